Background: an optimization exercise with open tools, aiming at small area and a short achievable clock period. Do not read the settings as production practice.
RTL that was checked went through simulation tests only; none was proved equivalent to the original.
Runs are listed by start time; runs that overlapped did not see each other's results, and the first one shown may already differ from the original design.
Some runs may be left out. An edit can pass the tests and still lose a function that they never use.
No functional check of the RTL was part of runs 2 and 3.

File: flow/design.v
module dff (din, clk, q, se, si, so);
parameter SIZE = 1;
input	[SIZE-1:0]	din ;	 
input			clk ;	 
output	[SIZE-1:0]	q ;	 
input			se ;	 
input	[SIZE-1:0]	si ;	 
output	[SIZE-1:0]	so ;	 
reg 	[SIZE-1:0]	q ;
always @ (posedge clk)
  q[SIZE-1:0]  <= din[SIZE-1:0] ;
endmodule  
module dffre (din, rst, en, clk, q, se, si, so);
parameter SIZE = 1;
input	[SIZE-1:0]	din ;	 
input			en ;	 
input			rst ;	 
input			clk ;	 
output	[SIZE-1:0]	q ;	 
input			se ;	 
input	[SIZE-1:0]	si ;	 
output	[SIZE-1:0]	so ;	 
reg 	[SIZE-1:0]	q ;
always @ (posedge clk)
	q[SIZE-1:0]  <= (rst ? {SIZE{1'b0}} : ((en) ? din[SIZE-1:0] : q[SIZE-1:0])) ;
endmodule  
module mul64(rs1_l, rs2, valid, areg, accreg, x2, out, rclk, si, so, se, 
	mul_rst_l, mul_step);
	input	[63:0]		rs1_l;
	input	[63:0]		rs2;
	input			valid;
	input	[96:0]		areg;
	input	[135:129]	accreg;
	input			x2;
	input			rclk;
	input			si;
	input			se;
	input			mul_rst_l;
	input			mul_step;
	output			so;
	output	[135:0]		out;
reg [135:0] myout, myout_a1, myout_a2, myout_a3;
reg [63:0] rs1_ff;
reg [64:0] rs2_ff;
reg [63:0] par1, par2;
reg [64:0] par3, par4;
reg [5:0] state;
always @(posedge rclk)
  state <= {valid,state[5:1]};
always @(posedge rclk) begin
  if(mul_step) begin
    if(valid) begin
      rs1_ff <= ~rs1_l;
      rs2_ff <= x2 ? {rs2,1'b0} : {1'b0,rs2};
    end else begin
      rs1_ff <= {32'b0, rs1_ff[63:32]};
    end
    par1 <= (rs1_ff[31:0] * rs2_ff[31:0]);
    par3 <= rs1_ff[31:0] * rs2_ff[64:32];
    myout_a1 <= ({32'b0, myout_a1[135:32]} & {136{state[3]}}) + par1 + {par3, 32'b0} + areg;
    myout <= {(myout_a1[103:97]+accreg),myout_a1[96:0],myout[63:32]};
  end 
end
assign out = myout;
assign so = 1'b0;
endmodule
module sparc_mul_cntl(
  ecl_mul_req_vld,
  spu_mul_req_vld,
  spu_mul_acc,
  spu_mul_areg_shf,
  spu_mul_areg_rst,
  spu_mul_mulres_lshft,
  c0_act,
  spick,
  byp_sel,
  byp_imm,
  acc_imm,
  acc_actc2,
  acc_actc3,
  acc_actc5,
  acc_reg_enb,
  acc_reg_rst,
  acc_reg_shf,
  x2,
  mul_ecl_ack,
  mul_spu_ack,
  mul_spu_shf_ack,
  rst_l,
  rclk
  );
input		rclk;
input		rst_l;			 
input		ecl_mul_req_vld; 	 
input		spu_mul_req_vld;	 
input		spu_mul_acc;		 
input 		spu_mul_areg_shf;	 
input 		spu_mul_areg_rst;	 
input		spu_mul_mulres_lshft;	 
output		c0_act;			 
output		spick;
output		byp_sel;		 
output		byp_imm;
output		acc_imm;
output		acc_actc2, acc_actc3;	 
output		acc_actc5;		 
output		acc_reg_enb;		 
output		acc_reg_rst;		 
output		acc_reg_shf;		 
output		x2;
output		mul_ecl_ack;		 
output		mul_spu_ack;		 
output		mul_spu_shf_ack;	 
reg 		mul_ecl_ack_d;
reg		mul_spu_ack_d;
reg		c1_act;			 
reg		c2_act;			 
reg		c3_act;			 
reg		favor_e;		 
reg 		acc_actc1, acc_actc2, acc_actc3, acc_actc4, acc_actc5;
reg		acc_reg_shf, acc_reg_rst; 
wire		exu_req_vld, spu_req_vld;
wire		epick;			 
wire		nobyps;			 
wire		noshft;			 
wire		acc_reg_shf_in;
wire 		spu_mul_byp = ~spu_mul_acc ; 
wire		clk;
assign clk = rclk ;
assign	c0_act = epick | spick ;				 
assign  nobyps = c1_act | acc_actc2 | acc_actc3 | acc_actc4 ; 	 
assign  x2 = spick & spu_mul_mulres_lshft;
assign	exu_req_vld = ecl_mul_req_vld & ~c1_act ;
assign	spu_req_vld = spu_mul_req_vld & ~c1_act & ~(nobyps & spu_mul_byp); 
assign	epick = exu_req_vld & ( favor_e | ~spu_req_vld) ; 
assign  spick = spu_req_vld & (~favor_e | ~exu_req_vld) ;
assign    mul_spu_ack = rst_l & spick ;
assign    mul_ecl_ack = rst_l & epick ;
always @(posedge clk)
  begin
	mul_ecl_ack_d <= rst_l & epick ;
	mul_spu_ack_d <= rst_l & spick ;
	c1_act <= rst_l & c0_act ;
	c2_act <= rst_l & c1_act ; 
	c3_act <= rst_l & c2_act ; 
	favor_e <= rst_l & (mul_spu_ack_d & ~mul_ecl_ack_d);		
  end
assign 	byp_sel = spick & spu_mul_byp ;	 
assign  noshft = acc_actc1 | acc_actc2 | c3_act | acc_actc4 ;
assign  acc_reg_shf_in =   spu_mul_areg_shf &	 
			  ~noshft	    &	 
			  ~acc_reg_shf ;	 
always @(posedge clk)
  begin
	acc_reg_shf <= rst_l & acc_reg_shf_in ;		 
	acc_reg_rst <=  spu_mul_areg_rst ;		 
        acc_actc1 <= rst_l & (spick & spu_mul_acc) ;	 
        acc_actc2 <= rst_l & acc_actc1 ;			 
        acc_actc3 <= rst_l & acc_actc2 ;			 
        acc_actc4 <= rst_l & acc_actc3 ;			 
        acc_actc5 <= rst_l & acc_actc4 ;			 
  end
assign  mul_spu_shf_ack = acc_reg_shf;
assign 	byp_imm = acc_actc5 ;
assign 	acc_imm = (acc_actc2 & acc_actc4) | ((acc_actc2 | acc_actc3) & acc_actc5)  ; 
assign 	acc_reg_enb = acc_actc5 | acc_reg_shf;		 
endmodule  
module sparc_mul_dp(
  ecl_mul_rs1_data,
  ecl_mul_rs2_data,
  spu_mul_op1_data,
  spu_mul_op2_data,
  valid,
  spick,
  byp_sel,
  byp_imm,
  acc_imm,
  acc_actc2,
  acc_actc3,
  acc_actc5,
  acc_reg_enb,
  acc_reg_rst,
  acc_reg_shf,
  x2,
  mul_data_out,
  rst_l,
  si,
  so,
  se,
  rclk
  );
input [63:0]	ecl_mul_rs1_data;	 
input [63:0]	ecl_mul_rs2_data;	 
input [63:0]	spu_mul_op1_data;	 
input [63:0]	spu_mul_op2_data;	 
input		valid;			 
input 		spick;			 
input		byp_sel;		 
input		byp_imm;		 
input		acc_imm;		 
input		acc_actc2, acc_actc3;	 
input		acc_actc5;		 
input		acc_reg_enb;		 
input		acc_reg_rst;		 
input 		acc_reg_shf;		 
input		x2;			 
input		rst_l;			 
input		si;			 
input		se;			 
input		rclk;
output		so;			 
output [63:0]	mul_data_out;		 
wire  [63:0]	mul_op1_d, mul_op2_d, bypreg;
wire  [63:32]	mux1_reg, mux1_mou;
wire  [96:0]    mux2_reg, areg;
wire  [135:0]	mout, acc_reg_in, acc_reg;
wire 		op2_s0, op2_s1, op2_s2;
wire 		acc_reg_shf2, clk_enb1;
wire 		clk;
assign clk = rclk ;
  assign mul_op1_d = ({64{spick}}  & spu_mul_op1_data) |
                     ({64{~spick}} & ecl_mul_rs1_data );
  assign op2_s0 = ~spick;
  assign op2_s1 = spick & byp_sel ; 
  assign op2_s2 = spick & ~byp_sel ; 
  assign mul_op2_d = (op2_s0 & op2_s1)|(op2_s0 & op2_s2)|(op2_s1 & op2_s2) ? 64'hxx :
                     (op2_s0 ? ecl_mul_rs2_data : 
		     (op2_s1 ? bypreg : 
		     (op2_s2 ? spu_mul_op2_data : 64'hxx)
		      ));
  assign mux1_reg[63:32] = acc_actc2 ? acc_reg[31:0] 
				     : acc_reg[63:32] ;
  assign mux1_mou[63:32] = (acc_actc2 & acc_actc5) ? mout[31:0]
				     		   : mout[63:32] ;
  assign mux2_reg[96:0]  = acc_imm   ? {mout[128:64],mux1_mou[63:32]}
                                     : {acc_reg[128:64],mux1_reg[63:32]};
  assign areg[96:32] = mux2_reg[96:32] & {65{acc_actc3}} ;
  assign areg[31:0] =  mux2_reg[31:0]  & {32{(acc_actc3 | acc_actc2)}};
  mul64		mulcore(.rs1_l	(~mul_op1_d),
			.rs2	(mul_op2_d),
			.valid	(valid),
			.areg	(areg),
			.accreg	(acc_reg[135:129]),
			.x2	(x2),
			.out	(mout),
			.rclk	(clk),
			.si	(),
			.so	(),
			.se	(se),
			.mul_rst_l (rst_l),
			.mul_step  (1'b1)
			);
  dff        	dffshf (.din    (acc_reg_shf),
                        .clk    (clk),
                        .q      (acc_reg_shf2),
                        .se     (se),
                        .si     (),
                        .so     ()
                        );
  assign acc_reg_in  =	acc_reg_shf  ?	{64'b0,acc_reg[135:64]}
				     :	mout ;
  assign mul_data_out =	acc_reg_shf2 ?	acc_reg[63:0]
				     :	mout[63:0]	;
  dffre  #(136)  accum  (.din    (acc_reg_in),
                        .rst    (acc_reg_rst),
                        .en (acc_reg_enb | acc_reg_rst), .clk(clk),  
                        .q      (acc_reg),
                        .se     (se),
                        .si     (),
                        .so     ()
                        );
  assign bypreg =  byp_imm ? mout[63:0]
			   : acc_reg[63:0] ;
endmodule 
module sparc_mul_top( 
   mul_exu_ack, mul_spu_ack, mul_spu_shf_ack, mul_data_out,
   rclk, grst_l, exu_mul_input_vld, exu_mul_rs1_data, exu_mul_rs2_data, 
   spu_mul_req_vld, spu_mul_acc, spu_mul_areg_shf, spu_mul_areg_rst, 
   spu_mul_op1_data, spu_mul_op2_data, spu_mul_mulres_lshft
   );
input		rclk;
input		grst_l;			 
input		exu_mul_input_vld;	 
input [63:0]	exu_mul_rs1_data;	 
input [63:0]	exu_mul_rs2_data;	 
input		spu_mul_req_vld;	 
input		spu_mul_acc;		 
input		spu_mul_areg_shf;	 
input		spu_mul_areg_rst;	 
input [63:0]	spu_mul_op1_data;	 
input [63:0]	spu_mul_op2_data;	 
input spu_mul_mulres_lshft;
output		mul_exu_ack;		 
output		mul_spu_ack;		 
output		mul_spu_shf_ack;	 
output [63:0]	mul_data_out;		 
wire 		acc_imm, acc_actc2, acc_actc3, acc_actc5, acc_reg_enb;
wire 		acc_reg_rst, acc_reg_shf;
wire		byp_sel, byp_imm, spick, x2;
wire		c0_act;
wire 		rst_l;
wire		clk;
wire		se = 1'b0;		 
assign clk = rclk ;
dff		rstff	(
			.din	(grst_l),
			.clk	(clk),
			.q	(rst_l),
			.se	(se),
			.si	(),
			.so	()); 
sparc_mul_cntl	control	(
			.ecl_mul_req_vld  	(exu_mul_input_vld),
			.spu_mul_req_vld  	(spu_mul_req_vld),
			.spu_mul_acc	  	(spu_mul_acc),
			.spu_mul_areg_shf 	(spu_mul_areg_shf),
			.spu_mul_areg_rst 	(spu_mul_areg_rst),
			.spu_mul_mulres_lshft 	(spu_mul_mulres_lshft),
			.c0_act	  	  	(c0_act),
			.spick	  	  	(spick),
			.byp_sel	  	(byp_sel),
			.byp_imm	  	(byp_imm),
			.acc_imm 	  	(acc_imm),
			.acc_actc2 	  	(acc_actc2),
			.acc_actc3	  	(acc_actc3),
			.acc_actc5	  	(acc_actc5),
			.acc_reg_enb	  	(acc_reg_enb),
			.acc_reg_rst	  	(acc_reg_rst),
			.acc_reg_shf	  	(acc_reg_shf),
			.x2		  	(x2),
			.mul_ecl_ack	  	(mul_exu_ack),
			.mul_spu_ack	  	(mul_spu_ack),
			.mul_spu_shf_ack  	(mul_spu_shf_ack),
			.rst_l		  	(rst_l),
			.rclk 		  	(clk));
sparc_mul_dp	dpath 	(
			.ecl_mul_rs1_data 	(exu_mul_rs1_data),
			.ecl_mul_rs2_data 	(exu_mul_rs2_data),
			.spu_mul_op1_data 	(spu_mul_op1_data),
			.spu_mul_op2_data 	(spu_mul_op2_data),
			.valid		  	(c0_act),
			.spick		  	(spick),
			.byp_sel	  	(byp_sel),
			.byp_imm	  	(byp_imm),
			.acc_imm          	(acc_imm),
			.acc_actc2        	(acc_actc2),
                        .acc_actc3        	(acc_actc3),  
                        .acc_actc5        	(acc_actc5),  
                        .acc_reg_enb      	(acc_reg_enb),
                        .acc_reg_rst      	(acc_reg_rst),
                        .acc_reg_shf      	(acc_reg_shf),
			.x2		  	(x2),
			.mul_data_out	  	(mul_data_out),
			.rst_l		  	(rst_l),
			.si		  	(),
			.so		  	(),
			.se		  	(se),
			.rclk		  	(clk));
endmodule  
File: flow/run.sh
#!/bin/bash
# synth_recipe.tcl (not shown) runs the flow's synth.tcl, then flattens the netlist and writes it again
# the make line also repeats each setting of config.mk as NAME=value (left out here)
make -C /OpenROAD-flow-scripts/flow DESIGN_CONFIG=/design/flow/config.mk WORK_HOME=/design/flow/orfs CLKGATE_MAP_FILE= SYNTH_SCRIPT=/design/flow/synth_recipe.tcl finish
File: flow/config.mk
export PLATFORM = sky130hd
export DESIGN_NAME = sparc_mul_top
export DESIGN_NICKNAME = sparc_mul_top
export VERILOG_FILES = /design/flow/design.v
export SDC_FILE = /design/flow/constraint.sdc
export NUM_CORES = 4
export LEC_CHECK = 0
export CAP_MARGIN = 20
export CORE_MARGIN = 2
export CORE_UTILIZATION = 40
export SLEW_MARGIN = 20
File: flow/constraint.sdc
create_clock -name core_clock -period 10.0 [get_ports {rclk}]
set_input_delay 2.0000 -clock core_clock [delete_from_list [all_inputs] [get_ports {rclk}]]
set_output_delay 2.0000 -clock core_clock [all_outputs]
set_load 0.01 [all_outputs]
==> metrics.yaml, run 1 <==
route.detailed.drc: 0
htree_levels: 3
crit_slowest_cell: "edfxtp_1"
synthCells: 11010
cts_resized: 0
first_pass_iters: 5
clock_latency_ns: 0.75
reg2reg_slack_ns: 1.07
worstPathRequired_ns: 10.53
numClockSinks: 647
path_clk_slew_ns: 0.06
grt_overflow: 0
final_common_cell: "fa_1"
max_stage_delay_ns: 0.92
crit_path_start: "dpath.mulcore.rs2_ff[10]"
rr_startpoint: "dpath.mulcore.rs2_ff[10]"
gp_congestion: 0.9988
fin_crit_sh: 0.8933
final_cell_mix: "fa_1, inv_1, nand2_1"
die_area_mm2: 0.2526
nFillCells: 24110
cp_cell_sequence: "buf_4, nand2_1, fa_1, fa_1, fa_1, fa_1, inv_1, fa_1, fa_1, fa_1, fa_1, ha_1, nand2_1, or3_1, nor2_1, nand3_1, o21ai_0, buf_4, a31oi_1, o31ai_1, a31oi_1, xnor2_1"
avgSynthCellArea_um2: 9.030
final.setup.tns_ns: 0
post_cts_buffers: 0
finClkSkew_ns: 0.1047
synth.top_cell.area_share: 0.3874
synth-async-reset-ratio: 0
cts_hold_buffers: 0
worstMarginPinSlew_ns: 1.212
grt_max_degree: 111
critPathMaxFanout: 18
postLayoutSetupSlackWorst_ns: 1.067
synth_seq_cells: 647
rr_endpoint: "dpath.mulcore.par1[60]"
cpMostUsedCell: "fa_1"
dr_wl_met3_um: 26630
rows: 183
crit_end: "dpath.mulcore.par1[60]"
synth-edff-count: 65
r2r_cells: 22
cts_tree: "done"
slew_violations: 0
min_path_type: "flop to flop"
grt_pass1_vias: 82060
synth_area_leaders: "fa_1, dfxtp_1, ha_1"
highest_layer: "met5"
rsz0062_at_grt: "false"
finish.utilization: 0.4404
fmax_mhz: 112.0
synth_nets: 13920
status: "no timing/DRC/antenna violations"
syn_area_mm2: 0.09943
drive_above_1_share: 0.05348
core_area_mm2: 0.2480
cp.arrival_ns: 9.46
die_w_um: 502.6
start_util: 0.4010
wl_met2_um: 160600
setup_viol: 0
period_minus_slack_ns: 8.933
vias: 76630
cts_made_buffers: 79
synth_warnings: 4
relSlewSlack: 0.1918
nets: 13890
cp-start-kind: "flop"
grt_usage: 0.2768
wl_per_cell_um: 24.12
cts_root_buf: "clkbuf_16"
hold_viol: 0
clk_path_buf_depth: 3
ys_seq_area_frac: 0.1368
drtAntennaViolNets: 0
hpwl_um: 289500
m1WireLength_um: 142600
synth_cell_type_count: 90
routed_wl_um: 347000
grt_pass1_wl_um: 521000
ioPinCount: 331
worstSetupPathType: "flop to flop"
drt-initial-drc-count: 5864
drv_cap: 0
die_y_um: 502.6
yosys.area.top_type: "fa_1"
ys.flop_type: "dfxtp_1"
viasPerCell: 5.326
cp-end-kind: "flop"
pre_cts_ws_ns: 1.113
antenna_found_initial: 27
portBuffers: 330
syn_to_final_growth_pct: 9.837
through the flow:
| stage | cells | area [um2] | hold slack [ns] |
|---|---|---|---|
| 2_1_floorplan | 11010 | 99430 | 0.3096 |
| 6_report | 14390 | 109200 | 0.3210 |
| 3_5_place_dp | 14230 | 106300 | 0.3121 |
| 5_1_grt | 14380 | 109200 | 0.3256 |
| 4_1_cts | 14380 | 109100 | 0.3204 |
| 3_3_place_gp | 14230 | 106300 | 0.3105 |
synthesized netlist by cell type, types with 21 or more instances:
cell type	instances
edfxtp_1	65
nor2_1	507
inv_1	1853
nand2_1	1683
a31oi_1	55
nor2b_1	78
a21boi_0	76
a21oi_1	329
o21a_1	21
nor3_1	105
nand3_1	44
o21ai_0	220
xor2_1	76
mux2i_1	143
clkbuf_1	607
nand4_1	66
mux2_2	128
buf_1	52
dfxtp_1	582
o21bai_1	52
xnor2_1	140
a221oi_1	43
fa_1	1924
a21o_1	140
a211oi_1	27
o31ai_1	21
and2_1	1047
ha_1	719
area by class of cell:
type | count | area (um2) | share of cell area
Sequential cell | 647 | 13660 | 0.1251
Antenna cell | 8 | 20.02 | 0.0001833
Multi-Input combinational cell | 7833 | 76300 | 0.6987
Tap cell | 3330 | 4167 | 0.03815
Timing Repair Buffer | 569 | 5299 | 0.04852
Inverter | 1854 | 6962 | 0.06375
Clock buffer | 95 | 2108 | 0.01931
Clock inverter | 52 | 694.4 | 0.006359
metal layers:
metal | vias up | track usage
met1 | 39590 | 0.3631
met4 | 8 | 0.1169
li1 | 33490 | -
met3 | 619 | 0.05119
met2 | 2932 | 0.4482
met5 | - | 0
logic make-up (layout without fill, tap and decap cells):
group                      Yosys count  after routing  share of synthesized area
AOI/OAI and AO/OA                 1093           1093                    0.07021
xor gates and xnor gates           216            216                    0.01903
adders and majority gates         2643           2643                     0.4779
buffers and inverters             2531           2570                    0.09633
DFF                                647            647                     0.1368
muxes                              271            271                    0.02889
other                                0              8                          0
and+or+nand+nor                   3610           3610                     0.1709
how the worst min path moves through the flow:
stage                          startpoint                      end  slack (ns)  cells after the start
2_1_floorplan   dpath.mulcore.myout_a1[0]  dpath.mulcore.myout[32]        0.31                      0
3_5_place_dp   dpath.mulcore.myout_a1[11]  dpath.mulcore.myout[43]        0.31                      0
6_report       dpath.mulcore.myout_a1[30]  dpath.mulcore.myout[62]        0.32                      0
3_3_place_gp    dpath.mulcore.myout_a1[3]  dpath.mulcore.myout[35]        0.31                      0
4_1_cts         dpath.mulcore.myout_a1[5]  dpath.mulcore.myout[37]        0.32                      0
5_1_grt         dpath.mulcore.myout_a1[4]  dpath.mulcore.myout[36]        0.33                      0
worst max-delay path, delay by kind of cell, from the launching register on:
kind,cells,cell delay [ns]
adder cells (fa/ha/maj),9,4.60
buffers and inverters,3,0.64
flip-flops,1,0.92
XOR/XNOR,1,0.17
AO/OA/AOI/OAI,4,1.37
AND/OR/NAND/NOR,5,0.99
Power of run 1 is left out: the tool's default activity adds up to more than one toggle a clock period on the data nets, which glitch-free logic cannot reach.
--- run 2: outline of the changes from run 1 ---
flow/design.v: 359 -> 7733 lines; modules unchanged: 2
  mul64: edited, 40 -> 7457 lines, shown in part
  sparc_mul_cntl: edited, 101 -> 90 lines
  sparc_mul_dp: edited, 107 -> 93 lines
  sparc_mul_top: edited, 85 -> 67 lines
==> module mul64, changes in run 2, first 87 of 7497 lines <==
@@ -1,40 +1,7457 @@
-module mul64(rs1_l, rs2, valid, areg, accreg, x2, out, rclk, si, so, se, 
-	mul_rst_l, mul_step);
-	input	[63:0]		rs1_l;
-	input	[63:0]		rs2;
-	input			valid;
-	input	[96:0]		areg;
-	input	[135:129]	accreg;
-	input			x2;
-	input			rclk;
-	input			si;
-	input			se;
-	input			mul_rst_l;
-	input			mul_step;
-	output			so;
-	output	[135:0]		out;
-reg [135:0] myout, myout_a1, myout_a2, myout_a3;
-reg [63:0] rs1_ff;
-reg [64:0] rs2_ff;
-reg [63:0] par1, par2;
-reg [64:0] par3, par4;
-reg [5:0] state;
-always @(posedge rclk)
-  state <= {valid,state[5:1]};
-always @(posedge rclk) begin
-  if(mul_step) begin
-    if(valid) begin
-      rs1_ff <= ~rs1_l;
-      rs2_ff <= x2 ? {rs2,1'b0} : {1'b0,rs2};
-    end else begin
-      rs1_ff <= {32'b0, rs1_ff[63:32]};
-    end
-    par1 <= (rs1_ff[31:0] * rs2_ff[31:0]);
-    par3 <= rs1_ff[31:0] * rs2_ff[64:32];
-    myout_a1 <= ({32'b0, myout_a1[135:32]} & {136{state[3]}}) + par1 + {par3, 32'b0} + areg;
-    myout <= {(myout_a1[103:97]+accreg),myout_a1[96:0],myout[63:32]};
-  end 
-end
-assign out = myout;
-assign so = 1'b0;
+module mul64(ch, b, p2, si, ci, so, co);
+input [31:0] ch;
+input [64:0] b;
+input p2;
+input [98:0] si, ci;
+output [98:0] so, co;
+wire one0;
+wire two0;
+wire neg0;
+wire pp0_0;
+wire pp0_1;
+wire pp0_2;
+wire pp0_3;
+wire pp0_4;
+wire pp0_5;
+wire pp0_6;
+wire pp0_7;
+wire pp0_8;
+wire pp0_9;
+wire pp0_10;
+wire pp0_11;
+wire pp0_12;
+wire pp0_13;
+wire pp0_14;
+wire pp0_15;
+wire pp0_16;
+wire pp0_17;
+wire pp0_18;
+wire pp0_19;
+wire pp0_20;
+wire pp0_21;
+wire pp0_22;
+wire pp0_23;
+wire pp0_24;
+wire pp0_25;
+wire pp0_26;
+wire pp0_27;
+wire pp0_28;
+wire pp0_29;
+wire pp0_30;
+wire pp0_31;
+wire pp0_32;
+wire pp0_33;
+wire pp0_34;
+wire pp0_35;
+wire pp0_36;
+wire pp0_37;
==> module sparc_mul_cntl as of run 2 <==
module sparc_mul_cntl(
  ecl_mul_req_vld,
  spu_mul_req_vld,
  spu_mul_acc,
  spu_mul_areg_shf,
  spu_mul_areg_rst,
  spu_mul_mulres_lshft,
  sel_spu,
  x2,
  c1_act,
  c2_act,
  c3_act,
  acc_actc2,
  acc_actc3,
  acc_clr,
  acc_reg_rst,
  acc_reg_shf,
  acc_reg_shf2,
  mul_ecl_ack,
  mul_spu_ack,
  mul_spu_shf_ack,
  grst_l,
  rclk
  );
input		rclk;
input		grst_l;
input		ecl_mul_req_vld;
input		spu_mul_req_vld;
input		spu_mul_acc;
input 		spu_mul_areg_shf;
input 		spu_mul_areg_rst;
input		spu_mul_mulres_lshft;
output		sel_spu;		 
output		x2;
output		c1_act, c2_act, c3_act;	 
output		acc_actc2, acc_actc3;	 
output		acc_clr;		 
output		acc_reg_rst;
output		acc_reg_shf;
output		acc_reg_shf2;
output		mul_ecl_ack;
output		mul_spu_ack;
output		mul_spu_shf_ack;
reg		rst_l;
reg		c1_act, c2_act, c3_act;
reg		spu_ack_d, favor_e;
reg		acc_actc1, acc_actc2, acc_actc3, acc_actc4;
reg		acc_reg_shf, acc_reg_rst, acc_reg_shf2;
reg		ok;		 
reg		ok_f;		 
reg		ok_nb;		 
reg		nf;		 
reg		nf_nb;		 
wire		nb3 = acc_actc2 | acc_actc3 | acc_actc4;
assign mul_ecl_ack = ecl_mul_req_vld &
		     (ok_f | (ok & ~spu_mul_req_vld) | (ok_nb & ~spu_mul_acc));
assign mul_spu_ack = spu_mul_req_vld & ok & (spu_mul_acc | ~ok_nb) &
		     (~favor_e | ~ecl_mul_req_vld);
assign sel_spu = ~ecl_mul_req_vld | (spu_mul_req_vld & nf & (spu_mul_acc | nf_nb));
assign x2 = sel_spu & spu_mul_mulres_lshft;
wire c0_act = mul_ecl_ack | mul_spu_ack;
wire noshft = acc_actc1 | acc_actc2 | c3_act | acc_actc4;
wire acc_reg_shf_in = spu_mul_areg_shf & ~noshft & ~acc_reg_shf;
wire ok_n  = grst_l & ~c0_act;
wire fe_n  = rst_l & spu_ack_d;
wire nb3_n = rst_l & (acc_actc1 | acc_actc2 | acc_actc3);
always @(posedge rclk)
  begin
	rst_l <= grst_l;
	c1_act <= c0_act;
	c2_act <= rst_l & c1_act;
	c3_act <= rst_l & c2_act;
	spu_ack_d <= mul_spu_ack;
	favor_e <= fe_n;
	acc_actc1 <= mul_spu_ack & spu_mul_acc;
	acc_actc2 <= rst_l & acc_actc1;
	acc_actc3 <= rst_l & acc_actc2;
	acc_actc4 <= rst_l & acc_actc3;
	acc_reg_shf <= rst_l & acc_reg_shf_in;
	acc_reg_rst <= spu_mul_areg_rst;
	acc_reg_shf2 <= acc_reg_shf;
	ok <= ok_n;
	ok_f <= ok_n & fe_n;
	ok_nb <= ok_n & nb3_n;
	nf <= ~fe_n;
	nf_nb <= ~fe_n & ~nb3_n;
  end
assign mul_spu_shf_ack = acc_reg_shf;
assign acc_clr = acc_reg_rst & ~(acc_actc3 | acc_actc4);
endmodule
==> module sparc_mul_dp as of run 2 <==
module sparc_mul_dp(
  ecl_mul_rs1_data,
  ecl_mul_rs2_data,
  spu_mul_op1_data,
  spu_mul_op2_data,
  spu_mul_acc,
  sel_spu,
  x2,
  c1_act,
  c2_act,
  c3_act,
  acc_actc2,
  acc_actc3,
  acc_clr,
  acc_reg_rst,
  acc_reg_shf,
  acc_reg_shf2,
  mul_data_out,
  rclk
  );
input [63:0]	ecl_mul_rs1_data;
input [63:0]	ecl_mul_rs2_data;
input [63:0]	spu_mul_op1_data;
input [63:0]	spu_mul_op2_data;
input		spu_mul_acc;
input		sel_spu;
input		x2;
input		c1_act, c2_act, c3_act;
input		acc_actc2, acc_actc3;
input		acc_clr;
input		acc_reg_rst;
input		acc_reg_shf;
input		acc_reg_shf2;
input		rclk;
output [63:0]	mul_data_out;
reg  [63:0]	rs1_ff;
reg  [64:0]	rs2_ff;
reg  [98:0]	rs, rc;
reg  [31:0]	lw;
reg		lc1, lc2;
reg  [63:0]	myout;
reg  [135:0]	acc_reg;
wire [63:0] op1 = sel_spu ? spu_mul_op1_data : ecl_mul_rs1_data;
wire [63:0] op2 = sel_spu ? (spu_mul_acc ? spu_mul_op2_data : acc_reg[63:0])
			  : ecl_mul_rs2_data;
always @(posedge rclk) begin
  if (c1_act) begin
    rs1_ff <= {32'b0, rs1_ff[63:32]};
  end else begin
    rs1_ff <= op1;
    rs2_ff <= x2 ? {op2, 1'b0} : {1'b0, op2};
  end
end
wire [98:0] ts, tc;
mul64 mulcore (.ch(rs1_ff[31:0]), .b(rs2_ff), .p2(c2_act),
	       .si(rs), .ci(rc), .so(ts), .co(tc));
always @(posedge rclk) begin
  rs <= ts;
  rc <= tc;
end
wire [31:0] areg2 = acc_reg[31:0] & {32{acc_actc2}};
wire [31:0] l_s = rs[31:0] ^ rc[31:0] ^ areg2;
wire [31:0] l_c = (rs[31:0] & rc[31:0]) | (rs[31:0] & areg2) | (rc[31:0] & areg2);
wire [32:0] l_sum = {1'b0, l_s} + {1'b0, l_c[30:0], 1'b0};
always @(posedge rclk) begin
  lw  <= l_sum[31:0];
  lc1 <= l_c[31];
  lc2 <= l_sum[32];
end
wire        xd = rs[98] ^ rc[98];
wire [6:0]  top = acc_reg_rst ? 7'b0 : acc_reg[135:129];
wire [6:0]  topx = top - {5'b0, xd, 1'b0};
wire [103:0] h_a = {6'b0, rs[97:0]};
wire [103:0] h_b = {6'b0, rc[97:0]};
wire [103:0] h_c = {topx, acc_reg[128:32] & {97{acc_actc3}}};
wire [103:0] h_s = h_a ^ h_b ^ h_c;
wire [103:0] h_k = (h_a & h_b) | (h_a & h_c) | (h_b & h_c);
wire [103:0] hi = h_s + {h_k[102:0], lc1} + {103'b0, lc2};
wire [135:0] result = {hi, lw};
always @(posedge rclk) begin
  if (c3_act)
    myout <= result[63:0];
end
always @(posedge rclk) begin
  if (acc_clr)
    acc_reg <= 136'b0;
  else if (acc_actc3)
    acc_reg <= result;
  else if (acc_reg_shf)
    acc_reg <= {64'b0, acc_reg[135:64]};
end
assign mul_data_out = acc_reg_shf2 ? acc_reg[63:0] : myout;
endmodule
==> module sparc_mul_top as of run 2 <==
module sparc_mul_top(
   mul_exu_ack, mul_spu_ack, mul_spu_shf_ack, mul_data_out,
   rclk, grst_l, exu_mul_input_vld, exu_mul_rs1_data, exu_mul_rs2_data,
   spu_mul_req_vld, spu_mul_acc, spu_mul_areg_shf, spu_mul_areg_rst,
   spu_mul_op1_data, spu_mul_op2_data, spu_mul_mulres_lshft
   );
input		rclk;
input		grst_l;
input		exu_mul_input_vld;
input [63:0]	exu_mul_rs1_data;
input [63:0]	exu_mul_rs2_data;
input		spu_mul_req_vld;
input		spu_mul_acc;
input		spu_mul_areg_shf;
input		spu_mul_areg_rst;
input [63:0]	spu_mul_op1_data;
input [63:0]	spu_mul_op2_data;
input		spu_mul_mulres_lshft;
output		mul_exu_ack;
output		mul_spu_ack;
output		mul_spu_shf_ack;
output [63:0]	mul_data_out;
wire sel_spu, x2, c1_act, c2_act, c3_act, acc_actc2, acc_actc3, acc_clr;
wire acc_reg_rst, acc_reg_shf, acc_reg_shf2;
sparc_mul_cntl control (
	.ecl_mul_req_vld	(exu_mul_input_vld),
	.spu_mul_req_vld	(spu_mul_req_vld),
	.spu_mul_acc		(spu_mul_acc),
	.spu_mul_areg_shf	(spu_mul_areg_shf),
	.spu_mul_areg_rst	(spu_mul_areg_rst),
	.spu_mul_mulres_lshft	(spu_mul_mulres_lshft),
	.sel_spu		(sel_spu),
	.x2			(x2),
	.c1_act			(c1_act),
	.c2_act			(c2_act),
	.c3_act			(c3_act),
	.acc_actc2		(acc_actc2),
	.acc_actc3		(acc_actc3),
	.acc_clr		(acc_clr),
	.acc_reg_rst		(acc_reg_rst),
	.acc_reg_shf		(acc_reg_shf),
	.acc_reg_shf2		(acc_reg_shf2),
	.mul_ecl_ack		(mul_exu_ack),
	.mul_spu_ack		(mul_spu_ack),
	.mul_spu_shf_ack	(mul_spu_shf_ack),
	.grst_l			(grst_l),
	.rclk			(rclk));
sparc_mul_dp dpath (
	.ecl_mul_rs1_data	(exu_mul_rs1_data),
	.ecl_mul_rs2_data	(exu_mul_rs2_data),
	.spu_mul_op1_data	(spu_mul_op1_data),
	.spu_mul_op2_data	(spu_mul_op2_data),
	.spu_mul_acc		(spu_mul_acc),
	.sel_spu		(sel_spu),
	.x2			(x2),
	.c1_act			(c1_act),
	.c2_act			(c2_act),
	.c3_act			(c3_act),
	.acc_actc2		(acc_actc2),
	.acc_actc3		(acc_actc3),
	.acc_clr		(acc_clr),
	.acc_reg_rst		(acc_reg_rst),
	.acc_reg_shf		(acc_reg_shf),
	.acc_reg_shf2		(acc_reg_shf2),
	.mul_data_out		(mul_data_out),
	.rclk			(rclk));
endmodule
removed: flow/run.sh
==> flow/flow/run.sh (new file) <==
#!/bin/bash
# Standard layout, except that synthesis skips the quick ABC pass that Yosys's
# synth runs before ORFS's full-adder extraction: that pass rewrites the
# carry-save tree's gates with mixed polarities, and extract_fa then leaves an
# inverter on most full-adder connections. Registers and everything else are
# as the standard synthesis makes them.
set -euo pipefail
export SYNTH_ARGS="-noabc"
bash standard.sh finish > flow_make.log 2>&1
==> flow/standard.sh (new file) <==
#!/bin/bash
# synth_recipe.tcl (not shown) runs the flow's synth.tcl, then flattens the netlist and writes it again
# the make line also repeats each setting of config.mk as NAME=value (left out here)
make -C /OpenROAD-flow-scripts/flow DESIGN_CONFIG=/design/flow/config.mk WORK_HOME=/design/flow/orfs CLKGATE_MAP_FILE= SYNTH_SCRIPT=/design/flow/synth_recipe.tcl "${@:-finish}"
--- a/flow/config.mk
+++ b/flow/config.mk
@@ -8,4 +8,5 @@
 export CAP_MARGIN = 20
 export CORE_MARGIN = 2
 export CORE_UTILIZATION = 40
+export SETUP_SLACK_MARGIN = 5.0
 export SLEW_MARGIN = 20
==> run 2 against run 1 <==
Against the previous run: still clean on timing, DRC and antenna; maximum frequency rose by 79%; final area fell by 23%; non-clock buffer count fell by 47; critical path type unchanged.
==> metrics.yaml, run 2 <==
status: "no timing/DRC/antenna violations"  # unchanged
hold_path.startpoint: "dpath.rs1_ff[62]"  # was dpath.mulcore.myout_a1[30]
final_cell_mix: "fa_1, xnor2_1, a22oi_1"  # was fa_1, inv_1, nand2_1
synth_seq_cells: 576  # was 647
relSlewSlack: 0.2995  # was 0.1918
cp.arrival_ns: 5.58  # was 9.46 ns
first_pass_iters: 9  # was 5
setup_viol: 0  # unchanged
numClockSinks: 576  # was 647
ys_seq_area_frac: 0.1710  # was 0.1368
synthCells: 7367  # was 11,010
r2r_cells: 11  # was 22
grt_usage: 0.3518  # was 0.2768
grt_pass1_vias: 65240  # was 82,060
synth_fa_ha_area_frac: 0.3610  # was 0.4779
htree_levels: 3  # unchanged
yosys-top-cells-count: "fa_1, xnor2_1, a22oi_1, clkbuf_1, nand2_1"  # was fa_1, inv_1, nand2_1, and2_1, ha_1
cts_tree: "done"  # unchanged
finish.utilization: 0.4520  # was 0.4404
min_path_type: "flop to flop"  # unchanged
synth-edff-count: 129  # was 65
syn_area_mm2: 0.07499  # was 0.09943 mm2
cpMostUsedCell: "fa_1"  # unchanged
rows: 158  # was 183
path_clk_slew_ns: 0.06  # about the same
vias: 62890  # was 76,630
cts_made_buffers: 72  # was 79
die_y_um: 437.0  # was 502.6 um
start_util: 0.4035  # was 0.4010
drv_cap: 0  # unchanged
ys.flop_type: "dfxtp_1"  # unchanged
hold_depth: 2  # was 0
drt-initial-drc-count: 8741  # was 5,864
fin_crit_sh: 0.4990  # was 0.8933
syn_to_final_growth_pct: 12.00  # was 9.837%
routed_wl_um: 344300  # was 347,000 um
worstMarginPinSlew_ns: 1.051  # was 1.212 ns
synth_cell_type_count: 85  # was 90
cp_cell_sequence: "ha_4, nand2b_2, clkinv_8, buf_8, xnor2_2, fa_1, fa_1, fa_1, fa_1, fa_1, fa_1"  # was buf_4, nand2_1, fa_1, fa_1, fa_1, fa_1, inv_1, fa_1, fa_1, fa_1, fa_1, ha_1, nand2_1, or3_1, nor2_1, nand3_1, o21ai_0, buf_4, a31oi_1, o31ai_1, a31oi_1, xnor2_1
hold_path_end: "dpath.rs1_ff[30]"  # was dpath.mulcore.myout[62]
drtAntennaViolNets: 0  # unchanged
cts_root_buf: "clkbuf_16"  # unchanged
fmax_mhz: 200.4  # was 112.0 MHz
rr_endpoint: "dpath.rc[71]"  # was dpath.mulcore.par1[60]
synth.most_common_cell: "fa_1"  # unchanged
gp_congestion: 1.005  # was 0.9988
avgSynthCellArea_um2: 10.18  # was 9.030 um2
max_stage_delay_ns: 0.65  # was 0.92 ns
hold_viol: 0  # unchanged
reg2reg_slack_ns: 5.01  # was 1.07 ns
slew_violations: 0  # unchanged
route.detailed.drc: 0  # unchanged
clock_latency_ns: 0.73  # was 0.75 ns
grt_max_degree: 92  # was 111
grt_overflow: 0  # unchanged
rr_startpoint: "dpath.rs1_ff[9]"  # was dpath.mulcore.rs2_ff[10]
synth_compound_area_frac: 0.1611  # was 0.07021
wl_per_cell_um: 35.37  # was 24.12 um
synth_nets: 9058  # was 13,920
final.setup.tns_ns: 0  # unchanged
yosys.area.top_type: "fa_1"  # unchanged
synth_mux_area_frac: 0.04250  # was 0.02889
critPathMaxFanout: 26  # was 18
ioPinCount: 331  # unchanged
cp-end-kind: "flop"  # unchanged
viasPerCell: 6.460  # was 5.326
worstSetupPathType: "flop to flop"  # unchanged
synthSimpleGateAreaFrac: 0.07732  # was 0.1709
portBuffers: 330  # unchanged
period_minus_slack_ns: 4.990  # was 8.933 ns
synth_warnings: 2  # was 4
finClkSkew_ns: 0.04056  # was 0.1047 ns
die_area_mm2: 0.1909  # was 0.2526 mm2
synth.top_cell.area_share: 0.3278  # was 0.3874
core_area_mm2: 0.1858  # was 0.2480 mm2
cp-start-kind: "flop"  # unchanged
final_common_cell: "fa_1"  # unchanged
synth_top_family_by_area: "adder cells"  # unchanged
worstPathRequired_ns: 10.59  # was 10.53 ns
clk_path_buf_depth: 3  # unchanged
grt_pass1_wl_um: 482300  # was 521,000 um
nets: 8883  # was 13,890
crit_slowest_cell: "fa_1"  # was edfxtp_1
antenna_found_initial: 24  # was 27
synthXorXnorAreaFrac: 0.1381  # was 0.01903
hpwl_um: 236700  # was 289,500 um
synth_area_leaders: "fa_1, xnor2_1, dfxtp_1"  # was fa_1, dfxtp_1, ha_1
drive_above_1_share: 0.07752  # was 0.05348
die_w_um: 437.0  # was 502.6 um
rsz0062_at_grt: "true"  # was false
largest_reg_flops: 136
synth-async-reset-ratio: 0  # unchanged
[run 2: layer usage]
layer | vias to the layer above | GRT usage | part of all wire
met5 | - | 0.001260 | 0.00060
met4 | 26 | 0.2195 | 0.081
met3 | 1485 | 0.1284 | 0.14
met2 | 4959 | 0.5172 | 0.42
met1 | 31680 | 0.4370 | 0.36
li1 | 24740 | - | -
[run 2: critical path: cells and delay by family (launching register included)]
| kind | cells | cell delay (ns) |
|---|---|---|
| fa+ha+maj | 7 | 3.18 |
| simple gates | 1 | 0.28 |
| buf+inv | 2 | 0.56 |
| flops | 1 | 0.48 |
| xor+xnor | 1 | 0.27 |
[run 2: worst max-delay path by stage]
stage	start	end	slack, ns	depth (start not counted)
final	dpath.rs1_ff[9]	dpath.rc[71]	5.01	11
after global routing	dpath.rs1_ff[15]	dpath.rc[71]	4.94	10
after CTS	dpath.rs1_ff[3]	dpath.rc[71]	4.97	13
after detailed placement	spu_mul_acc	mul_spu_ack	3.93	4
after global placement	spu_mul_acc	mul_spu_ack	3.93	4
after floorplan	dpath.rs1_ff[1]	dpath.rc[32]	5.28	12
[run 2: timing repair]
action,CTS,global route
cloned,3,4
gates resized for setup,163,81
hold buffers,0,0
setup buffers,12,20
setup endpoints to repair,217,116
endpoints found under the hold margin,0,0
pin swaps,6,9
[run 2: logic make-up (layout without fill, tap and decap cells)]
group | count (synthesis) | count (layout)
other | 0 | 5
muxes | 240 | 240
adders and majority gates | 1427 | 1427
and+or+nand+nor | 1215 | 1215
AOI/OAI and AO/OA | 1768 | 1770
DFF | 576 | 576
xor gates and xnor gates | 1182 | 1182
buffers and inverters | 959 | 840
[run 2: layout make-up]
cell class                      count  area, um2
Clock buffer                       88       1923
Tap cell                         2480       3103
Timing Repair Buffer              522       5731
Sequential cell                   576      12870
Fill cell                       17380     101800
Inverter                          186      853.3
Clock inverter                     44      578.1
Antenna cell                        5      12.51
Multi-Input combinational cell   5834      58920
[run 2: metrics by stage]
stage / hold WS [ns] / setup slack, ns / std cells / cell area, um2
5_1_grt: 0.4411 / 4.940 / 9731 / 83980
2_1_floorplan: 0.3888 / 5.280 / 7367 / 74990
3_3_place_gp: 0.3983 / 3.928 / 9559 / 79860
3_5_place_dp: 0.4156 / 3.928 / 9559 / 79860
4_1_cts: 0.4116 / 4.973 / 9706 / 83280
6_report: 0.4069 / 5.010 / 9735 / 83990
Power of run 2 is left out for the same reason.
--- run 3: outline of the changes from run 2 ---
flow/design.v: 7733 -> 8060 lines; modules unchanged: 2
  mul64: edited, 7457 -> 7765 lines, shown in part
  sparc_mul_cntl: edited, 90 -> 91 lines
  sparc_mul_dp: edited, 93 -> 109 lines
  sparc_mul_top: edited, 67 -> 69 lines
==> module mul64, changes in run 3, first 122 of 7925 lines <==
@@ -1,12 +1,11 @@
-module mul64(ch, b, p2, si, ci, so, co);
-input [31:0] ch;
+module mul64(one, two, neg, ch31, b, ea, p2, si, ci, so, co);
+input [15:0] one, two, neg;
+input ch31;
 input [64:0] b;
+input [96:0] ea;
 input p2;
-input [98:0] si, ci;
-output [98:0] so, co;
-wire one0;
-wire two0;
-wire neg0;
+input [99:0] si, ci;
+output [99:0] so, co;
 wire pp0_0;
 wire pp0_1;
 wire pp0_2;
@@ -74,9 +73,6 @@
 wire pp0_64;
 wire pp0_65;
 wire nn0;
-wire one1;
-wire two1;
-wire neg1;
 wire pp1_0;
 wire pp1_1;
 wire pp1_2;
@@ -144,9 +140,6 @@
 wire pp1_64;
 wire pp1_65;
 wire nn1;
-wire one2;
-wire two2;
-wire neg2;
 wire pp2_0;
 wire pp2_1;
 wire pp2_2;
@@ -214,9 +207,6 @@
 wire pp2_64;
 wire pp2_65;
 wire nn2;
-wire one3;
-wire two3;
-wire neg3;
 wire pp3_0;
 wire pp3_1;
 wire pp3_2;
@@ -284,9 +274,6 @@
 wire pp3_64;
 wire pp3_65;
 wire nn3;
-wire one4;
-wire two4;
-wire neg4;
 wire pp4_0;
 wire pp4_1;
 wire pp4_2;
@@ -354,9 +341,6 @@
 wire pp4_64;
 wire pp4_65;
 wire nn4;
-wire one5;
-wire two5;
-wire neg5;
 wire pp5_0;
 wire pp5_1;
 wire pp5_2;
@@ -424,9 +408,6 @@
 wire pp5_64;
 wire pp5_65;
 wire nn5;
-wire one6;
-wire two6;
-wire neg6;
 wire pp6_0;
 wire pp6_1;
 wire pp6_2;
@@ -494,9 +475,6 @@
 wire pp6_64;
 wire pp6_65;
 wire nn6;
-wire one7;
-wire two7;
-wire neg7;
 wire pp7_0;
 wire pp7_1;
 wire pp7_2;
@@ -564,9 +542,6 @@
 wire pp7_64;
 wire pp7_65;
 wire nn7;
-wire one8;
-wire two8;
-wire neg8;
 wire pp8_0;
 wire pp8_1;
 wire pp8_2;
@@ -634,9 +609,6 @@
 wire pp8_64;
 wire pp8_65;
 wire nn8;
-wire one9;
-wire two9;
-wire neg9;
 wire pp9_0;
 wire pp9_1;
 wire pp9_2;
@@ -704,9 +676,6 @@
 wire pp9_64;
 wire pp9_65;
 wire nn9;
-wire one10;
-wire two10;
-wire neg10;
 wire pp10_0;
 wire pp10_1;
 wire pp10_2;
@@ -774,9 +743,6 @@
 wire pp10_64;
 wire pp10_65;
==> module sparc_mul_cntl, changes in run 3 <==
@@ -10,6 +10,7 @@
   c1_act,
   c2_act,
   c3_act,
+  acc_actc1,
   acc_actc2,
   acc_actc3,
   acc_clr,
@@ -33,7 +34,7 @@
 output		sel_spu;		 
 output		x2;
 output		c1_act, c2_act, c3_act;	 
-output		acc_actc2, acc_actc3;	 
+output		acc_actc1, acc_actc2, acc_actc3;	 
 output		acc_clr;		 
 output		acc_reg_rst;
 output		acc_reg_shf;
==> module sparc_mul_dp as of run 3 <==
module sparc_mul_dp(
  ecl_mul_rs1_data,
  ecl_mul_rs2_data,
  spu_mul_op1_data,
  spu_mul_op2_data,
  spu_mul_acc,
  sel_spu,
  x2,
  c1_act,
  c2_act,
  c3_act,
  acc_actc1,
  acc_actc2,
  acc_actc3,
  acc_clr,
  acc_reg_rst,
  acc_reg_shf,
  acc_reg_shf2,
  mul_data_out,
  rclk
  );
input [63:0]	ecl_mul_rs1_data;
input [63:0]	ecl_mul_rs2_data;
input [63:0]	spu_mul_op1_data;
input [63:0]	spu_mul_op2_data;
input		spu_mul_acc;
input		sel_spu;
input		x2;
input		c1_act, c2_act, c3_act;
input		acc_actc1, acc_actc2, acc_actc3;
input		acc_clr;
input		acc_reg_rst;
input		acc_reg_shf;
input		acc_reg_shf2;
input		rclk;
output [63:0]	mul_data_out;
reg  [63:32]	rs1_ff;		 
reg  [15:0]	b_one, b_two, b_neg;	 
reg		b_top;		 
reg  [64:0]	rs2_ff;
reg  [99:0]	rs, rc;
reg  [31:0]	lw;
reg		lc;
reg  [63:0]	myout;
reg  [135:0]	acc_reg;
wire [63:0] op1 = sel_spu ? spu_mul_op1_data : ecl_mul_rs1_data;
wire [63:0] op2 = sel_spu ? (spu_mul_acc ? spu_mul_op2_data : acc_reg[63:0])
			  : ecl_mul_rs2_data;
wire [31:0] chunk = c1_act ? rs1_ff[63:32] : op1[31:0];
wire [15:0] e_one, e_two, e_neg;
genvar gi;
generate for (gi = 0; gi < 16; gi = gi + 1) begin : benc
  wire b2 = chunk[2*gi+1];
  wire b1 = chunk[2*gi];
  wire b0;
  if (gi == 0) begin : z
    assign b0 = 1'b0;
  end else begin : nz
    assign b0 = chunk[2*gi-1];
  end
  assign e_one[gi] = b1 ^ b0;
  assign e_two[gi] = (b2 & ~b1 & ~b0) | (~b2 & b1 & b0);
  assign e_neg[gi] = b2 & ~(b1 & b0);
end endgenerate
always @(posedge rclk) begin
  b_one <= e_one;
  b_two <= e_two;
  b_neg <= e_neg;
  b_top <= chunk[31];
  if (~c1_act) begin
    rs1_ff <= op1[63:32];
    rs2_ff <= x2 ? {op2, 1'b0} : {1'b0, op2};
  end
end
wire [135:0] acc_d;
wire [96:0] ea = acc_actc1 ? {65'b0, acc_d[31:0]} :
		 (acc_actc2 & ~acc_clr) ? acc_reg[128:32] : 97'b0;
wire [99:0] ts, tc;
mul64 mulcore (.one(b_one), .two(b_two), .neg(b_neg), .ch31(b_top), .b(rs2_ff),
	       .ea(ea), .p2(c2_act), .si(rs), .ci(rc), .so(ts), .co(tc));
always @(posedge rclk) begin
  rs <= ts;
  rc <= tc;
end
wire [32:0] l_sum = {1'b0, rs[31:0]} + {1'b0, rc[31:0]};
always @(posedge rclk) begin
  lw  <= l_sum[31:0];
  lc  <= l_sum[32];
end
wire        xd = rs[99] ^ rc[99];
wire [6:0]  top = acc_reg_rst ? 7'b0 : acc_reg[135:129];
wire [6:0]  topx = top - {4'b0, xd, 2'b0};
wire [1:0]  f_s = rs[98:97] ^ rc[98:97] ^ topx[1:0];
wire [1:0]  f_k = (rs[98:97] & rc[98:97]) | (rs[98:97] & topx[1:0]) | (rc[98:97] & topx[1:0]);
wire [103:0] h_x = {topx[6:2], f_s, rs[96:0]};
wire [103:0] h_y = {4'b0, f_k, 1'b0, rc[96:0]};
wire [103:0] hi = h_x + h_y + {103'b0, lc};
wire [135:0] result = {hi, lw};
always @(posedge rclk) begin
  if (c3_act)
    myout <= result[63:0];
end
assign acc_d = acc_clr ? 136'b0 :
	       acc_actc3 ? result :
	       acc_reg_shf ? {64'b0, acc_reg[135:64]} : acc_reg;
always @(posedge rclk)
  acc_reg <= acc_d;
assign mul_data_out = acc_reg_shf2 ? acc_reg[63:0] : myout;
endmodule
==> module sparc_mul_top, changes in run 3 <==
@@ -20,7 +20,7 @@
 output		mul_spu_ack;
 output		mul_spu_shf_ack;
 output [63:0]	mul_data_out;
-wire sel_spu, x2, c1_act, c2_act, c3_act, acc_actc2, acc_actc3, acc_clr;
+wire sel_spu, x2, c1_act, c2_act, c3_act, acc_actc1, acc_actc2, acc_actc3, acc_clr;
 wire acc_reg_rst, acc_reg_shf, acc_reg_shf2;
 sparc_mul_cntl control (
 	.ecl_mul_req_vld	(exu_mul_input_vld),
@@ -34,6 +34,7 @@
 	.c1_act			(c1_act),
 	.c2_act			(c2_act),
 	.c3_act			(c3_act),
+	.acc_actc1		(acc_actc1),
 	.acc_actc2		(acc_actc2),
 	.acc_actc3		(acc_actc3),
 	.acc_clr		(acc_clr),
@@ -56,6 +57,7 @@
 	.c1_act			(c1_act),
 	.c2_act			(c2_act),
 	.c3_act			(c3_act),
+	.acc_actc1		(acc_actc1),
 	.acc_actc2		(acc_actc2),
 	.acc_actc3		(acc_actc3),
 	.acc_clr		(acc_clr),
==> flow/flow/run.sh (replaced) <==
#!/bin/bash
# Standard layout with two changes:
# - synthesis skips the quick ABC pass that Yosys's synth runs before ORFS's
#   full-adder extraction: that pass rewrites the carry-save tree's gates with
#   mixed polarities, and extract_fa then leaves an inverter on most
#   full-adder connections. Registers are as the standard synthesis makes them.
# - the delay cells are kept out of the cell choice, so that the port buffers
#   (buffer_ports takes the weakest buffer) are plain buffers.
set -euo pipefail
export SYNTH_ARGS="-noabc"
DLY=""
for c in clkdlybuf4s15_1 clkdlybuf4s15_2 clkdlybuf4s18_1 clkdlybuf4s18_2 \
         clkdlybuf4s25_1 clkdlybuf4s25_2 clkdlybuf4s50_1 clkdlybuf4s50_2 \
         dlygate4sd1_1 dlygate4sd2_1 dlygate4sd3_1 \
         dlymetal6s2s_1 dlymetal6s4s_1 dlymetal6s6s_1; do
  DLY="$DLY sky130_fd_sc_hd__$c"
done
export DONT_USE_CELLS="$DLY"
bash standard.sh finish > flow_make.log 2>&1
==> run 3 against run 2 <==
Against the previous run: still clean on timing, DRC and antenna; clock-buffer cell count is 9 higher; sequential share of layout area is 1.3 points higher; wire length is 0.44% higher; synthesized cell count is 5.3% lower; maximum frequency is 1.2% lower; area after synthesis is 1.3% lower; critical path depth is 3 lower; non-clock buffer count is 15 lower; register-to-register slack worse by 0.06 ns; clock skew is 0.015 ns higher; first-iteration DRC count is 3.3% higher; worst hold slack better by 0.029 ns; critical path type unchanged; critical endpoint is now dpath.rc[32].
==> metrics.yaml, run 3 <==
final_area_mm2: 0.08192  # was 0.08399 mm2
clk_path_buf_depth: 3  # unchanged
grt_max_degree: 69  # was 92
drtAntennaViolNets: 0  # unchanged
cts_made_buffers: 73  # was 72
routed_wl_um: 345800  # was 344,300 um
ys_seq_area_frac: 0.1825  # was 0.1710
grt_usage: 0.3609  # was 0.3518
cp-end-kind: "flop"  # unchanged
relSlewSlack: 0.3396  # was 0.2995
syn_area_mm2: 0.07398  # was 0.07499 mm2
yosys-top-cells-count: "fa_1, xnor2_1, a22oi_1, clkbuf_1, dfxtp_1"  # was fa_1, xnor2_1, a22oi_1, clkbuf_1, nand2_1
die_y_um: 434.0  # was 437.0 um
reg2reg_slack_ns: 4.95  # was 5.01 ns
start_util: 0.4032  # was 0.4035
viasPerCell: 6.648  # was 6.460
dpl-instance-area_mm2: 0.07856  # was 0.07986 mm2
setup_viol: 0  # unchanged
hold_viol: 0  # unchanged
worstMarginPinSlew_ns: 0.9906  # was 1.051 ns
portBuffers: 330  # unchanged
drv_cap: 0  # unchanged
antenna_found_initial: 35  # was 24
synth_area_leaders: "fa_1, xnor2_1, dfxtp_1"  # unchanged
synthCells: 6976  # was 7,367
grt_pass1_vias: 64180  # was 65,240
rr_startpoint: "dpath.b_neg[1]"  # was dpath.rs1_ff[9]
hold_depth: 1  # was 2
cp.arrival_ns: 5.64  # was 5.58 ns
synth-edff-count: 161  # was 129
wl_per_cell_um: 37.20  # was 35.37 um
nets: 8399  # was 8,883
htree_levels: 3  # unchanged
worstSetupPathType: "flop to flop"  # unchanged
die_area_mm2: 0.1884  # was 0.1909 mm2
synth_seq_cells: 594  # was 576
whs_ns: 0.4358  # was 0.4069 ns
final_common_cell: "fa_1"  # unchanged
cts_tree: "done"  # unchanged
synth-async-reset-ratio: 0  # unchanged
final_cell_mix: "fa_1, xnor2_1, a22oi_1"  # unchanged
clock_latency_ns: 0.73  # about the same
worstPathRequired_ns: 10.59  # about the same
synth_nets: 8612  # was 9,058
path_clk_slew_ns: 0.06  # about the same
cts_root_buf: "clkbuf_16"  # unchanged
drt-initial-drc-count: 9027  # was 8,741
ioPinCount: 331  # unchanged
route.detailed.drc: 0  # unchanged
syn_to_final_growth_pct: 10.74  # was 12.00%
grt_overflow: 0  # unchanged
synth_warnings: 2  # unchanged
drive_above_1_share: 0.09659  # was 0.07752
hpwl_um: 243900  # was 236,700 um
synth_cell_type_count: 87  # was 85
status: "no timing/DRC/antenna violations"  # unchanged
hold_path.startpoint: "control.spu_ack_d"  # was dpath.rs1_ff[62]
slew_violations: 0  # unchanged
period_minus_slack_ns: 5.050  # was 4.990 ns
first_pass_iters: 9  # unchanged
core_area_mm2: 0.1835  # was 0.1858 mm2
grt_pass1_wl_um: 483000  # was 482,300 um
cp-start-kind: "flop"  # unchanged
synth.top_cell.area_share: 0.3228  # was 0.3278
ys.flop_type: "dfxtp_1"  # unchanged
die_w_um: 434.0  # was 437.0 um
finClkSkew_ns: 0.05563  # was 0.04056 ns
largest_reg_flops: 136  # unchanged
yosys.area.top_type: "fa_1"  # unchanged
critPathMaxFanout: 41  # was 26
vias: 61790  # was 62,890
rows: 157  # was 158
min_path_type: "flop to flop"  # unchanged
rr_endpoint: "dpath.rc[32]"  # was dpath.rc[71]
hold_path_end: "control.nf"  # was dpath.rs1_ff[30]
synth.most_common_cell: "fa_1"  # unchanged
fmax_mhz: 198.0  # was 200.4 MHz
fin_crit_sh: 0.5050  # was 0.4990
rsz0062_at_grt: "true"  # unchanged
nFillCells: 17170  # was 17,380
avgSynthCellArea_um2: 10.60  # was 10.18 um2
gp_congestion: 1.054  # was 1.005
numClockSinks: 594  # was 576
r2r_cells: 8  # was 11
final.setup.tns_ns: 0  # unchanged
==> run 3: cell count changes after synthesis, moves of 59 or more <==
cell / previous run / this run
nand2_1: 506 / 294
a21oi_1: 321 / 214
and2_1: 317 / 213
mux2_2: 67 / 161
buf_1: 104 / 176
inv_1: 184 / 113
a22oi_1: 960 / 1029
clkbuf_1: 648 / 579
o21ai_0: 220 / 161
==> run 3: cell families after synthesis <==
family | Yosys count | share of synthesized area
buffers and inverters | 909 | 0.04770
AOI/OAI and AO/OA | 1682 | 0.1602
muxes | 331 | 0.05698
and+or+nand+nor | 907 | 0.05969
DFF | 594 | 0.1825
adders and majority gates | 1372 | 0.3531
xor gates and xnor gates | 1181 | 0.1398
==> run 3: how the worst max path moves through the flow <==
stage                         endpoint                 from  depth (start not counted)  slack [ns]
final                     dpath.rc[32]       dpath.b_neg[1]                          8        4.95
after global routing      dpath.rc[25]    control.acc_actc3                         13        4.95
after CTS                  mul_spu_ack          spu_mul_acc                          4        4.99
after detailed placement   mul_spu_ack          spu_mul_acc                          4        4.37
after global placement    dpath.rc[31]  control.acc_reg_shf                         13        4.43
after floorplan           dpath.rc[70]    control.acc_actc3                         15        5.01
==> run 3: repair_timing <==
item,in CTS,in global routing
gates cloned,3,5
gates resized for setup,48,77
hold buffers,0,0
pin swaps,3,24
setup buffers,13,3
endpoints found under the setup margin,160,95
==> run 3: worst max-delay path, cell delays in order (launching register included) <==
cell and delay (ns):
dfxtp_4 0.89, buf_8 0.59, xnor2_1 0.21, fa_1 0.54, fa_1 0.69, fa_1 0.50
fa_1 0.41, fa_1 0.53, fa_1 0.41
==> run 3: routing by layer <==
layer	part of all wire	up-vias	GRT usage
met5	0.00073	-	0
met2	0.42	5284	0.5279
met3	0.14	1250	0.1231
met4	0.074	36	0.2227
li1	-	23720	-
met1	0.36	31500	0.4576
==> run 3: metrics by stage <==
stage	util	setup slack [ns]	instances
finish	0.4465	4.950	9295
floorplan	-	5.010	6976
global route	0.4464	4.947	9288
global placement	0.4282	4.434	9128
CTS	0.4442	4.989	9279
detailed placement	0.4282	4.368	9128
==> run 3: cell type report <==
class	instances	area, um2	area share
inverters	114	431.7	0.005269
well taps	2464	3083	0.03763
multi-input cells	5473	57070	0.6966
diodes	8	20.02	0.0002444
clock inverters	38	412.9	0.005040
clock buffers	97	2095	0.02557
flip-flops and latches	594	13630	0.1664
repair buffers	507	5181	0.06325
Power of run 3 is left out for the same reason.
## Run 4: large edit since run 3, in outline
flow/design.v: 8060 -> 8725 lines; modules unchanged: 4
  mul64: edited, 7765 -> 7627 lines, shown in part
  cpa104: new, 675 lines, not shown
  cpa32: new, 125 lines
  sparc_mul_dp: edited, 109 -> 112 lines
==> module mul64 as of run 4, first 133 of 7627 lines <==
module mul64(one, two, neg, ch31, b, ea, p2, si, ci, so, co);
input [15:0] one, two, neg;
input ch31;
input [64:0] b;
input [31:0] ea;
input p2;
input [98:0] si, ci;
output [98:0] so, co;
wire pp0_0;
wire pp0_1;
wire pp0_2;
wire pp0_3;
wire pp0_4;
wire pp0_5;
wire pp0_6;
wire pp0_7;
wire pp0_8;
wire pp0_9;
wire pp0_10;
wire pp0_11;
wire pp0_12;
wire pp0_13;
wire pp0_14;
wire pp0_15;
wire pp0_16;
wire pp0_17;
wire pp0_18;
wire pp0_19;
wire pp0_20;
wire pp0_21;
wire pp0_22;
wire pp0_23;
wire pp0_24;
wire pp0_25;
wire pp0_26;
wire pp0_27;
wire pp0_28;
wire pp0_29;
wire pp0_30;
wire pp0_31;
wire pp0_32;
wire pp0_33;
wire pp0_34;
wire pp0_35;
wire pp0_36;
wire pp0_37;
wire pp0_38;
wire pp0_39;
wire pp0_40;
wire pp0_41;
wire pp0_42;
wire pp0_43;
wire pp0_44;
wire pp0_45;
wire pp0_46;
wire pp0_47;
wire pp0_48;
wire pp0_49;
wire pp0_50;
wire pp0_51;
wire pp0_52;
wire pp0_53;
wire pp0_54;
wire pp0_55;
wire pp0_56;
wire pp0_57;
wire pp0_58;
wire pp0_59;
wire pp0_60;
wire pp0_61;
wire pp0_62;
wire pp0_63;
wire pp0_64;
wire pp0_65;
wire nn0;
wire pp1_0;
wire pp1_1;
wire pp1_2;
wire pp1_3;
wire pp1_4;
wire pp1_5;
wire pp1_6;
wire pp1_7;
wire pp1_8;
wire pp1_9;
wire pp1_10;
wire pp1_11;
wire pp1_12;
wire pp1_13;
wire pp1_14;
wire pp1_15;
wire pp1_16;
wire pp1_17;
wire pp1_18;
wire pp1_19;
wire pp1_20;
wire pp1_21;
wire pp1_22;
wire pp1_23;
wire pp1_24;
wire pp1_25;
wire pp1_26;
wire pp1_27;
wire pp1_28;
wire pp1_29;
wire pp1_30;
wire pp1_31;
wire pp1_32;
wire pp1_33;
wire pp1_34;
wire pp1_35;
wire pp1_36;
wire pp1_37;
wire pp1_38;
wire pp1_39;
wire pp1_40;
wire pp1_41;
wire pp1_42;
wire pp1_43;
wire pp1_44;
wire pp1_45;
wire pp1_46;
wire pp1_47;
wire pp1_48;
wire pp1_49;
wire pp1_50;
wire pp1_51;
wire pp1_52;
wire pp1_53;
wire pp1_54;
wire pp1_55;
wire pp1_56;
wire pp1_57;
==> module cpa32 as of run 4 <==
module cpa32(a, b, ci, s, co);
input [31:0] a, b;
input ci;
output [31:0] s;
output co;
wire [31:0] p0 = a ^ b;
wire [31:0] g0 = a & b;
wire gc0 = g0[0] | (p0[0] & ci);
wire gg0 = g0[1] | (p0[1] & gc0);
wire gg1 = g0[3] | (p0[3] & g0[2]);
wire pp1 = p0[3] & p0[2];
wire gg2 = g0[5] | (p0[5] & g0[4]);
wire pp2 = p0[5] & p0[4];
wire gg3 = g0[7] | (p0[7] & g0[6]);
wire pp3 = p0[7] & p0[6];
wire gg4 = g0[9] | (p0[9] & g0[8]);
wire pp4 = p0[9] & p0[8];
wire gg5 = g0[11] | (p0[11] & g0[10]);
wire pp5 = p0[11] & p0[10];
wire gg6 = g0[13] | (p0[13] & g0[12]);
wire pp6 = p0[13] & p0[12];
wire gg7 = g0[15] | (p0[15] & g0[14]);
wire pp7 = p0[15] & p0[14];
wire gg8 = g0[17] | (p0[17] & g0[16]);
wire pp8 = p0[17] & p0[16];
wire gg9 = g0[19] | (p0[19] & g0[18]);
wire pp9 = p0[19] & p0[18];
wire gg10 = g0[21] | (p0[21] & g0[20]);
wire pp10 = p0[21] & p0[20];
wire gg11 = g0[23] | (p0[23] & g0[22]);
wire pp11 = p0[23] & p0[22];
wire gg12 = g0[25] | (p0[25] & g0[24]);
wire pp12 = p0[25] & p0[24];
wire gg13 = g0[27] | (p0[27] & g0[26]);
wire pp13 = p0[27] & p0[26];
wire gg14 = g0[29] | (p0[29] & g0[28]);
wire pp14 = p0[29] & p0[28];
wire gg15 = g0[31] | (p0[31] & g0[30]);
wire pp15 = p0[31] & p0[30];
wire gg16 = gg1 | (pp1 & gg0);
wire gg17 = gg3 | (pp3 & gg2);
wire pp17 = pp3 & pp2;
wire gg18 = gg5 | (pp5 & gg4);
wire pp18 = pp5 & pp4;
wire gg19 = gg7 | (pp7 & gg6);
wire pp19 = pp7 & pp6;
wire gg20 = gg9 | (pp9 & gg8);
wire pp20 = pp9 & pp8;
wire gg21 = gg11 | (pp11 & gg10);
wire pp21 = pp11 & pp10;
wire gg22 = gg13 | (pp13 & gg12);
wire pp22 = pp13 & pp12;
wire gg23 = gg15 | (pp15 & gg14);
wire pp23 = pp15 & pp14;
wire gg24 = gg17 | (pp17 & gg16);
wire gg25 = gg19 | (pp19 & gg18);
wire pp25 = pp19 & pp18;
wire gg26 = gg21 | (pp21 & gg20);
wire pp26 = pp21 & pp20;
wire gg27 = gg23 | (pp23 & gg22);
wire pp27 = pp23 & pp22;
wire gg28 = gg25 | (pp25 & gg24);
wire gg29 = gg27 | (pp27 & gg26);
wire pp29 = pp27 & pp26;
wire gg30 = gg29 | (pp29 & gg28);
wire gg31 = gg26 | (pp26 & gg28);
wire gg32 = gg18 | (pp18 & gg24);
wire gg33 = gg20 | (pp20 & gg28);
wire gg34 = gg22 | (pp22 & gg31);
wire gg35 = gg2 | (pp2 & gg16);
wire gg36 = gg4 | (pp4 & gg24);
wire gg37 = gg6 | (pp6 & gg32);
wire gg38 = gg8 | (pp8 & gg28);
wire gg39 = gg10 | (pp10 & gg33);
wire gg40 = gg12 | (pp12 & gg31);
wire gg41 = gg14 | (pp14 & gg34);
wire gg42 = g0[2] | (p0[2] & gg0);
wire gg43 = g0[4] | (p0[4] & gg16);
wire gg44 = g0[6] | (p0[6] & gg35);
wire gg45 = g0[8] | (p0[8] & gg24);
wire gg46 = g0[10] | (p0[10] & gg36);
wire gg47 = g0[12] | (p0[12] & gg32);
wire gg48 = g0[14] | (p0[14] & gg37);
wire gg49 = g0[16] | (p0[16] & gg28);
wire gg50 = g0[18] | (p0[18] & gg38);
wire gg51 = g0[20] | (p0[20] & gg33);
wire gg52 = g0[22] | (p0[22] & gg39);
wire gg53 = g0[24] | (p0[24] & gg31);
wire gg54 = g0[26] | (p0[26] & gg40);
wire gg55 = g0[28] | (p0[28] & gg34);
wire gg56 = g0[30] | (p0[30] & gg41);
assign s[0] = p0[0] ^ ci;
assign s[1] = p0[1] ^ gc0;
assign s[2] = p0[2] ^ gg0;
assign s[3] = p0[3] ^ gg42;
assign s[4] = p0[4] ^ gg16;
assign s[5] = p0[5] ^ gg43;
assign s[6] = p0[6] ^ gg35;
assign s[7] = p0[7] ^ gg44;
assign s[8] = p0[8] ^ gg24;
assign s[9] = p0[9] ^ gg45;
assign s[10] = p0[10] ^ gg36;
assign s[11] = p0[11] ^ gg46;
assign s[12] = p0[12] ^ gg32;
assign s[13] = p0[13] ^ gg47;
assign s[14] = p0[14] ^ gg37;
assign s[15] = p0[15] ^ gg48;
assign s[16] = p0[16] ^ gg28;
assign s[17] = p0[17] ^ gg49;
assign s[18] = p0[18] ^ gg38;
assign s[19] = p0[19] ^ gg50;
assign s[20] = p0[20] ^ gg33;
assign s[21] = p0[21] ^ gg51;
assign s[22] = p0[22] ^ gg39;
assign s[23] = p0[23] ^ gg52;
assign s[24] = p0[24] ^ gg31;
assign s[25] = p0[25] ^ gg53;
assign s[26] = p0[26] ^ gg40;
assign s[27] = p0[27] ^ gg54;
assign s[28] = p0[28] ^ gg34;
assign s[29] = p0[29] ^ gg55;
assign s[30] = p0[30] ^ gg41;
assign s[31] = p0[31] ^ gg56;
assign co = gg30;
endmodule
==> module sparc_mul_dp, changes in run 4 <==
@@ -38,7 +38,7 @@
 reg  [15:0]	b_one, b_two, b_neg;	 
 reg		b_top;		 
 reg  [64:0]	rs2_ff;
-reg  [99:0]	rs, rc;
+reg  [98:0]	rs, rc;
 reg  [31:0]	lw;
 reg		lc;
 reg  [63:0]	myout;
@@ -73,28 +73,31 @@
   end
 end
 wire [135:0] acc_d;
-wire [96:0] ea = acc_actc1 ? {65'b0, acc_d[31:0]} :
-		 (acc_actc2 & ~acc_clr) ? acc_reg[128:32] : 97'b0;
-wire [99:0] ts, tc;
+wire [31:0] ea = acc_d[31:0] & {32{acc_actc1}};
+wire [98:0] ts, tc;
 mul64 mulcore (.one(b_one), .two(b_two), .neg(b_neg), .ch31(b_top), .b(rs2_ff),
 	       .ea(ea), .p2(c2_act), .si(rs), .ci(rc), .so(ts), .co(tc));
 always @(posedge rclk) begin
   rs <= ts;
   rc <= tc;
 end
-wire [32:0] l_sum = {1'b0, rs[31:0]} + {1'b0, rc[31:0]};
+wire [32:0] l_sum;
+cpa32 lowadd (.a(rs[31:0]), .b(rc[31:0]), .ci(1'b0), .s(l_sum[31:0]), .co(l_sum[32]));
 always @(posedge rclk) begin
   lw  <= l_sum[31:0];
   lc  <= l_sum[32];
 end
-wire        xd = rs[99] ^ rc[99];
+wire        xd = rs[98] ^ rc[98];
 wire [6:0]  top = acc_reg_rst ? 7'b0 : acc_reg[135:129];
-wire [6:0]  topx = top - {4'b0, xd, 2'b0};
-wire [1:0]  f_s = rs[98:97] ^ rc[98:97] ^ topx[1:0];
-wire [1:0]  f_k = (rs[98:97] & rc[98:97]) | (rs[98:97] & topx[1:0]) | (rc[98:97] & topx[1:0]);
-wire [103:0] h_x = {topx[6:2], f_s, rs[96:0]};
-wire [103:0] h_y = {4'b0, f_k, 1'b0, rc[96:0]};
-wire [103:0] hi = h_x + h_y + {103'b0, lc};
+wire [6:0]  topx = top - {5'b0, xd, 1'b0};
+wire [103:0] h_a = {6'b0, rs[97:0]};
+wire [103:0] h_b = {6'b0, rc[97:0]};
+wire [103:0] h_c = {topx, acc_reg[128:32] & {97{acc_actc3}}};
+wire [103:0] h_s = h_a ^ h_b ^ h_c;
+wire [103:0] h_k = (h_a & h_b) | (h_a & h_c) | (h_b & h_c);
+wire [103:0] hi;
+wire        hi_co;
+cpa104 hiadd (.a(h_s), .b({h_k[102:0], 1'b0}), .ci(lc), .s(hi), .co(hi_co));
 wire [135:0] result = {hi, lw};
 always @(posedge rclk) begin
   if (c3_act)
--- a/flow/flow/run.sh
+++ b/flow/flow/run.sh
@@ -8,6 +8,8 @@
 #   (buffer_ports takes the weakest buffer) are plain buffers.
 set -euo pipefail
 export SYNTH_ARGS="-noabc"
+# repair timing towards a 4.7 ns period (the clock stays at 10 ns)
+export SETUP_SLACK_MARGIN=5.3
 DLY=""
 for c in clkdlybuf4s15_1 clkdlybuf4s15_2 clkdlybuf4s18_1 clkdlybuf4s18_2 \
          clkdlybuf4s25_1 clkdlybuf4s25_2 clkdlybuf4s50_1 clkdlybuf4s50_2 \
--- a/flow/config.mk
+++ b/flow/config.mk
@@ -8,5 +8,4 @@
 export CAP_MARGIN = 20
 export CORE_MARGIN = 2
 export CORE_UTILIZATION = 40
-export SETUP_SLACK_MARGIN = 5.0
 export SLEW_MARGIN = 20
==> run 4 against run 3 <==
Against the previous run: largest cell class unchanged; final cell count decreased by 4.8%; clock skew shrank 0.011 ns; core utilization rose by 0.54 points; final area is essentially flat; die area fell by 1.3%; register-to-register slack improved by 0.32 ns; worst setup slack improved by 0.32 ns; maximum frequency rose by 6.8%; worst hold slack gained 0.0027 ns.
==> metrics.yaml, run 4 <==
status: "no timing/DRC/antenna violations"  # unchanged
cpMostUsedCell: "fa_1"  # unchanged
clk_path_buf_depth: 3  # unchanged
htree_levels: 3  # unchanged
cts_root_buf: "clkbuf_16"  # unchanged
drtAntennaViolNets: 0  # unchanged
cp-start-kind: "flop"  # unchanged
route.detailed.drc: 0  # unchanged
portBuffers: 330  # unchanged
final_common_cell: "fa_1"  # unchanged
synth.most_common_cell: "fa_1"  # unchanged
numClockSinks: 592  # was 594
ys.flop_type: "dfxtp_1"  # unchanged
clock_latency_ns: 0.72  # was 0.73 ns
rows: 156  # was 157
drt-initial-drc-count: 7316  # was 9,027
cp.arrival_ns: 5.30  # was 5.64 ns
cts_tree: "done"  # unchanged
worstPathRequired_ns: 10.58  # was 10.59 ns
vias: 58160  # was 61,790
largest_reg_flops: 136  # unchanged
period_minus_slack_ns: 4.726  # was 5.050 ns
grt_usage: 0.3332  # was 0.3609
hold_viol: 0  # unchanged
grt_pass1_wl_um: 445500  # was 483,000 um
ys_seq_area_frac: 0.1844  # was 0.1825
viasPerCell: 6.576  # was 6.648
synth_cell_type_count: 66  # was 87
slew_violations: 0  # unchanged
synth_seq_cells: 592  # was 594
fin_crit_sh: 0.4726  # was 0.5050
cts_made_buffers: 72  # was 73
worstSetupPathType: "flop to flop"  # unchanged
syn_area_mm2: 0.07299  # was 0.07398 mm2
crit_slowest_cell: "fa_2"  # was dfxtp_4
antenna_found_initial: 20  # was 35
die_area_mm2: 0.1859  # was 0.1884 mm2
die_y_um: 431.2  # was 434.0 um
path_clk_slew_ns: 0.06  # about the same
final_cell_mix: "fa_1, xnor2_1, a22oi_1"  # unchanged
synth_nets: 8278  # was 8,612
nFillCells: 16730  # was 17,170
nets: 8155  # was 8,399
fmax_mhz: 211.6  # was 198.0 MHz
synth-edff-count: 161  # unchanged
synth_area_leaders: "fa_1, xnor2_1, dfxtp_1"  # unchanged
synthCells: 6533  # was 6,976
multiInputGateArea_mm2: 0.05649  # was 0.05707 mm2
ioPinCount: 331  # unchanged
min_path_type: "flop to flop"  # unchanged
yosys.area.top_type: "fa_1"  # unchanged
synth.top_cell.area_share: 0.3423  # was 0.3228
yosys-top-cells-count: "fa_1, xnor2_1, a22oi_1, clkbuf_1, dfxtp_1"  # unchanged
cp-end-kind: "flop"  # unchanged
gp_congestion: 0.9469  # was 1.054
avgSynthCellArea_um2: 11.17  # was 10.60 um2
start_util: 0.4030  # was 0.4032
finClkSkew_ns: 0.04506  # was 0.05563 ns
max_stage_delay_ns: 0.72  # was 0.89 ns
routed_wl_um: 315900  # was 345,800 um
grt_overflow: 0  # unchanged
synth_warnings: 2  # unchanged
worstMarginPinSlew_ns: 1.070  # was 0.9906 ns
hold_depth: 0  # was 1
grt_max_degree: 109  # was 69
die_w_um: 431.2  # was 434.0 um
final.setup.tns_ns: 0  # unchanged
hpwl_um: 211200  # was 243,900 um
drive_above_1_share: 0.09988  # was 0.09659
core_area_mm2: 0.1811  # was 0.1835 mm2
r2r_cells: 10  # was 8
critPathMaxFanout: 44  # was 41
cp_cell_sequence: "buf_8, buf_8, a22oi_1, xnor2_1, fa_1, fa_1, fa_1, fa_1, fa_2, fa_1"  # was buf_8, xnor2_1, fa_1, fa_1, fa_1, fa_1, fa_1, fa_1
syn_to_final_growth_pct: 12.13  # was 10.74%
wl_per_cell_um: 35.72  # was 37.20 um
drv_cap: 0  # unchanged
grt_pass1_vias: 61920  # was 64,180
seq_area_mm2: 0.01363  # about the same
synth-async-reset-ratio: 0  # unchanged
rsz0062_at_grt: "true"  # unchanged
setup_viol: 0  # unchanged
first_pass_iters: 9  # unchanged
relSlewSlack: 0.2869  # was 0.3396
cts_hold_buffers: 0  # unchanged
## run 4: cell types whose count changed in the layout (fill, tap and decap cells not counted), sizes merged, moves of 16 or more
cell,previous run,this run
nor2,216,56
a21oi,214,79
and2,214,304
nand2,296,222
fa,1193,1248
ha,179,233
o21ai,174,129
xnor2,1116,1071
a211oi,41,7
nand4,39,10
buf,172,193
nor3,35,17
xor2,65,81
## run 4: path summary, 6_finish.rpt
kind / slack [ns] / from / to
setup / recovery: 5.27 / dpath.b_one[10] / dpath.rc[36]
hold / removal: 0.44 / dpath.lw[17] / dpath.myout[17]
setup reg to reg: 5.27 / dpath.b_one[10] / dpath.rc[36]
hold reg to reg: 0.44 / dpath.lw[17] / dpath.myout[17]
## run 4: per-layer routing
metal  vias up  GRT usage  routed length (um)
met5         -  0.0002602                 132
met4        20     0.2062               25260
met3      1500     0.1106               41700
met2      4712     0.5028              136200
met1     29670     0.4119              112600
li1      22260          -                   -
## run 4: final cells by class
| type | instances | share of cell area |
|---|---|---|
| Timing Repair Buffer | 530 | 0.07147 |
| Clock inverter | 31 | 0.003547 |
| Sequential cell | 592 | 0.1665 |
| Antenna cell | 7 | 0.0002140 |
| Tap cell | 2370 | 0.03623 |
| Clock buffer | 101 | 0.02637 |
| Inverter | 117 | 0.005396 |
| Multi-Input combinational cell | 5097 | 0.6902 |
## run 4: cells by family after synthesis
kind of cell	count (synthesis)	synth area share
compound gates	1431	0.1425
flops	592	0.1844
mux	333	0.05835
buf+inv	845	0.04385
fa+ha+maj	1481	0.3822
xor+xnor	1152	0.1382
simple gates	699	0.05040
## run 4: metrics by stage
step	area [um2]	setup WS (ns)	cells	hold slack (ns)	util
floorplan	72990	5.332	6533	0.3899	-
global placement	77810	4.429	8660	0.4162	0.4296
detailed placement	77810	4.381	8660	0.4194	0.4296
CTS	81040	5.213	8810	0.4376	0.4474
global route	81830	5.209	8839	0.4505	0.4518
finish	81850	5.274	8845	0.4385	0.4519
## run 4: repair_timing
action	4_1_cts	5_1_grt
pin swaps	5	15
gates cloned	5	4
hold endpoints to repair	0	0
setup endpoints to repair	249	80
gates resized for setup	127	97
buffers inserted	13	24
## run 4: critical path, delay by kind of cell (launching register included)
family	cells	cell delay, ns
AO/OA/AOI/OAI	1	0.13
XOR/XNOR	1	0.26
adder cells (fa/ha/maj)	6	3.06
buffers and inverters	2	0.71
flip-flops	1	0.33
Power of run 4 is left out for the same reason.
==> run 5, diff against run 4 <==
--- a/flow/design.v
+++ b/flow/design.v
@@ -8611,10 +8611,9 @@
   b_two <= e_two;
   b_neg <= e_neg;
   b_top <= chunk[31];
-  if (~c1_act) begin
-    rs1_ff <= op1[63:32];
+  rs1_ff <= op1[63:32];
+  if (~c1_act)
     rs2_ff <= x2 ? {op2, 1'b0} : {1'b0, op2};
-  end
 end
 wire [135:0] acc_d;
 wire [31:0] ea = acc_d[31:0] & {32{acc_actc1}};
==> flow/flow/run.sh (replaced) <==
#!/bin/bash
# Standard layout (standard.sh's make call) with a config that adds to
# the standard flow's config.mk:
# - SYNTH_ARGS=-noabc: synthesis skips the quick ABC pass that Yosys's synth
#   runs before ORFS's full-adder extraction. That pass rewrites the
#   carry-save tree's gates with mixed polarities, and extract_fa then leaves
#   an inverter on most full-adder connections. The registers are the ones
#   the standard synthesis makes.
# - the delay cells join DONT_USE_CELLS, so that the port buffers
#   (buffer_ports takes the weakest buffer) are plain buffers.
# - timing repair aims at a 4.7 ns period (the clock stays at 10 ns).
set -euo pipefail
W=$PWD
DLY=""
for c in clkdlybuf4s15_1 clkdlybuf4s15_2 clkdlybuf4s18_1 clkdlybuf4s18_2 \
         clkdlybuf4s25_1 clkdlybuf4s25_2 clkdlybuf4s50_1 clkdlybuf4s50_2 \
         dlygate4sd1_1 dlygate4sd2_1 dlygate4sd3_1 \
         dlymetal6s2s_1 dlymetal6s4s_1 dlymetal6s6s_1; do
  DLY="$DLY sky130_fd_sc_hd__$c"
done
cat > $W/flow/own_config.mk <<EOC
include $W/config.mk
export SYNTH_ARGS = -noabc
export SETUP_SLACK_MARGIN = 5.3
export DONT_USE_CELLS = $DLY
EOC
sed "s#DESIGN_CONFIG=[^ ]*#DESIGN_CONFIG=$W/flow/own_config.mk#" standard.sh > $W/flow/own_standard.sh
bash $W/flow/own_standard.sh finish > flow_make.log 2>&1
==> flow/flow/own_config.mk (new file) <==
include /design/flow/config.mk
export SYNTH_ARGS = -noabc
export SETUP_SLACK_MARGIN = 5.3
export DONT_USE_CELLS =  sky130_fd_sc_hd__clkdlybuf4s15_1 sky130_fd_sc_hd__clkdlybuf4s15_2 sky130_fd_sc_hd__clkdlybuf4s18_1 sky130_fd_sc_hd__clkdlybuf4s18_2 sky130_fd_sc_hd__clkdlybuf4s25_1 sky130_fd_sc_hd__clkdlybuf4s25_2 sky130_fd_sc_hd__clkdlybuf4s50_1 sky130_fd_sc_hd__clkdlybuf4s50_2 sky130_fd_sc_hd__dlygate4sd1_1 sky130_fd_sc_hd__dlygate4sd2_1 sky130_fd_sc_hd__dlygate4sd3_1 sky130_fd_sc_hd__dlymetal6s2s_1 sky130_fd_sc_hd__dlymetal6s4s_1 sky130_fd_sc_hd__dlymetal6s6s_1
==> flow/flow/own_standard.sh (new file) <==
#!/bin/bash
# The standard flow's own layout of this design, on the ORFS make targets given (by default finish). After
# finish it leaves the final layout's DEF at /design/flow/out/final.def.
set -euo pipefail
make -C /OpenROAD-flow-scripts/flow DESIGN_CONFIG=/design/flow/flow/own_config.mk WORK_HOME=/design/flow/orfs CLKGATE_MAP_FILE= SYNTH_SCRIPT=/design/flow/synth_recipe.tcl CAP_MARGIN=20 CORE_MARGIN=2 CORE_UTILIZATION=40 CTS_BUF_LIST=sky130_fd_sc_hd__clkbuf_8 SLEW_MARGIN=20 "${@:-finish}"
if [[ -f /design/flow/orfs/results/sky130hd/sparc_mul_top/base/6_final.odb ]]; then
  : # left out here: write the final layout as DEF
fi
--- a/flow/config.mk
+++ b/flow/config.mk
@@ -8,4 +8,5 @@
 export CAP_MARGIN = 20
 export CORE_MARGIN = 2
 export CORE_UTILIZATION = 40
+export CTS_BUF_LIST = sky130_fd_sc_hd__clkbuf_8
 export SLEW_MARGIN = 20
==> run 5 against run 4 <==
Against the previous run: sequential share of layout area increased by 0.12 points; worst setup slack better by 0.0078 ns; maximum frequency grew 0.16%; clock-buffer cell count rose by 15; non-clock buffer count increased by 51; first-iteration DRC count grew 11%; largest cell class unchanged.
==> metrics.yaml, run 5 <==
syn_to_final_growth_pct: 8.787  # was 12.13%
cp_top_family: "adder cells"  # unchanged
pre_cts_ws_ns: 4.452  # was 4.381 ns
crit_slowest_cell: "edfxtp_1"  # was fa_2
syn_area_mm2: 0.07295  # was 0.07299 mm2
postLayoutSetupSlackWorst_ns: 5.281  # was 5.274 ns
drive_above_1_share: 0.1048  # was 0.09988
synth_nets: 8358  # was 8,278
synth.most_common_cell: "fa_1"  # unchanged
ys_seq_area_frac: 0.1802  # was 0.1844
critPathMaxFanout: 31  # was 44
grtUsageMet2: 0.5022  # was 0.5028
grt_max_degree: 71  # was 109
synth_warnings: 2  # unchanged
htree_levels: 3  # unchanged
synth_area_leaders: "fa_1, dfxtp_1, xnor2_1"  # was fa_1, xnor2_1, dfxtp_1
min_path_type: "flop to flop"  # unchanged
max_stage_delay_ns: 0.72  # about the same
synth-edff-count: 129  # was 161
worstPathRequired_ns: 10.75  # was 10.58 ns
fmax_mhz: 211.9  # was 211.6 MHz
clock_latency_ns: 0.88  # was 0.72 ns
numClockSinks: 592  # unchanged
worstMarginPinSlew_ns: 1.091  # was 1.070 ns
crit_buf_inv: 1  # was 2
synth_cell_type_count: 75  # was 66
vias: 58420  # was 58,160
rows: 156  # unchanged
antenna_found_initial: 18  # was 20
ys.flop_type: "dfxtp_1"  # unchanged
die_y_um: 431.0  # was 431.2 um
start_util: 0.4032  # was 0.4030
worstSetupPathType: "flop to flop"  # unchanged
clk_path_buf_depth: 3  # unchanged
nets: 8322  # was 8,155
yosys.area.top_type: "fa_1"  # unchanged
cp_cell_sequence: "buf_6, a22oi_1, xnor2_1, fa_1, fa_1, fa_1, fa_1, fa_1, fa_1"  # was buf_8, buf_8, a22oi_1, xnor2_1, fa_1, fa_1, fa_1, fa_1, fa_2, fa_1
hold_viol: 0  # unchanged
drtAntennaViolNets: 0  # unchanged
drt-initial-drc-count: 8142  # was 7,316
final.setup.tns_ns: 0  # unchanged
first_pass_iters: 8  # was 9
cp-end-kind: "flop"  # unchanged
die_w_um: 431.0  # was 431.2 um
status: "no timing/DRC/antenna violations"  # unchanged
gp_congestion: 0.9476  # was 0.9469
slew_violations: 0  # unchanged
cts_root_buf: "clkbuf_8"  # was clkbuf_16
fin_crit_sh: 0.4719  # was 0.4726
drv_cap: 0  # unchanged
grt_pass1_wl_um: 445300  # was 445,500 um
avgSynthCellArea_um2: 11.03  # was 11.17 um2
route.detailed.drc: 0  # unchanged
final_common_cell: "fa_1"  # unchanged
synth.top_cell.area_share: 0.3425  # was 0.3423
portBuffers: 330  # unchanged
wl_per_cell_um: 34.96  # was 35.72 um
hpwl_um: 216700  # was 211,200 um
cts_made_buffers: 107  # was 72
grt_usage: 0.3335  # was 0.3332
cpMostUsedCell: "fa_1"  # unchanged
final_cell_mix: "fa_1, xnor2_1, a22oi_1"  # unchanged
viasPerCell: 6.460  # was 6.576
yosys-top-cells-count: "fa_1, xnor2_1, a22oi_1, clkbuf_1, dfxtp_1"  # unchanged
synthCells: 6613  # was 6,533
cp-start-kind: "flop"  # unchanged
synth-async-reset-ratio: 0  # unchanged
setup_viol: 0  # unchanged
grt_pass1_vias: 60960  # was 61,920
core_area_mm2: 0.1809  # was 0.1811 mm2
synth_seq_cells: 592  # unchanged
relSlewSlack: 0.2729  # was 0.2869
largest_reg_flops: 136  # unchanged
grtUsageMet3: 0.1083  # was 0.1106
routed_wl_um: 316200  # was 315,900 um
grt.met1_usage: 0.4186  # was 0.4119
ioPinCount: 331  # unchanged
cp.arrival_ns: 5.47  # was 5.30 ns
path_clk_slew_ns: 0.07  # was 0.06 ns
busiest_layer: "met2"  # unchanged
die_area_mm2: 0.1858  # was 0.1859 mm2
period_minus_slack_ns: 4.719  # was 4.726 ns
rsz0062_at_grt: "true"  # unchanged
cts_tree: "done"  # unchanged
finClkSkew_ns: 0.06259  # was 0.04506 ns
grt_overflow: 0  # unchanged
## run 5: cell type report
cell class	instances	area, um2
antenna	11	27.53
clock buffer	116	1597
clock inverter	79	725.7
fill	16980	101600
inverter	122	462.9
multi-input combinational	5173	56730
sequential	592	13310
tap	2370	2965
timing repair buffer	581	3537
## run 5: timing repair
| action | 4_1_cts | 5_1_grt |
|---|---|---|
| buffers inserted | 58 | 42 |
| resized for setup | 128 | 104 |
| hold buffers | 0 | 0 |
| gates cloned | 4 | 2 |
| setup endpoints to repair | 276 | 144 |
| pin swaps | 2 | 7 |
## run 5: worst paths after layout
path / startpoint / endpoint / slack (ns) / cells after the start
min: dpath.lw[4] / dpath.myout[4] / 0.43 / 0
max reg2reg: dpath.rs2_ff[21] / dpath.rc[29] / 5.28 / 9
max: dpath.rs2_ff[21] / dpath.rc[29] / 5.28 / 9
min reg2reg: dpath.lw[4] / dpath.myout[4] / 0.43 / 0
## run 5: through the flow
step	utilization	cells	cell area (um2)	hold slack, ns
after floorplan	-	6613	72950	0.3902
after global placement	0.4170	8731	75450	0.4186
after global routing	0.4385	9036	79340	0.4449
after CTS	0.4350	8989	78710	0.4270
after detailed placement	0.4172	8732	75480	0.4170
final	0.4386	9044	79360	0.4315
## run 5: metal layers
metal  vias to the layer above  part of all wire
met5                         -           0.00073
met4                        14             0.076
met3                      1277              0.13
met2                      4517              0.43
met1                     29900              0.36
li1                      22710                 -
## run 5: logic make-up after synthesis
group,synth area share
fa+ha+maj,0.3825
compound gates,0.1446
xor+xnor,0.1360
buf+inv,0.04396
simple gates,0.05437
flops,0.1802
mux,0.05840
Power of run 5 is left out for the same reason.
==> run 6, diff against run 5 <==
removed: flow/flow/own_config.mk
removed: flow/flow/own_standard.sh
==> run 6 against run 5 <==
Against the previous run: still clean; worst hold slack unchanged; non-clock buffer count unchanged; area after synthesis unchanged; die area unchanged; flip-flop and latch count unchanged; worst setup slack unchanged; register-to-register slack about the same; clock-buffer cell count unchanged; sequential share of layout area unchanged; synthesized cell count unchanged; global-route usage unchanged; highest routed layer unchanged.
==> metrics.yaml, run 6 <==
cts_root_buf: "clkbuf_8"  # unchanged
ys_seq_area_frac: 0.1802  # unchanged
gp_congestion: 0.9476  # unchanged
cp.arrival_ns: 5.47  # about the same
die_area_mm2: 0.1858  # unchanged
drtAntennaViolNets: 0  # unchanged
m1WireLength_um: 115100  # unchanged
hold_path.startpoint: "dpath.lw[4]"  # unchanged
grt_usage: 0.3335  # unchanged
hold_viol: 0  # unchanged
clock_latency_ns: 0.88  # about the same
cp-end-kind: "flop"  # unchanged
routed_wl_um: 316200  # unchanged
vias: 58420  # unchanged
max_stage_delay_ns: 0.72  # about the same
cts_tree: "done"  # unchanged
critPathMaxFanout: 31  # unchanged
first_pass_iters: 8  # unchanged
fin_crit_sh: 0.4719  # unchanged
rr_startpoint: "dpath.rs2_ff[21]"  # unchanged
cts_hold_buffers: 0  # unchanged
grt_pass1_wl_um: 445300  # unchanged
cp_cell_sequence: "buf_6, a22oi_1, xnor2_1, fa_1, fa_1, fa_1, fa_1, fa_1, fa_1"  # unchanged
highest_layer: "met5"  # unchanged
dr_wl_met3_um: 40170  # unchanged
status: "no timing/DRC/antenna violations"  # unchanged
route.detailed.drc: 0  # unchanged
yosys-top-cells-count: "fa_1, xnor2_1, a22oi_1, clkbuf_1, dfxtp_1"  # unchanged
grt_overflow: 0  # unchanged
synth_nets: 8358  # unchanged
largest_reg_flops: 136  # unchanged
synth.most_common_cell: "fa_1"  # unchanged
nFillCells: 16980  # unchanged
synth_area_leaders: "fa_1, dfxtp_1, xnor2_1"  # unchanged
worstPathRequired_ns: 10.75  # about the same
syn_area_mm2: 0.07295  # unchanged
worstMarginPinSlew_ns: 1.091  # unchanged
synthCells: 6613  # unchanged
synth_cell_type_count: 75  # unchanged
whs_ns: 0.4315  # unchanged
numClockSinks: 592  # unchanged
dpl-instance-area_mm2: 0.07548  # unchanged
synth-edff-count: 129  # unchanged
setup_viol: 0  # unchanged
cp-start-kind: "flop"  # unchanged
antenna_found_initial: 18  # unchanged
drv_cap: 0  # unchanged
synth_warnings: 2  # unchanged
die_w_um: 431.0  # unchanged
ioPinCount: 331  # unchanged
cpMostUsedCell: "fa_1"  # unchanged
min_path_type: "flop to flop"  # unchanged
portBuffers: 330  # unchanged
final_cell_mix: "fa_1, xnor2_1, a22oi_1"  # unchanged
final_common_cell: "fa_1"  # unchanged
grt_max_degree: 71  # unchanged
clk_path_buf_depth: 3  # unchanged
synth-async-reset-ratio: 0  # unchanged
crit_path_start: "dpath.rs2_ff[21]"  # unchanged
finClkSkew_ns: 0.06259  # unchanged
wl_met2_um: 136600  # unchanged
die_y_um: 431.0  # unchanged
worstSetupPathType: "flop to flop"  # unchanged
viasPerCell: 6.460  # unchanged
wl_per_cell_um: 34.96  # unchanged
cts_made_buffers: 107  # unchanged
rows: 156  # unchanged
htree_levels: 3  # unchanged
start_util: 0.4032  # unchanged
slew_violations: 0  # unchanged
synth.top_cell.area_share: 0.3425  # unchanged
syn_to_final_growth_pct: 8.787  # unchanged
drt-initial-drc-count: 8142  # unchanged
relSlewSlack: 0.2729  # unchanged
path_clk_slew_ns: 0.07  # about the same
fmax_mhz: 211.9  # unchanged
synth_seq_cells: 592  # unchanged
period_minus_slack_ns: 4.719  # unchanged
avgSynthCellArea_um2: 11.03  # unchanged
drive_above_1_share: 0.1048  # unchanged
grt_pass1_vias: 60960  # unchanged
final_area_mm2: 0.07936  # unchanged
hpwl_um: 216700  # unchanged
ys.flop_type: "dfxtp_1"  # unchanged
seq_area_mm2: 0.01331  # unchanged
crit_slowest_cell: "edfxtp_1"  # unchanged
nets: 8322  # unchanged
rsz0062_at_grt: "true"  # unchanged
multiInputGateArea_mm2: 0.05673  # unchanged
core_area_mm2: 0.1809  # unchanged
final.setup.tns_ns: 0  # unchanged
yosys.area.top_type: "fa_1"  # unchanged
-- run 6: worst paths after layout --
path | endpoint | slack, ns | cells after the start
setup / recovery | dpath.rc[29] | 5.28 | 9
hold / removal | dpath.myout[4] | 0.43 | 0
setup reg to reg | dpath.rc[29] | 5.28 | 9
hold reg to reg | dpath.myout[4] | 0.43 | 0
-- run 6: metal layers --
metal / vias to the layer above / global-route usage
met5: - / 0.0007806
met4: 14 / 0.1958
met3: 1277 / 0.1083
met2: 4517 / 0.5022
met1: 29900 / 0.4186
li1: 22710 / -
-- run 6: worst max-delay path, delay by kind of cell (launching register included) --
family / cells / cell delay, ns
adders and majority gates: 6 / 2.92
DFF: 1 / 0.72
buffers and inverters: 1 / 0.46
xor gates and xnor gates: 1 / 0.30
AOI/OAI and AO/OA: 1 / 0.19
-- run 6: layout make-up --
class / instances / area share
Multi-Input combinational cell: 5173 / 0.7148
Antenna cell: 11 / 0.0003469
Inverter: 122 / 0.005834
Timing Repair Buffer: 581 / 0.04457
Tap cell: 2370 / 0.03737
Clock buffer: 116 / 0.02012
Sequential cell: 592 / 0.1678
Clock inverter: 79 / 0.009145
-- run 6: cell families after synthesis --
kind of cell,share of synthesized area
buffers and inverters,0.04396
multiplexers,0.05840
XOR/XNOR,0.1360
flip-flops,0.1802
AO/OA/AOI/OAI,0.1446
adder cells (fa/ha/maj),0.3825
AND/OR/NAND/NOR,0.05437
-- run 6: repair_timing --
item | 4_1_cts | 5_1_grt
endpoints found under the hold margin | 0 | 0
pin swaps | 2 | 7
endpoints found under the setup margin | 276 | 144
resized for setup | 128 | 104
setup buffers | 58 | 42
gates cloned | 4 | 2
-- run 6: through the flow --
step / utilization / cells / setup WS [ns]
2_1_floorplan: - / 6613 / 5.322
3_3_place_gp: 0.4170 / 8731 / 4.430
3_5_place_dp: 0.4172 / 8732 / 4.452
4_1_cts: 0.4350 / 8989 / 5.283
5_1_grt: 0.4385 / 9036 / 5.258
6_report: 0.4386 / 9044 / 5.281
Power of run 6 is left out for the same reason.
==> run 7: too many edits to list; what changed since run 6 <==
flow/design.v: 8724 -> 8460 lines; modules unchanged: 7
  mul64: edited, 7627 -> 7363 lines, shown in part
==> module mul64 as of run 7, first 133 of 7363 lines <==
module mul64(one, two, neg, ch31, b, ea, p2, si, ci, so, co);
input [15:0] one, two, neg;
input ch31;
input [64:0] b;
input [31:0] ea;
input p2;
input [98:0] si, ci;
output [98:0] so, co;
wire pp0_0;
wire pp0_1;
wire pp0_2;
wire pp0_3;
wire pp0_4;
wire pp0_5;
wire pp0_6;
wire pp0_7;
wire pp0_8;
wire pp0_9;
wire pp0_10;
wire pp0_11;
wire pp0_12;
wire pp0_13;
wire pp0_14;
wire pp0_15;
wire pp0_16;
wire pp0_17;
wire pp0_18;
wire pp0_19;
wire pp0_20;
wire pp0_21;
wire pp0_22;
wire pp0_23;
wire pp0_24;
wire pp0_25;
wire pp0_26;
wire pp0_27;
wire pp0_28;
wire pp0_29;
wire pp0_30;
wire pp0_31;
wire pp0_32;
wire pp0_33;
wire pp0_34;
wire pp0_35;
wire pp0_36;
wire pp0_37;
wire pp0_38;
wire pp0_39;
wire pp0_40;
wire pp0_41;
wire pp0_42;
wire pp0_43;
wire pp0_44;
wire pp0_45;
wire pp0_46;
wire pp0_47;
wire pp0_48;
wire pp0_49;
wire pp0_50;
wire pp0_51;
wire pp0_52;
wire pp0_53;
wire pp0_54;
wire pp0_55;
wire pp0_56;
wire pp0_57;
wire pp0_58;
wire pp0_59;
wire pp0_60;
wire pp0_61;
wire pp0_62;
wire pp0_63;
wire pp0_64;
wire pp0_65;
wire nn0;
wire pp1_0;
wire pp1_1;
wire pp1_2;
wire pp1_3;
wire pp1_4;
wire pp1_5;
wire pp1_6;
wire pp1_7;
wire pp1_8;
wire pp1_9;
wire pp1_10;
wire pp1_11;
wire pp1_12;
wire pp1_13;
wire pp1_14;
wire pp1_15;
wire pp1_16;
wire pp1_17;
wire pp1_18;
wire pp1_19;
wire pp1_20;
wire pp1_21;
wire pp1_22;
wire pp1_23;
wire pp1_24;
wire pp1_25;
wire pp1_26;
wire pp1_27;
wire pp1_28;
wire pp1_29;
wire pp1_30;
wire pp1_31;
wire pp1_32;
wire pp1_33;
wire pp1_34;
wire pp1_35;
wire pp1_36;
wire pp1_37;
wire pp1_38;
wire pp1_39;
wire pp1_40;
wire pp1_41;
wire pp1_42;
wire pp1_43;
wire pp1_44;
wire pp1_45;
wire pp1_46;
wire pp1_47;
wire pp1_48;
wire pp1_49;
wire pp1_50;
wire pp1_51;
wire pp1_52;
wire pp1_53;
wire pp1_54;
wire pp1_55;
wire pp1_56;
wire pp1_57;
==> flow/flow/own_config.mk (new file) <==
include /design/flow/config.mk
export SYNTH_ARGS = -noabc
export SETUP_SLACK_MARGIN = 5.3
export DONT_USE_CELLS =  sky130_fd_sc_hd__clkdlybuf4s15_1 sky130_fd_sc_hd__clkdlybuf4s15_2 sky130_fd_sc_hd__clkdlybuf4s18_1 sky130_fd_sc_hd__clkdlybuf4s18_2 sky130_fd_sc_hd__clkdlybuf4s25_1 sky130_fd_sc_hd__clkdlybuf4s25_2 sky130_fd_sc_hd__clkdlybuf4s50_1 sky130_fd_sc_hd__clkdlybuf4s50_2 sky130_fd_sc_hd__dlygate4sd1_1 sky130_fd_sc_hd__dlygate4sd2_1 sky130_fd_sc_hd__dlygate4sd3_1 sky130_fd_sc_hd__dlymetal6s2s_1 sky130_fd_sc_hd__dlymetal6s4s_1 sky130_fd_sc_hd__dlymetal6s6s_1
==> flow/flow/own_standard.sh (new file) <==
#!/bin/bash
# The standard flow's own layout of this design, on the ORFS make targets given (by default finish). After
# finish it leaves the final layout's DEF at /design/flow/out/final.def.
set -euo pipefail
make -C /OpenROAD-flow-scripts/flow DESIGN_CONFIG=/design/flow/flow/own_config.mk WORK_HOME=/design/flow/orfs CLKGATE_MAP_FILE= SYNTH_SCRIPT=/design/flow/synth_recipe.tcl CAP_MARGIN=20 CORE_MARGIN=2 CORE_UTILIZATION=40 CTS_BUF_LIST=sky130_fd_sc_hd__clkbuf_8 SLEW_MARGIN=20 "${@:-finish}"
if [[ -f /design/flow/orfs/results/sky130hd/sparc_mul_top/base/6_final.odb ]]; then
  : # left out here: write the final layout as DEF
fi
==> run 7 against run 6 <==
Against the previous run: sequential share of layout area is 0.26 points higher; worst setup slack better by 0.027 ns; critical endpoint is now dpath.rc[64]; synthesized cell count grew 1.3%; maximum frequency up 0.58%; wire length up 1.2%; core utilization about the same; final cell count grew 0.97%; area after synthesis decreased by 1.7%; clock-buffer cell count rose by 11; worst hold slack worse by 0.00088 ns; final area down 1.5%; flip-flop and latch count stayed put.
==> metrics.yaml, run 7 <==
cts_hold_buffers: 0  # unchanged
routed_wl_um: 320100  # was 316,200 um
final_cell_mix: "fa_1, xnor2_1, a22oi_1"  # unchanged
cp-start-kind: "flop"  # unchanged
core_area_mm2: 0.1782  # was 0.1809 mm2
cp.arrival_ns: 5.39  # was 5.47 ns
slew_violations: 0  # unchanged
reg2reg_slack_ns: 5.31  # was 5.28 ns
die_w_um: 427.4  # was 431.0 um
gp_congestion: 1.000  # was 0.9476
worstPathRequired_ns: 10.70  # was 10.75 ns
synth.most_common_cell: "fa_1"  # unchanged
start_util: 0.4024  # was 0.4032
nets: 8357  # was 8,322
synth_warnings: 2  # unchanged
fmax_mhz: 213.2  # was 211.9 MHz
cts_made_buffers: 107  # unchanged
hold_path_end: "dpath.myout[28]"  # was dpath.myout[4]
drt-initial-drc-count: 8038  # was 8,142
cp_cell_sequence: "buf_6, buf_1, a22oi_1, xnor2_1, fa_1, fa_1, fa_1, fa_1, fa_1, fa_1"  # was buf_6, a22oi_1, xnor2_1, fa_1, fa_1, fa_1, fa_1, fa_1, fa_1
synth-edff-count: 129  # unchanged
yosys-top-cells-count: "fa_1, xnor2_1, a22oi_1, clkbuf_1, nand2_1"  # was fa_1, xnor2_1, a22oi_1, clkbuf_1, dfxtp_1
r2r_cells: 10  # was 9
syn_area_mm2: 0.07171  # was 0.07295 mm2
crit_path_start: "dpath.rs2_ff[43]"  # was dpath.rs2_ff[21]
cp-end-kind: "flop"  # unchanged
grt_pass1_wl_um: 449100  # was 445,300 um
fin_crit_sh: 0.4691  # was 0.4719
max_stage_delay_ns: 0.64  # was 0.72 ns
final_common_cell: "fa_1"  # unchanged
cts_tree: "done"  # unchanged
hold_depth: 0  # unchanged
synth.top_cell.area_share: 0.3395  # was 0.3425
rr_endpoint: "dpath.rc[64]"  # was dpath.rc[29]
hold_viol: 0  # unchanged
worstMarginPinSlew_ns: 1.153  # was 1.091 ns
rows: 155  # was 156
cts_root_buf: "clkbuf_8"  # unchanged
ys.flop_type: "dfxtp_1"  # unchanged
path_clk_slew_ns: 0.06  # was 0.07 ns
largest_reg_flops: 136  # unchanged
wl_per_cell_um: 35.06  # was 34.96 um
route.detailed.drc: 0  # unchanged
avgSynthCellArea_um2: 10.70  # was 11.03 um2
grt_max_degree: 80  # was 71
relSlewSlack: 0.2314  # was 0.2729
syn_to_final_growth_pct: 9.000  # was 8.787%
status: "no timing/DRC/antenna violations"  # unchanged
period_minus_slack_ns: 4.691  # was 4.719 ns
synth-async-reset-ratio: 0  # unchanged
min_path_type: "flop to flop"  # unchanged
rr_startpoint: "dpath.rs2_ff[43]"  # was dpath.rs2_ff[21]
drv_cap: 0  # unchanged
rsz0062_at_grt: "true"  # unchanged
antenna_found_initial: 24  # was 18
drtAntennaViolNets: 0  # unchanged
ioPinCount: 331  # unchanged
grt_pass1_vias: 62260  # was 60,960
synth_seq_cells: 592  # unchanged
hpwl_um: 217500  # was 216,700 um
synth_nets: 8379  # was 8,358
vias: 59330  # was 58,420
synth_cell_type_count: 74  # was 75
setup_viol: 0  # unchanged
grt_usage: 0.3441  # was 0.3335
nFillCells: 16840  # was 16,980
clk_path_buf_depth: 3  # unchanged
yosys.area.top_type: "fa_1"  # unchanged
synthCells: 6700  # was 6,613
grt_overflow: 0  # unchanged
clock_latency_ns: 0.90  # was 0.88 ns
synth_area_leaders: "fa_1, xnor2_1, dfxtp_1"  # was fa_1, dfxtp_1, xnor2_1
crit_slowest_cell: "buf_1"  # was edfxtp_1
numClockSinks: 592  # unchanged
worstSetupPathType: "flop to flop"  # unchanged
viasPerCell: 6.497  # was 6.460
ys_seq_area_frac: 0.1833  # was 0.1802
drive_above_1_share: 0.09502  # was 0.1048
cpMostUsedCell: "fa_1"  # unchanged
final.setup.tns_ns: 0  # unchanged
die_area_mm2: 0.1827  # was 0.1858 mm2
portBuffers: 330  # unchanged
first_pass_iters: 9  # was 8
critPathMaxFanout: 12  # was 31
finClkSkew_ns: 0.06013  # was 0.06259 ns
htree_levels: 3  # unchanged
die_y_um: 427.4  # was 431.0 um
hold_path.startpoint: "dpath.lw[28]"  # was dpath.lw[4]
-- run 7: logic make-up (layout without fill, tap and decap cells) --
logic type,Yosys count,in the layout,share of synthesized area
AO/OA/AOI/OAI,1478,1479,0.1501
adder cells (fa/ha/maj),1415,1415,0.3742
XOR/XNOR,1133,1133,0.1384
AND/OR/NAND/NOR,979,979,0.06428
buffers and inverters,861,927,0.04522
flip-flops,592,592,0.1833
multiplexers,242,242,0.04456
other,0,10,0
-- run 7: timing repair --
action / in CTS / in global routing
setup buffers: 63 / 63
pin swaps: 3 / 5
cloned: 2 / 2
setup endpoints to repair: 263 / 152
gates resized for setup: 143 / 86
-- run 7: cell type report --
type	instances	area (um2)	share of cell area
Sequential cell	592	13320	0.1703
Clock buffer	127	1748	0.02236
Inverter	120	459.2	0.005875
Timing Repair Buffer	609	3647	0.04666
Clock inverter	71	538.0	0.006883
Tap cell	2355	2947	0.03770
Antenna cell	10	25.02	0.0003201
Multi-Input combinational cell	5248	55490	0.7099
-- run 7: worst max-delay path by stage --
stage,endpoint
2_1_floorplan,mul_spu_ack
3_3_place_gp,dpath.rc[33]
3_5_place_dp,mul_spu_ack
4_1_cts,dpath.rc[64]
5_1_grt,dpath.acc_reg[124]
6_report,dpath.rc[64]
-- run 7: per-layer routing --
| metal | track usage | up-vias | share of wire |
|---|---|---|---|
| met1 | 0.4198 | 30140 | 0.35 |
| met3 | 0.1254 | 1423 | 0.14 |
| met2 | 0.5101 | 4876 | 0.43 |
| met4 | 0.2263 | 20 | 0.083 |
| met5 | 0 | - | 0.00051 |
| li1 | - | 22870 | - |
-- run 7: critical path, delay by kind of cell, from the launching register on --
| kind | cells | cell delay [ns] |
|---|---|---|
| compound gates | 1 | 0.26 |
| fa+ha+maj | 6 | 2.92 |
| xor+xnor | 1 | 0.21 |
| buf+inv | 2 | 0.78 |
| flops | 1 | 0.35 |
-- run 7: metrics by stage --
stage / hold WS, ns / std cells / instance area (um2) / utilization / worst slack (ns)
finish: 0.4307 / 9132 / 78170 / 0.4386 / 5.309
global route: 0.4525 / 9128 / 78160 / 0.4385 / 5.240
CTS: 0.4364 / 9057 / 77410 / 0.4343 / 5.198
detailed placement: 0.4220 / 8794 / 74150 / 0.4161 / 4.529
global placement: 0.4209 / 8793 / 74130 / 0.4159 / 4.614
floorplan: 0.3987 / 6700 / 71710 / - / 5.308
Power of run 7 is left out for the same reason.
==> run 8, diff against run 7 <==
==> flow/flow/own_standard.sh (replaced) <==
#!/bin/bash
# The standard flow's own layout of this design, on the ORFS make targets given (by default finish). After
# finish it leaves the final layout's DEF at /design/flow/out/final.def.
set -euo pipefail
make -C /OpenROAD-flow-scripts/flow DESIGN_CONFIG=/design/flow/flow/own_config.mk WORK_HOME=/design/flow/orfs CLKGATE_MAP_FILE= SYNTH_SCRIPT=/design/flow/synth_recipe.tcl CAP_MARGIN=20 CORE_MARGIN=2 CORE_UTILIZATION=55 CTS_BUF_LIST=sky130_fd_sc_hd__clkbuf_8 SLEW_MARGIN=20 "${@:-finish}"
if [[ -f /design/flow/orfs/results/sky130hd/sparc_mul_top/base/6_final.odb ]]; then
  : # left out here: write the final layout as DEF
fi
--- a/flow/config.mk
+++ b/flow/config.mk
@@ -7,6 +7,6 @@
 export LEC_CHECK = 0
 export CAP_MARGIN = 20
 export CORE_MARGIN = 2
-export CORE_UTILIZATION = 40
+export CORE_UTILIZATION = 55
 export CTS_BUF_LIST = sky130_fd_sc_hd__clkbuf_8
 export SLEW_MARGIN = 20
==> run 8 against run 7 <==
Against the previous run: still clean; clock skew decreased by 0.0063 ns; non-clock buffer count decreased by 8; first-iteration DRC count increased by 1.0%; critical path depth decreased by 1; critical endpoint is now dpath.rc[32].
==> metrics.yaml, run 8 <==
vias: 59910  # was 59,330
synth.most_common_cell: "fa_1"  # unchanged
grt_usage: 0.4869  # was 0.3441
cp-start-kind: "flop"  # unchanged
r2r_cells: 9  # was 10
htree_levels: 3  # unchanged
die_area_mm2: 0.1333  # was 0.1827 mm2
start_util: 0.5538  # was 0.4024
cts_tree: "done"  # unchanged
finClkSkew_ns: 0.05378  # was 0.06013 ns
synth_mux_area_frac: 0.04456  # unchanged
final_cell_mix: "fa_1, xnor2_1, a22oi_1"  # unchanged
fmax_mhz: 212.7  # was 213.2 MHz
grt_pass1_vias: 61530  # was 62,260
avgSynthCellArea_um2: 10.70  # unchanged
worstSetupPathType: "flop to flop"  # unchanged
hold_depth: 0  # unchanged
dpl-instance-area_mm2: 0.07337  # was 0.07415 mm2
ys.flop_type: "dfxtp_1"  # unchanged
fin_crit_sh: 0.4702  # was 0.4691
drive_above_1_share: 0.09564  # was 0.09502
portBuffers: 330  # unchanged
largest_reg_flops: 136  # unchanged
hpwl_um: 217900  # was 217,500 um
synth-async-reset-ratio: 0  # unchanged
relSlewSlack: 0.2469  # was 0.2314
status: "no timing/DRC/antenna violations"  # unchanged
drt-initial-drc-count: 8118  # was 8,038
final_common_cell: "fa_1"  # unchanged
cp.arrival_ns: 5.41  # was 5.39 ns
hold_viol: 0  # unchanged
cts_hold_buffers: 0  # unchanged
rows: 132  # was 155
syn_area_mm2: 0.07171  # unchanged
numClockSinks: 592  # unchanged
setup_viol: 0  # unchanged
dpl.cell_count: 8179  # was 8,794
final.setup.tns_ns: 0  # unchanged
first_pass_iters: 7  # was 9
grt_pass1_wl_um: 455600  # was 449,100 um
route.detailed.drc: 0  # unchanged
synth_fa_ha_area_frac: 0.3742  # unchanged
period_minus_slack_ns: 4.702  # was 4.691 ns
synth_area_leaders: "fa_1, xnor2_1, dfxtp_1"  # unchanged
die_w_um: 365.1  # was 427.4 um
synth_seq_cells: 592  # unchanged
worstMarginPinSlew_ns: 1.130  # was 1.153 ns
synth_compound_area_frac: 0.1501  # unchanged
synth_top_family_by_area: "adder cells"  # unchanged
grt_overflow: 0  # unchanged
worstPathRequired_ns: 10.70  # about the same
instances_no_fill: 8534  # was 9,132
drv_cap: 0  # unchanged
final_area_mm2: 0.07745  # was 0.07817 mm2
clock_latency_ns: 0.87  # was 0.90 ns
nets: 8351  # was 8,357
gp_congestion: 0.9796  # was 1.000
rsz0062_at_grt: "true"  # unchanged
critPathMaxFanout: 31  # was 12
antenna_found_initial: 26  # was 24
cts_made_buffers: 109  # was 107
ys_seq_area_frac: 0.1833  # unchanged
synth.top_cell.area_share: 0.3395  # unchanged
synthSimpleGateAreaFrac: 0.06428  # unchanged
synth-edff-count: 129  # unchanged
clk_path_buf_depth: 3  # unchanged
core_area_mm2: 0.1295  # was 0.1782 mm2
routed_wl_um: 329300  # was 320,100 um
viasPerCell: 7.020  # was 6.497
grt_max_degree: 69  # was 80
die_y_um: 365.1  # was 427.4 um
slew_violations: 0  # unchanged
path_clk_slew_ns: 0.07  # was 0.06 ns
yosys-top-cells-count: "fa_1, xnor2_1, a22oi_1, clkbuf_1, nand2_1"  # unchanged
synthXorXnorAreaFrac: 0.1384  # unchanged
cp-end-kind: "flop"  # unchanged
yosys.area.top_type: "fa_1"  # unchanged
min_path_type: "flop to flop"  # unchanged
synth_nets: 8379  # unchanged
ioPinCount: 331  # unchanged
synth_cell_type_count: 74  # unchanged
syn_to_final_growth_pct: 8.009  # was 9.000%
wl_per_cell_um: 38.59  # was 35.06 um
synthCells: 6700  # unchanged
cts_root_buf: "clkbuf_8"  # unchanged
synth_warnings: 2  # unchanged
drtAntennaViolNets: 0  # unchanged
run 8: through the flow:
stage,util,hold WS (ns),worst slack [ns]
2_1_floorplan,-,0.3987,5.308
6_report,0.5982,0.4408,5.298
4_1_cts,0.5938,0.4406,5.301
5_1_grt,0.5978,0.4615,5.292
3_3_place_gp,0.5665,0.4239,4.447
3_5_place_dp,0.5666,0.4206,4.356
run 8: routing by layer:
metal,up-vias,wire [um],global-route usage
met3,1723,47780,0.1990
met4,24,32630,0.3675
met2,5109,139100,0.7102
li1,22910,-,-
met1,30150,109600,0.5743
met5,-,235,0.003994
run 8: logic make-up after synthesis:
kind of cell | after synthesis
AOI/OAI and AO/OA | 1478
adders and majority gates | 1415
xor gates and xnor gates | 1133
and+or+nand+nor | 979
buffers and inverters | 861
DFF | 592
muxes | 242
run 8: area by class of cell:
type,count,area [um2]
Antenna cell,27,67.56
Clock buffer,135,1858
Clock inverter,69,412.9
Fill cell,11150,52030
Inverter,120,461.7
Multi-Input combinational cell,5248,55480
Sequential cell,592,13330
Tap cell,1742,2180
Timing Repair Buffer,601,3669
run 8: path summary, 6_finish.rpt:
kind	startpoint	to	slack [ns]
setup / recovery	dpath.rs2_ff[17]	dpath.rc[32]	5.30
hold reg to reg	dpath.lw[11]	dpath.myout[11]	0.44
setup reg to reg	dpath.rs2_ff[17]	dpath.rc[32]	5.30
hold / removal	dpath.lw[11]	dpath.myout[11]	0.44
run 8: critical path: stages (launching register included):
cell and delay (ns):
edfxtp_1 0.63, buf_4 0.55, a22oi_1 0.19, xnor2_1 0.18, fa_1 0.55, fa_1 0.60
fa_1 0.44, fa_1 0.40, fa_1 0.54, fa_1 0.46
run 8: timing repair:
action | CTS | global route
cloned | 4 | 1
pin swaps | 5 | 8
endpoints found under the hold margin | 0 | 0
setup buffers | 82 | 37
endpoints found under the setup margin | 299 | 145
gates resized for setup | 160 | 65
Power of run 8 is left out for the same reason.
==> run 9, diff against run 8 <==
--- a/flow/config.mk
+++ b/flow/config.mk
@@ -7,6 +7,6 @@
 export LEC_CHECK = 0
 export CAP_MARGIN = 20
 export CORE_MARGIN = 2
-export CORE_UTILIZATION = 55
+export CORE_UTILIZATION = 40
 export CTS_BUF_LIST = sky130_fd_sc_hd__clkbuf_8
 export SLEW_MARGIN = 20
removed: flow/flow/own_config.mk
removed: flow/flow/own_standard.sh
==> run 9 against run 8 <==
Against the previous run: via count fell by 0.97%; worst hold slack worse by 0.010 ns; non-clock buffer count rose by 8; worst setup slack gained 0.011 ns; first-iteration DRC count down 0.99%; wire length is 2.8% lower; die area grew 37%; register-to-register slack about the same; sequential share of layout area is 0.18 points lower; area after synthesis stayed put; synthesized cell count did not move; critical endpoint is now dpath.rc[64].
==> metrics.yaml, run 9 <==
status: "no timing/DRC/antenna violations"  # unchanged
drt-initial-drc-count: 8038  # was 8,118
route.detailed.drc: 0  # unchanged
rr_endpoint: "dpath.rc[64]"  # was dpath.rc[32]
htree_levels: 3  # unchanged
ioPinCount: 331  # unchanged
gp_congestion: 1.000  # was 0.9796
final_cell_mix: "fa_1, xnor2_1, a22oi_1"  # unchanged
synthCells: 6700  # unchanged
reg2reg_slack_ns: 5.31  # was 5.30 ns
hold_path_end: "dpath.myout[28]"  # was dpath.myout[11]
hpwl_um: 217500  # was 217,900 um
path_clk_slew_ns: 0.06  # was 0.07 ns
cts_root_buf: "clkbuf_8"  # unchanged
rr_startpoint: "dpath.rs2_ff[43]"  # was dpath.rs2_ff[17]
hold_viol: 0  # unchanged
routed_wl_um: 320100  # was 329,300 um
start_util: 0.4024  # was 0.5538
grt_max_degree: 80  # was 69
synth-edff-count: 129  # unchanged
ys_seq_area_frac: 0.1833  # unchanged
final.setup.tns_ns: 0  # unchanged
syn_area_mm2: 0.07171  # unchanged
yosys.area.top_type: "fa_1"  # unchanged
synth_cell_type_count: 74  # unchanged
portBuffers: 330  # unchanged
yosys-top-cells-count: "fa_1, xnor2_1, a22oi_1, clkbuf_1, nand2_1"  # unchanged
drtAntennaViolNets: 0  # unchanged
fmax_mhz: 213.2  # was 212.7 MHz
crit_slowest_cell: "buf_1"  # was edfxtp_1
worstSetupPathType: "flop to flop"  # unchanged
die_w_um: 427.4  # was 365.1 um
antenna_found_initial: 24  # was 26
crit_buf_inv: 2  # was 1
syn_to_final_growth_pct: 9.000  # was 8.009%
synth-async-reset-ratio: 0  # unchanged
critPathMaxFanout: 12  # was 31
fin_crit_sh: 0.4691  # was 0.4702
cp.arrival_ns: 5.39  # was 5.41 ns
synth.most_common_cell: "fa_1"  # unchanged
rsz0062_at_grt: "true"  # unchanged
grt_pass1_vias: 62260  # was 61,530
synth_warnings: 2  # unchanged
clk_path_buf_depth: 3  # unchanged
ys.flop_type: "dfxtp_1"  # unchanged
period_minus_slack_ns: 4.691  # was 4.702 ns
grt_usage: 0.3441  # was 0.4869
drv_cap: 0  # unchanged
synth_seq_cells: 592  # unchanged
largest_reg_flops: 136  # unchanged
first_pass_iters: 9  # was 7
core_area_mm2: 0.1782  # was 0.1295 mm2
nFillCells: 16840  # was 11,150
cp-start-kind: "flop"  # unchanged
pre_cts_ws_ns: 4.529  # was 4.356 ns
synth_area_leaders: "fa_1, xnor2_1, dfxtp_1"  # unchanged
worstPathRequired_ns: 10.70  # about the same
nets: 8357  # was 8,351
relSlewSlack: 0.2314  # was 0.2469
clock_latency_ns: 0.90  # was 0.87 ns
vias: 59330  # was 59,910
die_area_mm2: 0.1827  # was 0.1333 mm2
synth.top_cell.area_share: 0.3395  # unchanged
grt_overflow: 0  # unchanged
slew_violations: 0  # unchanged
drive_above_1_share: 0.09502  # was 0.09564
cpMostUsedCell: "fa_1"  # unchanged
rows: 155  # was 132
hold_depth: 0  # unchanged
numClockSinks: 592  # unchanged
cp_top_family: "adder cells"  # unchanged
finClkSkew_ns: 0.06013  # was 0.05378 ns
cts_made_buffers: 107  # was 109
avgSynthCellArea_um2: 10.70  # unchanged
grt_pass1_wl_um: 449100  # was 455,600 um
cp-end-kind: "flop"  # unchanged
viasPerCell: 6.497  # was 7.020
wl_per_cell_um: 35.06  # was 38.59 um
final_common_cell: "fa_1"  # unchanged
whs_ns: 0.4307  # was 0.4408 ns
die_y_um: 427.4  # was 365.1 um
finish.utilization: 0.4386  # was 0.5982
setup_viol: 0  # unchanged
synth_nets: 8379  # unchanged
postLayoutSetupSlackWorst_ns: 5.309  # was 5.298 ns
min_path_type: "flop to flop"  # unchanged
r2r_cells: 10  # was 9
cts_tree: "done"  # unchanged
cp_cell_sequence: "buf_6, buf_1, a22oi_1, xnor2_1, fa_1, fa_1, fa_1, fa_1, fa_1, fa_1"  # was buf_4, a22oi_1, xnor2_1, fa_1, fa_1, fa_1, fa_1, fa_1, fa_1
worstMarginPinSlew_ns: 1.153  # was 1.130 ns
hold_path.startpoint: "dpath.lw[28]"  # was dpath.lw[11]
max_stage_delay_ns: 0.64  # was 0.63 ns
-- run 9: cell counts after synthesis --
Identical to the previous run, type by type.
-- run 9: final cells by class --
cell class	instances	area (um2)	area share
inverter	120	459.2	0.005875
antenna	10	25.02	0.0003201
clock inverter	71	538.0	0.006883
clock buffer	127	1748	0.02236
multi-input combinational	5248	55490	0.7099
sequential	592	13320	0.1703
tap	2355	2947	0.03770
timing repair buffer	609	3647	0.04666
-- run 9: logic make-up after synthesis --
kind of cell | after synthesis | share of synthesized area
AOI/OAI and AO/OA | 1478 | 0.1501
xor gates and xnor gates | 1133 | 0.1384
adders and majority gates | 1415 | 0.3742
buffers and inverters | 861 | 0.04522
DFF | 592 | 0.1833
muxes | 242 | 0.04456
and+or+nand+nor | 979 | 0.06428
-- run 9: per-stage QoR --
stage               std cells  instance area (um2)
finish                   9132                78170
global route             9128                78160
CTS                      9057                77410
detailed placement       8794                74150
global placement         8793                74130
floorplan                6700                71710
-- run 9: layer usage --
metal | GRT usage | up-vias | wire length (um)
met5 | 0 | - | 162
met1 | 0.4198 | 30140 | 113500
met3 | 0.1254 | 1423 | 43430
met4 | 0.2263 | 20 | 26620
li1 | - | 22870 | -
met2 | 0.5101 | 4876 | 136400
-- run 9: timing repair --
action                                  4_1_cts  5_1_grt
pin swaps                                     3        5
gates cloned                                  2        2
gates resized for setup                     143       86
buffers inserted                             63       63
hold buffers                                  0        0
endpoints found under the setup margin      263      152
-- run 9: worst max path at each step --
| stage | from | to | slack (ns) | cells past startpoint |
|---|---|---|---|---|
| CTS | dpath.b_neg[10] | dpath.rc[64] | 5.20 | 8 |
| detailed placement | spu_mul_acc | mul_spu_ack | 4.53 | 4 |
| global route | control.acc_actc3 | dpath.acc_reg[124] | 5.24 | 16 |
| floorplan | spu_mul_acc | mul_spu_ack | 5.31 | 3 |
| finish | dpath.rs2_ff[43] | dpath.rc[64] | 5.31 | 10 |
| global placement | control.c2_act | dpath.rc[33] | 4.61 | 9 |
-- run 9: worst reg2reg max path: cells and delay by family, from the launching register on --
| kind | cells | cell delay, ns |
|---|---|---|
| compound gates | 1 | 0.26 |
| xor+xnor | 1 | 0.21 |
| fa+ha+maj | 6 | 2.93 |
| buf+inv | 2 | 0.79 |
| flops | 1 | 0.35 |
Power of run 9 is left out for the same reason.
==> run 10, diff against run 9 <==
==> flow/flow/own_config.mk (new file) <==
include /design/flow/config.mk
export SYNTH_ARGS = -noabc
export SETUP_SLACK_MARGIN = 5.3
export DONT_USE_CELLS =  sky130_fd_sc_hd__clkdlybuf4s15_1 sky130_fd_sc_hd__clkdlybuf4s15_2 sky130_fd_sc_hd__clkdlybuf4s18_1 sky130_fd_sc_hd__clkdlybuf4s18_2 sky130_fd_sc_hd__clkdlybuf4s25_1 sky130_fd_sc_hd__clkdlybuf4s25_2 sky130_fd_sc_hd__clkdlybuf4s50_1 sky130_fd_sc_hd__clkdlybuf4s50_2 sky130_fd_sc_hd__dlygate4sd1_1 sky130_fd_sc_hd__dlygate4sd2_1 sky130_fd_sc_hd__dlygate4sd3_1 sky130_fd_sc_hd__dlymetal6s2s_1 sky130_fd_sc_hd__dlymetal6s4s_1 sky130_fd_sc_hd__dlymetal6s6s_1
==> flow/flow/own_standard.sh (new file) <==
#!/bin/bash
# The standard flow's own layout of this design, on the ORFS make targets given (by default finish). After
# finish it leaves the final layout's DEF at /design/flow/out/final.def.
set -euo pipefail
make -C /OpenROAD-flow-scripts/flow DESIGN_CONFIG=/design/flow/flow/own_config.mk WORK_HOME=/design/flow/orfs CLKGATE_MAP_FILE= SYNTH_SCRIPT=/design/flow/synth_recipe.tcl CAP_MARGIN=20 CORE_MARGIN=2 CORE_UTILIZATION=40 CTS_BUF_LIST=sky130_fd_sc_hd__clkbuf_4 SLEW_MARGIN=20 "${@:-finish}"
if [[ -f /design/flow/orfs/results/sky130hd/sparc_mul_top/base/6_final.odb ]]; then
  : # left out here: write the final layout as DEF
fi
--- a/flow/config.mk
+++ b/flow/config.mk
@@ -8,5 +8,5 @@
 export CAP_MARGIN = 20
 export CORE_MARGIN = 2
 export CORE_UTILIZATION = 40
-export CTS_BUF_LIST = sky130_fd_sc_hd__clkbuf_8
+export CTS_BUF_LIST = sky130_fd_sc_hd__clkbuf_4
 export SLEW_MARGIN = 20
==> run 10 against run 9 <==
Against the previous run: critical path depth decreased by 2; die area unchanged; non-clock buffer count decreased by 1; clock skew is 0.036 ns higher; register-to-register slack about the same; core utilization about the same; global-route usage is 0.31 points higher; final cell count increased by 1.2%; first-iteration DRC count increased by 0.86%; maximum frequency grew 0.24%; critical path type unchanged; critical endpoint is now dpath.rc[61].
==> metrics.yaml, run 10 <==
status: "no timing/DRC/antenna violations"  # unchanged
viasPerCell: 6.485  # was 6.497
synth_compound_area_frac: 0.1501  # unchanged
hold_path_end: "dpath.myout[15]"  # was dpath.myout[28]
relSlewSlack: 0.2472  # was 0.2314
cts_root_buf: "clkbuf_4"  # was clkbuf_8
htree_levels: 4  # was 3
synthXorXnorAreaFrac: 0.1384  # unchanged
rr_startpoint: "dpath.b_neg[10]"  # was dpath.rs2_ff[43]
synth_nets: 8379  # unchanged
synth.most_common_cell: "fa_1"  # unchanged
reg2reg_slack_ns: 5.32  # was 5.31 ns
rows: 155  # unchanged
synth_fa_ha_area_frac: 0.3742  # unchanged
avgSynthCellArea_um2: 10.70  # unchanged
period_minus_slack_ns: 4.680  # was 4.691 ns
routed_wl_um: 321600  # was 320,100 um
rsz0062_at_grt: "true"  # unchanged
die_y_um: 427.4  # unchanged
numClockSinks: 592  # unchanged
largest_reg_flops: 136  # unchanged
ys_seq_area_frac: 0.1833  # unchanged
antenna_found_initial: 27  # was 24
grt_overflow: 0  # unchanged
cts_made_buffers: 165  # was 107
core_area_mm2: 0.1782  # unchanged
drtAntennaViolNets: 0  # unchanged
synthCells: 6700  # unchanged
vias: 59910  # was 59,330
final_common_cell: "fa_1"  # unchanged
die_w_um: 427.4  # unchanged
wl_per_cell_um: 34.81  # was 35.06 um
synth_top_family_by_area: "adder cells"  # unchanged
path_clk_slew_ns: 0.07  # was 0.06 ns
setup_viol: 0  # unchanged
r2r_cells: 8  # was 10
min_path_type: "flop to flop"  # unchanged
ioPinCount: 331  # unchanged
slew_violations: 0  # unchanged
worstSetupPathType: "flop to flop"  # unchanged
final_cell_mix: "fa_1, xnor2_1, a22oi_1"  # unchanged
final.setup.tns_ns: 0  # unchanged
drive_above_1_share: 0.1086  # was 0.09502
start_util: 0.4024  # unchanged
synth_cell_type_count: 74  # unchanged
clk_path_buf_depth: 3  # unchanged
hold_depth: 0  # unchanged
fin_crit_sh: 0.4680  # was 0.4691
synth_warnings: 2  # unchanged
drv_cap: 0  # unchanged
yosys-top-cells-count: "fa_1, xnor2_1, a22oi_1, clkbuf_1, nand2_1"  # unchanged
grt_pass1_wl_um: 452000  # was 449,100 um
cp-end-kind: "flop"  # unchanged
synth_area_leaders: "fa_1, xnor2_1, dfxtp_1"  # unchanged
drt-initial-drc-count: 8107  # was 8,038
synth_seq_cells: 592  # unchanged
nets: 8414  # was 8,357
synth_mux_area_frac: 0.04456  # unchanged
portBuffers: 330  # unchanged
hpwl_um: 217500  # unchanged
cts_hold_buffers: 0  # unchanged
ys.flop_type: "dfxtp_1"  # unchanged
synth-edff-count: 129  # unchanged
synth-async-reset-ratio: 0  # unchanged
route.detailed.drc: 0  # unchanged
fmax_mhz: 213.7  # was 213.2 MHz
hold_viol: 0  # unchanged
cp-start-kind: "flop"  # unchanged
first_pass_iters: 9  # unchanged
finClkSkew_ns: 0.09591  # was 0.06013 ns
grt_usage: 0.3472  # was 0.3441
syn_to_final_growth_pct: 8.916  # was 9.000%
grt_max_degree: 80  # unchanged
clock_latency_ns: 1.27  # was 0.90 ns
syn_area_mm2: 0.07171  # unchanged
critPathMaxFanout: 19  # was 12
worstMarginPinSlew_ns: 1.129  # was 1.153 ns
die_area_mm2: 0.1827  # unchanged
rr_endpoint: "dpath.rc[61]"  # was dpath.rc[64]
yosys.area.top_type: "fa_1"  # unchanged
cts_tree: "done"  # unchanged
hold_path.startpoint: "dpath.lw[15]"  # was dpath.lw[28]
synthSimpleGateAreaFrac: 0.06428  # unchanged
grt_pass1_vias: 62840  # was 62,260
worstPathRequired_ns: 11.04  # was 10.70 ns
cp.arrival_ns: 5.72  # was 5.39 ns
synth.top_cell.area_share: 0.3395  # unchanged
gp_congestion: 1.000  # unchanged
==> run 10: changes by cell type in the layout (fill, tap and decap cells not counted), moves of 4 or more <==
| cell | previous run | this run |
|---|---|---|
| clkbuf_8 | 128 | 2 |
| buf_4 | 54 | 58 |
| clkinv_2 | 18 | 11 |
| inv_2 | 1 | 5 |
| buf_6 | 59 | 55 |
| clkbuf_4 | 23 | 261 |
| inv_1 | 146 | 117 |
| diode_2 | 10 | 16 |
| buf_2 | 81 | 73 |
| clkinv_1 | 9 | 34 |
==> run 10: worst max path at each step <==
stage	startpoint	end	depth (start not counted)
floorplan	spu_mul_acc	mul_spu_ack	3
global placement	control.c2_act	dpath.rc[33]	9
detailed placement	spu_mul_acc	mul_spu_ack	4
CTS	control.acc_actc3	dpath.acc_reg[95]	15
global route	dpath.b_neg[1]	dpath.rc[28]	8
finish	dpath.b_neg[10]	dpath.rc[61]	8
==> run 10: stage by stage <==
step	instances	util	setup WS (ns)	area (um2)	hold slack [ns]
after floorplan	6700	-	5.308	71710	0.3987
after global placement	8793	0.4159	4.614	74130	0.4209
after detailed placement	8794	0.4161	4.529	74150	0.4220
after CTS	9174	0.4344	5.301	77430	0.4300
after global routing	9230	0.4381	5.280	78080	0.4443
final	9238	0.4382	5.320	78100	0.4392
==> run 10: cell type report <==
type / count / area, um2
antenna: 16 / 40.04
multi-input combinational: 5248 / 55480
clock buffer: 238 / 1787
inverter: 120 / 456.7
clock inverter: 61 / 407.9
fill: 16890 / 100100
tap: 2355 / 2947
timing repair buffer: 608 / 3674
sequential: 592 / 13320
==> run 10: cell families after synthesis <==
kind of cell,count (synthesis)
compound gates,1478
fa+ha+maj,1415
xor+xnor,1133
simple gates,979
buf+inv,861
flops,592
mux,242
==> run 10: layer usage <==
layer | track usage | up-vias | wire length [um]
met2 | 0.5151 | 4974 | 137400
met3 | 0.1296 | 1472 | 43780
met1 | 0.4212 | 30330 | 114300
met4 | 0.2286 | 24 | 25930
li1 | - | 23110 | -
met5 | 0 | - | 186
==> run 10: timing repair <==
item,CTS,global route
setup endpoints to repair,278,160
gates resized for setup,151,87
setup buffers,78,46
pin swaps,5,8
cloned,3,2
==> run 10: critical path: stages, from the launching register on <==
cell and delay (ns):
dfxtp_4 0.79, buf_2 0.59, xnor2_1 0.18, fa_1 0.49, fa_1 0.59, fa_1 0.43
fa_1 0.41, fa_1 0.54, fa_1 0.44
Power of run 10 is left out for the same reason.
==> run 11, diff against run 10 <==
--- a/flow/flow/run.sh
+++ b/flow/flow/run.sh
@@ -8,7 +8,7 @@
 #   the standard synthesis makes.
 # - the delay cells join DONT_USE_CELLS, so that the port buffers
 #   (buffer_ports takes the weakest buffer) are plain buffers.
-# - timing repair aims at a 4.7 ns period (the clock stays at 10 ns).
+# - timing repair aims at a 4.55 ns period (the clock stays at 10 ns).
 set -euo pipefail
 W=$PWD
 DLY=""
@@ -21,7 +21,7 @@
 cat > $W/flow/own_config.mk <<EOC
 include $W/config.mk
 export SYNTH_ARGS = -noabc
-export SETUP_SLACK_MARGIN = 5.3
+export SETUP_SLACK_MARGIN = 5.45
 export DONT_USE_CELLS = $DLY
 EOC
 sed "s#DESIGN_CONFIG=[^ ]*#DESIGN_CONFIG=$W/flow/own_config.mk#" standard.sh > $W/flow/own_standard.sh
==> flow/flow/own_config.mk (replaced) <==
include /design/flow/config.mk
export SYNTH_ARGS = -noabc
export SETUP_SLACK_MARGIN = 5.45
export DONT_USE_CELLS =  sky130_fd_sc_hd__clkdlybuf4s15_1 sky130_fd_sc_hd__clkdlybuf4s15_2 sky130_fd_sc_hd__clkdlybuf4s18_1 sky130_fd_sc_hd__clkdlybuf4s18_2 sky130_fd_sc_hd__clkdlybuf4s25_1 sky130_fd_sc_hd__clkdlybuf4s25_2 sky130_fd_sc_hd__clkdlybuf4s50_1 sky130_fd_sc_hd__clkdlybuf4s50_2 sky130_fd_sc_hd__dlygate4sd1_1 sky130_fd_sc_hd__dlygate4sd2_1 sky130_fd_sc_hd__dlygate4sd3_1 sky130_fd_sc_hd__dlymetal6s2s_1 sky130_fd_sc_hd__dlymetal6s4s_1 sky130_fd_sc_hd__dlymetal6s6s_1
==> flow/flow/own_standard.sh (replaced) <==
#!/bin/bash
# The standard flow's own layout of this design, on the ORFS make targets given (by default finish). After
# finish it leaves the final layout's DEF at /design/flow/out/final.def.
set -euo pipefail
make -C /OpenROAD-flow-scripts/flow DESIGN_CONFIG=/design/flow/flow/own_config.mk WORK_HOME=/design/flow/orfs CLKGATE_MAP_FILE= SYNTH_SCRIPT=/design/flow/synth_recipe.tcl CAP_MARGIN=20 CORE_MARGIN=2 CORE_UTILIZATION=40 CTS_BUF_LIST=sky130_fd_sc_hd__clkbuf_8 SLEW_MARGIN=20 "${@:-finish}"
if [[ -f /design/flow/orfs/results/sky130hd/sparc_mul_top/base/6_final.odb ]]; then
  : # left out here: write the final layout as DEF
fi
--- a/flow/config.mk
+++ b/flow/config.mk
@@ -8,5 +8,5 @@
 export CAP_MARGIN = 20
 export CORE_MARGIN = 2
 export CORE_UTILIZATION = 40
-export CTS_BUF_LIST = sky130_fd_sc_hd__clkbuf_4
+export CTS_BUF_LIST = sky130_fd_sc_hd__clkbuf_8
 export SLEW_MARGIN = 20
==> run 11 against run 10 <==
Against the previous run: area after synthesis unchanged; critical endpoint is now mul_exu_ack; largest cell class unchanged; core utilization increased by 0.38 points; via count shrank 0.79%; clock skew decreased by 0.0081 ns; sequential share of layout area decreased by 0.13 points; critical path depth down 4; maximum frequency is 2.2% higher; still clean; final cell count is 1.2% lower; critical path type is now input port to output pin; non-clock buffer count is 1 lower.
==> metrics.yaml, run 11 <==
critPathMaxFanout: 3  # was 19
ioPinCount: 331  # unchanged
period_minus_slack_ns: 4.581  # was 4.680 ns
hpwl_um: 212400  # was 217,500 um
final_cell_mix: "fa_1, xnor2_1, a22oi_1"  # unchanged
crit_slowest_cell: "o31a_1"  # was dfxtp_4
rr_startpoint: "dpath.rs2_ff[23]"  # was dpath.b_neg[10]
synth-edff-count: 129  # unchanged
htree_levels: 3  # was 4
yosys.area.top_type: "fa_1"  # unchanged
antenna_found_initial: 22  # was 27
finish.utilization: 0.4420  # was 0.4382
cp_cell_sequence: "clkbuf_16, nor2b_4, o31a_1, buf_2"  # was buf_2, xnor2_1, fa_1, fa_1, fa_1, fa_1, fa_1, fa_1
worstSetupPathType: "input port to output pin"  # was flop to flop
routed_wl_um: 320100  # was 321,600 um
synth_fa_ha_area_frac: 0.3742  # unchanged
worstMarginPinSlew_ns: 1.046  # was 1.129 ns
viasPerCell: 6.510  # was 6.485
cp-start-kind: "input port"  # was flop
fin_crit_sh: 0.4581  # was 0.4680
cp.arrival_ns: 2.58  # was 5.72 ns
core_area_mm2: 0.1782  # unchanged
die_y_um: 427.4  # unchanged
synth_mux_area_frac: 0.04456  # unchanged
final.setup.tns_ns: 0  # unchanged
grt_usage: 0.3422  # was 0.3472
synth_warnings: 2  # unchanged
crit_buf_inv: 2  # was 1
first_pass_iters: 8  # was 9
ys_seq_area_frac: 0.1833  # unchanged
syn_area_mm2: 0.07171  # unchanged
start_util: 0.4024  # unchanged
synthXorXnorAreaFrac: 0.1384  # unchanged
cts_made_buffers: 103  # was 165
drt-initial-drc-count: 8459  # was 8,107
synth.most_common_cell: "fa_1"  # unchanged
grt_pass1_vias: 61490  # was 62,840
gp_congestion: 0.9861  # was 1.000
grt_overflow: 0  # unchanged
numClockSinks: 592  # unchanged
synth-async-reset-ratio: 0  # unchanged
syn_to_final_growth_pct: 9.856  # was 8.916%
slew_violations: 0  # unchanged
hold_viol: 0  # unchanged
fmax_mhz: 218.3  # was 213.7 MHz
cp-end-kind: "output pin"  # was flop
synth_compound_area_frac: 0.1501  # unchanged
avgSynthCellArea_um2: 10.70  # unchanged
portBuffers: 330  # unchanged
yosys-top-cells-count: "fa_1, xnor2_1, a22oi_1, clkbuf_1, nand2_1"  # unchanged
synth_top_family_by_area: "adder cells"  # unchanged
drive_above_1_share: 0.09613  # was 0.1086
relSlewSlack: 0.3027  # was 0.2472
nets: 8351  # was 8,414
max_stage_delay_ns: 0.17  # was 0.79 ns
cts_tree: "done"  # unchanged
status: "no timing/DRC/antenna violations"  # unchanged
clk_path_buf_depth: 3  # unchanged
synth_nets: 8379  # unchanged
final_common_cell: "fa_1"  # unchanged
synthSimpleGateAreaFrac: 0.06428  # unchanged
synthCells: 6700  # unchanged
ys.flop_type: "dfxtp_1"  # unchanged
synth_area_leaders: "fa_1, xnor2_1, dfxtp_1"  # unchanged
drtAntennaViolNets: 0  # unchanged
setup_viol: 0  # unchanged
die_area_mm2: 0.1827  # unchanged
grt_max_degree: 75  # was 80
drv_cap: 0  # unchanged
cp_top_family: "buffers and inverters"  # was adder cells
worstPathRequired_ns: 8.00  # was 11.04 ns
nFillCells: 16660  # was 16,890
grt_pass1_wl_um: 446500  # was 452,000 um
largest_reg_flops: 136  # unchanged
synth_seq_cells: 592  # unchanged
path_clk_slew_ns: 0.07  # about the same
vias: 59440  # was 59,910
hold_path.startpoint: "dpath.lw[16]"  # was dpath.lw[15]
synth_cell_type_count: 74  # unchanged
finClkSkew_ns: 0.08782  # was 0.09591 ns
cts_root_buf: "clkbuf_8"  # was clkbuf_4
wl_per_cell_um: 35.06  # was 34.81 um
min_path_type: "flop to flop"  # unchanged
rsz0062_at_grt: "true"  # unchanged
rows: 155  # unchanged
die_w_um: 427.4  # unchanged
route.detailed.drc: 0  # unchanged
crit_path_start: "spu_mul_acc"  # was dpath.b_neg[10]
synth.top_cell.area_share: 0.3395  # unchanged
clock_latency_ns: 0.94  # was 1.27 ns
==> run 11: cell count changes in the layout (fill, tap and decap cells not counted), moves of 5 or more <==
cell,delta
clkbuf_8,+120
dfxtp_4,+5
buf_4,-8
clkbuf_16,+5
buf_16,+11
clkbuf_4,-241
inv_1,+36
buf_2,-20
o21ai_0,-6
clkinv_1,-26
dfxtp_2,-7
==> run 11: repair_timing <==
action                                 in CTS  in global routing
resized for setup                         206                142
endpoints found under the hold margin       0                  0
hold buffers                                0                  0
pin swaps                                   7                 24
cloned                                      5                  8
setup endpoints to repair                 298                138
buffers inserted                           93                 30
==> run 11: cells by family after synthesis <==
logic type               after synthesis
AO/OA/AOI/OAI                       1478
adder cells (fa/ha/maj)             1415
XOR/XNOR                            1133
AND/OR/NAND/NOR                      979
buffers and inverters                861
flip-flops                           592
multiplexers                         242
==> run 11: worst paths after layout <==
check               endpoint  slack [ns]  cells past startpoint
max              mul_exu_ack        5.42                      4
min          dpath.myout[16]        0.43                      0
max reg2reg     dpath.rc[33]        5.44                      9
min reg2reg  dpath.myout[16]        0.43                      0
==> run 11: layout make-up <==
| cell class | instances | area [um2] | share of cell area |
|---|---|---|---|
| repair buffers | 607 | 4155 | 0.05275 |
| flip-flops and latches | 592 | 13330 | 0.1692 |
| clock buffers | 120 | 1652 | 0.02096 |
| inverters | 120 | 464.2 | 0.005892 |
| well taps | 2355 | 2947 | 0.03740 |
| repair inverters | 1 | 5.005 | 0.00006353 |
| diodes | 13 | 32.53 | 0.0004129 |
| clock inverters | 75 | 564.3 | 0.007163 |
| multi-input cells | 5247 | 55630 | 0.7062 |
==> run 11: stage by stage <==
step	worst slack [ns]	hold WS [ns]	cells	cell area, um2
floorplan	5.441	0.3987	6700	71720
global placement	4.418	0.4241	8785	74110
detailed placement	4.308	0.4243	8786	74130
CTS	5.445	0.4328	9079	77840
global route	5.367	0.4380	9122	78760
finish	5.419	0.4345	9130	78780
==> run 11: layer usage <==
metal	routed length [um]	global-route usage	share of wire	up-vias
met2	135600	0.5040	0.42	4853
met1	112400	0.4171	0.35	30100
met5	224	0.004497	0.00070	-
met3	43620	0.1236	0.14	1587
li1	-	-	-	22880
met4	28220	0.2346	0.088	18
Power of run 11 is left out for the same reason.
==> run 12, diff against run 11 <==
removed: flow/flow/own_config.mk
removed: flow/flow/own_standard.sh
==> run 12 against run 11 <==
Against the previous run: first-iteration DRC count unchanged; worst hold slack unchanged; die area unchanged; sequential share of layout area did not move; critical path type unchanged; flip-flop and latch count did not move.
==> metrics.yaml, run 12 <==
gp_congestion: 0.9861  # unchanged
largest_reg_flops: 136  # unchanged
finish.utilization: 0.4420  # unchanged
synth-edff-count: 129  # unchanged
first_pass_iters: 8  # unchanged
synth_nets: 8379  # unchanged
period_minus_slack_ns: 4.581  # unchanged
final_common_cell: "fa_1"  # unchanged
cp.arrival_ns: 2.58  # about the same
synthCells: 6700  # unchanged
drv_cap: 0  # unchanged
grt_overflow: 0  # unchanged
grt_usage: 0.3422  # unchanged
syn_to_final_growth_pct: 9.856  # unchanged
clock_latency_ns: 0.94  # about the same
syn_area_mm2: 0.07171  # unchanged
drtAntennaViolNets: 0  # unchanged
nets: 8351  # unchanged
grt_max_degree: 75  # unchanged
hpwl_um: 212400  # unchanged
critPathMaxFanout: 3  # unchanged
dpl-instance-area_mm2: 0.07413  # unchanged
nFillCells: 16660  # unchanged
route.detailed.drc: 0  # unchanged
synth-async-reset-ratio: 0  # unchanged
cts_root_buf: "clkbuf_8"  # unchanged
relSlewSlack: 0.3027  # unchanged
reg2reg_slack_ns: 5.44  # about the same
synth_seq_cells: 592  # unchanged
portBuffers: 330  # unchanged
min_path_type: "flop to flop"  # unchanged
fin_crit_sh: 0.4581  # unchanged
drt-initial-drc-count: 8459  # unchanged
viasPerCell: 6.510  # unchanged
status: "no timing/DRC/antenna violations"  # unchanged
cts_tree: "done"  # unchanged
finClkSkew_ns: 0.08782  # unchanged
synth_cell_type_count: 74  # unchanged
grt_pass1_wl_um: 446500  # unchanged
die_y_um: 427.4  # unchanged
cp-end-kind: "output pin"  # unchanged
setup_viol: 0  # unchanged
ioPinCount: 331  # unchanged
rr_startpoint: "dpath.rs2_ff[23]"  # unchanged
drive_above_1_share: 0.09613  # unchanged
rsz0062_at_grt: "true"  # unchanged
path_clk_slew_ns: 0.07  # about the same
htree_levels: 3  # unchanged
synth.top_cell.area_share: 0.3395  # unchanged
synth_area_leaders: "fa_1, xnor2_1, dfxtp_1"  # unchanged
ys.flop_type: "dfxtp_1"  # unchanged
hold_path.startpoint: "dpath.lw[16]"  # unchanged
slew_violations: 0  # unchanged
core_area_mm2: 0.1782  # unchanged
cts_made_buffers: 103  # unchanged
die_w_um: 427.4  # unchanged
antenna_found_initial: 22  # unchanged
wl_per_cell_um: 35.06  # unchanged
synth.most_common_cell: "fa_1"  # unchanged
synth_warnings: 2  # unchanged
fmax_mhz: 218.3  # unchanged
yosys-top-cells-count: "fa_1, xnor2_1, a22oi_1, clkbuf_1, nand2_1"  # unchanged
ys_seq_area_frac: 0.1833  # unchanged
cp-start-kind: "input port"  # unchanged
hold_viol: 0  # unchanged
final_cell_mix: "fa_1, xnor2_1, a22oi_1"  # unchanged
grt_pass1_vias: 61490  # unchanged
yosys.area.top_type: "fa_1"  # unchanged
avgSynthCellArea_um2: 10.70  # unchanged
worstPathRequired_ns: 8.00  # about the same
final.setup.tns_ns: 0  # unchanged
die_area_mm2: 0.1827  # unchanged
numClockSinks: 592  # unchanged
worstSetupPathType: "input port to output pin"  # unchanged
final_area_mm2: 0.07878  # unchanged
max_stage_delay_ns: 0.17  # about the same
crit_path_start: "spu_mul_acc"  # unchanged
vias: 59440  # unchanged
clk_path_buf_depth: 3  # unchanged
cp_cell_sequence: "clkbuf_16, nor2b_4, o31a_1, buf_2"  # unchanged
worstMarginPinSlew_ns: 1.046  # unchanged
routed_wl_um: 320100  # unchanged
start_util: 0.4024  # unchanged
crit_slowest_cell: "o31a_1"  # unchanged
rows: 155  # unchanged
## run 12: cell counts after synthesis
Identical to the previous run, type by type.
## run 12: worst paths after layout
kind / endpoint / depth (start not counted)
setup / recovery: mul_exu_ack / 4
hold / removal: dpath.myout[16] / 0
hold reg to reg: dpath.myout[16] / 0
setup reg to reg: dpath.rc[33] / 9
## run 12: cells by family (layout without fill, tap and decap cells)
kind of cell | count (synthesis) | after routing | share of synthesized area
AOI/OAI and AO/OA | 1478 | 1478 | 0.1501
xor gates and xnor gates | 1133 | 1133 | 0.1384
adders and majority gates | 1415 | 1415 | 0.3742
buffers and inverters | 861 | 923 | 0.04522
DFF | 592 | 592 | 0.1833
muxes | 242 | 242 | 0.04456
other | 0 | 13 | 0
and+or+nand+nor | 979 | 979 | 0.06428
## run 12: timing repair
| action | CTS | global route |
|---|---|---|
| hold endpoints to repair | 0 | 0 |
| setup buffers | 93 | 30 |
| setup endpoints to repair | 298 | 138 |
| resized for setup | 206 | 142 |
| hold buffers | 0 | 0 |
| pin swaps | 7 | 24 |
| cloned | 5 | 8 |
## run 12: cell type report
cell class / count / area (um2) / area share
antenna: 13 / 32.53 / 0.0004129
clock buffer: 120 / 1652 / 0.02096
clock inverter: 75 / 564.3 / 0.007163
inverter: 120 / 464.2 / 0.005892
multi-input combinational: 5247 / 55630 / 0.7062
sequential: 592 / 13330 / 0.1692
tap: 2355 / 2947 / 0.03740
timing repair buffer: 607 / 4155 / 0.05275
timing repair inverter: 1 / 5.005 / 0.00006353
## run 12: per-layer routing
metal,share of wire,up-vias,track usage
li1,-,22880,-
met1,0.35,30100,0.4171
met2,0.42,4853,0.5040
met3,0.14,1587,0.1236
met4,0.088,18,0.2346
met5,0.00070,-,0.004497
## run 12: critical path, delay by kind of cell
| family | cells | cell delay [ns] |
|---|---|---|
| compound gates | 1 | 0.17 |
| buf+inv | 2 | 0.26 |
| simple gates | 1 | 0.14 |
## run 12: through the flow
| step | cells | hold slack, ns | setup slack [ns] |
|---|---|---|---|
| after floorplan | 6700 | 0.3987 | 5.441 |
| after global routing | 9122 | 0.4380 | 5.367 |
| final | 9130 | 0.4345 | 5.419 |
| after global placement | 8785 | 0.4241 | 4.418 |
| after detailed placement | 8786 | 0.4243 | 4.308 |
| after CTS | 9079 | 0.4328 | 5.445 |
Power of run 12 is left out for the same reason.
==> run 13, diff against run 12 <==
==> flow/flow/own_config.mk (new file) <==
include /design/flow/config.mk
export SYNTH_ARGS = -noabc
export SETUP_SLACK_MARGIN = 5.45
export DONT_USE_CELLS =  sky130_fd_sc_hd__clkdlybuf4s15_1 sky130_fd_sc_hd__clkdlybuf4s15_2 sky130_fd_sc_hd__clkdlybuf4s18_1 sky130_fd_sc_hd__clkdlybuf4s18_2 sky130_fd_sc_hd__clkdlybuf4s25_1 sky130_fd_sc_hd__clkdlybuf4s25_2 sky130_fd_sc_hd__clkdlybuf4s50_1 sky130_fd_sc_hd__clkdlybuf4s50_2 sky130_fd_sc_hd__dlygate4sd1_1 sky130_fd_sc_hd__dlygate4sd2_1 sky130_fd_sc_hd__dlygate4sd3_1 sky130_fd_sc_hd__dlymetal6s2s_1 sky130_fd_sc_hd__dlymetal6s4s_1 sky130_fd_sc_hd__dlymetal6s6s_1
==> flow/flow/own_standard.sh (new file) <==
#!/bin/bash
# The standard flow's own layout of this design, on the ORFS make targets given (by default finish). After
# finish it leaves the final layout's DEF at /design/flow/out/final.def.
set -euo pipefail
make -C /OpenROAD-flow-scripts/flow DESIGN_CONFIG=/design/flow/flow/own_config.mk WORK_HOME=/design/flow/orfs CLKGATE_MAP_FILE= SYNTH_SCRIPT=/design/flow/synth_recipe.tcl CAP_MARGIN=20 CORE_MARGIN=2 CORE_UTILIZATION=40 CTS_BUF_LIST=sky130_fd_sc_hd__clkbuf_4 SLEW_MARGIN=20 "${@:-finish}"
if [[ -f /design/flow/orfs/results/sky130hd/sparc_mul_top/base/6_final.odb ]]; then
  : # left out here: write the final layout as DEF
fi
--- a/flow/config.mk
+++ b/flow/config.mk
@@ -8,5 +8,5 @@
 export CAP_MARGIN = 20
 export CORE_MARGIN = 2
 export CORE_UTILIZATION = 40
-export CTS_BUF_LIST = sky130_fd_sc_hd__clkbuf_8
+export CTS_BUF_LIST = sky130_fd_sc_hd__clkbuf_4
 export SLEW_MARGIN = 20
==> run 13 against run 12 <==
Against the previous run: wire length barely moved; highest routed layer unchanged; critical path type unchanged; register-to-register slack about the same; first-iteration DRC count down 3.1%; worst hold slack better by 0.0085 ns; sequential share of layout area hardly changed; via count rose by 0.98%.
==> metrics.yaml, run 13 <==
status: "no timing/DRC/antenna violations"  # unchanged
hold_depth: 0  # unchanged
grt_max_degree: 75  # unchanged
cts_tree: "done"  # unchanged
cts_made_buffers: 167  # was 103
finish.utilization: 0.4419  # was 0.4420
die_area_mm2: 0.1827  # unchanged
cts_root_buf: "clkbuf_4"  # was clkbuf_8
drt-initial-drc-count: 8197  # was 8,459
syn_area_mm2: 0.07171  # unchanged
slew_violations: 0  # unchanged
rsz0062_at_grt: "true"  # unchanged
die_y_um: 427.4  # unchanged
setup_viol: 0  # unchanged
grt_pass1_wl_um: 447500  # was 446,500 um
grt_usage: 0.3433  # was 0.3422
worstSetupPathType: "input port to output pin"  # unchanged
grt_pass1_vias: 62100  # was 61,490
postLayoutSetupSlackWorst_ns: 5.423  # was 5.419 ns
grt_overflow: 0  # unchanged
synth_nets: 8379  # unchanged
fin_crit_sh: 0.4577  # was 0.4581
synth_seq_cells: 592  # unchanged
largest_reg_flops: 136  # unchanged
path_clk_slew_ns: 0.07  # about the same
viasPerCell: 6.488  # was 6.510
worstMarginPinSlew_ns: 1.065  # was 1.046 ns
worstPathRequired_ns: 8.00  # about the same
htree_levels: 4  # was 3
synth-edff-count: 129  # unchanged
hold_viol: 0  # unchanged
route.detailed.drc: 0  # unchanged
antenna_found_initial: 27  # was 22
synth_cell_type_count: 74  # unchanged
ioPinCount: 331  # unchanged
avgSynthCellArea_um2: 10.70  # unchanged
synth_area_leaders: "fa_1, xnor2_1, dfxtp_1"  # unchanged
r2r_cells: 9  # unchanged
critPathMaxFanout: 3  # unchanged
cp.arrival_ns: 2.58  # about the same
vias: 60020  # was 59,440
synth-async-reset-ratio: 0  # unchanged
hpwl_um: 212400  # unchanged
drtAntennaViolNets: 0  # unchanged
drive_above_1_share: 0.1113  # was 0.09613
period_minus_slack_ns: 4.577  # was 4.581 ns
die_w_um: 427.4  # unchanged
nets: 8410  # was 8,351
clk_path_buf_depth: 3  # unchanged
fmax_mhz: 218.5  # was 218.3 MHz
syn_to_final_growth_pct: 9.833  # was 9.856%
yosys.area.top_type: "fa_1"  # unchanged
synth.top_cell.area_share: 0.3395  # unchanged
clock_latency_ns: 1.35  # was 0.94 ns
rows: 155  # unchanged
cp-start-kind: "input port"  # unchanged
relSlewSlack: 0.2900  # was 0.3027
final_cell_mix: "fa_1, xnor2_1, a22oi_1"  # unchanged
finClkSkew_ns: 0.1546  # was 0.08782 ns
synth.most_common_cell: "fa_1"  # unchanged
first_pass_iters: 9  # was 8
portBuffers: 330  # unchanged
crit_path_start: "spu_mul_acc"  # unchanged
wl_per_cell_um: 34.61  # was 35.06 um
drv_cap: 0  # unchanged
start_util: 0.4024  # unchanged
final_common_cell: "fa_1"  # unchanged
core_area_mm2: 0.1782  # unchanged
hold_path.startpoint: "dpath.lw[28]"  # was dpath.lw[16]
cp-end-kind: "output pin"  # unchanged
final.setup.tns_ns: 0  # unchanged
max_stage_delay_ns: 0.16  # was 0.17 ns
crit_slowest_cell: "o31a_1"  # unchanged
routed_wl_um: 320200  # was 320,100 um
gp_congestion: 0.9861  # unchanged
synth_warnings: 2  # unchanged
yosys-top-cells-count: "fa_1, xnor2_1, a22oi_1, clkbuf_1, nand2_1"  # unchanged
pre_cts_ws_ns: 4.308  # unchanged
cp_cell_sequence: "clkbuf_16, nor2b_4, o31a_1, buf_2"  # unchanged
nFillCells: 16750  # was 16,660
ys_seq_area_frac: 0.1833  # unchanged
rr_startpoint: "dpath.b_one[2]"  # was dpath.rs2_ff[23]
numClockSinks: 592  # unchanged
synthCells: 6700  # unchanged
min_path_type: "flop to flop"  # unchanged
ys.flop_type: "dfxtp_1"  # unchanged
[run 13: cell type report]
| cell class | count | area, um2 | area share |
|---|---|---|---|
| clock buffer | 243 | 1824 | 0.02316 |
| tap | 2355 | 2947 | 0.03741 |
| antenna | 22 | 55.05 | 0.0006990 |
| multi-input combinational | 5247 | 55610 | 0.7060 |
| clock inverter | 69 | 409.1 | 0.005195 |
| inverter | 120 | 462.9 | 0.005878 |
| timing repair buffer | 603 | 4139 | 0.05255 |
| sequential | 592 | 13320 | 0.1691 |
[run 13: final timing paths]
kind | slack (ns) | end
worst max-delay path | 5.42 | mul_exu_ack
worst min-delay path | 0.44 | dpath.myout[28]
worst max register to register | 5.43 | dpath.rs[67]
worst min register to register | 0.44 | dpath.myout[28]
[run 13: routing by layer]
metal  up-vias  GRT usage  wire, um
li1      23100          -         -
met1     30240     0.4160    112000
met2      5002     0.5065    135600
met3      1646     0.1273     44210
met4        32     0.2338     28060
met5         -   0.004762       341
[run 13: timing repair]
action                                  in CTS  in global routing
gates resized for setup                    200                148
buffers inserted                            91                 28
cloned                                       6                  6
hold endpoints to repair                     0                  0
pin swaps                                    6                 13
endpoints found under the setup margin     333                153
hold buffers                                 0                  0
[run 13: kinds of logic (layout without fill, tap and decap cells)]
logic type,count (synthesis),after routing,synth area share
AO/OA/AOI/OAI,1478,1478,0.1501
flip-flops,592,592,0.1833
buffers and inverters,861,1035,0.04522
AND/OR/NAND/NOR,979,979,0.06428
XOR/XNOR,1133,1133,0.1384
other,0,22,0
multiplexers,242,242,0.04456
adder cells (fa/ha/maj),1415,1415,0.3742
[run 13: per-stage QoR]
stage	hold WS, ns	cell area, um2	std cells
after global placement	0.4241	74110	8785
after global routing	0.4474	78730	9237
after detailed placement	0.4243	74130	8786
after CTS	0.4391	77860	9195
final	0.4430	78760	9251
after floorplan	0.3987	71720	6700
[run 13: worst max-delay path: cells and delay by family]
| family | cells | cell delay [ns] |
|---|---|---|
| simple gates | 1 | 0.15 |
| buf+inv | 2 | 0.26 |
| compound gates | 1 | 0.16 |
Power of run 13 is left out for the same reason.
==> run 14, diff against run 13 <==
--- a/flow/flow/run.sh
+++ b/flow/flow/run.sh
@@ -8,7 +8,7 @@
 #   the standard synthesis makes.
 # - the delay cells join DONT_USE_CELLS, so that the port buffers
 #   (buffer_ports takes the weakest buffer) are plain buffers.
-# - timing repair aims at a 4.55 ns period (the clock stays at 10 ns).
+# - timing repair aims at a 4.4 ns period (the clock stays at 10 ns).
 set -euo pipefail
 W=$PWD
 DLY=""
@@ -21,7 +21,7 @@
 cat > $W/flow/own_config.mk <<EOC
 include $W/config.mk
 export SYNTH_ARGS = -noabc
-export SETUP_SLACK_MARGIN = 5.45
+export SETUP_SLACK_MARGIN = 5.6
 export DONT_USE_CELLS = $DLY
 EOC
 sed "s#DESIGN_CONFIG=[^ ]*#DESIGN_CONFIG=$W/flow/own_config.mk#" standard.sh > $W/flow/own_standard.sh
==> flow/flow/own_config.mk (replaced) <==
include /design/flow/config.mk
export SYNTH_ARGS = -noabc
export SETUP_SLACK_MARGIN = 5.6
export DONT_USE_CELLS =  sky130_fd_sc_hd__clkdlybuf4s15_1 sky130_fd_sc_hd__clkdlybuf4s15_2 sky130_fd_sc_hd__clkdlybuf4s18_1 sky130_fd_sc_hd__clkdlybuf4s18_2 sky130_fd_sc_hd__clkdlybuf4s25_1 sky130_fd_sc_hd__clkdlybuf4s25_2 sky130_fd_sc_hd__clkdlybuf4s50_1 sky130_fd_sc_hd__clkdlybuf4s50_2 sky130_fd_sc_hd__dlygate4sd1_1 sky130_fd_sc_hd__dlygate4sd2_1 sky130_fd_sc_hd__dlygate4sd3_1 sky130_fd_sc_hd__dlymetal6s2s_1 sky130_fd_sc_hd__dlymetal6s4s_1 sky130_fd_sc_hd__dlymetal6s6s_1
==> run 14 against run 13 <==
Against the previous run: still clean; worst hold slack worse by 0.011 ns; maximum frequency down 0.17%; core utilization is 2.2 points higher; clock skew decreased by 0.034 ns; global-route usage rose by 1.1 points; critical endpoint unchanged.
==> metrics.yaml, run 14 <==
status: "no timing/DRC/antenna violations"  # unchanged
hold_depth: 0  # unchanged
ys_seq_area_frac: 0.1833  # unchanged
synth_cell_type_count: 74  # unchanged
drtAntennaViolNets: 0  # unchanged
drt-initial-drc-count: 9196  # was 8,197
synthCells: 6700  # unchanged
synth-edff-count: 129  # unchanged
grt_usage: 0.3542  # was 0.3433
rsz0062_at_grt: "true"  # unchanged
vias: 62030  # was 60,020
synth_warnings: 2  # unchanged
ioPinCount: 331  # unchanged
cp.arrival_ns: 2.58  # about the same
largest_reg_flops: 136  # unchanged
finClkSkew_ns: 0.1205  # was 0.1546 ns
final_cell_mix: "fa_1, xnor2_1, a22oi_1"  # unchanged
grt_overflow: 0  # unchanged
synth_area_leaders: "fa_1, xnor2_1, dfxtp_1"  # unchanged
rr_startpoint: "control.acc_actc3"  # was dpath.b_one[2]
viasPerCell: 6.549  # was 6.488
rows: 155  # unchanged
cts_root_buf: "clkbuf_4"  # unchanged
cp-start-kind: "input port"  # unchanged
syn_to_final_growth_pct: 15.18  # was 9.833%
clock_latency_ns: 1.28  # was 1.35 ns
syn_area_mm2: 0.07171  # unchanged
synth.most_common_cell: "fa_1"  # unchanged
cts_made_buffers: 165  # was 167
hold_path.startpoint: "dpath.lw[16]"  # was dpath.lw[28]
gp_congestion: 0.9811  # was 0.9861
routed_wl_um: 334900  # was 320,200 um
final_area_mm2: 0.08260  # was 0.07876 mm2
die_y_um: 427.4  # unchanged
relSlewSlack: 0.2635  # was 0.2900
synth-async-reset-ratio: 0  # unchanged
avgSynthCellArea_um2: 10.70  # unchanged
synth_seq_cells: 592  # unchanged
core_area_mm2: 0.1782  # unchanged
slew_violations: 0  # unchanged
drive_above_1_share: 0.1557  # was 0.1113
antenna_found_initial: 34  # was 27
fmax_mhz: 218.1  # was 218.5 MHz
dpl-instance-area_mm2: 0.07416  # was 0.07413 mm2
start_util: 0.4024  # unchanged
hpwl_um: 209100  # was 212,400 um
instances_no_fill: 9473  # was 9,251
first_pass_iters: 7  # was 9
grt_pass1_wl_um: 459200  # was 447,500 um
whs_ns: 0.4318  # was 0.4430 ns
cp-end-kind: "output pin"  # unchanged
nFillCells: 16370  # was 16,750
nets: 8637  # was 8,410
setup_viol: 0  # unchanged
drv_cap: 0  # unchanged
fin_crit_sh: 0.4584  # was 0.4577
r2r_cells: 18  # was 9
dpl.cell_count: 8783  # was 8,786
yosys.area.top_type: "fa_1"  # unchanged
route.detailed.drc: 0  # unchanged
path_clk_slew_ns: 0.07  # about the same
clk_path_buf_depth: 3  # unchanged
rr_endpoint: "dpath.acc_reg[102]"  # was dpath.rs[67]
critPathMaxFanout: 3  # unchanged
final_common_cell: "fa_1"  # unchanged
die_area_mm2: 0.1827  # unchanged
final.setup.tns_ns: 0  # unchanged
hold_path_end: "dpath.myout[16]"  # was dpath.myout[28]
ys.flop_type: "dfxtp_1"  # unchanged
grt_pass1_vias: 62760  # was 62,100
worstPathRequired_ns: 8.00  # about the same
die_w_um: 427.4  # unchanged
min_path_type: "flop to flop"  # unchanged
worstMarginPinSlew_ns: 1.105  # was 1.065 ns
worstSetupPathType: "input port to output pin"  # unchanged
cts_tree: "done"  # unchanged
htree_levels: 4  # unchanged
grt_max_degree: 71  # was 75
hold_viol: 0  # unchanged
portBuffers: 330  # unchanged
yosys-top-cells-count: "fa_1, xnor2_1, a22oi_1, clkbuf_1, nand2_1"  # unchanged
numClockSinks: 592  # unchanged
period_minus_slack_ns: 4.584  # was 4.577 ns
synth.top_cell.area_share: 0.3395  # unchanged
synth_nets: 8379  # unchanged
wl_per_cell_um: 35.36  # was 34.61 um
reg2reg_slack_ns: 5.53  # was 5.43 ns
==> run 14: cell counts after synthesis <==
No cell type changed its count.
==> run 14: logic make-up after synthesis <==
kind of cell | count (synthesis) | synth area share
AO/OA/AOI/OAI | 1478 | 0.1501
XOR/XNOR | 1133 | 0.1384
adder cells (fa/ha/maj) | 1415 | 0.3742
buffers and inverters | 861 | 0.04522
flip-flops | 592 | 0.1833
multiplexers | 242 | 0.04456
AND/OR/NAND/NOR | 979 | 0.06428
==> run 14: repair_timing <==
item	CTS	global route
pin swaps	11	86
buffers inserted	153	174
hold buffers	0	0
setup endpoints to repair	338	228
resized for setup	388	499
hold endpoints to repair	0	0
cloned	20	16
==> run 14: through the flow <==
| step | utilization | setup WS [ns] |
|---|---|---|
| floorplan | - | 5.562 |
| global placement | 0.4160 | 4.497 |
| detailed placement | 0.4161 | 4.461 |
| CTS | 0.4462 | 5.435 |
| global route | 0.4633 | 5.401 |
| finish | 0.4634 | 5.416 |
==> run 14: worst max-delay path by stage <==
stage,cells past startpoint,from,to
2_1_floorplan,3,spu_mul_acc,mul_exu_ack
3_3_place_gp,16,control.acc_actc3,dpath.acc_reg[124]
3_5_place_dp,16,control.acc_actc3,dpath.acc_reg[124]
4_1_cts,4,spu_mul_req_vld,mul_exu_ack
5_1_grt,4,spu_mul_acc,mul_exu_ack
6_report,4,spu_mul_req_vld,mul_exu_ack
==> run 14: per-layer routing <==
metal,share of wire,vias to the layer above,global-route usage
li1,-,23570,-
met1,0.34,31020,0.4228
met2,0.41,5648,0.4997
met3,0.16,1749,0.1612
met4,0.095,44,0.2569
met5,0.0028,-,0.01032
==> run 14: cell type report <==
type | count | area (um2) | area share
inverters | 120 | 456.7 | 0.005529
well taps | 2355 | 2947 | 0.03567
flip-flops and latches | 592 | 13350 | 0.1616
repair buffers | 831 | 7028 | 0.08509
diodes | 21 | 52.55 | 0.0006362
clock inverters | 57 | 379.1 | 0.004590
multi-input cells | 5248 | 56520 | 0.6843
clock buffers | 249 | 1869 | 0.02263
==> run 14: worst max-delay path: stages <==
cell	delay [ns]
buf_8	0.08
nor2b_2	0.04
o31a_1	0.31
buf_2	0.15
Power of run 14 is left out for the same reason.
==> run 15, diff against run 14 <==
--- a/flow/flow/run.sh
+++ b/flow/flow/run.sh
@@ -8,7 +8,7 @@
 #   the standard synthesis makes.
 # - the delay cells join DONT_USE_CELLS, so that the port buffers
 #   (buffer_ports takes the weakest buffer) are plain buffers.
-# - timing repair aims at a 4.4 ns period (the clock stays at 10 ns).
+# - timing repair aims at a 4.5 ns period (the clock stays at 10 ns).
 set -euo pipefail
 W=$PWD
 DLY=""
@@ -21,7 +21,7 @@
 cat > $W/flow/own_config.mk <<EOC
 include $W/config.mk
 export SYNTH_ARGS = -noabc
-export SETUP_SLACK_MARGIN = 5.6
+export SETUP_SLACK_MARGIN = 5.5
 export DONT_USE_CELLS = $DLY
 EOC
 sed "s#DESIGN_CONFIG=[^ ]*#DESIGN_CONFIG=$W/flow/own_config.mk#" standard.sh > $W/flow/own_standard.sh
==> flow/flow/own_config.mk (replaced) <==
include /design/flow/config.mk
export SYNTH_ARGS = -noabc
export SETUP_SLACK_MARGIN = 5.5
export DONT_USE_CELLS =  sky130_fd_sc_hd__clkdlybuf4s15_1 sky130_fd_sc_hd__clkdlybuf4s15_2 sky130_fd_sc_hd__clkdlybuf4s18_1 sky130_fd_sc_hd__clkdlybuf4s18_2 sky130_fd_sc_hd__clkdlybuf4s25_1 sky130_fd_sc_hd__clkdlybuf4s25_2 sky130_fd_sc_hd__clkdlybuf4s50_1 sky130_fd_sc_hd__clkdlybuf4s50_2 sky130_fd_sc_hd__dlygate4sd1_1 sky130_fd_sc_hd__dlygate4sd2_1 sky130_fd_sc_hd__dlygate4sd3_1 sky130_fd_sc_hd__dlymetal6s2s_1 sky130_fd_sc_hd__dlymetal6s4s_1 sky130_fd_sc_hd__dlymetal6s6s_1
==> flow/flow/own_standard.sh (replaced) <==
#!/bin/bash
# The standard flow's own layout of this design, on the ORFS make targets given (by default finish). After
# finish it leaves the final layout's DEF at /design/flow/out/final.def.
set -euo pipefail
make -C /OpenROAD-flow-scripts/flow DESIGN_CONFIG=/design/flow/flow/own_config.mk WORK_HOME=/design/flow/orfs CLKGATE_MAP_FILE= SYNTH_SCRIPT=/design/flow/synth_recipe.tcl CAP_MARGIN=20 CORE_MARGIN=2 CORE_UTILIZATION=40 CTS_BUF_LIST=sky130_fd_sc_hd__clkbuf_8 SLEW_MARGIN=20 "${@:-finish}"
if [[ -f /design/flow/orfs/results/sky130hd/sparc_mul_top/base/6_final.odb ]]; then
  : # left out here: write the final layout as DEF
fi
--- a/flow/config.mk
+++ b/flow/config.mk
@@ -8,5 +8,5 @@
 export CAP_MARGIN = 20
 export CORE_MARGIN = 2
 export CORE_UTILIZATION = 40
-export CTS_BUF_LIST = sky130_fd_sc_hd__clkbuf_4
+export CTS_BUF_LIST = sky130_fd_sc_hd__clkbuf_8
 export SLEW_MARGIN = 20
==> run 15 against run 14 <==
Against the previous run: core utilization shrank 1.6 points; critical path depth rose by 35; highest routed layer unchanged; critical path type is now input port to flop; final cell count is 2.2% lower; area after synthesis unchanged; first-iteration DRC count fell by 6.5%; register-to-register slack worse by 0.05 ns; critical endpoint is now control.ok_f; maximum frequency decreased by 8.6%; still clean on timing, DRC and antenna.
==> metrics.yaml, run 15 <==
rsz0062_at_grt: "true"  # unchanged
final.setup.tns_ns: 0  # unchanged
synthCells: 6700  # unchanged
setup_viol: 0  # unchanged
grt_pass1_vias: 61800  # was 62,760
rr_startpoint: "control.acc_actc3"  # unchanged
max_stage_delay_ns: 0.30  # was 0.31 ns
hold_viol: 0  # unchanged
cts_root_buf: "clkbuf_8"  # was clkbuf_4
vias: 60220  # was 62,030
min_path_type: "flop to flop"  # unchanged
cts_hold_buffers: 0  # unchanged
wl_per_cell_um: 35.42  # was 35.36 um
portBuffers: 330  # unchanged
rows: 155  # unchanged
routed_wl_um: 328100  # was 334,900 um
ys_seq_area_frac: 0.1833  # unchanged
rr_endpoint: "dpath.acc_reg[117]"  # was dpath.acc_reg[102]
whs_ns: 0.4189  # was 0.4318 ns
drv_cap: 0  # unchanged
synth_cell_type_count: 74  # unchanged
clk_path_buf_depth: 3  # unchanged
drive_above_1_share: 0.1097  # was 0.1557
dpl.cell_count: 8790  # was 8,783
drtAntennaViolNets: 0  # unchanged
drt-initial-drc-count: 8596  # was 9,196
die_area_mm2: 0.1827  # unchanged
grt_overflow: 0  # unchanged
synth-async-reset-ratio: 0  # unchanged
grt_pass1_wl_um: 455300  # was 459,200 um
syn_to_final_growth_pct: 11.25  # was 15.18%
worstSetupPathType: "input port to flop"  # was input port to output pin
numClockSinks: 592  # unchanged
hold_depth: 0  # unchanged
worstMarginPinSlew_ns: 1.105  # about the same
crit_slowest_cell: "o31a_1"  # unchanged
die_y_um: 427.4  # unchanged
start_util: 0.4024  # unchanged
synth-edff-count: 129  # unchanged
worstPathRequired_ns: 10.78  # was 8.00 ns
route.detailed.drc: 0  # unchanged
viasPerCell: 6.501  # was 6.549
relSlewSlack: 0.2633  # was 0.2635
period_minus_slack_ns: 5.014  # was 4.584 ns
hold_path.startpoint: "dpath.lw[25]"  # was dpath.lw[16]
status: "no timing/DRC/antenna violations"  # unchanged
largest_reg_flops: 136  # unchanged
clock_latency_ns: 0.95  # was 1.28 ns
fmax_mhz: 199.4  # was 218.1 MHz
hold_path_end: "dpath.myout[25]"  # was dpath.myout[16]
first_pass_iters: 12  # was 7
cts_tree: "done"  # unchanged
hpwl_um: 215000  # was 209,100 um
cp-end-kind: "flop"  # was output pin
die_w_um: 427.4  # unchanged
cpMostUsedCell: "buf_1"
synth_warnings: 2  # unchanged
synth_seq_cells: 592  # unchanged
cp-start-kind: "input port"  # unchanged
yosys.area.top_type: "fa_1"  # unchanged
critPathMaxFanout: 3  # unchanged
synth.top_cell.area_share: 0.3395  # unchanged
ys.flop_type: "dfxtp_1"  # unchanged
slew_violations: 0  # unchanged
instances_no_fill: 9262  # was 9,473
final_cell_mix: "fa_1, xnor2_1, a22oi_1"  # unchanged
gp_congestion: 0.9884  # was 0.9811
reg2reg_slack_ns: 5.48  # was 5.53 ns
core_area_mm2: 0.1782  # unchanged
avgSynthCellArea_um2: 10.70  # unchanged
fin_crit_sh: 0.5014  # was 0.4584
synth_area_leaders: "fa_1, xnor2_1, dfxtp_1"  # unchanged
antenna_found_initial: 29  # was 34
cts_made_buffers: 107  # was 165
finish.utilization: 0.4476  # was 0.4634
synth.most_common_cell: "fa_1"  # unchanged
final_common_cell: "fa_1"  # unchanged
finClkSkew_ns: 0.1069  # was 0.1205 ns
htree_levels: 3  # was 4
ioPinCount: 331  # unchanged
path_clk_slew_ns: 0.07  # about the same
nets: 8479  # was 8,637
r2r_cells: 18  # unchanged
grt_usage: 0.3503  # was 0.3542
syn_area_mm2: 0.07171  # unchanged
cp.arrival_ns: 5.79  # was 2.58 ns
synth_nets: 8379  # unchanged
grt_max_degree: 98  # was 71
yosys-top-cells-count: "fa_1, xnor2_1, a22oi_1, clkbuf_1, nand2_1"  # unchanged
-- run 15: cell families (layout without fill, tap and decap cells) --
logic type	Yosys count	count (layout)	share of synthesized area
buf+inv	861	1053	0.04522
xor+xnor	1133	1133	0.1384
simple gates	979	979	0.06428
other cells	0	15	0
compound gates	1478	1478	0.1501
fa+ha+maj	1415	1415	0.3742
flops	592	592	0.1833
mux	242	242	0.04456
-- run 15: how the worst max path moves through the flow --
stage	start	to	slack [ns]	depth (start not counted)
2_1_floorplan	control.acc_actc3	dpath.rc[26]	5.50	12
5_1_grt	spu_mul_acc	control.ok_f	4.71	39
3_3_place_gp	control.acc_actc3	dpath.acc_reg[95]	4.56	15
4_1_cts	spu_mul_acc	mul_spu_ack	5.44	4
3_5_place_dp	control.acc_actc3	dpath.acc_reg[95]	4.46	15
6_report	spu_mul_acc	control.ok_f	4.99	39
-- run 15: repair_timing --
action | 4_1_cts | 5_1_grt
setup buffers | 137 | 110
setup endpoints to repair | 286 | 170
pin swaps | 9 | 35
gates cloned | 4 | 4
hold endpoints to repair | 0 | 0
resized for setup | 256 | 162
-- run 15: area by class of cell --
cell class	instances	area, um2
antenna	15	37.54
clock buffer	128	1762
clock inverter	73	646.9
fill	16620	98450
inverter	120	457.9
multi-input combinational	5247	55770
sequential	592	13350
tap	2355	2947
timing repair buffer	732	4812
-- run 15: worst max-delay path, delay by kind of cell --
kind / cells / cell delay, ns
buf+inv: 34 / 3.00
compound gates: 1 / 0.30
simple gates: 4 / 0.49
-- run 15: routing by layer --
metal	up-vias	track usage	part of all wire
met1	30360	0.4248	0.35
met4	24	0.2389	0.091
li1	23150	-	-
met3	1606	0.1403	0.14
met2	5071	0.5086	0.42
met5	-	0.003968	0.00091
-- run 15: stage by stage --
| step | setup WS (ns) | cell area (um2) |
|---|---|---|
| 5_1_grt | 4.711 | 79750 |
| 3_3_place_gp | 4.562 | 74100 |
| 4_1_cts | 5.438 | 78330 |
| 2_1_floorplan | 5.502 | 71720 |
| 3_5_place_dp | 4.457 | 74140 |
| 6_report | 4.986 | 79780 |
Power of run 15 is left out for the same reason.
==> run 16, diff against run 15 <==
--- a/flow/flow/run.sh
+++ b/flow/flow/run.sh
@@ -8,7 +8,7 @@
 #   the standard synthesis makes.
 # - the delay cells join DONT_USE_CELLS, so that the port buffers
 #   (buffer_ports takes the weakest buffer) are plain buffers.
-# - timing repair aims at a 4.5 ns period (the clock stays at 10 ns).
+# - timing repair aims at a 4.6 ns period (the clock stays at 10 ns).
 set -euo pipefail
 W=$PWD
 DLY=""
@@ -21,7 +21,7 @@
 cat > $W/flow/own_config.mk <<EOC
 include $W/config.mk
 export SYNTH_ARGS = -noabc
-export SETUP_SLACK_MARGIN = 5.5
+export SETUP_SLACK_MARGIN = 5.4
 export DONT_USE_CELLS = $DLY
 EOC
 sed "s#DESIGN_CONFIG=[^ ]*#DESIGN_CONFIG=$W/flow/own_config.mk#" standard.sh > $W/flow/own_standard.sh
==> flow/flow/own_config.mk (replaced) <==
include /design/flow/config.mk
export SYNTH_ARGS = -noabc
export SETUP_SLACK_MARGIN = 5.4
export DONT_USE_CELLS =  sky130_fd_sc_hd__clkdlybuf4s15_1 sky130_fd_sc_hd__clkdlybuf4s15_2 sky130_fd_sc_hd__clkdlybuf4s18_1 sky130_fd_sc_hd__clkdlybuf4s18_2 sky130_fd_sc_hd__clkdlybuf4s25_1 sky130_fd_sc_hd__clkdlybuf4s25_2 sky130_fd_sc_hd__clkdlybuf4s50_1 sky130_fd_sc_hd__clkdlybuf4s50_2 sky130_fd_sc_hd__dlygate4sd1_1 sky130_fd_sc_hd__dlygate4sd2_1 sky130_fd_sc_hd__dlygate4sd3_1 sky130_fd_sc_hd__dlymetal6s2s_1 sky130_fd_sc_hd__dlymetal6s4s_1 sky130_fd_sc_hd__dlymetal6s6s_1
==> run 16 against run 15 <==
Against the previous run: still clean on timing, DRC and antenna; synthesized cell count unchanged; first-iteration DRC count decreased by 2.6%; sequential share of layout area increased by 0.12 points; worst hold slack improved by 0.028 ns; wire length decreased by 2.7%; final cell count decreased by 0.80%; maximum frequency decreased by 2.0%; final area decreased by 0.85%; core utilization decreased by 0.38 points; flip-flop and latch count unchanged; clock-buffer cell count increased by 3; critical endpoint is now control.ok_nb; highest routed layer unchanged.
==> metrics.yaml, run 16 <==
status: "no timing/DRC/antenna violations"  # unchanged
cp-start-kind: "input port"  # unchanged
synth_area_leaders: "fa_1, xnor2_1, dfxtp_1"  # unchanged
synth_nets: 8379  # unchanged
hold_viol: 0  # unchanged
gp_congestion: 0.9797  # was 0.9884
die_area_mm2: 0.1827  # unchanged
synthCells: 6700  # unchanged
die_w_um: 427.4  # unchanged
yosys-top-cells-count: "fa_1, xnor2_1, a22oi_1, clkbuf_1, nand2_1"  # unchanged
finish.utilization: 0.4438  # was 0.4476
worstPathRequired_ns: 10.70  # was 10.78 ns
synth-edff-count: 129  # unchanged
cts_root_buf: "clkbuf_8"  # unchanged
drive_above_1_share: 0.1020  # was 0.1097
hold_path.startpoint: "dpath.lw[20]"  # was dpath.lw[25]
syn_area_mm2: 0.07171  # unchanged
synth_fa_ha_area_frac: 0.3742  # unchanged
wl_per_cell_um: 34.74  # was 35.42 um
cts_tree: "done"  # unchanged
rows: 155  # unchanged
synth_warnings: 2  # unchanged
final.setup.tns_ns: 0  # unchanged
relSlewSlack: 0.2631  # was 0.2633
synth_mux_area_frac: 0.04456  # unchanged
yosys.area.top_type: "fa_1"  # unchanged
start_util: 0.4024  # unchanged
rr_startpoint: "dpath.b_one[4]"  # was control.acc_actc3
ys_seq_area_frac: 0.1833  # unchanged
fin_crit_sh: 0.5118  # was 0.5014
grt_overflow: 0  # unchanged
core_area_mm2: 0.1782  # unchanged
cts_made_buffers: 104  # was 107
critPathMaxFanout: 3  # unchanged
grt_pass1_vias: 62000  # was 61,800
slew_violations: 0  # unchanged
crit_path_start: "spu_mul_req_vld"  # was spu_mul_acc
fmax_mhz: 195.4  # was 199.4 MHz
hpwl_um: 211800  # was 215,000 um
drt-initial-drc-count: 8374  # was 8,596
htree_levels: 3  # unchanged
cpMostUsedCell: "buf_1"  # unchanged
final_cell_mix: "fa_1, xnor2_1, a22oi_1"  # unchanged
drv_cap: 0  # unchanged
ys.flop_type: "dfxtp_1"  # unchanged
worstSetupPathType: "input port to flop"  # unchanged
synthSimpleGateAreaFrac: 0.06428  # unchanged
avgSynthCellArea_um2: 10.70  # unchanged
synth_seq_cells: 592  # unchanged
min_path_type: "flop to flop"  # unchanged
largest_reg_flops: 136  # unchanged
finClkSkew_ns: 0.06452  # was 0.1069 ns
nets: 8414  # was 8,479
numClockSinks: 592  # unchanged
drtAntennaViolNets: 0  # unchanged
grt_pass1_wl_um: 446400  # was 455,300 um
first_pass_iters: 12  # unchanged
synth_cell_type_count: 74  # unchanged
max_stage_delay_ns: 0.21  # was 0.30 ns
vias: 60000  # was 60,220
synthXorXnorAreaFrac: 0.1384  # unchanged
cp-end-kind: "flop"  # unchanged
routed_wl_um: 319200  # was 328,100 um
route.detailed.drc: 0  # unchanged
synth.top_cell.area_share: 0.3395  # unchanged
clock_latency_ns: 0.90  # was 0.95 ns
synth_compound_area_frac: 0.1501  # unchanged
final_common_cell: "fa_1"  # unchanged
whs_ns: 0.4466  # was 0.4189 ns
period_minus_slack_ns: 5.118  # was 5.014 ns
worstMarginPinSlew_ns: 1.105  # about the same
antenna_found_initial: 25  # was 29
die_y_um: 427.4  # unchanged
synth-async-reset-ratio: 0  # unchanged
rsz0062_at_grt: "true"  # unchanged
clk_path_buf_depth: 3  # unchanged
viasPerCell: 6.530  # was 6.501
synth_top_family_by_area: "adder cells"  # unchanged
portBuffers: 330  # unchanged
crit_slowest_cell: "a211oi_4"  # was o31a_1
ioPinCount: 331  # unchanged
grt_usage: 0.3420  # was 0.3503
cp.arrival_ns: 5.81  # was 5.79 ns
grt_max_degree: 71  # was 98
setup_viol: 0  # unchanged
syn_to_final_growth_pct: 10.31  # was 11.25%
path_clk_slew_ns: 0.06  # was 0.07 ns
synth.most_common_cell: "fa_1"  # unchanged
[run 16: cell counts after synthesis]
Identical to the previous run, type by type.
[run 16: cells by family after synthesis]
group / Yosys count
xor gates and xnor gates: 1133
and+or+nand+nor: 979
muxes: 242
adders and majority gates: 1415
DFF: 592
buffers and inverters: 861
AOI/OAI and AO/OA: 1478
[run 16: per-layer routing]
metal	global-route usage	vias up	part of all wire
met1	0.4146	30200	0.34
met4	0.2266	32	0.086
met3	0.1312	1591	0.15
met5	0.005820	-	0.0011
li1	-	22990	-
met2	0.5038	5187	0.42
[run 16: critical path: cells and delay by family]
| family | cells | cell delay, ns |
|---|---|---|
| buf+inv | 34 | 3.29 |
| simple gates | 4 | 0.32 |
| compound gates | 1 | 0.21 |
[run 16: final timing paths]
kind	end	slack, ns	cells past startpoint
worst max register to register	dpath.rc[66]	5.35	9
worst min register to register	dpath.myout[20]	0.45	0
worst max-delay path	control.ok_nb	4.88	39
worst min-delay path	dpath.myout[20]	0.45	0
[run 16: layout make-up]
class	instances	area [um2]
Fill cell	16690	99120
Multi-Input combinational cell	5248	55540
Sequential cell	592	13340
Timing Repair Buffer	669	4499
Tap cell	2355	2947
Clock buffer	131	1803
Clock inverter	65	508.0
Inverter	120	455.4
Antenna cell	8	20.02
[run 16: stage by stage]
step / instance area (um2) / worst slack, ns / std cells
after CTS: 78020 / 5.322 / 9101
after global routing: 79090 / 4.714 / 9181
after global placement: 74120 / 4.232 / 8785
after detailed placement: 74210 / 4.134 / 8790
final: 79100 / 4.882 / 9188
after floorplan: 71720 / 5.435 / 6700
[run 16: repair_timing]
| item | in CTS | in global routing |
|---|---|---|
| resized for setup | 225 | 139 |
| pin swaps | 4 | 16 |
| endpoints found under the setup margin | 319 | 181 |
| buffers inserted | 112 | 73 |
| hold buffers | 0 | 0 |
| cloned | 3 | 6 |
Power of run 16 is left out for the same reason.
==> run 17, diff against run 16 <==
--- a/flow/flow/run.sh
+++ b/flow/flow/run.sh
@@ -8,7 +8,6 @@
 #   the standard synthesis makes.
 # - the delay cells join DONT_USE_CELLS, so that the port buffers
 #   (buffer_ports takes the weakest buffer) are plain buffers.
-# - timing repair aims at a 4.6 ns period (the clock stays at 10 ns).
 set -euo pipefail
 W=$PWD
 DLY=""
@@ -21,7 +20,6 @@
 cat > $W/flow/own_config.mk <<EOC
 include $W/config.mk
 export SYNTH_ARGS = -noabc
-export SETUP_SLACK_MARGIN = 5.4
 export DONT_USE_CELLS = $DLY
 EOC
 sed "s#DESIGN_CONFIG=[^ ]*#DESIGN_CONFIG=$W/flow/own_config.mk#" standard.sh > $W/flow/own_standard.sh
--- a/flow/config.mk
+++ b/flow/config.mk
@@ -9,4 +9,5 @@
 export CORE_MARGIN = 2
 export CORE_UTILIZATION = 40
 export CTS_BUF_LIST = sky130_fd_sc_hd__clkbuf_8
+export SETUP_SLACK_MARGIN = 5.0
 export SLEW_MARGIN = 20
removed: flow/flow/own_config.mk
removed: flow/flow/own_standard.sh
==> run 17 against run 16 <==
Against the previous run: critical path depth down 29; worst hold slack better by 0.0064 ns; flip-flop and latch count unchanged; synthesized cell count unchanged; sequential share of layout area up 0.31 points; register-to-register slack worse by 0.35 ns; final cell count down 1.5%; first-iteration DRC count down 9.3%; core utilization down 1.0 points; clock-buffer cell count down 10; global-route usage down 0.67 points.
==> metrics.yaml, run 17 <==
fin_crit_sh: 0.5005  # was 0.5118
synth_area_leaders: "fa_1, xnor2_1, dfxtp_1"  # unchanged
cts_made_buffers: 106  # was 104
start_util: 0.4024  # unchanged
drv_cap: 0  # unchanged
finClkSkew_ns: 0.05294  # was 0.06452 ns
slew_violations: 0  # unchanged
clock_latency_ns: 0.88  # was 0.90 ns
cts_hold_buffers: 0  # unchanged
critPathMaxFanout: 16  # was 3
cts_root_buf: "clkbuf_8"  # unchanged
syn_area_mm2: 0.07171  # unchanged
rows: 155  # unchanged
grt_pass1_wl_um: 439400  # was 446,400 um
numClockSinks: 592  # unchanged
yosys.area.top_type: "fa_1"  # unchanged
htree_levels: 3  # unchanged
rsz0062_at_grt: "true"  # unchanged
cp-end-kind: "flop"  # unchanged
clk_path_buf_depth: 3  # unchanged
grt_usage: 0.3353  # was 0.3420
synth-edff-count: 129  # unchanged
vias: 58560  # was 60,000
ioPinCount: 331  # unchanged
viasPerCell: 6.468  # was 6.530
worstMarginPinSlew_ns: 1.164  # was 1.105 ns
cts_tree: "done"  # unchanged
hold_viol: 0  # unchanged
worstSetupPathType: "flop to flop"  # was input port to flop
hpwl_um: 212100  # was 211,800 um
final_common_cell: "fa_1"  # unchanged
portBuffers: 330  # unchanged
synth_cell_type_count: 74  # unchanged
fmax_mhz: 199.8  # was 195.4 MHz
path_clk_slew_ns: 0.06  # about the same
core_area_mm2: 0.1782  # unchanged
routed_wl_um: 309300  # was 319,200 um
first_pass_iters: 9  # was 12
drt-initial-drc-count: 7592  # was 8,374
nets: 8280  # was 8,414
ys.flop_type: "dfxtp_1"  # unchanged
setup_viol: 0  # unchanged
synth.most_common_cell: "fa_1"  # unchanged
gp_congestion: 0.9925  # was 0.9797
die_area_mm2: 0.1827  # unchanged
grt_pass1_vias: 61540  # was 62,000
nFillCells: 16800  # was 16,690
ys_seq_area_frac: 0.1833  # unchanged
route.detailed.drc: 0  # unchanged
period_minus_slack_ns: 5.005  # was 5.118 ns
drtAntennaViolNets: 0  # unchanged
antenna_found_initial: 25  # unchanged
synth_seq_cells: 592  # unchanged
synth_nets: 8379  # unchanged
cp.arrival_ns: 5.77  # was 5.81 ns
worstPathRequired_ns: 10.76  # was 10.70 ns
cp-start-kind: "flop"  # was input port
grt_overflow: 0  # unchanged
largest_reg_flops: 136  # unchanged
synthCells: 6700  # unchanged
die_w_um: 427.4  # unchanged
status: "no timing/DRC/antenna violations"  # unchanged
min_path_type: "flop to flop"  # unchanged
relSlewSlack: 0.2242  # was 0.2631
synth-async-reset-ratio: 0  # unchanged
final_cell_mix: "fa_1, xnor2_1, a22oi_1"  # unchanged
die_y_um: 427.4  # unchanged
yosys-top-cells-count: "fa_1, xnor2_1, a22oi_1, clkbuf_1, nand2_1"  # unchanged
avgSynthCellArea_um2: 10.70  # unchanged
syn_to_final_growth_pct: 7.789  # was 10.31%
synth_warnings: 2  # unchanged
final.setup.tns_ns: 0  # unchanged
wl_per_cell_um: 34.17  # was 34.74 um
synth.top_cell.area_share: 0.3395  # unchanged
grt_max_degree: 75  # was 71
drive_above_1_share: 0.08459  # was 0.1020
run 17: cell counts after synthesis:
No cell type changed its count.
run 17: cells by family after synthesis:
group,count (synthesis),share of synthesized area
buffers and inverters,861,0.04522
adders and majority gates,1415,0.3742
DFF,592,0.1833
and+or+nand+nor,979,0.06428
muxes,242,0.04456
AOI/OAI and AO/OA,1478,0.1501
xor gates and xnor gates,1133,0.1384
run 17: what timing repair did:
item,in CTS,in global routing
setup buffers,28,33
pin swaps,1,0
gates cloned,2,0
setup endpoints to repair,212,74
resized for setup,69,52
run 17: area by class of cell:
cell class	count	area, um2	share of cell area
diodes	8	20.02	0.0002590
clock buffers	121	1665	0.02154
clock inverters	77	639.4	0.008272
inverters	120	450.4	0.005827
multi-input cells	5248	55400	0.7167
flip-flops and latches	592	13270	0.1717
well taps	2355	2947	0.03812
repair buffers	533	2904	0.03757
run 17: critical path: stages, from the launching register on:
cell	delay (ns)
edfxtp_1	0.73
buf_12	0.24
buf_2	0.35
a22oi_1	0.16
xnor2_1	0.21
fa_1	0.47
fa_1	0.54
fa_1	0.47
fa_1	0.53
fa_1	0.50
fa_1	0.65
run 17: routing by layer:
metal	part of all wire	up-vias	wire, um	track usage
met3	0.14	1348	42100	0.1206
li1	-	22710	-	-
met5	0.00034	-	104	0
met2	0.43	4699	132400	0.4972
met4	0.077	14	23920	0.2117
met1	0.36	29790	110900	0.4134
run 17: final timing paths:
| path | from | endpoint | slack, ns | depth (start not counted) |
|---|---|---|---|---|
| max | dpath.rs2_ff[47] | dpath.rc[51] | 5.00 | 10 |
| min | dpath.lw[16] | dpath.myout[16] | 0.45 | 0 |
| max reg2reg | dpath.rs2_ff[47] | dpath.rc[51] | 5.00 | 10 |
| min reg2reg | dpath.lw[16] | dpath.myout[16] | 0.45 | 0 |
run 17: through the flow:
stage               utilization  instance area [um2]  hold slack [ns]  worst slack, ns  cells
floorplan                     -                71710           0.3987            5.283   6700
global placement         0.4158                74110           0.4273            4.350   8784
detailed placement       0.4159                74130           0.4274            4.314   8785
CTS                      0.4316                76920           0.4532            5.003   9013
global route             0.4336                77280           0.4575            4.978   9049
finish                   0.4337                77300           0.4529            4.995   9054
Power of run 17 is left out for the same reason.
==> run 18, diff against run 17 <==
--- a/flow/flow/run.sh
+++ b/flow/flow/run.sh
@@ -8,6 +8,7 @@
 #   the standard synthesis makes.
 # - the delay cells join DONT_USE_CELLS, so that the port buffers
 #   (buffer_ports takes the weakest buffer) are plain buffers.
+# - timing repair aims at a 4.55 ns period (the clock stays at 10 ns).
 set -euo pipefail
 W=$PWD
 DLY=""
@@ -20,6 +21,7 @@
 cat > $W/flow/own_config.mk <<EOC
 include $W/config.mk
 export SYNTH_ARGS = -noabc
+export SETUP_SLACK_MARGIN = 5.45
 export DONT_USE_CELLS = $DLY
 EOC
 sed "s#DESIGN_CONFIG=[^ ]*#DESIGN_CONFIG=$W/flow/own_config.mk#" standard.sh > $W/flow/own_standard.sh
==> flow/flow/own_config.mk (new file) <==
include /design/flow/config.mk
export SYNTH_ARGS = -noabc
export SETUP_SLACK_MARGIN = 5.45
export DONT_USE_CELLS =  sky130_fd_sc_hd__clkdlybuf4s15_1 sky130_fd_sc_hd__clkdlybuf4s15_2 sky130_fd_sc_hd__clkdlybuf4s18_1 sky130_fd_sc_hd__clkdlybuf4s18_2 sky130_fd_sc_hd__clkdlybuf4s25_1 sky130_fd_sc_hd__clkdlybuf4s25_2 sky130_fd_sc_hd__clkdlybuf4s50_1 sky130_fd_sc_hd__clkdlybuf4s50_2 sky130_fd_sc_hd__dlygate4sd1_1 sky130_fd_sc_hd__dlygate4sd2_1 sky130_fd_sc_hd__dlygate4sd3_1 sky130_fd_sc_hd__dlymetal6s2s_1 sky130_fd_sc_hd__dlymetal6s4s_1 sky130_fd_sc_hd__dlymetal6s6s_1
==> flow/flow/own_standard.sh (new file) <==
#!/bin/bash
# The standard flow's own layout of this design, on the ORFS make targets given (by default finish). After
# finish it leaves the final layout's DEF at /design/flow/out/final.def.
set -euo pipefail
make -C /OpenROAD-flow-scripts/flow DESIGN_CONFIG=/design/flow/flow/own_config.mk WORK_HOME=/design/flow/orfs CLKGATE_MAP_FILE= SYNTH_SCRIPT=/design/flow/synth_recipe.tcl CAP_MARGIN=20 CORE_MARGIN=2 CORE_UTILIZATION=55 CTS_BUF_LIST=sky130_fd_sc_hd__clkbuf_8 SLEW_MARGIN=20 "${@:-finish}"
if [[ -f /design/flow/orfs/results/sky130hd/sparc_mul_top/base/6_final.odb ]]; then
  : # left out here: write the final layout as DEF
fi
--- a/flow/config.mk
+++ b/flow/config.mk
@@ -7,7 +7,6 @@
 export LEC_CHECK = 0
 export CAP_MARGIN = 20
 export CORE_MARGIN = 2
-export CORE_UTILIZATION = 40
+export CORE_UTILIZATION = 55
 export CTS_BUF_LIST = sky130_fd_sc_hd__clkbuf_8
-export SETUP_SLACK_MARGIN = 5.0
 export SLEW_MARGIN = 20
==> run 18 against run 17 <==
Against the previous run: critical endpoint is now mul_spu_ack; first-iteration DRC count is 16% higher; die area is 27% lower; flip-flop and latch count is the same; worst setup slack better by 0.44 ns; core utilization increased by 18 points; maximum frequency is 9.7% higher; still clean on timing, DRC and antenna; highest routed layer unchanged; largest cell class unchanged; clock-buffer cell count grew 5.
==> metrics.yaml, run 18 <==
final_common_cell: "fa_1"  # unchanged
critPathMaxFanout: 3  # was 16
r2r_cells: 8  # was 10
grt_overflow: 0  # unchanged
postLayoutSetupSlackWorst_ns: 5.437  # was 4.995 ns
synth-async-reset-ratio: 0  # unchanged
start_util: 0.5538  # was 0.4024
die_w_um: 365.1  # was 427.4 um
drtAntennaViolNets: 0  # unchanged
worstPathRequired_ns: 8.00  # was 10.76 ns
period_minus_slack_ns: 4.563  # was 5.005 ns
die_area_mm2: 0.1333  # was 0.1827 mm2
pre_cts_ws_ns: 4.344  # was 4.314 ns
path_clk_slew_ns: 0.07  # was 0.06 ns
yosys.area.top_type: "fa_1"  # unchanged
slew_violations: 0  # unchanged
finClkSkew_ns: 0.08027  # was 0.05294 ns
worstMarginPinSlew_ns: 1.071  # was 1.164 ns
dpl-instance-area_mm2: 0.07342  # was 0.07413 mm2
numClockSinks: 592  # unchanged
synth.most_common_cell: "fa_1"  # unchanged
clock_latency_ns: 0.90  # was 0.88 ns
ioPinCount: 331  # unchanged
hold_depth: 0  # unchanged
fin_crit_sh: 0.4563  # was 0.5005
cp_cell_sequence: "buf_8, nand2_4, a211oi_4, buf_2"  # was buf_12, buf_2, a22oi_1, xnor2_1, fa_1, fa_1, fa_1, fa_1, fa_1, fa_1
htree_levels: 3  # unchanged
synth_area_leaders: "fa_1, xnor2_1, dfxtp_1"  # unchanged
drt-initial-drc-count: 8772  # was 7,592
relSlewSlack: 0.2861  # was 0.2242
final_cell_mix: "fa_1, xnor2_1, a22oi_1"  # unchanged
cp_top_family: "buffers and inverters"  # was adder cells
largest_reg_flops: 136  # unchanged
ys.flop_type: "dfxtp_1"  # unchanged
syn_area_mm2: 0.07171  # unchanged
cts_tree: "done"  # unchanged
drv_cap: 0  # unchanged
first_pass_iters: 9  # unchanged
cts_root_buf: "clkbuf_8"  # unchanged
worstSetupPathType: "input port to output pin"  # was flop to flop
cp_num_cells: 4  # was 10
cp-end-kind: "output pin"  # was flop
final_area_mm2: 0.07896  # was 0.07730 mm2
viasPerCell: 7.037  # was 6.468
drive_above_1_share: 0.1070  # was 0.08459
synthCells: 6700  # unchanged
route.detailed.drc: 0  # unchanged
cp.arrival_ns: 2.56  # was 5.77 ns
synth_seq_cells: 592  # unchanged
setup_viol: 0  # unchanged
hpwl_um: 214400  # was 212,100 um
avgSynthCellArea_um2: 10.70  # unchanged
grt_max_degree: 90  # was 75
synth_warnings: 2  # unchanged
cts_hold_buffers: 0  # unchanged
gp_congestion: 0.9867  # was 0.9925
grt_usage: 0.4938  # was 0.3353
yosys-top-cells-count: "fa_1, xnor2_1, a22oi_1, clkbuf_1, nand2_1"  # unchanged
cp-start-kind: "input port"  # was flop
vias: 60610  # was 58,560
clk_path_buf_depth: 3  # unchanged
routed_wl_um: 334000  # was 309,300 um
crit_buf_inv: 2  # unchanged
antenna_found_initial: 28  # was 25
wl_per_cell_um: 38.78  # was 34.17 um
rsz0062_at_grt: "true"  # unchanged
synth_nets: 8379  # unchanged
core_area_mm2: 0.1295  # was 0.1782 mm2
nets: 8430  # was 8,280
synth-edff-count: 129  # unchanged
die_y_um: 365.1  # was 427.4 um
portBuffers: 330  # unchanged
rows: 132  # was 155
synth.top_cell.area_share: 0.3395  # unchanged
grt_pass1_vias: 61800  # was 61,540
status: "no timing/DRC/antenna violations"  # unchanged
cts_made_buffers: 108  # was 106
nFillCells: 11010  # was 16,800
syn_to_final_growth_pct: 10.10  # was 7.789%
ys_seq_area_frac: 0.1833  # unchanged
fmax_mhz: 219.2  # was 199.8 MHz
synth_cell_type_count: 74  # unchanged
min_path_type: "flop to flop"  # unchanged
crit_slowest_cell: "a211oi_4"  # was edfxtp_1
final.setup.tns_ns: 0  # unchanged
grt_pass1_wl_um: 461300  # was 439,400 um
finish.utilization: 0.6098  # was 0.4337
max_stage_delay_ns: 0.25  # was 0.73 ns
hold_viol: 0  # unchanged
run 18: layout make-up:
cell class | instances | area (um2) | share of cell area
clock buffers | 126 | 1734 | 0.02196
inverters | 120 | 470.5 | 0.005958
multi-input cells | 5248 | 55640 | 0.7047
well taps | 1742 | 2180 | 0.02760
flip-flops and latches | 592 | 13350 | 0.1691
clock inverters | 77 | 696.9 | 0.008827
repair buffers | 681 | 4817 | 0.06101
diodes | 26 | 65.06 | 0.0008240
run 18: worst paths after layout:
kind,startpoint,to,slack (ns)
setup / recovery,spu_mul_req_vld,mul_spu_ack,5.44
hold / removal,dpath.lw[9],dpath.myout[9],0.44
setup reg to reg,dpath.b_neg[2],dpath.rs[48],5.44
hold reg to reg,dpath.lw[9],dpath.myout[9],0.44
run 18: per-stage QoR:
step                      hold slack (ns)  cells
after floorplan                    0.3987   6700
after global placement             0.4171   8169
after detailed placement           0.4262   8173
after CTS                          0.4432   8494
after global routing               0.4605   8597
final                              0.4419   8612
run 18: layer usage:
metal  share of wire  GRT usage  routed length [um]
met5         0.00096   0.003631                 322
met4            0.11     0.3939               35310
met1            0.33     0.5736              109100
met2            0.42     0.7167              140100
met3            0.15     0.2068               49190
run 18: kinds of logic (layout without fill, tap and decap cells):
family / Yosys count / in the layout / synth area share
multiplexers: 242 / 242 / 0.04456
XOR/XNOR: 1133 / 1133 / 0.1384
AO/OA/AOI/OAI: 1478 / 1479 / 0.1501
other: 0 / 26 / 0
buffers and inverters: 861 / 1004 / 0.04522
flip-flops: 592 / 592 / 0.1833
adder cells (fa/ha/maj): 1415 / 1415 / 0.3742
AND/OR/NAND/NOR: 979 / 979 / 0.06428
run 18: repair_timing:
| item | CTS | global route |
|---|---|---|
| setup buffers | 114 | 86 |
| gates resized for setup | 250 | 146 |
| gates cloned | 4 | 6 |
| pin swaps | 10 | 16 |
| setup endpoints to repair | 313 | 170 |
Power of run 18 is left out for the same reason.
==> run 19, diff against run 18 <==
==> flow/flow/own_standard.sh (replaced) <==
#!/bin/bash
# The standard flow's own layout of this design, on the ORFS make targets given (by default finish). After
# finish it leaves the final layout's DEF at /design/flow/out/final.def.
set -euo pipefail
make -C /OpenROAD-flow-scripts/flow DESIGN_CONFIG=/design/flow/flow/own_config.mk WORK_HOME=/design/flow/orfs CLKGATE_MAP_FILE= SYNTH_SCRIPT=/design/flow/synth_recipe.tcl CAP_MARGIN=20 CORE_MARGIN=2 CORE_UTILIZATION=40 CTS_BUF_LIST=sky130_fd_sc_hd__clkbuf_8 PLACE_DENSITY=0.7 SLEW_MARGIN=20 "${@:-finish}"
if [[ -f /design/flow/orfs/results/sky130hd/sparc_mul_top/base/6_final.odb ]]; then
  : # left out here: write the final layout as DEF
fi
--- a/flow/config.mk
+++ b/flow/config.mk
@@ -7,6 +7,7 @@
 export LEC_CHECK = 0
 export CAP_MARGIN = 20
 export CORE_MARGIN = 2
-export CORE_UTILIZATION = 55
+export CORE_UTILIZATION = 40
 export CTS_BUF_LIST = sky130_fd_sc_hd__clkbuf_8
+export PLACE_DENSITY = 0.7
 export SLEW_MARGIN = 20
==> run 19 against run 18 <==
Against the previous run: still clean; worst hold slack about the same; wire length decreased by 6.4%; maximum frequency fell by 11%; area after synthesis did not move; global-route usage down 16 points; final area rose by 0.31%; worst setup slack worse by 0.56 ns; via count is 0.11% lower; sequential share of layout area shrank 0.065 points; non-clock buffer count down 15; critical path type is now input port to flop.
==> metrics.yaml, run 19 <==
grt_pass1_vias: 62610  # was 61,800
first_pass_iters: 10  # was 9
cpMostUsedCell: "buf_1"
period_minus_slack_ns: 5.127  # was 4.563 ns
htree_levels: 3  # unchanged
antenna_found_initial: 25  # was 28
worstPathRequired_ns: 10.72  # was 8.00 ns
final_cell_mix: "fa_1, xnor2_1, a22oi_1"  # unchanged
grt_pass1_wl_um: 439800  # was 461,300 um
syn_to_final_growth_pct: 10.45  # was 10.10%
clock_latency_ns: 0.91  # was 0.90 ns
cts_tree: "done"  # unchanged
setup_viol: 0  # unchanged
max_stage_delay_ns: 0.23  # was 0.25 ns
synth_cell_type_count: 74  # unchanged
final.setup.tns_ns: 0  # unchanged
rows: 155  # was 132
grt_overflow: 0  # unchanged
synth_warnings: 2  # unchanged
synth.most_common_cell: "fa_1"  # unchanged
status: "no timing/DRC/antenna violations"  # unchanged
cp-end-kind: "flop"  # was output pin
worstSetupPathType: "input port to flop"  # was input port to output pin
relSlewSlack: 0.2869  # was 0.2861
cts_made_buffers: 102  # was 108
synthCells: 6700  # unchanged
synth.top_cell.area_share: 0.3395  # unchanged
path_clk_slew_ns: 0.07  # about the same
routed_wl_um: 312700  # was 334,000 um
largest_reg_flops: 136  # unchanged
die_y_um: 427.4  # was 365.1 um
crit_buf_inv: 33  # was 2
rsz0062_at_grt: "true"  # unchanged
core_area_mm2: 0.1782  # was 0.1295 mm2
nets: 8410  # was 8,430
crit_slowest_cell: "a211oi_4"  # unchanged
vias: 60540  # was 60,610
synth_nets: 8379  # unchanged
syn_area_mm2: 0.07171  # unchanged
whs_ns: 0.4417  # was 0.4419 ns
cp_top_family: "buffers and inverters"  # unchanged
grt_max_degree: 81  # was 90
gp_congestion: 1.002  # was 0.9867
ioPinCount: 331  # unchanged
slew_violations: 0  # unchanged
fmax_mhz: 195.1  # was 219.2 MHz
synth-async-reset-ratio: 0  # unchanged
cts_root_buf: "clkbuf_8"  # unchanged
drv_cap: 0  # unchanged
cp.arrival_ns: 5.85  # was 2.56 ns
cts_hold_buffers: 0  # unchanged
ys.flop_type: "dfxtp_1"  # unchanged
numClockSinks: 592  # unchanged
start_util: 0.4024  # was 0.5538
critPathMaxFanout: 3  # unchanged
clk_path_buf_depth: 3  # unchanged
viasPerCell: 6.586  # was 7.037
final_common_cell: "fa_1"  # unchanged
synth_area_leaders: "fa_1, xnor2_1, dfxtp_1"  # unchanged
yosys.area.top_type: "fa_1"  # unchanged
synth_seq_cells: 592  # unchanged
dpl-instance-area_mm2: 0.07418  # was 0.07342 mm2
nFillCells: 16440  # was 11,010
drive_above_1_share: 0.1027  # was 0.1070
ys_seq_area_frac: 0.1833  # unchanged
fin_crit_sh: 0.5127  # was 0.4563
finish.utilization: 0.4444  # was 0.6098
die_area_mm2: 0.1827  # was 0.1333 mm2
worstMarginPinSlew_ns: 1.058  # was 1.071 ns
die_w_um: 427.4  # was 365.1 um
final_area_mm2: 0.07920  # was 0.07896 mm2
portBuffers: 330  # unchanged
synth-edff-count: 129  # unchanged
finClkSkew_ns: 0.09078  # was 0.08027 ns
hpwl_um: 207700  # was 214,400 um
avgSynthCellArea_um2: 10.70  # unchanged
hold_viol: 0  # unchanged
route.detailed.drc: 0  # unchanged
drt-initial-drc-count: 9280  # was 8,772
min_path_type: "flop to flop"  # unchanged
yosys-top-cells-count: "fa_1, xnor2_1, a22oi_1, clkbuf_1, nand2_1"  # unchanged
grt_usage: 0.3345  # was 0.4938
drtAntennaViolNets: 0  # unchanged
wl_per_cell_um: 34.01  # was 38.78 um
cp-start-kind: "input port"  # unchanged
-- run 19: worst paths after layout --
kind	end	cells past startpoint	start	slack, ns
max	control.ok_nb	38	spu_mul_req_vld	4.87
min	dpath.myout[15]	0	dpath.lw[15]	0.44
max reg2reg	dpath.rc[51]	9	dpath.b_two[6]	5.38
min reg2reg	dpath.myout[15]	0	dpath.lw[15]	0.44
-- run 19: cell families after synthesis --
logic type / count (synthesis) / share of synthesized area
AO/OA/AOI/OAI: 1478 / 0.1501
adder cells (fa/ha/maj): 1415 / 0.3742
XOR/XNOR: 1133 / 0.1384
AND/OR/NAND/NOR: 979 / 0.06428
buffers and inverters: 861 / 0.04522
flip-flops: 592 / 0.1833
multiplexers: 242 / 0.04456
-- run 19: routing by layer --
layer / global-route usage / vias up / wire length [um]
li1: - / 23000 / -
met1: 0.4003 / 30150 / 106300
met2: 0.4842 / 5566 / 129000
met3: 0.1436 / 1796 / 48040
met4: 0.2287 / 30 / 29030
met5: 0.003968 / - / 299
-- run 19: per-stage QoR --
stage	instances	setup slack [ns]
6_report	9193	4.873
5_1_grt	9176	4.730
4_1_cts	9114	5.442
3_5_place_dp	8787	4.504
3_3_place_gp	8785	4.534
2_1_floorplan	6700	5.441
-- run 19: layout make-up --
cell class	instances	area (um2)	area share
diodes	20	50.05	0.0006319
clock buffers	116	1597	0.02016
clock inverters	75	666.9	0.008420
inverters	120	464.2	0.005861
multi-input cells	5248	55680	0.7030
flip-flops and latches	592	13340	0.1684
well taps	2355	2947	0.03720
repair buffers	666	4456	0.05625
repair inverters	1	5.005	0.00006319
-- run 19: timing repair --
item                                   4_1_cts  5_1_grt
resized for setup                          189      184
pin swaps                                    4       21
endpoints found under the hold margin        0        0
setup buffers                              130       53
cloned                                       6        6
setup endpoints to repair                  261      148
-- run 19: worst register-to-register path, stage by stage, from the launching register on --
cell     delay, ns
dfxtp_4       0.64
buf_12        0.38
a22oi_1       0.20
xnor2_1       0.33
fa_1          0.50
fa_1          0.54
fa_1          0.45
fa_1          0.49
fa_1          0.56
fa_1          0.42
Power of run 19 is left out for the same reason.

==> re-timing with driven ports <==
The results above use ideal ports. As a check the final layouts listed here were re-extracted and re-timed, cells and wires unchanged.
Step 1 (the two cells are an assumption about what drives the block):
set clk [get_ports {rclk}]
set_driving_cell -lib_cell sky130_fd_sc_hd__clkbuf_16 $clk
set_driving_cell -lib_cell sky130_fd_sc_hd__buf_2 [delete_from_list [all_inputs] $clk]
Step 2 also shifts input and output timing later by t, the mid clock arrival at the registers, as if the neighbouring blocks saw the same clock.
Slacks: no drivers / after step 1 / after step 2; pairs: no drivers / after step 1.
run	t, ns	slack for setup (ns)	worst setup path after step 2	slew at the worst register clock pin (ns)
run 1	0.786	1.067 / 1.067 / 1.067	register to register	0.07 / 0.07
run 2	0.798	5.010 / 5.006 / 5.006	input to output	0.07 / 0.07
run 3	0.789	4.950 / 4.950 / 4.905	input to register	0.09 / 0.09
run 4	0.786	5.274 / 5.238 / 4.823	input to register	0.07 / 0.07
run 5	0.940	5.281 / 5.242 / 5.084	input to register	0.08 / 0.08
run 6	0.940	5.281 / 5.242 / 5.084	input to register	0.08 / 0.08
run 7	0.958	5.309 / 5.123 / 5.059	input to register	0.08 / 0.08
run 8	0.931	5.298 / 5.110 / 4.905	input to register	0.07 / 0.07
run 9	0.958	5.309 / 5.123 / 5.059	input to register	0.08 / 0.08
run 10	1.303	5.320 / 5.145 / 5.100	input to register	0.09 / 0.09
run 11	0.983	5.419 / 5.269 / 4.681	input to register	0.08 / 0.08
run 12	0.983	5.419 / 5.269 / 4.681	input to register	0.08 / 0.08
run 13	1.361	5.423 / 5.270 / 4.476	input to register	0.09 / 0.09
run 14	1.304	5.416 / 5.140 / 4.688	input to register	0.09 / 0.09
run 15	0.988	4.986 / 4.911 / 3.924	input to register	0.09 / 0.09
run 16	0.952	4.882 / 4.785 / 3.834	input to register	0.07 / 0.07
run 17	0.940	4.995 / 4.995 / 4.995	register to register	0.08 / 0.08
run 18	0.945	5.437 / 5.247 / 4.740	input to register	0.08 / 0.08
run 19	0.951	4.873 / 4.801 / 3.850	input to register	0.09 / 0.09
After both steps setup and hold are still met in every run listed. The setup slack of run 15, which loses most, moves by -0.075 ns with the drivers and by -1.062 ns with both steps.
